Background: an optimization exercise with open tools, aiming at a short achievable clock period and few clock cycles. Do not read the settings as production practice.
RTL that was checked went through simulation tests only; none was proved equivalent to the original.
Runs are listed by start time; runs that overlapped did not see each other's results, and the first one shown may already differ from the original design.
The series may have gaps, and a smaller design here may also do less where the tests do not look.
Only the layout flow was run in runs 2, 4, 5 and 7; the RTL was not checked for function there.
The clock port is modelled as an ideal driver; clocking choices that lean on that would not hold on a real chip.
No activity file was given, so power comes from the tool's default toggle rates.

### design/flow/design.v
`timescale 1ns/1ps
module mips(input         clk, reset,
            output [31:0] pc,
            input  [31:0] instr,
            output        memwrite,
            output [31:0] memaddr,
            output [31:0] memwritedata,
            input  [31:0] memreaddata);
  wire shift16, zeroext;
  wire [31:0] instrD;
  wire [31:0] pcplusF, pcplusD, pcplusE, pcbranch;
  wire [31:0] rd0, rd1, rd0D, rd1D, rd0E, rd1E;
  wire [31:0] immD, immE;
  wire regwriteD, regwriteE, regwriteM, regwriteW;
  wire memtoregD, memtoregE, memtoregM, memtoregW;
  wire branch, branchD, branchE;
  wire bneD, bneE;
  wire memwriteD, memwriteE, memwriteM;
  wire [31:0] regdataW;
  wire [3:0] aluopD, aluopE;
  wire [1:0] regdstD, regdstE;
  wire jump, jumpR;
  wire [31:0] aluoutE, aluoutM, aluoutW;
  wire [31:0] writedataE, writedataM;
  wire [31:0] bmuxo, jmuxo;
  wire [31:0] pcS;
  wire [4:0] writeregE, writeregM, writeregW;
  wire [1:0] alusrcAD, alusrcBD, alusrcAE, alusrcBE;
  wire [4:0] rsD, rsE, rtE, rdE;
  wire forwardAD, forwardBD;
  wire [1:0] forwardAE, forwardBE;
  wire [31:0] readdataM, readdataW;
  wire flushE, flushD, stallD, stallF;
  assign rsD = (alusrcAD != 2'b00) ? 5'b0 : instrD[25:21];
  forward_unit fu(.rsD(rsD), .rtD(instrD[20:16]), .rsE(rsE), .rtE(rtE),
                  .writeregM(writeregM), .regwriteM(regwriteM),
                  .writeregW(writeregW), .regwriteW(regwriteW),
                  .forwardAD(forwardAD), .forwardAE(forwardAE),
                  .forwardBD(forwardBD), .forwardBE(forwardBE));
  hazard_unit hu(.rsD(instrD[25:21]), .rtD(instrD[20:16]), .rtE(rtE),
                 .memtoregE(memtoregE), .branch(branch),
                 .jump(jump), .jumpR(jumpR),
                 .regwriteE(regwriteE), .writeregE(writeregE),
                 .regwriteM(regwriteM), .writeregM(writeregM),
                 .stallF(stallF), .stallD(stallD), .flushD(flushD), .flushE(flushE));
  mux2 #(32) Jmux(
    .d0       (pcplusF),
    .d1       ({pcplusD[31:28], instrD[25:0], 2'b00}),
    .s        (jump),
    .y        (jmuxo));
  mux2 #(32) JRmux(
    .d0       (jmuxo),
    .d1       (rd0D),
    .s        (jumpR),
    .y        (bmuxo));
  mux2 #(32) Bmux(
    .d0       (bmuxo),
    .d1       (pcbranch),
    .s        (branch),
    .y        (pcS));
  start_fetch sf(.clk(clk),
                 .reset(reset), .stallF(stallF),
                 .pcS(pcS), .pcF(pc));
  adder pcplus(.a (pc), .b (32'b100), .y (pcplusF));
  fetch_decode fd(.clk(clk), .reset(reset),
                  .stallD  (stallD),
                  .flushD  (flushD),
                  .instrF  (instr),
                  .instrD  (instrD),
                  .pcF     (pcplusF),
                  .pcD     (pcplusD));
  controller c(.op         (instrD[31:26]),
               .funct      (instrD[5:0]),
               .jump       (jump),
               .jumpR      (jumpR),
               .shift16    (shift16),
               .zeroext    (zeroext),
               .regwrite   (regwriteD),
               .memtoreg   (memtoregD),
               .memwrite   (memwriteD),
               .branch     (branchD),
               .bne        (bneD),
               .alucontrol (aluopD),
               .alusrcB    (alusrcBD),
               .alusrcA    (alusrcAD),
               .regdst     (regdstD));
  regfile rf(
    .clk     (clk),
    .we      (regwriteW),
    .ra1     (instrD[25:21]),
    .ra2     (instrD[20:16]),
    .wa      (writeregW),
    .wd      (regdataW),
    .rd1     (rd0),
    .rd2     (rd1));
  wire [31:0] tmp_immD, ext_immD;
  sign_ext signext(
    .a       (instrD[15:0]),
    .y       (tmp_immD));
  mux2 #(32) immzsel(
    .d0      (tmp_immD),
    .d1      ({16'b0, instrD[15:0]}),
    .s       (zeroext),
    .y       (ext_immD));
  mux2 #(32) immdsel(
    .d0      (ext_immD),
    .d1      ({instrD[15:0], 16'b0}),
    .s       (shift16),
    .y       (immD));
  wire [31:0] rdtmp;
  mux4 #(32) rdsrc(
    .d0       (rd0),
    .d1       (32'b0),
    .d2       (32'b0),
    .d3       (32'b0),
    .s        (alusrcAD),
    .y        (rdtmp));
  mux2 #(32) rdsrc0(
    .d0       (rdtmp),
    .d1       (regdataW),
    .s        (forwardAD),
    .y        (rd0D));
  mux2 #(32) rdsrc1(
    .d0       (rd1),
    .d1       (regdataW),
    .s        (forwardBD),
    .y        (rd1D));
  decode_execute de(.clk(clk), .flushE(flushE),
                    .reset(reset),
                    .pcD(pcplusD), .pcE(pcplusE),
                    .immD(immD), .immE(immE),
                    .rsD(rsD), .rsE(rsE),
                    .rtD(instrD[20:16]), .rtE(rtE),
                    .rdD(instrD[15:11]), .rdE(rdE),
                    .rd0D(rd0D), .rd0E(rd0E),
                    .rd1D(rd1D), .rd1E(rd1E),
                    .regwriteD(regwriteD), .regwriteE(regwriteE),
                    .memtoregD(memtoregD), .memtoregE(memtoregE),
                    .memwriteD(memwriteD), .memwriteE(memwriteE),
                    .branchD(branchD), .branchE(branchE),
                    .aluopD(aluopD), .aluopE(aluopE),
                    .alusrcBD(alusrcBD), .alusrcBE(alusrcBE),
                    .regdstD(regdstD), .regdstE(regdstE),
                    .bneD(bneD), .bneE(bneE));
  wire [31:0] srca, srcb;
  mux3 #(32) rd0e(
    .d0   (rd0E),
    .d1   (regdataW),
    .d2   (aluoutM),
    .s    (forwardAE),
    .y    (srca));
  mux3 #(32) rd1e(
    .d0   (rd1E),
    .d1   (regdataW),
    .d2   (aluoutM),
    .s    (forwardBE),
    .y    (writedataE));
  mux3 #(32) rd1ee(
    .d0   (writedataE),
    .d1   (immE),
    .d2   (pcplusE),
    .s    (alusrcBE),
    .y    (srcb));
  alu alu(
    .a       (srca),
    .b       (srcb),
    .alucont (aluopE),
    .result  (aluoutE));
  assign branch = branchE & (bneE ? (aluoutE != 32'b0) : (aluoutE == 32'b0));
  mux4 #(5) wreg(
    .d0   (rtE),
    .d1   (rdE),
    .d2   (5'b11111),
    .d3   (5'b0),
    .s    (regdstE),
    .y    (writeregE));
  adder pcadd(.a (pcplusE), .b ({immE[29:0], 2'b00}), .y (pcbranch));
  execute_memory em(.clk(clk),
                    .reset(reset),
                    .writeregE(writeregE), .writeregM(writeregM),
                    .writedataE(writedataE), .writedataM(writedataM),
                    .aluoutE(aluoutE), .aluoutM(aluoutM),
                    .memwriteE(memwriteE), .memwriteM(memwriteM),
                    .memtoregE(memtoregE), .memtoregM(memtoregM),
                    .regwriteE(regwriteE), .regwriteM(regwriteM));
  assign memwrite = memwriteM;
  assign memaddr = aluoutM;
  assign memwritedata = writedataM;
  assign readdataM = memreaddata;
  memory_wb mw(.clk(clk),
               .reset(reset),
               .regwriteM(regwriteM), .regwriteW(regwriteW),
               .memtoregM(memtoregM), .memtoregW(memtoregW),
               .readdataM(readdataM), .readdataW(readdataW),
               .aluoutM(aluoutM), .aluoutW(aluoutW),
               .writeregM(writeregM), .writeregW(writeregW));
  mux2 #(32) lastmux(
    .d0  (aluoutW),
    .d1  (readdataW),
    .s   (memtoregW),
    .y   (regdataW));
endmodule
module controller(input  [5:0] op, funct,
                  output [3:0] alucontrol,
                  output [1:0] regdst,
                  output [1:0] alusrcA, alusrcB,
                  output       jump, jumpR, regwrite, memtoreg, memwrite,
                  output       branch, bne, shift16, zeroext);
  wire [2:0] aluop;
  maindec md(
    .op       (op),
    .memtoreg (memtoreg),
    .memwrite (memwrite),
    .branch   (branch),
    .bne      (bne),
    .alusrcA  (alusrcA),
    .alusrc   (alusrcB),
    .regdst   (regdst),
    .regwrite (regwrite),
    .jump     (jump),
    .aluop    (aluop),
    .shift16  (shift16),
    .zeroext  (zeroext));
  aludec ad(
    .funct      (funct),
    .aluop      (aluop),
    .jumpR      (jumpR),
    .alucontrol (alucontrol));
endmodule
module maindec(input  [5:0] op,
               output       memtoreg, memwrite,
               output       branch, bne,
               output [1:0] alusrcA,
               output [1:0] alusrc,
               output [1:0] regdst,
               output       regwrite, jump, shift16, zeroext,
               output [2:0] aluop);
  reg [16:0] controls;
  assign {shift16, zeroext, regwrite, regdst, alusrcA, alusrc, branch, bne,
          memwrite, memtoreg, jump, aluop} = controls;
  always @(*)
    case(op)
      6'b000000: controls = 17'b00101000000000100;  
      6'b100011: controls = 17'b00100000100010000;  
      6'b101011: controls = 17'b00000000100100000;  
      6'b000100: controls = 17'b00000000010000001;  
      6'b000101: controls = 17'b00000000011000001;  
      6'b001000,
      6'b001001: controls = 17'b00100000100000000;  
      6'b001010: controls = 17'b00100000100000011;  
      6'b001011: controls = 17'b00100000100000101;  
      6'b001101: controls = 17'b01100000100000010;  
      6'b001111: controls = 17'b10100000100000000;  
      6'b000010: controls = 17'b00000000000001000;  
      6'b000011: controls = 17'b00110011000001000;  
      default:   controls = 17'b00000000000000000;  
    endcase
endmodule
module aludec(input      [5:0] funct,
              input      [2:0] aluop,
              output     jumpR,
              output     [3:0] alucontrol);
  reg [4:0] controls;
  assign {jumpR, alucontrol} = controls;
  always @(*)
    case(aluop)
      3'b000: controls = 5'b00010;   
      3'b001: controls = 5'b00110;   
      3'b010: controls = 5'b00001;   
      3'b011: controls = 5'b01111;   
      3'b101: controls = 5'b00111;   
      3'b100: case(funct)            
          6'b100000,
          6'b100001: controls = 5'b00010;  
          6'b100010,
          6'b100011: controls = 5'b00110;  
          6'b100100: controls = 5'b00000;  
          6'b100101: controls = 5'b00001;  
          6'b001000: controls = 5'b10000;  
          6'b101010: controls = 5'b01111;  
          6'b101011: controls = 5'b00111;  
          default:   controls = 5'b00000;  
        endcase
      default: controls = 5'b00000;
    endcase
endmodule
`timescale 1ns/1ps
module forward_unit (input [4:0] rsD, rtD, rsE, rtE,
                     input regwriteM, regwriteW,
                     input [4:0] writeregM, writeregW,
                     output forwardAD,
                     output forwardBD,
                     output [1:0] forwardAE,
                     output [1:0] forwardBE);
  wire hitM = regwriteM && (writeregM != 5'b0);
  wire hitW = regwriteW && (writeregW != 5'b0);
  assign forwardAE = (hitM && rsE == writeregM) ? 2'b10 :
                     (hitW && rsE == writeregW) ? 2'b01 : 2'b00;
  assign forwardBE = (hitM && rtE == writeregM) ? 2'b10 :
                     (hitW && rtE == writeregW) ? 2'b01 : 2'b00;
  assign forwardAD = hitW && (rsD == writeregW);
  assign forwardBD = hitW && (rtD == writeregW);
endmodule
module hazard_unit (input [4:0] rsD, rtD, rtE,
                    input memtoregE, branch, jump, jumpR,
                    input regwriteE, regwriteM,
                    input [4:0] writeregE, writeregM,
                    output stallF, stallD, flushD, flushE);
  wire lwstall = memtoregE && ((rtE == rsD) || (rtE == rtD));
  wire jrstall = jumpR && ((regwriteE && writeregE != 5'b0 && writeregE == rsD) ||
                           (regwriteM && writeregM != 5'b0 && writeregM == rsD));
  wire stall = (lwstall || jrstall) && !branch;
  assign stallF = stall;
  assign stallD = stall;
  assign flushE = stall || branch;
  assign flushD = branch || ((jump || jumpR) && !stall);
endmodule
module start_fetch(input clk,
                   input reset, stallF,
                   input [31:0] pcS,
                   output reg [31:0] pcF);
  always @(posedge clk)
  begin
    if(reset) pcF <= 32'b0;
    else if (stallF) pcF <= pcF;
    else pcF <= pcS;
  end
endmodule
module fetch_decode(input clk,
                    input reset,
                    input stallD, flushD,
                    input [31:0] pcF,
                    input [31:0] instrF,
                    output reg [31:0] pcD,
                    output reg [31:0] instrD);
  always @(posedge clk)
  begin
    if (reset || flushD) begin
      instrD <= 32'b0;
      pcD <= 32'b0;
    end
    else if (stallD) begin
      instrD <= instrD;
      pcD <= pcD;
    end
    else begin
      instrD <= instrF;
      pcD <= pcF;
    end
  end
endmodule
module decode_execute(input clk,
                      input reset, flushE,
                      input [31:0] pcD, output reg [31:0] pcE,
                      input [31:0] immD, output reg [31:0] immE,
                      input [4:0] rsD, output reg [4:0] rsE,
                      input [4:0] rtD, output reg [4:0] rtE,
                      input [4:0] rdD, output reg [4:0] rdE,
                      input [31:0] rd0D, output reg [31:0] rd0E,
                      input [31:0] rd1D, output reg [31:0] rd1E,
                      input regwriteD, output reg regwriteE,
                      input memtoregD, output reg memtoregE,
                      input memwriteD, output reg memwriteE,
                      input branchD, output reg branchE,
                      input [3:0] aluopD, output reg [3:0] aluopE,
                      input [1:0] alusrcBD, output reg [1:0] alusrcBE,
                      input [1:0] regdstD, output reg [1:0] regdstE,
                      input bneD, output reg bneE);
  always @(posedge clk)
  begin
    if (reset || flushE) begin
      pcE <= 32'b0;
      immE <= 32'b0;
      rsE <= 5'b0;
      rtE <= 5'b0;
      rdE <= 5'b0;
      rd0E <= 32'b0;
      rd1E <= 32'b0;
      regwriteE <= 1'b0;
      memtoregE <= 1'b0;
      memwriteE <= 1'b0;
      branchE <= 1'b0;
      aluopE <= 4'b0;
      alusrcBE <= 2'b0;
      regdstE <= 2'b0;
      bneE <= 1'b0;
    end
    else begin
      pcE <= pcD;
      immE <= immD;
      rsE <= rsD;
      rtE <= rtD;
      rdE <= rdD;
      rd0E <= rd0D;
      rd1E <= rd1D;
      regwriteE <= regwriteD;
      memtoregE <= memtoregD;
      memwriteE <= memwriteD;
      branchE <= branchD;
      aluopE <= aluopD;
      alusrcBE <= alusrcBD;
      regdstE <= regdstD;
      bneE <= bneD;
    end
  end
endmodule
module execute_memory(input clk,
                      input reset,
                      input [4:0] writeregE, output reg [4:0] writeregM,
                      input [31:0] writedataE, output reg [31:0] writedataM,
                      input [31:0] aluoutE, output reg [31:0] aluoutM,
                      input memwriteE, output reg memwriteM,
                      input memtoregE, output reg memtoregM,
                      input regwriteE, output reg regwriteM);
  always @(posedge clk)
  begin
    if (reset) begin
      writeregM <= 5'b0;
      writedataM <= 32'b0;
      aluoutM <= 32'b0;
      memwriteM <= 1'b0;
      memtoregM <= 1'b0;
      regwriteM <= 1'b0;
    end
    else begin
      writeregM <= writeregE;
      writedataM <= writedataE;
      aluoutM <= aluoutE;
      memwriteM <= memwriteE;
      memtoregM <= memtoregE;
      regwriteM <= regwriteE;
    end
  end
endmodule
module memory_wb(input clk,
                 input reset,
                 input regwriteM, output reg regwriteW,
                 input memtoregM, output reg memtoregW,
                 input [31:0] readdataM, output reg [31:0] readdataW,
                 input [31:0] aluoutM, output reg [31:0] aluoutW,
                 input [4:0] writeregM, output reg [4:0] writeregW);
  always @(posedge clk)
  begin
    if (reset) begin
      regwriteW <= 1'b0;
      memtoregW <= 1'b0;
      readdataW <= 32'b0;
      aluoutW <= 32'b0;
      writeregW <= 5'b0;
    end
    else begin
      regwriteW <= regwriteM;
      memtoregW <= memtoregM;
      readdataW <= readdataM;
      aluoutW <= aluoutM;
      writeregW <= writeregM;
    end
  end
endmodule
module regfile(input         clk,
               input         we,
               input  [4:0]  ra1, ra2, wa,
               input  [31:0] wd,
               output [31:0] rd1, rd2);
  reg [31:0] rf[31:0];
  always @(posedge clk)
    if (we) rf[wa] <= wd;
  assign rd1 = (ra1 != 0) ? rf[ra1] : 0;
  assign rd2 = (ra2 != 0) ? rf[ra2] : 0;
endmodule
module alu(input [31:0] a, b,
           input [3:0] alucont,
           output reg [31:0] result);
  wire [31:0] b2;
  wire sltu, slt;
  wire [32:0] sum;
  assign b2 = alucont[2] ? ~b : b;
  assign sum[32:0] = a + b2 + alucont[2];
  assign sltu = ~sum[32];
  assign slt = (a[31] != b[31]) ? a[31] : sum[31];
  always@(*)
    case(alucont[1:0])
      2'b00: result = a & b;
      2'b01: result = a | b;
      2'b10: result = sum[31:0];
      2'b11: result = {31'b0, alucont[3] ? slt : sltu};
    endcase
endmodule
module adder(input [31:0] a, b,
             output [31:0] y);
  assign y = a + b;
endmodule
module sign_ext(input [15:0] a,
                output [31:0] y);
  assign y = {{16{a[15]}}, a[15:0]};
endmodule
module mux2 #(parameter WIDTH = 8)
             (input  [WIDTH-1:0] d0, d1,
              input              s,
              output [WIDTH-1:0] y);
  assign y = s ? d1 : d0;
endmodule
module mux3 #(parameter WIDTH = 8)
              (input [WIDTH-1:0] d0, d1, d2,
               input [1:0] s,
               output reg [WIDTH-1:0] y);
  always @(*)
    case (s)
      2'b00: y = d0;
      2'b01: y = d1;
      default: y = d2;
    endcase
endmodule
module mux4 #(parameter WIDTH = 8)
              (input [WIDTH-1:0] d0, d1, d2, d3,
               input [1:0] s,
               output reg [WIDTH-1:0] y);
  always @(*)
    case (s)
      2'b00: y = d0;
      2'b01: y = d1;
      2'b10: y = d2;
      2'b11: y = d3;
    endcase
endmodule
### design/flow/run.sh
#!/bin/bash
# synth_recipe.tcl (not shown) runs the flow's synth.tcl, then flattens the netlist and writes it again
# the make line also repeats each setting of config.mk as NAME=value (left out here)
make -C /OpenROAD-flow-scripts/flow DESIGN_CONFIG=/design/flow/config.mk WORK_HOME=/design/flow/orfs CLKGATE_MAP_FILE= SYNTH_SCRIPT=/design/flow/synth_recipe.tcl finish
### design/flow/config.mk
export PLATFORM = sky130hd
export DESIGN_NAME = mips
export DESIGN_NICKNAME = mips
export VERILOG_FILES = /design/flow/design.v
export SDC_FILE = /design/flow/constraint.sdc
export NUM_CORES = 4
export LEC_CHECK = 0
export CAP_MARGIN = 20
export CORE_MARGIN = 2
export CORE_UTILIZATION = 40
export SLEW_MARGIN = 20
### design/flow/constraint.sdc
create_clock -name core_clock -period 7.5 [get_ports {clk}]
set_input_delay 1.5000 -clock core_clock [delete_from_list [all_inputs] [get_ports {clk}]]
set_output_delay 1.5000 -clock core_clock [all_outputs]
set_load 0.01 [all_outputs]
==> impl_metrics.csv, run 1 <==
group,metric,value,unit
floorplanning,fp.dieH,418,um
critical_path,end_kind,"register",
floorplanning,fp-row-count,151,
cells_and_area,fill_cells,14600,
placed_design,io_buffers,162,
sta,max_freq,139,MHz
global_route,antenna_found_initial,8,
pwr,ir_drop,0.177,mV
clock_network,cts_buffer_depth,3,
pwr,p_clk_frac,0.401,
pwr,power.total,18.9,mW
sta,worst_pin_slew,1.08,ns
global_route,grt.overflow.total,0,
critical_path,cp_common_cell,"buf_4",
critical_path,cp-start-kind,"register",
global_route,grt_pass1_vias,44600,
pwr,swShare,0.259,
global_route,grt_start_max_net_pins,110,
pwr,power.net_switching,4.91,mW
placed_design,placedCellCount,7069,
critical_path,endpoint,"c.md.controls[14]",
pwr,p_leak,27.0,nW
pwr,intPower,14.0,mW
sta,period_minus_slack,7.19,ns
yosys,synthArstFlopShare,0,
critical_path,worstPathArrival,7.92,ns
floorplanning,dieArea,0.175,mm^2
route,ant_nets,0,
outcome,outcome,"timing/DRC/antenna clean",
cells_and_area,fin_cells,7361,
yosys,ys_ff_latch,1442,
clock_network,numCtsBuffers,153,
placed_design,place.gp.congestion,0.975,
sta,drv_slew,0,
clock_network,htreeDepth,4,
pwr,p_per_area,236,mW/mm^2
clock_network,insertion_delay,0.83,ns
pwr,p_seq_frac,0.468,
route,drc,0,
route,vias,45400,
flow_run,cap_violations,0,
critical_path,crit_fanout,16,
cells_and_area,synthToLayoutAreaGrowth,17.0,%
route,routedWlPerCell,31.9,um
floorplanning,die_x,418,um
sta,min_period_over_period,0.959,
critical_path,required,8.23,ns
yosys,synth.area.top_cells,"edfxtp_1 45%, mux4_2 21%, dfxtp_1 12%",
yosys,synth_cells,4665,
yosys,synth.distinct_cells,97,
min_path,hold_path.class,"reg -> reg",
clock_network,cts_tree,"built",
yosys,syn_area_per_cell,14.7,um^2
sta,report.final.hold_viol_count,0,
yosys,synth_top_area_cell,"edfxtp_1",
yosys,synth.top_cell.area_share,0.448,
global_route,grt_pass1_wl,332,mm
sta,maxSlewHeadroom,0.274,
route,viasPerCell,6.17,
critical_path,ff2ff_path_depth,31,
sta,rsz0062_at_grt,"no",
cells_and_area,layout-drive-gt1-share,0.267,
critical_path,crit_path_max_incr_delay,0.58,ns
yosys,synth-seq-area-share,0.571,
sta,fin_skew,0.0351,ns
critical_path,cpMaxStageDelayCell,"or4_4",
placed_design,hpwlAfterDp,150,mm
clock_network,clk_pin_slew,0.06,ns
sta,finalSetupViolCount,0,
yosys,syn-num-nets,4800,
floorplanning,core,0.170,mm^2
yosys,synth_edf_count,1024,
yosys,yosysWarnings,12,
clock_network,ctsHoldBuffers,0,
global_route,grt_use_total,0.267,
critical_path,r2r_end,"c.md.controls[14]",
floorplanning,start_util,0.404,
clock_network,clock_sinks,1442,
critical_path,crit_start,"mw.writeregW[2]",
route,initialDrtViolationCount,5710,
route,dr.pass1.iters,6,
critical_path,r2r_start,"mw.writeregW[2]",
route,drt-total-wl,235,mm
critical_path,reg2reg_slack,0.31,ns
critical_path,critPathKind,"reg -> reg",
pwr,combPwrFrac,0.131,
yosys,synth_area,0.0686,mm^2
cells_and_area,layout.nets,5149,
yosys,ys.flop_type,"edfxtp_1",
clock_network,cts_root_buffer,"clkbuf_16",
floorplanning,io_pins,163,
logic make-up (layout without fill, tap and decap cells):
| group | Yosys count | in the layout | share of synthesized area |
|---|---|---|---|
| AO/OA/AOI/OAI | 681 | 681 | 0.0651 |
| XOR/XNOR | 138 | 138 | 0.0176 |
| adder cells (fa/ha/maj) | 89 | 89 | 0.0158 |
| buffers and inverters | 477 | 950 | 0.0271 |
| flip-flops | 1442 | 1442 | 0.571 |
| multiplexers | 803 | 803 | 0.234 |
| other | 0 | 5 | 0 |
| AND/OR/NAND/NOR | 1035 | 1035 | 0.0694 |
registers in the layout, indices dropped and copies added (netlist names), 2 cells and up, named ones only:
name,cells
em.writedataM,32
fd.pcD,32
de.rdE,5
mw.readdataW,32
fd.instrD,32
de.aluopE,4
rf.rf,1024
mw.writeregW,5
c.md.controls,14
em.writeregM,5
mw.aluoutW,32
sf.pcF,32
de.immE,32
de.rtE,5
de.rsE,5
de.pcE,32
de.alusrcBE,2
de.rd1E,32
de.rd0E,32
em.aluoutM,32
cell usage in the layout (no fill, tap or decap), types with 21 or more instances in the layout:
master and instances:
a211oi_1 51, a21o_1 24, a21oi_1 195, and2_1 43, buf_4 343, clkbuf_1 34, clkbuf_16 157, clkdlybuf4s50_1 161
clkinv_1 23, clkinv_2 25, dfxtp_1 403, edfxtp_1 1024, ha_1 65, inv_1 141, mux2_2 22, mux2i_1 141
mux4_2 640, nand2_1 200, nand3_1 66, nand4_1 24, nor2_1 417, nor2_4 36, nor2b_1 76, nor3_1 60
o211ai_1 21, o21ai_0 141, o22a_1 62, xnor2_1 72, xor2_1 64
how the worst min path moves through the flow:
stage	from	end	slack [ns]	depth (start not counted)
3_3_place_gp	c.md.controls[7]	de.branchE	0.41	2
2_1_floorplan	c.md.controls[8]	de.alusrcBE[0]	0.39	2
6_report	c.md.controls[7]	de.branchE	0.41	2
3_5_place_dp	c.md.controls[4]	de.memtoregE	0.40	2
5_1_grt	c.md.controls[6]	de.bneE	0.43	2
4_1_cts	c.md.controls[7]	de.branchE	0.42	2
layout make-up:
class / instances / area (um^2) / area share
Timing Repair Buffer: 526 / 4590 / 0.0573
Multi-Input combinational cell: 2746 / 28100 / 0.350
Clock inverter: 79 / 856 / 0.0107
Antenna cell: 5 / 12.5 / 0.000156
Clock buffer: 200 / 4170 / 0.0520
Inverter: 145 / 544 / 0.00679
Sequential cell: 1442 / 39200 / 0.488
Tap cell: 2218 / 2780 / 0.0346
cell usage after synthesis (9+ instances only):
library cell  instances
o21ai_1               9
inv_1               142
xnor2_1              74
nor3b_1               9
buf_1                81
o21a_1               18
nor4_1               11
maj3_1               18
dfxtp_1             418
mux4_2              640
o31a_1                9
a22oi_1              11
or3_1                16
nand3_1              69
o22a_1               62
nor2b_1              76
o31ai_1              17
nor2_1              455
and3_1               21
ha_1                 67
clkbuf_1            221
a21oi_1             199
nand4_1              24
xor2_1               64
nand2b_1             11
mux2i_1             141
a21o_1               24
and2_1               43
a31oi_1              17
o21ai_0             149
buf_2                23
a211oi_1             53
mux2_2               22
nand2_1             201
edfxtp_1           1024
o211ai_1             21
nor3_1               63
critical path, delay by kind of cell (launching register included):
family	cells	cell delay, ns
adders and majority gates	2	0.55
buffers and inverters	6	1.04
muxes	1	0.14
DFF	1	0.31
AOI/OAI and AO/OA	9	2.01
and+or+nand+nor	13	3.01
what timing repair did:
action,CTS,global route
endpoints found under the setup margin,13,73
resized for setup,5,44
pin swaps,2,12
buffers inserted,1,7
routing by layer:
metal	GRT usage	vias to the layer above	share of wire
met3	0.0534	499	0.090
met4	0.119	8	0.050
li1	-	19000	-
met1	0.359	23600	0.39
met5	0	-	0.00025
met2	0.421	2293	0.46
through the flow:
step | utilization | hold slack (ns) | area (um^2) | worst slack, ns | TNS (ns)
global placement | 0.441 | 0.407 | 74900 | -0.255 | -1.05
global route | 0.472 | 0.429 | 80200 | 0.0121 | 0
detailed placement | 0.441 | 0.404 | 74900 | -0.202 | -0.771
finish | 0.472 | 0.412 | 80200 | 0.306 | 0
floorplan | - | 0.394 | 68600 | 0.101 | 0
CTS | 0.471 | 0.416 | 79900 | 0.00392 | 0
power by group through the flow:
stage | clock network [mW] | logic, mW | registers, mW
floorplan | 0 | 1.45 | 8.92
global placement | 0 | 2.42 | 9.03
detailed placement | 0 | 2.41 | 9.03
CTS | 7.69 | 2.43 | 8.86
global route | 8.01 | 2.62 | 8.87
finish | 7.59 | 2.48 | 8.87
Testbench counts, summed over its fixed seeds: cycles 22,749.
==> run 2, diff against run 1 <==
==> design/flow/design.v (replaced) <==
`timescale 1ns/1ps
module mips(input         clk, reset,
            output [31:0] pc,
            input  [31:0] instr,
            output        memwrite,
            output [31:0] memaddr,
            output [31:0] memwritedata,
            input  [31:0] memreaddata);
  reg  [31:0] pcF;
  reg  [31:0] rasF;        
  reg  [31:0] rasC;        
  reg  [31:0] instrD;
  reg  [31:0] pc4D;        
  reg  [31:0] btgtD;       
  reg  [31:0] rasD;        
  reg         predTD;      
  reg  [31:0] aE, bE, wdE;
  reg  [31:0] altE;        
  reg         fwdAE, fwdBE, fwdWE;
  reg         subE;
  reg  [3:0]  selE;        
  reg         sltsE;       
  reg         brE, bneE, predTE, jrE, jalE;
  reg         regwriteE, memtoregE, memwriteE;
  reg  [4:0]  wrE;
  reg  [31:0] aluoutM, wdM;
  reg         regwriteM, memtoregM, memwriteM;
  reg  [4:0]  wrM;
  reg  [31:0] resW;
  reg         regwriteW;
  reg  [4:0]  wrW;
  wire        redirect;    
  wire [31:0] redirpc;
  wire        stall;       
  assign pc = pcF;
  wire [5:0] opF = instr[31:26];
  wire isJF   = (opF == 6'b000010);
  wire isJALF = (opF == 6'b000011);
  wire isBEQF = (opF == 6'b000100);
  wire isBNEF = (opF == 6'b000101);
  wire isJRF  = (opF == 6'b000000) && (instr[5:0] == 6'b001000);
  wire rseqF  = (instr[25:21] == instr[20:16]);
  wire predTF = (isBEQF & rseqF) | (isBNEF & ~rseqF);
  wire [29:0] pcinc;
  pfx_add #(30) incf(.a(pcF[31:2]), .b(30'b0), .cin(1'b1), .s(pcinc), .cout());
  wire [31:0] pc4F = {pcinc, pcF[1:0]};
  wire [15:0] blo;
  wire        bc;
  pfx_add #(16) badd(.a(pcF[17:2]), .b(instr[15:0]), .cin(1'b1), .s(blo), .cout(bc));
  wire [13:0] bhi0 = pcF[31:18];
  wire [13:0] bhip, bhim;
  pfx_add #(14) hip(.a(bhi0), .b(14'b0), .cin(1'b1), .s(bhip), .cout());
  pfx_add #(14) him(.a(bhi0), .b(14'h3fff), .cin(1'b0), .s(bhim), .cout());
  wire [13:0] bhi = instr[15] ? (bc ? bhi0 : bhim) : (bc ? bhip : bhi0);
  wire [31:0] btgtF = {bhi, blo, pcF[1:0]};
  wire [31:0] jtgtF = {pc4F[31:28], instr[25:0], 2'b00};
  wire [31:0] npcF = (isJF | isJALF) ? jtgtF :
                     predTF          ? btgtF :
                     isJRF           ? rasF  : pc4F;
  always @(posedge clk) begin
    if (reset)         pcF <= 32'b0;
    else if (redirect) pcF <= redirpc;
    else if (!stall)   pcF <= npcF;
  end
  always @(posedge clk) begin
    if (reset) begin
      rasF <= 32'b0;
      rasC <= 32'b0;
    end else begin
      if (redirect)    rasF <= rasC;
      else if (isJALF) rasF <= pc4F;
      if (jalE)        rasC <= bE;
    end
  end
  always @(posedge clk) begin
    if (reset || redirect) begin
      instrD <= 32'b0;
      predTD <= 1'b0;
    end else if (!stall) begin
      instrD <= instr;
      predTD <= predTF;
    end
    if (!stall) begin
      pc4D  <= pc4F;
      btgtD <= btgtF;
      rasD  <= rasF;
    end
  end
  wire [5:0]  op = instrD[31:26];
  wire [5:0]  fn = instrD[5:0];
  wire [4:0]  rs = instrD[25:21];
  wire [4:0]  rt = instrD[20:16];
  wire [4:0]  rd = instrD[15:11];
  wire [15:0] imm = instrD[15:0];
  wire isR    = (op == 6'b000000);
  wire rAdd   = isR & ((fn == 6'b100000) | (fn == 6'b100001));
  wire rSub   = isR & ((fn == 6'b100010) | (fn == 6'b100011));
  wire rAnd   = isR & (fn == 6'b100100);
  wire rOr    = isR & (fn == 6'b100101);
  wire rSlt   = isR & (fn == 6'b101010);
  wire rSltu  = isR & (fn == 6'b101011);
  wire isJR   = isR & (fn == 6'b001000);
  wire rAlu   = rAdd | rSub | rAnd | rOr | rSlt | rSltu;
  wire isAddi = (op == 6'b001000) | (op == 6'b001001);
  wire isSlti = (op == 6'b001010);
  wire isSltiu= (op == 6'b001011);
  wire isOri  = (op == 6'b001101);
  wire isLui  = (op == 6'b001111);
  wire isLw   = (op == 6'b100011);
  wire isSw   = (op == 6'b101011);
  wire isBeq  = (op == 6'b000100);
  wire isBne  = (op == 6'b000101);
  wire isJal  = (op == 6'b000011);
  wire isBr   = isBeq | isBne;
  wire iAlu   = isAddi | isSlti | isSltiu | isOri | isLui | isLw;
  wire [4:0] wrD = rAlu ? rd : isJal ? 5'd31 : rt;
  wire regwriteD = (rAlu | iAlu | isJal) & (wrD != 5'b0);
  wire usesA  = rAlu | isAddi | isSlti | isSltiu | isOri | isLw | isSw | isBr | isJR;
  wire usesBr = rAlu | isBr;           
  wire usesRt = usesBr | isSw;
  wire [31:0] rf1, rf2;
  regfile rf(.clk(clk), .we(regwriteW), .ra1(rs), .ra2(rt), .wa(wrW),
             .wd(resW), .rd1(rf1), .rd2(rf2));
  wire [31:0] resM = memtoregM ? memreaddata : aluoutM;
  wire fMs = regwriteM && (wrM == rs);
  wire fWs = regwriteW && (wrW == rs);
  wire fMt = regwriteM && (wrM == rt);
  wire fWt = regwriteW && (wrW == rt);
  wire [31:0] rsv = fMs ? resM : fWs ? resW : rf1;
  wire [31:0] rtv = fMt ? resM : fWt ? resW : rf2;
  wire fEs = regwriteE && (wrE == rs);
  wire fEt = regwriteE && (wrE == rt);
  assign stall = memtoregE && ((usesA && fEs) || (usesRt && fEt));
  wire [31:0] sextD = {{16{imm[15]}}, imm};
  wire [31:0] aD = (isLui | isJal) ? 32'b0 : rsv;
  wire [31:0] bD = usesBr ? rtv :
                   isJR   ? rasD :
                   isLui  ? {imm, 16'b0} :
                   isJal  ? pc4D :
                   isOri  ? {16'b0, imm} : sextD;
  wire subD  = rSub | rSlt | rSltu | isSlti | isSltiu;
  wire sltD  = rSlt | rSltu | isSlti | isSltiu;
  wire [3:0] selD = {sltD, rOr | isOri, rAnd, ~(sltD | rOr | isOri | rAnd)};
  always @(posedge clk) begin
    if (reset || redirect || stall) begin
      regwriteE <= 1'b0;
      memtoregE <= 1'b0;
      memwriteE <= 1'b0;
      brE       <= 1'b0;
      jrE       <= 1'b0;
      jalE      <= 1'b0;
    end else begin
      regwriteE <= regwriteD;
      memtoregE <= isLw;
      memwriteE <= isSw;
      brE       <= isBr;
      jrE       <= isJR;
      jalE      <= isJal;
    end
    aE     <= aD;
    bE     <= bD;
    wdE    <= rtv;
    altE   <= predTD ? pc4D : btgtD;
    fwdAE  <= usesA & fEs;
    fwdBE  <= usesBr & fEt;
    fwdWE  <= isSw & fEt;
    subE   <= subD;
    selE   <= selD;
    sltsE  <= rSlt | isSlti;
    bneE   <= isBne;
    predTE <= predTD;
    wrE    <= wrD;
  end
  wire [31:0] srca = fwdAE ? aluoutM : aE;
  wire [31:0] srcb = fwdBE ? aluoutM : bE;
  wire [31:0] wdX  = fwdWE ? aluoutM : wdE;
  wire [31:0] sum;
  wire        cout;
  pfx_add #(32) alu(.a(srca), .b(srcb ^ {32{subE}}), .cin(subE), .s(sum), .cout(cout));
  wire lt = sltsE ? ((srca[31] ^ srcb[31]) ? srca[31] : sum[31]) : ~cout;
  wire [31:0] aluoutE = ({32{selE[0]}} & sum) |
                        ({32{selE[1]}} & (srca & srcb)) |
                        ({32{selE[2]}} & (srca | srcb)) |
                        {31'b0, selE[3] & lt};
  wire eq = (srca == srcb);
  wire takenE = bneE ? ~eq : eq;
  assign redirect = (brE & (takenE ^ predTE)) | (jrE & ~eq);
  assign redirpc  = jrE ? srca : altE;
  always @(posedge clk) begin
    if (reset) begin
      regwriteM <= 1'b0;
      memtoregM <= 1'b0;
      memwriteM <= 1'b0;
    end else begin
      regwriteM <= regwriteE;
      memtoregM <= memtoregE;
      memwriteM <= memwriteE;
    end
    aluoutM <= aluoutE;
    wdM     <= wdX;
    wrM     <= wrE;
  end
  assign memwrite     = memwriteM;
  assign memaddr      = aluoutM;
  assign memwritedata = wdM;
  always @(posedge clk) begin
    if (reset) regwriteW <= 1'b0;
    else       regwriteW <= regwriteM;
    resW <= resM;
    wrW  <= wrM;
  end
endmodule
`timescale 1ns/1ps
module pfx_add #(parameter W = 32)
                (input  [W-1:0] a, b,
                 input          cin,
                 output [W-1:0] s,
                 output         cout);
  localparam L = $clog2(W);
  wire [W-1:0] p0 = a ^ b;
  wire [W-1:0] g0 = a & b;
  wire [W-1:0] gl [0:L];
  wire [W-1:0] pl [0:L];
  assign gl[0] = {g0[W-1:1], g0[0] | (p0[0] & cin)};
  assign pl[0] = p0;
  genvar k, i;
  generate
    for (k = 0; k < L; k = k + 1) begin : lvl
      for (i = 0; i < W; i = i + 1) begin : bitk
        if (i >= (1 << k)) begin : comb
          assign gl[k+1][i] = gl[k][i] | (pl[k][i] & gl[k][i - (1 << k)]);
          assign pl[k+1][i] = pl[k][i] & pl[k][i - (1 << k)];
        end else begin : pass
          assign gl[k+1][i] = gl[k][i];
          assign pl[k+1][i] = pl[k][i];
        end
      end
    end
  endgenerate
  wire [W:0] c = {gl[L], cin};
  assign s = p0 ^ c[W-1:0];
  assign cout = c[W];
endmodule
module regfile(input         clk,
               input         we,
               input  [4:0]  ra1, ra2, wa,
               input  [31:0] wd,
               output [31:0] rd1, rd2);
  reg [31:0] rf[31:0];
  always @(posedge clk)
    if (we) rf[wa] <= wd;
  assign rd1 = (ra1 != 0) ? rf[ra1] : 32'b0;
  assign rd2 = (ra2 != 0) ? rf[ra2] : 32'b0;
endmodule
--- a/design/flow/config.mk
+++ b/design/flow/config.mk
@@ -5,7 +5,9 @@
 export SDC_FILE = /design/flow/constraint.sdc
 export NUM_CORES = 4
 export LEC_CHECK = 0
+export ABC_CLOCK_PERIOD_IN_PS = 3000
 export CAP_MARGIN = 20
 export CORE_MARGIN = 2
 export CORE_UTILIZATION = 40
+export SETUP_SLACK_MARGIN = 4.5
 export SLEW_MARGIN = 20
==> run 2 against run 1 <==
Compared with the run above: still clean; combinational power up 47%; design area grew 12%; synthesized cell count down 2.5%; utilization up 3.8 points; sequential cell count up 75; final cell count rose by 1.9%; critical path type is now in -> reg; largest cell class unchanged.
==> impl_metrics.csv, run 2 <==
group,metric,value,unit
outcome,outcome,"timing/DRC/antenna clean",
floorplanning,fp.dieH,426,um
route,drt-total-wl,249,mm
route,viasPerCell,6.29,
yosys,synthArstFlopShare,0,
global_route,gr-usage-met1,0.360,
floorplanning,fp-row-count,154,
global_route,grt_start_max_net_pins,84,
clock_network,ctsHoldBuffers,0,
cells_and_area,final_common_cell,"edfxtp_1",
yosys,yosysWarnings,6,
min_path,holdPathStages,0,
global_route,gr-usage-met3,0.0483,
pwr,ir_drop,0.180,mV
critical_path,cp_cell_sequence,"buf_12 > inv_12 > ha_4 > inv_2 > fa_2 > a21o_1 > a21oi_2 > o21ai_2 > a31o_2 > a22oi_2 > buf_6 > mux2_4 > xor2_2 > a221oi_2 > a211oi_2 > o21a_1",
critical_path,crit_fanout,2,
clock_network,numCtsBuffers,162,
placed_design,place.gp.congestion,0.901,
placed_design,io_buffers,162,
sta,report.final.hold_viol_count,0,
critical_path,crit_path_max_incr_delay,0.33,ns
critical_path,r2r_end,"aluoutM[0]",
min_path,hold_end,"wrW[0]",
floorplanning,start_util,0.404,
critical_path,r2r_start,"fwdBE",
yosys,synthTopCellsByCount,"1,118 x edfxtp_1, 640 x mux4_2, 399 x dfxtp_1, 268 x nor2_1, 223 x nand2_1",
yosys,synth_edf_count,1118,
global_route,antenna_found_initial,4,
critical_path,critPathKind,"in -> reg",
pwr,p_leak,30.2,nW
yosys,syn-num-nets,4730,
critical_path,end_kind,"register",
yosys,synth.most_common_cell,"edfxtp_1",
yosys,ys.flop_type,"edfxtp_1",
cells_and_area,largest_reg_flops,1024,
clock_network,clk_pin_slew,0.06,ns
critical_path,required,8.21,ns
route,ant_nets,0,
pwr,power.total,22.7,mW
route,vias,47200,
critical_path,worstPathArrival,4.35,ns
global_route,grt_use_total,0.267,
yosys,synth_cells,4548,
sta,worst_pin_slew,1.13,ns
floorplanning,dieArea,0.182,mm^2
sta,finalSetupViolCount,0,
placed_design,hpwlAfterDp,137,mm
route,routedWlPerCell,33.2,um
flow_run,cap_violations,0,
yosys,synth.distinct_cells,73,
min_path,hp-start,"wrM[0]",
cells_and_area,layout.nets,5211,
global_route,grt.overflow.total,0,
cells_and_area,fill_cells,14200,
pwr,p_per_area,252,mW/mm^2
yosys,ys_ff_latch,1517,
cells_and_area,layout-drive-gt1-share,0.413,
sta,tns,0,ns
clock_network,cts_root_buffer,"clkbuf_16",
floorplanning,io_pins,163,
sta,maxSlewHeadroom,0.242,
cells_and_area,regMostFlops,"rf.rf",
cells_and_area,final_cell_mix,"1,118 x edfxtp_1, 640 x mux4_2, 291 x dfxtp_1, 261 x buf_4, 225 x nor2_1",
global_route,grt_pass1_vias,46400,
sta,max_freq,275,MHz
global_route,grt.busiest_layer,"met2",
clock_network,clock_sinks,1517,
yosys,synth.top_cell.area_share,0.471,
cells_and_area,multi_input_area,0.0317,mm^2
critical_path,cpMaxStageDelayCell,"fa_2",
floorplanning,core,0.177,mm^2
critical_path,reg2reg_slack,3.90,ns
clock_network,cts_buffer_depth,3,
yosys,synth_area,0.0713,mm^2
cells_and_area,seqCellArea,0.0419,mm^2
route,initialDrtViolationCount,6234,
yosys,synth-seq-area-share,0.583,
yosys,syn_area_per_cell,15.7,um^2
yosys,synth_top_area_cell,"edfxtp_1",
clock_network,htreeDepth,4,
route,drc,0,
clock_network,cts_tree,"built",
global_route,met2_usage,0.417,
critical_path,ff2ff_path_depth,14,
sta,drv_slew,0,
critical_path,cp-start-kind,"input pin",
sta,period_minus_slack,3.64,ns
clock_network,insertion_delay,0.82,ns
sta,rsz0062_at_grt,"yes",
route,dr.pass1.iters,6,
cells_and_area,synthToLayoutAreaGrowth,26.4,%
sta,fin_skew,0.0377,ns
global_route,grt_pass1_wl,345,mm
sta,min_period_over_period,0.485,
min_path,hold_path.class,"reg -> reg",
yosys,synth.area.top_cells,"edfxtp_1 47%, mux4_2 20%, dfxtp_1 11%",
floorplanning,die_x,426,um
-- run 2: stage by stage --
stage	utilization	hold slack, ns	setup slack [ns]	instance area [um^2]	cells
after floorplan	-	0.373	3.45	72000	4548
after global placement	0.430	0.353	1.99	76000	6806
after detailed placement	0.430	0.369	1.96	76000	6806
after CTS	0.493	0.388	3.96	87100	7396
after global routing	0.510	0.397	3.80	90100	7501
final	0.510	0.399	3.86	90100	7503
-- run 2: logic make-up after synthesis --
family          synth area share
mux                        0.243
compound gates            0.0624
simple gates              0.0450
fa+ha+maj                 0.0206
flops                      0.583
xor+xnor                  0.0182
buf+inv                   0.0281
-- run 2: worst max-delay path, delay by kind of cell --
kind                       cells  cell delay, ns
buffers and inverters          4            0.34
muxes                          1            0.31
AOI/OAI and AO/OA              8            1.59
adders and majority gates      2            0.45
xor gates and xnor gates       1            0.16
-- run 2: how the worst max path moves through the flow --
| stage | startpoint | to | cells after the start |
|---|---|---|---|
| floorplan | instr[0] | pcF[21] | 14 |
| global placement | instr[0] | pcF[21] | 16 |
| detailed placement | instr[0] | pcF[21] | 16 |
| CTS | instr[0] | pcF[21] | 16 |
| global route | fwdBE | aluoutM[27] | 17 |
| finish | instr[0] | pcF[21] | 16 |
-- run 2: layout make-up --
cell class                 instances  area share
tap                             2340      0.0325
clock inverter                    81     0.00855
multi-input combinational       2557       0.352
sequential                      1517       0.465
inverter                         137     0.00599
timing repair buffer             654      0.0877
antenna                            2   0.0000555
clock buffer                     215      0.0486
-- run 2: what timing repair did --
action                     4_1_cts  5_1_grt
gates cloned                    49       16
setup buffers                  245       89
pin swaps                      118      116
resized for setup              860      351
setup endpoints to repair      668      360
-- run 2: report_power, final --
part / total (mW) / switching (mW) / internal, mW
Clock: 7.95 / 3.45 / 4.50
Combinational: 3.65 / 2.00 / 1.65
Sequential: 11.1 / 0.983 / 10.2
-- run 2: per-layer routing --
layer | share of wire | vias to the layer above | routed length, um
met2 | 0.46 | 2793 | 115000
li1 | - | 19200 | -
met4 | 0.057 | 4 | 14200
met3 | 0.094 | 580 | 23400
met1 | 0.38 | 24600 | 95600
met5 | 0.00011 | - | 27
==> run 3, diff against run 2 <==
--- a/design/flow/design.v
+++ b/design/flow/design.v
@@ -42,15 +42,15 @@
   wire rseqF  = (instr[25:21] == instr[20:16]);
   wire predTF = (isBEQF & rseqF) | (isBNEF & ~rseqF);
   wire [29:0] pcinc;
-  pfx_add #(30) incf(.a(pcF[31:2]), .b(30'b0), .cin(1'b1), .s(pcinc), .cout());
+  pfx_add #(30, 5) incf(.a(pcF[31:2]), .b(30'b0), .cin(1'b1), .s(pcinc), .cout());
   wire [31:0] pc4F = {pcinc, pcF[1:0]};
   wire [15:0] blo;
   wire        bc;
-  pfx_add #(16) badd(.a(pcF[17:2]), .b(instr[15:0]), .cin(1'b1), .s(blo), .cout(bc));
+  pfx_add #(16, 4) badd(.a(pcF[17:2]), .b(instr[15:0]), .cin(1'b1), .s(blo), .cout(bc));
   wire [13:0] bhi0 = pcF[31:18];
   wire [13:0] bhip, bhim;
-  pfx_add #(14) hip(.a(bhi0), .b(14'b0), .cin(1'b1), .s(bhip), .cout());
-  pfx_add #(14) him(.a(bhi0), .b(14'h3fff), .cin(1'b0), .s(bhim), .cout());
+  pfx_add #(14, 4) hip(.a(bhi0), .b(14'b0), .cin(1'b1), .s(bhip), .cout());
+  pfx_add #(14, 4) him(.a(bhi0), .b(14'h3fff), .cin(1'b0), .s(bhim), .cout());
   wire [13:0] bhi = instr[15] ? (bc ? bhi0 : bhim) : (bc ? bhip : bhi0);
   wire [31:0] btgtF = {bhi, blo, pcF[1:0]};
   wire [31:0] jtgtF = {pc4F[31:28], instr[25:0], 2'b00};
@@ -176,7 +176,7 @@
   wire [31:0] wdX  = fwdWE ? aluoutM : wdE;
   wire [31:0] sum;
   wire        cout;
-  pfx_add #(32) alu(.a(srca), .b(srcb ^ {32{subE}}), .cin(subE), .s(sum), .cout(cout));
+  pfx_add #(32, 5) alu(.a(srca), .b(srcb ^ {32{subE}}), .cin(subE), .s(sum), .cout(cout));
   wire lt = sltsE ? ((srca[31] ^ srcb[31]) ? srca[31] : sum[31]) : ~cout;
   wire [31:0] aluoutE = ({32{selE[0]}} & sum) |
                         ({32{selE[1]}} & (srca & srcb)) |
@@ -211,12 +211,11 @@
   end
 endmodule
 `timescale 1ns/1ps
-module pfx_add #(parameter W = 32)
+module pfx_add #(parameter W = 32, parameter L = 5)    
                 (input  [W-1:0] a, b,
                  input          cin,
                  output [W-1:0] s,
                  output         cout);
-  localparam L = $clog2(W);
   wire [W-1:0] p0 = a ^ b;
   wire [W-1:0] g0 = a & b;
   wire [W-1:0] gl [0:L];
==> run 3 against run 2 <==
Compared with the run above: non-clock buffer count did not move; clock skew did not move; sequential share of layout area did not move; via count did not move; hold slack did not move; combinational power barely moved; synthesized cell count did not move; largest cell class unchanged; critical endpoint unchanged; design area did not move; count of clock-buffer cells in the layout did not move; maximum frequency did not move; highest routed layer unchanged; sequential cell count did not move; utilization did not move.
==> impl_metrics.csv, run 3 <==
group,metric,value,unit
cells_and_area,fin_util,0.510,
clock_network,clock_sinks,1517,
global_route,grt.overflow.total,0,
placed_design,hpwlAfterDp,137,mm
sta,fin_skew,0.0377,ns
sta,timing.hold.ws,0.399,ns
cells_and_area,fill_cells,14200,
cells_and_area,synthToLayoutAreaGrowth,26.4,%
sta,period_minus_slack,3.64,ns
route,ant_nets,0,
outcome,outcome,"timing/DRC/antenna clean",
global_route,antenna_found_initial,4,
sta,tns,0,ns
clock_network,cts_root_buffer,"clkbuf_16",
sta,maxSlewHeadroom,0.242,
route,viasPerCell,6.29,
clock_network,insertion_delay,0.82,ns
pwr,ir_drop,0.180,mV
critical_path,crit_path_max_incr_delay,0.33,ns
global_route,grt_pass1_vias,46400,
yosys,synth_edf_count,1118,
critical_path,critPathKind,"in -> reg",
critical_path,end_kind,"register",
yosys,synth_cells,4548,
cells_and_area,final_common_cell,"edfxtp_1",
route,routedWlPerCell,33.2,um
route,drt-total-wl,249,mm
critical_path,cp_cell_sequence,"buf_12 > inv_12 > ha_4 > inv_2 > fa_2 > a21o_1 > a21oi_2 > o21ai_2 > a31o_2 > a22oi_2 > buf_6 > mux2_4 > xor2_2 > a221oi_2 > a211oi_2 > o21a_1",
sta,rsz0062_at_grt,"yes",
yosys,ys_ff_latch,1517,
pwr,p_leak,30.2,nW
route,initialDrtViolationCount,6234,
critical_path,crit_fanout,2,
yosys,syn-num-nets,4730,
global_route,grt_pass1_wl,345,mm
sta,report.final.hold_viol_count,0,
clock_network,ctsHoldBuffers,0,
yosys,synth.top_cell.area_share,0.471,
yosys,ys.flop_type,"edfxtp_1",
sta,max_freq,275,MHz
sta,finalSetupViolCount,0,
placed_design,place.gp.congestion,0.901,
cells_and_area,layout-drive-gt1-share,0.413,
yosys,synth.distinct_cells,73,
flow_run,cap_violations,0,
yosys,synthArstFlopShare,0,
floorplanning,dieArea,0.182,mm^2
global_route,grt_start_max_net_pins,84,
cells_and_area,final_area,0.0901,mm^2
cells_and_area,regMostFlops,"rf.rf",
route,dr.pass1.iters,6,
placed_design,io_buffers,162,
cells_and_area,fin_cells,7503,
min_path,hold_path.class,"reg -> reg",
placed_design,place_ws,1.96,ns
floorplanning,fp.dieH,426,um
critical_path,worstPathArrival,4.35,ns
clock_network,numCtsBuffers,162,
sta,fin_ws,3.86,ns
yosys,synth_top_area_cell,"edfxtp_1",
cells_and_area,final_cell_mix,"1,118 x edfxtp_1, 640 x mux4_2, 291 x dfxtp_1, 261 x buf_4, 225 x nor2_1",
yosys,synth_area,0.0713,mm^2
floorplanning,core,0.177,mm^2
sta,min_period_over_period,0.485,
floorplanning,fp-row-count,154,
pwr,p_per_area,252,mW/mm^2
sta,drv_slew,0,
cells_and_area,largest_reg_flops,1024,
placed_design,place_area,0.0760,mm^2
clock_network,cts_buffer_depth,3,
yosys,synth.most_common_cell,"edfxtp_1",
critical_path,cpMaxStageDelayCell,"fa_2",
clock_network,cts_tree,"built",
yosys,syn_area_per_cell,15.7,um^2
yosys,synthTopCellsByCount,"1,118 x edfxtp_1, 640 x mux4_2, 399 x dfxtp_1, 268 x nor2_1, 223 x nand2_1",
global_route,grt_use_total,0.267,
route,drc,0,
yosys,yosysWarnings,6,
yosys,synth-seq-area-share,0.583,
critical_path,required,8.21,ns
placed_design,placedCellCount,6806,
route,vias,47200,
sta,worst_pin_slew,1.13,ns
floorplanning,io_pins,163,
yosys,synth.area.top_cells,"edfxtp_1 47%, mux4_2 20%, dfxtp_1 11%",
critical_path,cp-start-kind,"input pin",
cells_and_area,layout.nets,5211,
floorplanning,start_util,0.404,
clock_network,htreeDepth,4,
clock_network,clk_pin_slew,0.06,ns
pwr,power.total,22.7,mW
floorplanning,die_x,426,um
-- run 3: report_power, final --
part / switching [mW] / internal (mW)
sequential: 0.983 / 10.2
clock: 3.45 / 4.50
combinational: 2.00 / 1.65
total: 6.44 / 16.3
-- run 3: cell type report --
cell class / count / area [um^2] / share of cell area
Sequential cell: 1517 / 41900 / 0.465
Multi-Input combinational cell: 2557 / 31700 / 0.352
Timing Repair Buffer: 654 / 7900 / 0.0877
Clock buffer: 215 / 4380 / 0.0486
Tap cell: 2340 / 2930 / 0.0325
Clock inverter: 81 / 771 / 0.00855
Inverter: 137 / 539 / 0.00599
Antenna cell: 2 / 5.00 / 0.0000555
-- run 3: critical path, delay by kind of cell --
kind            cells  cell delay, ns
buf+inv             4            0.34
mux                 1            0.31
xor+xnor            1            0.16
compound gates      8            1.59
fa+ha+maj           2            0.45
-- run 3: logic make-up (layout without fill, tap and decap cells) --
group	after synthesis	count (layout)	synth area share
muxes	918	920	0.243
adders and majority gates	116	116	0.0206
and+or+nand+nor	720	721	0.0450
AOI/OAI and AO/OA	652	652	0.0624
buffers and inverters	477	1087	0.0281
DFF	1517	1517	0.583
other	0	2	0
xor gates and xnor gates	148	148	0.0182
-- run 3: final timing paths --
kind / slack, ns / end / from / depth (start not counted)
setup reg to reg: 3.90 / aluoutM[0] / fwdBE / 14
setup / recovery: 3.86 / pcF[21] / instr[0] / 16
hold / removal: 0.40 / wrW[0] / wrM[0] / 0
hold reg to reg: 0.40 / wrW[0] / wrM[0] / 0
-- run 3: per-layer routing --
layer | track usage | vias to the layer above | part of all wire
met1 | 0.360 | 24600 | 0.38
met4 | 0.133 | 4 | 0.057
li1 | - | 19200 | -
met2 | 0.417 | 2793 | 0.46
met5 | 0 | - | 0.00011
met3 | 0.0483 | 580 | 0.094
-- run 3: repair_timing --
item | 4_1_cts | 5_1_grt
endpoints found under the setup margin | 668 | 360
pin swaps | 118 | 116
resized for setup | 860 | 351
buffers inserted | 245 | 89
gates cloned | 49 | 16
Testbench counts for the RTL of run 3, summed over its fixed seeds: cycles 19,042.
==> run 4, diff against run 3 <==
--- a/design/flow/design.v
+++ b/design/flow/design.v
@@ -16,7 +16,6 @@
   reg         predTD;      
   reg  [31:0] aE, bE, wdE;
   reg  [31:0] altE;        
-  reg         fwdAE, fwdBE, fwdWE;
   reg         subE;
   reg  [3:0]  selE;        
   reg         sltsE;       
@@ -29,6 +28,7 @@
   reg  [31:0] resW;
   reg         regwriteW;
   reg  [4:0]  wrW;
+  wire [31:0] aluoutE;
   wire        redirect;    
   wire [31:0] redirpc;
   wire        stall;       
@@ -44,23 +44,30 @@
   wire [29:0] pcinc;
   pfx_add #(30, 5) incf(.a(pcF[31:2]), .b(30'b0), .cin(1'b1), .s(pcinc), .cout());
   wire [31:0] pc4F = {pcinc, pcF[1:0]};
+  wire        cinc = &pcF[17:2];
   wire [15:0] blo;
   wire        bc;
-  pfx_add #(16, 4) badd(.a(pcF[17:2]), .b(instr[15:0]), .cin(1'b1), .s(blo), .cout(bc));
-  wire [13:0] bhi0 = pcF[31:18];
-  wire [13:0] bhip, bhim;
-  pfx_add #(14, 4) hip(.a(bhi0), .b(14'b0), .cin(1'b1), .s(bhip), .cout());
-  pfx_add #(14, 4) him(.a(bhi0), .b(14'h3fff), .cin(1'b0), .s(bhim), .cout());
-  wire [13:0] bhi = instr[15] ? (bc ? bhi0 : bhim) : (bc ? bhip : bhi0);
+  pfx_add #(16, 4) badd(.a(pc4F[17:2]), .b(instr[15:0]), .cin(1'b0), .s(blo), .cout(bc));
+  wire [13:0] h0 = pcF[31:18];
+  wire [13:0] hp1, hp2, hm1;
+  pfx_add #(14, 4) ah1(.a(h0), .b(14'd1),    .cin(1'b0), .s(hp1), .cout());
+  pfx_add #(14, 4) ah2(.a(h0), .b(14'd2),    .cin(1'b0), .s(hp2), .cout());
+  pfx_add #(14, 4) ahm(.a(h0), .b(14'h3fff), .cin(1'b0), .s(hm1), .cout());
+  wire [13:0] hA  = cinc ? hp1 : h0;     
+  wire [13:0] hAp = cinc ? hp2 : hp1;    
+  wire [13:0] hAm = cinc ? h0  : hm1;    
+  wire [13:0] bhi = (bc & ~instr[15]) ? hAp :
+                    (~bc & instr[15]) ? hAm : hA;
   wire [31:0] btgtF = {bhi, blo, pcF[1:0]};
   wire [31:0] jtgtF = {pc4F[31:28], instr[25:0], 2'b00};
   wire [31:0] npcF = (isJF | isJALF) ? jtgtF :
-                     predTF          ? btgtF :
                      isJRF           ? rasF  : pc4F;
   always @(posedge clk) begin
     if (reset)         pcF <= 32'b0;
     else if (redirect) pcF <= redirpc;
-    else if (!stall)   pcF <= npcF;
+    else if (stall)    pcF <= pcF;
+    else if (predTF)   pcF <= btgtF;
+    else               pcF <= npcF;
   end
   always @(posedge clk) begin
     if (reset) begin
@@ -157,13 +164,10 @@
       jrE       <= isJR;
       jalE      <= isJal;
     end
-    aE     <= aD;
-    bE     <= bD;
-    wdE    <= rtv;
+    aE     <= (usesA & fEs)  ? aluoutE : aD;
+    bE     <= (usesBr & fEt) ? aluoutE : bD;
+    wdE    <= (isSw & fEt)   ? aluoutE : rtv;
     altE   <= predTD ? pc4D : btgtD;
-    fwdAE  <= usesA & fEs;
-    fwdBE  <= usesBr & fEt;
-    fwdWE  <= isSw & fEt;
     subE   <= subD;
     selE   <= selD;
     sltsE  <= rSlt | isSlti;
@@ -171,14 +175,13 @@
     predTE <= predTD;
     wrE    <= wrD;
   end
-  wire [31:0] srca = fwdAE ? aluoutM : aE;
-  wire [31:0] srcb = fwdBE ? aluoutM : bE;
-  wire [31:0] wdX  = fwdWE ? aluoutM : wdE;
+  wire [31:0] srca = aE;
+  wire [31:0] srcb = bE;
   wire [31:0] sum;
   wire        cout;
   pfx_add #(32, 5) alu(.a(srca), .b(srcb ^ {32{subE}}), .cin(subE), .s(sum), .cout(cout));
   wire lt = sltsE ? ((srca[31] ^ srcb[31]) ? srca[31] : sum[31]) : ~cout;
-  wire [31:0] aluoutE = ({32{selE[0]}} & sum) |
+  assign aluoutE = ({32{selE[0]}} & sum) |
                         ({32{selE[1]}} & (srca & srcb)) |
                         ({32{selE[2]}} & (srca | srcb)) |
                         {31'b0, selE[3] & lt};
@@ -197,7 +200,7 @@
       memwriteM <= memwriteE;
     end
     aluoutM <= aluoutE;
-    wdM     <= wdX;
+    wdM     <= wdE;
     wrM     <= wrE;
   end
   assign memwrite     = memwriteM;
==> run 4 against run 3 <==
Compared with the run above: setup slack worse by 0.014 ns; clock power increased by 2.8%; final cell count grew 2.8%; sequential power hardly changed; largest cell class unchanged; combinational power fell by 1%; hold slack worse by 0.072 ns; count of clock-buffer cells in the layout fell by 19; critical path type unchanged.
==> impl_metrics.csv, run 4 <==
group,metric,value,unit
outcome,outcome,"timing/DRC/antenna clean",
sta,max_freq,274,MHz
critical_path,worstPathArrival,4.31,ns
placed_design,io_buffers,162,
clock_network,cts_tree,"built",
route,routedWlPerCell,33.0,um
yosys,syn-num-nets,4990,
sta,tns,0,ns
yosys,synthArstFlopShare,0,
pwr,p_leak,30.1,nW
floorplanning,start_util,0.403,
sta,fin_skew,0.0322,ns
cells_and_area,layout.nets,5406,
route,vias,49400,
critical_path,ff2ff_path_depth,17,
clock_network,cts_buffer_depth,3,
critical_path,required,8.16,ns
yosys,yosysWarnings,6,
critical_path,critPathKind,"in -> reg",
yosys,synth.top_cell.area_share,0.465,
clock_network,ctsHoldBuffers,0,
placed_design,place.gp.congestion,1.00,
flow_run,cap_violations,0,
floorplanning,fp.dieH,429,um
yosys,synthTopCellsByCount,"1,118 x edfxtp_1, 636 x mux4_2, 396 x dfxtp_1, 293 x nor2_1, 253 x nand2_1",
sta,min_period_over_period,0.487,
clock_network,htreeDepth,4,
yosys,synth_area,0.0722,mm^2
sta,rsz0062_at_grt,"yes",
sta,finalSetupViolCount,0,
yosys,synth-seq-area-share,0.575,
placed_design,place_ws,2.39,ns
cells_and_area,final_cell_mix,"1,118 x edfxtp_1, 636 x mux4_2, 277 x buf_4, 241 x dfxtp_1, 239 x nor2_1",
route,viasPerCell,6.40,
route,initialDrtViolationCount,6527,
floorplanning,dieArea,0.184,mm^2
yosys,synth.area.top_cells,"edfxtp_1 46%, mux4_2 20%, dfxtp_1 11%",
route,ant_nets,0,
critical_path,endpoint,"pcF[19]",
yosys,synth_cells,4805,
cells_and_area,synthToLayoutAreaGrowth,24.3,%
yosys,synth_top_area_cell,"edfxtp_1",
pwr,p_per_area,255,mW/mm^2
route,dr.pass1.iters,6,
critical_path,cp-start-kind,"input pin",
yosys,syn_area_per_cell,15.0,um^2
route,drc,0,
global_route,antenna_found_initial,5,
global_route,grt_pass1_vias,48100,
yosys,synth.most_common_cell,"edfxtp_1",
global_route,grt_start_max_net_pins,76,
cells_and_area,fill_cells,14600,
cells_and_area,final_area,0.0898,mm^2
sta,drv_slew,0,
clock_network,insertion_delay,0.83,ns
sta,report.final.hold_viol_count,0,
placed_design,hpwlAfterDp,149,mm
yosys,synth_edf_count,1118,
min_path,hold_path.class,"reg -> reg",
global_route,grt.overflow.total,0,
floorplanning,io_pins,163,
sta,worst_pin_slew,1.26,ns
floorplanning,core,0.179,mm^2
floorplanning,die_x,429,um
global_route,grt_pass1_wl,357,mm
critical_path,crit_fanout,7,
critical_path,end_kind,"register",
cells_and_area,final_common_cell,"edfxtp_1",
yosys,ys_ff_latch,1514,
yosys,synth.distinct_cells,97,
placed_design,place_area,0.0769,mm^2
floorplanning,fp-row-count,155,
cells_and_area,regMostFlops,"rf.rf",
clock_network,cts_root_buffer,"clkbuf_16",
critical_path,reg2reg_slack,3.86,ns
sta,period_minus_slack,3.65,ns
sta,maxSlewHeadroom,0.161,
sta,fin_ws,3.85,ns
cells_and_area,largest_reg_flops,1024,
clock_network,numCtsBuffers,162,
route,drt-total-wl,254,mm
clock_network,clk_pin_slew,0.06,ns
critical_path,crit_start,"instr[13]",
critical_path,r2r_start,"pcF[2]",
cells_and_area,layout-drive-gt1-share,0.393,
clock_network,clock_sinks,1514,
yosys,ys.flop_type,"edfxtp_1",
pwr,ir_drop,0.241,mV
critical_path,r2r_end,"pcF[27]",
global_route,grt_use_total,0.269,
## run 4: cell count changes after synthesis, moves of 18 or more
cell      delta
a211oi_1    -35
a21oi_1     +25
a221oi_1    +23
a221oi_2    -26
a22oi_1     +18
clkbuf_1    +29
mux2_2      -27
mux2i_1     -35
nand2_1     +30
nor2_1      +25
o21ai_0     +24
o21ai_1     +57
xnor2_1     -45
xor2_1      +28
## run 4: area by class of cell
cell class                 count  area [um^2]  share of cell area
sequential                  1514        41900               0.466
multi-input combinational   2790        32200               0.358
timing repair buffer         603         6790              0.0756
clock buffer                 196         4320              0.0481
tap                         2355         2950              0.0328
clock inverter               103         1070              0.0120
inverter                     150          586             0.00652
antenna                        5         12.5            0.000139
## run 4: repair_timing
action / 4_1_cts / 5_1_grt
endpoints found under the setup margin: 603 / 285
endpoints found under the hold margin: 0 / 0
pin swaps: 149 / 119
resized for setup: 882 / 306
gates cloned: 31 / 8
buffers inserted: 210 / 89
## run 4: metrics by stage
step	hold WS [ns]	util	power, mW	std cells
2_1_floorplan	0.310	-	12.4	4805
3_3_place_gp	0.315	0.429	13.9	7072
3_5_place_dp	0.314	0.429	14.0	7074
4_1_cts	0.329	0.489	22.6	7614
5_1_grt	0.337	0.502	23.5	7712
6_report	0.327	0.502	22.9	7716
## run 4: layer usage
layer  global-route usage  wire (um)
met1                0.362      98100
met2                0.425     119000
met3               0.0496      23700
met4                0.125      13900
met5                    0         22
## run 4: logic make-up (layout without fill, tap and decap cells)
| group | Yosys count | count (layout) | share of synthesized area |
|---|---|---|---|
| flip-flops | 1514 | 1514 | 0.575 |
| AND/OR/NAND/NOR | 863 | 866 | 0.0555 |
| multiplexers | 854 | 855 | 0.230 |
| AO/OA/AOI/OAI | 818 | 818 | 0.0749 |
| buffers and inverters | 505 | 1052 | 0.0282 |
| XOR/XNOR | 131 | 131 | 0.0159 |
| adder cells (fa/ha/maj) | 120 | 120 | 0.0210 |
| other | 0 | 5 | 0 |
## run 4: where the power goes
group	internal, mW	total [mW]	switching, mW
Clock	4.66	8.17	3.51
Sequential	10.1	11.1	0.980
Combinational	1.60	3.61	2.01
Total	16.4	22.9	6.51
## run 4: worst min-delay path by stage
stage	from	to	slack (ns)	cells past startpoint
5_1_grt	wdE[27]	wdM[27]	0.34	0
4_1_cts	wdE[10]	wdM[10]	0.33	0
6_report	wdE[10]	wdM[10]	0.33	0
3_5_place_dp	wdE[24]	wdM[24]	0.31	0
2_1_floorplan	wdE[0]	wdM[0]	0.31	0
3_3_place_gp	wdE[7]	wdM[7]	0.31	0
## run 4: worst max-delay path, stage by stage
cell	delay (ns)
clkdlybuf4s50_1	0.58
ha_2	0.37
a211oi_2	0.29
nor2_2	0.09
a2111o_2	0.58
nand2_4	0.15
buf_4	0.12
a21oi_2	0.04
a41oi_1	0.25
and4b_1	0.27
o22ai_2	0.07
==> run 5, diff against run 4 <==
--- a/design/flow/design.v
+++ b/design/flow/design.v
@@ -14,7 +14,7 @@
   reg  [31:0] btgtD;       
   reg  [31:0] rasD;        
   reg         predTD;      
-  reg  [31:0] aE, bE, wdE;
+  reg  [31:0] aE, bE, wdE;    
   reg  [31:0] altE;        
   reg         subE;
   reg  [3:0]  selE;        
@@ -44,20 +44,15 @@
   wire [29:0] pcinc;
   pfx_add #(30, 5) incf(.a(pcF[31:2]), .b(30'b0), .cin(1'b1), .s(pcinc), .cout());
   wire [31:0] pc4F = {pcinc, pcF[1:0]};
-  wire        cinc = &pcF[17:2];
   wire [15:0] blo;
   wire        bc;
-  pfx_add #(16, 4) badd(.a(pc4F[17:2]), .b(instr[15:0]), .cin(1'b0), .s(blo), .cout(bc));
+  pfx_add #(16, 4) badd(.a(pcF[17:2]), .b(instr[15:0]), .cin(1'b1), .s(blo), .cout(bc));
   wire [13:0] h0 = pcF[31:18];
-  wire [13:0] hp1, hp2, hm1;
-  pfx_add #(14, 4) ah1(.a(h0), .b(14'd1),    .cin(1'b0), .s(hp1), .cout());
-  pfx_add #(14, 4) ah2(.a(h0), .b(14'd2),    .cin(1'b0), .s(hp2), .cout());
+  wire [13:0] hp1, hm1;
+  pfx_add #(14, 4) ahp(.a(h0), .b(14'd1),    .cin(1'b0), .s(hp1), .cout());
   pfx_add #(14, 4) ahm(.a(h0), .b(14'h3fff), .cin(1'b0), .s(hm1), .cout());
-  wire [13:0] hA  = cinc ? hp1 : h0;     
-  wire [13:0] hAp = cinc ? hp2 : hp1;    
-  wire [13:0] hAm = cinc ? h0  : hm1;    
-  wire [13:0] bhi = (bc & ~instr[15]) ? hAp :
-                    (~bc & instr[15]) ? hAm : hA;
+  wire [13:0] bhi = (bc & ~instr[15]) ? hp1 :
+                    (~bc & instr[15]) ? hm1 : h0;
   wire [31:0] btgtF = {bhi, blo, pcF[1:0]};
   wire [31:0] jtgtF = {pc4F[31:28], instr[25:0], 2'b00};
   wire [31:0] npcF = (isJF | isJALF) ? jtgtF :
@@ -165,7 +160,7 @@
       jalE      <= isJal;
     end
     aE     <= (usesA & fEs)  ? aluoutE : aD;
-    bE     <= (usesBr & fEt) ? aluoutE : bD;
+    bE     <= (usesBr & fEt) ? (aluoutE ^ {32{subD}}) : (bD ^ {32{subD}});
     wdE    <= (isSw & fEt)   ? aluoutE : rtv;
     altE   <= predTD ? pc4D : btgtD;
     subE   <= subD;
@@ -176,11 +171,11 @@
     wrE    <= wrD;
   end
   wire [31:0] srca = aE;
-  wire [31:0] srcb = bE;
+  wire [31:0] srcb = bE;       
   wire [31:0] sum;
   wire        cout;
-  pfx_add #(32, 5) alu(.a(srca), .b(srcb ^ {32{subE}}), .cin(subE), .s(sum), .cout(cout));
-  wire lt = sltsE ? ((srca[31] ^ srcb[31]) ? srca[31] : sum[31]) : ~cout;
+  pfx_add #(32, 5) alu(.a(srca), .b(srcb), .cin(subE), .s(sum), .cout(cout));
+  wire lt = sltsE ? ((srca[31] ^ ~srcb[31]) ? srca[31] : sum[31]) : ~cout;
   assign aluoutE = ({32{selE[0]}} & sum) |
                         ({32{selE[1]}} & (srca & srcb)) |
                         ({32{selE[2]}} & (srca | srcb)) |
==> design/flow/flow/run.sh (new file) <==
#!/bin/bash
# Layout flow: the standard ORFS flow (standard.sh), run unchanged for
# synthesis, then from floorplan on with two changes:
#  - the port buffers are plain sky130_fd_sc_hd__buf_4 cells (buffer_ports
#    otherwise picks a clkdlybuf4s50 delay cell, about 0.5 ns slow), and
#  - the delay cells are added to the don't-use list, so timing repair does
#    not size buffers into them.
# Each step's full output goes to a log file of its own here.
set -euo pipefail

# the platform's own don't-use list
PLAT_CFG="$FLOW_HOME/platforms/$FLOW_PLATFORM/config.mk"
DU=$(awk '/^export DONT_USE_CELLS \+= *\\/{on=1; next} on{ line=$0; cont=sub(/\\[ \t]*$/, "", line); printf "%s ", line; if (!cont) on=0 }' "$PLAT_CFG" | xargs)
DLY="sky130_fd_sc_hd__clkdlybuf4s15_1 sky130_fd_sc_hd__clkdlybuf4s15_2 sky130_fd_sc_hd__clkdlybuf4s18_1 sky130_fd_sc_hd__clkdlybuf4s18_2 sky130_fd_sc_hd__clkdlybuf4s25_1 sky130_fd_sc_hd__clkdlybuf4s25_2 sky130_fd_sc_hd__clkdlybuf4s50_1 sky130_fd_sc_hd__clkdlybuf4s50_2 sky130_fd_sc_hd__dlygate4sd1_1 sky130_fd_sc_hd__dlygate4sd2_1 sky130_fd_sc_hd__dlygate4sd3_1 sky130_fd_sc_hd__dlymetal6s2s_1 sky130_fd_sc_hd__dlymetal6s4s_1 sky130_fd_sc_hd__dlymetal6s6s_1"
echo "platform don't-use: $DU" > flow_dont_use.log
echo "added: $DLY" >> flow_dont_use.log

# synthesis exactly as the standard flow makes it
bash standard.sh synth > flow_synth.log 2>&1

# the rest of the layout
bash standard.sh "DONT_USE_CELLS=$DU $DLY" \
  "BUFFER_PORTS_ARGS=-buffer_cell sky130_fd_sc_hd__buf_4" finish > flow_layout.log 2>&1
==> design/flow/standard.sh (new file) <==
#!/bin/bash
# synth_recipe.tcl (not shown) runs the flow's synth.tcl, then flattens the netlist and writes it again
# the make line also repeats each setting of config.mk as NAME=value (left out here)
make -C /OpenROAD-flow-scripts/flow DESIGN_CONFIG=/design/flow/config.mk WORK_HOME=/design/flow/orfs CLKGATE_MAP_FILE= SYNTH_SCRIPT=/design/flow/synth_recipe.tcl "${@:-finish}"
removed: design/flow/run.sh
==> run 5 against run 4 <==
Compared with the run above: maximum frequency shrank 5.1%; power is 1.3% higher; still clean; sequential cell count unchanged; register-to-register slack got worse by 0.20 ns; final cell count is 0.47% higher; via count grew 0.61%; clock power rose by 0.9%.
==> impl_metrics.csv, run 5 <==
group,metric,value,unit
route,drc,0,
placed_design,io_buffers,162,
global_route,antenna_found_initial,11,
critical_path,cp-start-kind,"register",
floorplanning,fp.dieH,426,um
yosys,synth.most_common_cell,"edfxtp_1",
cells_and_area,layout.nets,5429,
critical_path,crit_start,"bE[0]",
route,initialDrtViolationCount,7068,
critical_path,required,8.19,ns
clock_network,numCtsBuffers,160,
sta,rsz0062_at_grt,"yes",
yosys,yosysWarnings,6,
cells_and_area,final_common_cell,"edfxtp_1",
yosys,ys_ff_latch,1514,
floorplanning,core,0.176,mm^2
critical_path,critPathKind,"reg -> reg",
yosys,synth.distinct_cells,88,
pwr,p_per_area,263,mW/mm^2
route,routedWlPerCell,34.1,um
yosys,synthTopCellsByCount,"1,118 x edfxtp_1, 637 x mux4_2, 396 x dfxtp_1, 386 x nor2_1, 244 x a21oi_1",
sta,maxSlewHeadroom,0.230,
route,drt-total-wl,264,mm
floorplanning,start_util,0.404,
placed_design,place.gp.congestion,0.966,
yosys,synth_edf_count,1118,
global_route,grt_start_max_net_pins,78,
yosys,synth_top_area_cell,"edfxtp_1",
route,vias,49700,
sta,fin_ws,3.66,ns
global_route,grt.overflow.total,0,
sta,min_period_over_period,0.513,
pwr,p_leak,29.7,nW
yosys,syn-num-nets,4880,
floorplanning,die_x,426,um
sta,max_freq,260,MHz
floorplanning,fp-row-count,154,
global_route,grt_use_total,0.281,
sta,tns,0,ns
floorplanning,io_pins,163,
yosys,ys.flop_type,"edfxtp_1",
critical_path,worstPathArrival,4.54,ns
yosys,synth.area.top_cells,"edfxtp_1 47%, mux4_2 20%, dfxtp_1 11%",
min_path,hold_path.class,"reg -> reg",
cells_and_area,synthToLayoutAreaGrowth,23.7,%
sta,period_minus_slack,3.84,ns
cells_and_area,regMostFlops,"rf.rf",
clock_network,clk_pin_slew,0.06,ns
global_route,grt_pass1_wl,360,mm
sta,drv_slew,0,
clock_network,clock_sinks,1514,
clock_network,insertion_delay,0.84,ns
global_route,grt_pass1_vias,47400,
critical_path,end_kind,"register",
placed_design,hpwlAfterDp,153,mm
outcome,outcome,"timing/DRC/antenna clean",
yosys,syn_area_per_cell,15.1,um^2
sta,fin_skew,0.0493,ns
critical_path,crit_fanout,2,
sta,worst_pin_slew,1.15,ns
pwr,ir_drop,0.268,mV
floorplanning,dieArea,0.181,mm^2
clock_network,cts_buffer_depth,3,
flow_run,cap_violations,0,
clock_network,ctsHoldBuffers,0,
cells_and_area,layout-drive-gt1-share,0.392,
yosys,synth.top_cell.area_share,0.471,
yosys,synth-seq-area-share,0.583,
yosys,synthArstFlopShare,0,
route,viasPerCell,6.41,
critical_path,r2r_start,"bE[0]",
clock_network,cts_tree,"built",
clock_network,htreeDepth,4,
cells_and_area,largest_reg_flops,1024,
yosys,synth_area,0.0712,mm^2
sta,finalSetupViolCount,0,
yosys,synth_cells,4727,
placed_design,place_ws,2.79,ns
route,ant_nets,0,
cells_and_area,final_cell_mix,"1,118 x edfxtp_1, 637 x mux4_2, 334 x nor2_1, 254 x dfxtp_1, 225 x buf_4",
clock_network,cts_root_buffer,"clkbuf_16",
route,dr.pass1.iters,6,
sta,report.final.hold_viol_count,0,
min_path,hp-start,"wdE[7]",
[run 5: cell type report]
class                   instances  area [um^2]
clock inverters                92         1030
diodes                          4         10.0
repair buffers                737         6580
inverters                     144          577
flip-flops and latches       1514        41800
fillers                     14800        88400
multi-input cells            2719        30800
well taps                    2340         2930
clock buffers                 202         4420
[run 5: path summary, 6_finish.rpt]
kind | slack, ns | to | cells after the start
min | 0.33 | wdM[7] | 0
min reg2reg | 0.33 | wdM[7] | 0
max reg2reg | 3.66 | bE[31] | 15
max | 3.66 | bE[31] | 15
[run 5: stage by stage]
stage          cell area (um^2)  utilization  hold WS, ns  instances  power (mW)
4_1_cts                   85100        0.482        0.327       7537        22.7
3_5_place_dp              75300        0.427        0.312       6985        14.1
2_1_floorplan             71600            -        0.310       4727        12.5
3_3_place_gp              75300        0.426        0.311       6984        14.0
5_1_grt                   88100        0.499        0.332       7749        23.7
6_report                  88100        0.499        0.327       7752        23.2
[run 5: worst max-delay path, stage by stage (launching register included)]
cell and delay [ns]:
dfxtp_4 0.35, fa_2 0.41, a211oi_4 0.23, o21ai_2 0.09
o211ai_1 0.35, a21o_1 0.22, a21oi_2 0.09, o211a_1 0.27
o21ai_2 0.13, a21oi_2 0.07, a211oi_2 0.29, fa_2 0.50
o221ai_4 0.29, nor3_2 0.07, a211oi_2 0.24, xor2_1 0.09
[run 5: layer usage]
layer | routed length [um] | up-vias | track usage
met2 | 121000 | 3291 | 0.441
met4 | 18000 | 6 | 0.156
met3 | 28900 | 732 | 0.0608
met1 | 96300 | 25700 | 0.364
li1 | - | 19900 | -
met5 | 43 | - | 0
[run 5: report_power, final]
group	total [mW]	internal, mW	switching [mW]
clock	8.24	4.73	3.51
sequential	11.3	10.2	1.12
combinational	3.63	1.58	2.05
[run 5: timing repair]
action / CTS / global route
endpoints found under the setup margin: 889 / 327
cloned: 32 / 23
gates resized for setup: 603 / 390
setup buffers: 226 / 188
pin swaps: 104 / 130
[run 5: cell families after synthesis]
logic type,share of synthesized area
adder cells (fa/ha/maj),0.0157
buffers and inverters,0.0280
flip-flops,0.583
XOR/XNOR,0.0165
AO/OA/AOI/OAI,0.0644
multiplexers,0.235
AND/OR/NAND/NOR,0.0576
==> run 6, diff against run 5 <==
--- a/design/flow/design.v
+++ b/design/flow/design.v
@@ -14,10 +14,9 @@
   reg  [31:0] btgtD;       
   reg  [31:0] rasD;        
   reg         predTD;      
-  reg  [31:0] aE, bE, wdE;    
+  reg  [31:0] aE, bE, wdE;
   reg  [31:0] altE;        
-  reg         subE;
-  reg  [3:0]  selE;        
+  reg  [4:0]  selE;        
   reg         sltsE;       
   reg         brE, bneE, predTE, jrE, jalE;
   reg         regwriteE, memtoregE, memwriteE;
@@ -28,6 +27,7 @@
   reg  [31:0] resW;
   reg         regwriteW;
   reg  [4:0]  wrW;
+  reg  [31:1] weW;         
   wire [31:0] aluoutE;
   wire        redirect;    
   wire [31:0] redirpc;
@@ -121,7 +121,7 @@
   wire usesBr = rAlu | isBr;           
   wire usesRt = usesBr | isSw;
   wire [31:0] rf1, rf2;
-  regfile rf(.clk(clk), .we(regwriteW), .ra1(rs), .ra2(rt), .wa(wrW),
+  regfile rf(.clk(clk), .we(weW), .ra1(rs), .ra2(rt),
              .wd(resW), .rd1(rf1), .rd2(rf2));
   wire [31:0] resM = memtoregM ? memreaddata : aluoutM;
   wire fMs = regwriteM && (wrM == rs);
@@ -140,9 +140,8 @@
                    isLui  ? {imm, 16'b0} :
                    isJal  ? pc4D :
                    isOri  ? {16'b0, imm} : sextD;
-  wire subD  = rSub | rSlt | rSltu | isSlti | isSltiu;
   wire sltD  = rSlt | rSltu | isSlti | isSltiu;
-  wire [3:0] selD = {sltD, rOr | isOri, rAnd, ~(sltD | rOr | isOri | rAnd)};
+  wire [4:0] selD = {sltD, rOr | isOri, rAnd, rSub, ~(sltD | rOr | isOri | rAnd | rSub)};
   always @(posedge clk) begin
     if (reset || redirect || stall) begin
       regwriteE <= 1'b0;
@@ -160,10 +159,9 @@
       jalE      <= isJal;
     end
     aE     <= (usesA & fEs)  ? aluoutE : aD;
-    bE     <= (usesBr & fEt) ? (aluoutE ^ {32{subD}}) : (bD ^ {32{subD}});
+    bE     <= (usesBr & fEt) ? aluoutE : bD;
     wdE    <= (isSw & fEt)   ? aluoutE : rtv;
     altE   <= predTD ? pc4D : btgtD;
-    subE   <= subD;
     selE   <= selD;
     sltsE  <= rSlt | isSlti;
     bneE   <= isBne;
@@ -171,15 +169,17 @@
     wrE    <= wrD;
   end
   wire [31:0] srca = aE;
-  wire [31:0] srcb = bE;       
-  wire [31:0] sum;
-  wire        cout;
-  pfx_add #(32, 5) alu(.a(srca), .b(srcb), .cin(subE), .s(sum), .cout(cout));
-  wire lt = sltsE ? ((srca[31] ^ ~srcb[31]) ? srca[31] : sum[31]) : ~cout;
+  wire [31:0] srcb = bE;
+  wire [31:0] sum, dif;
+  wire        coutd;
+  pfx_add #(32, 5) adda(.a(srca), .b(srcb),  .cin(1'b0), .s(sum), .cout());
+  pfx_add #(32, 5) adds(.a(srca), .b(~srcb), .cin(1'b1), .s(dif), .cout(coutd));
+  wire lt = sltsE ? ((srca[31] ^ srcb[31]) ? srca[31] : dif[31]) : ~coutd;
   assign aluoutE = ({32{selE[0]}} & sum) |
-                        ({32{selE[1]}} & (srca & srcb)) |
-                        ({32{selE[2]}} & (srca | srcb)) |
-                        {31'b0, selE[3] & lt};
+                   ({32{selE[1]}} & dif) |
+                   ({32{selE[2]}} & (srca & srcb)) |
+                   ({32{selE[3]}} & (srca | srcb)) |
+                   {31'b0, selE[4] & lt};
   wire eq = (srca == srcb);
   wire takenE = bneE ? ~eq : eq;
   assign redirect = (brE & (takenE ^ predTE)) | (jrE & ~eq);
@@ -202,8 +202,13 @@
   assign memaddr      = aluoutM;
   assign memwritedata = wdM;
   always @(posedge clk) begin
-    if (reset) regwriteW <= 1'b0;
-    else       regwriteW <= regwriteM;
+    if (reset) begin
+      regwriteW <= 1'b0;
+      weW       <= 31'b0;
+    end else begin
+      regwriteW <= regwriteM;
+      weW       <= regwriteM ? (32'b1 << wrM) >> 1 : 31'b0;
+    end
     resW <= resM;
     wrW  <= wrM;
   end
@@ -239,13 +244,45 @@
   assign cout = c[W];
 endmodule
 module regfile(input         clk,
-               input         we,
-               input  [4:0]  ra1, ra2, wa,
+               input  [31:1] we,
+               input  [4:0]  ra1, ra2,
                input  [31:0] wd,
                output [31:0] rd1, rd2);
-  reg [31:0] rf[31:0];
-  always @(posedge clk)
-    if (we) rf[wa] <= wd;
-  assign rd1 = (ra1 != 0) ? rf[ra1] : 32'b0;
-  assign rd2 = (ra2 != 0) ? rf[ra2] : 32'b0;
-endmodule
+  wire [32*32-1:0] q;
+  assign q[31:0] = 32'b0;
+  genvar k;
+  generate
+    for (k = 1; k < 32; k = k + 1) begin : r
+      reg [31:0] d;
+      always @(posedge clk)
+        if (we[k]) d <= wd;
+      assign q[32*k +: 32] = d;
+    end
+  endgenerate
+  rfmux m1(.q(q), .a(ra1), .y(rd1));
+  rfmux m2(.q(q), .a(ra2), .y(rd2));
+endmodule
+module rfmux(input  [32*32-1:0] q,
+             input  [4:0]       a,
+             output [31:0]      y);
+  wire [16*32-1:0] l1;
+  wire [8*32-1:0]  l2;
+  wire [4*32-1:0]  l3;
+  wire [2*32-1:0]  l4;
+  genvar i;
+  generate
+    for (i = 0; i < 16; i = i + 1) begin : m1
+      assign l1[32*i +: 32] = a[0] ? q[64*i+32 +: 32] : q[64*i +: 32];
+    end
+    for (i = 0; i < 8; i = i + 1) begin : m2
+      assign l2[32*i +: 32] = a[1] ? l1[64*i+32 +: 32] : l1[64*i +: 32];
+    end
+    for (i = 0; i < 4; i = i + 1) begin : m3
+      assign l3[32*i +: 32] = a[2] ? l2[64*i+32 +: 32] : l2[64*i +: 32];
+    end
+    for (i = 0; i < 2; i = i + 1) begin : m4
+      assign l4[32*i +: 32] = a[3] ? l3[64*i+32 +: 32] : l3[64*i +: 32];
+    end
+  endgenerate
+  assign y = a[4] ? l4[63:32] : l4[31:0];
+endmodule
--- a/design/flow/flow/run.sh
+++ b/design/flow/flow/run.sh
@@ -1,6 +1,11 @@
 #!/bin/bash
-# Layout flow: the standard ORFS flow (standard.sh), run unchanged for
-# synthesis, then from floorplan on with two changes:
+# Layout flow: the standard ORFS flow (standard.sh) with these changes:
+#  - synthesis leaves adders to abc (ADDER_MAP_FILE empty) instead of
+#    mapping them to the library's full/half adder cells, which cut the
+#    carry paths into pieces abc times on their own, and abc maps with
+#    flow/abc.script (one choice-computing pass and a delay-oriented
+#    mapping, instead of five restructuring rounds); everything else in
+#    synthesis (and so every register) is as standard.sh makes it,
 #  - the port buffers are plain sky130_fd_sc_hd__buf_4 cells (buffer_ports
 #    otherwise picks a clkdlybuf4s50 delay cell, about 0.5 ns slow), and
 #  - the delay cells are added to the don't-use list, so timing repair does
@@ -15,8 +20,15 @@
 echo "platform don't-use: $DU" > flow_dont_use.log
 echo "added: $DLY" >> flow_dont_use.log
 
-# synthesis exactly as the standard flow makes it
-bash standard.sh synth > flow_synth.log 2>&1
+# synthesis as the standard flow makes it (synth_recipe.tcl), but with no
+# adder cells and with abc's script replaced by flow/abc.script
+ABC_SCRIPT="$PWD/flow/abc.script"
+{
+  head -n 1 synth_recipe.tcl
+  echo "proc abc {args} { set i [lsearch -exact \$args -script]; if {\$i >= 0} { lset args [expr {\$i + 1}] {$ABC_SCRIPT} }; yosys abc {*}\$args }"
+  tail -n +2 synth_recipe.tcl
+} > flow_synth.tcl
+bash standard.sh "ADDER_MAP_FILE=" "SYNTH_SCRIPT=$PWD/flow_synth.tcl" synth > flow_synth.log 2>&1
 
 # the rest of the layout
 bash standard.sh "DONT_USE_CELLS=$DU $DLY" \
==> design/flow/flow/abc.script (new file) <==
&get -n
&st
&dch
&nf
&put
buffer -c
topo
stime -c
upsize -c
dnsize -c
==> run 6 against run 5 <==
Compared with the run above: first-iteration DRC count up 8.5%; largest power group unchanged; still clean on timing, DRC and antenna; non-clock buffer count down 184; power down 0.87%; sequential share of layout area up 0.58 points; count of clock-buffer cells in the layout up 9; global-route usage up 1.1 points; clock power up 2.8%; die area about the same.
==> impl_metrics.csv, run 6 <==
group,metric,value,unit
pwr,p_clk_frac,0.369,
yosys,ys.flop_type,"edfxtp_1",
sta,period_minus_slack,3.13,ns
pwr,swShare,0.294,
yosys,synthTopCellsByCount,"1,086 x edfxtp_1, 576 x mux4_2, 417 x dfxtp_1, 386 x nand2_1, 363 x o21ai_0",
yosys,synth.area.top_cells,"edfxtp_1 46%, mux4_2 18%, dfxtp_1 12%",
floorplanning,fp-row-count,154,
cells_and_area,layout-drive-gt1-share,0.346,
placed_design,hpwlAfterDp,163,mm
yosys,synth_top_area_cell,"edfxtp_1",
pwr,p_seq_frac,0.475,
critical_path,cp_common_cell,"a21oi_1",
critical_path,cp-start-kind,"register",
clock_network,clk_pin_slew,0.07,ns
global_route,grt_use_total,0.292,
sta,maxSlewHeadroom,0.145,
min_path,hold_path.class,"reg -> reg",
sta,timing.hold.ws,0.325,ns
cells_and_area,final_cell_mix,"1,086 x edfxtp_1, 576 x mux4_2, 382 x nand2_1, 305 x o21ai_0, 273 x nor2_1",
clock_network,cts_tree,"built",
global_route,met2_usage,0.451,
sta,fin_skew,0.0669,ns
route,dr.pass1.iters,7,
yosys,ys_ff_latch,1503,
global_route,grt.busiest_layer,"met2",
floorplanning,start_util,0.403,
floorplanning,io_pins,163,
clock_network,insertion_delay,0.84,ns
pwr,ir_drop,0.170,mV
cells_and_area,final_common_cell,"edfxtp_1",
global_route,grt.overflow.total,0,
pwr,intPower,16.2,mW
route,drt-total-wl,273,mm
clock_network,numCtsBuffers,159,
cells_and_area,multi_input_area,0.0308,mm^2
sta,min_period_over_period,0.418,
route,ant_nets,0,
route,routedWlPerCell,34.9,um
clock_network,htreeDepth,4,
yosys,synth.most_common_cell,"edfxtp_1",
cells_and_area,regMostFlops,"rf.r.d",
sta,rsz0062_at_grt,"yes",
route,vias,50600,
placed_design,place.gp.congestion,0.968,
flow_run,cap_violations,0,
sta,tns,0,ns
pwr,combPwrFrac,0.156,
critical_path,end_kind,"register",
sta,drv_slew,0,
yosys,synth_area,0.0712,mm^2
floorplanning,die_x,426,um
critical_path,path_buf_inv,0,
sta,finalSetupViolCount,0,
critical_path,cpLargestDelayFamily,"compound AO/OA/AOI/OAI gates",
yosys,syn-num-nets,5113,
global_route,grt_pass1_wl,371,mm
clock_network,cts_root_buffer,"clkbuf_16",
global_route,gr-usage-met3,0.0626,
route,drc,0,
cells_and_area,layout.nets,5424,
cells_and_area,fin_cells,7837,
clock_network,cts_buffer_depth,3,
floorplanning,fp.dieH,426,um
yosys,synth.top_cell.area_share,0.458,
placed_design,placedCellCount,7251,
route,viasPerCell,6.46,
global_route,gr-usage-met1,0.388,
critical_path,required,8.24,ns
yosys,synth_edf_count,1086,
critical_path,crit_path_max_incr_delay,0.88,ns
placed_design,io_buffers,162,
critical_path,worstPathArrival,3.87,ns
floorplanning,dieArea,0.181,mm^2
critical_path,critPathKind,"reg -> reg",
critical_path,cpMaxStageDelayCell,"a211oi_1",
yosys,synth.distinct_cells,94,
cells_and_area,seqCellArea,0.0413,mm^2
global_route,antenna_found_initial,7,
sta,worst_pin_slew,1.25,ns
cells_and_area,synthToLayoutAreaGrowth,20.9,%
clock_network,clock_sinks,1503,
sta,report.final.hold_viol_count,0,
critical_path,reg2reg_slack,4.37,ns
pwr,p_leak,28.3,nW
yosys,synthArstFlopShare,0,
yosys,synth_cells,5047,
route,initialDrtViolationCount,7667,
global_route,grt_pass1_vias,48100,
critical_path,crit_fanout,16,
yosys,yosysWarnings,6,
cells_and_area,fill_cells,15100,
pwr,power.net_switching,6.74,mW
pwr,p_per_area,267,mW/mm^2
critical_path,cp_cell_sequence,"nand4_1 > or3_1 > o21ai_0 > a21oi_1 > a211oi_1 > a21oi_1 > o21a_1",
yosys,syn_area_per_cell,14.1,um^2
outcome,outcome,"timing/DRC/antenna clean",
yosys,synth-seq-area-share,0.575,
cells_and_area,largest_reg_flops,992,
sta,max_freq,319,MHz
global_route,grt_start_max_net_pins,73,
floorplanning,core,0.176,mm^2
==> run 6: cell type report <==
cell class                      count  area share
Antenna cell                        3   0.0000872
Tap cell                         2340      0.0340
Clock buffer                      211      0.0513
Clock inverter                     86      0.0141
Timing Repair Buffer              553      0.0603
Inverter                           49     0.00233
Timing Repair inverter              1    0.000102
Multi-Input combinational cell   3091       0.357
Sequential cell                  1503       0.480
==> run 6: worst paths after layout <==
kind,startpoint,end,cells after the start
worst max-delay path,instrD[28],bE[19],7
worst min-delay path,wdE[0],wdM[0],0
worst max register to register,instrD[28],bE[19],7
worst min register to register,wdE[0],wdM[0],0
==> run 6: metal layers <==
layer | share of wire | wire length, um
met2 | 0.45 | 124000
met1 | 0.38 | 103000
met4 | 0.064 | 17600
met3 | 0.11 | 29400
met5 | 0.00015 | 40
==> run 6: timing repair <==
item                       in CTS  in global routing
pin swaps                      50                 72
cloned                         33                 22
buffers inserted              131                100
hold buffers                    0                  0
setup endpoints to repair     369                248
gates resized for setup       503                277
==> run 6: power groups by stage <==
stage	Sequential (mW)	Clock, mW	Combinational [mW]
global route	11.0	8.85	3.70
detailed placement	11.0	0	2.86
floorplan	10.5	0	1.78
global placement	11.0	0	2.86
CTS	10.9	8.52	3.25
finish	10.9	8.47	3.58
==> run 6: stage by stage <==
step,setup slack (ns),power [mW],area (um^2),utilization
5_1_grt,4.37,23.5,86100,0.488
3_3_place_gp,2.62,13.9,74600,0.422
3_5_place_dp,2.47,13.9,74600,0.423
2_1_floorplan,4.20,12.3,71600,-
4_1_cts,4.39,22.6,83800,0.475
6_report,4.37,22.9,86100,0.488
==> run 6: cell families after synthesis <==
group	after synthesis	synth area share
AOI/OAI and AO/OA	973	0.0823
xor gates and xnor gates	214	0.0271
adders and majority gates	2	0.000281
buffers and inverters	461	0.0281
DFF	1503	0.575
muxes	782	0.213
and+or+nand+nor	1112	0.0741
Testbench counts for the RTL of run 6, summed over its fixed seeds: cycles 19,042.
==> run 7, diff against run 6 <==
--- a/design/flow/design.v
+++ b/design/flow/design.v
@@ -1,5 +1,7 @@
 `timescale 1ns/1ps
-module mips(input         clk, reset,
+module mips #(parameter BLO = 16,    
+              parameter BLL = 4)     
+            (input         clk, reset,
             output [31:0] pc,
             input  [31:0] instr,
             output        memwrite,
@@ -11,14 +13,16 @@
   reg  [31:0] rasC;        
   reg  [31:0] instrD;
   reg  [31:0] pc4D;        
-  reg  [31:0] btgtD;       
   reg  [31:0] rasD;        
   reg         predTD;      
+  reg         bmissD;      
+  reg  [31:0] rv1D, rv2D;  
   reg  [31:0] aE, bE, wdE;
   reg  [31:0] altE;        
   reg  [4:0]  selE;        
   reg         sltsE;       
-  reg         brE, bneE, predTE, jrE, jalE;
+  reg         jrE, jalE;
+  reg         misEqE, misNeE;   
   reg         regwriteE, memtoregE, memwriteE;
   reg  [4:0]  wrE;
   reg  [31:0] aluoutM, wdM;
@@ -32,6 +36,8 @@
   wire        redirect;    
   wire [31:0] redirpc;
   wire        stall;       
+  wire        redirectD;   
+  wire [31:0] btrueD;      
   assign pc = pcF;
   wire [5:0] opF = instr[31:26];
   wire isJF   = (opF == 6'b000010);
@@ -44,25 +50,23 @@
   wire [29:0] pcinc;
   pfx_add #(30, 5) incf(.a(pcF[31:2]), .b(30'b0), .cin(1'b1), .s(pcinc), .cout());
   wire [31:0] pc4F = {pcinc, pcF[1:0]};
-  wire [15:0] blo;
-  wire        bc;
-  pfx_add #(16, 4) badd(.a(pcF[17:2]), .b(instr[15:0]), .cin(1'b1), .s(blo), .cout(bc));
-  wire [13:0] h0 = pcF[31:18];
-  wire [13:0] hp1, hm1;
-  pfx_add #(14, 4) ahp(.a(h0), .b(14'd1),    .cin(1'b0), .s(hp1), .cout());
-  pfx_add #(14, 4) ahm(.a(h0), .b(14'h3fff), .cin(1'b0), .s(hm1), .cout());
-  wire [13:0] bhi = (bc & ~instr[15]) ? hp1 :
-                    (~bc & instr[15]) ? hm1 : h0;
-  wire [31:0] btgtF = {bhi, blo, pcF[1:0]};
+  wire [BLO-1:0] blo;
+  wire           bc;
+  pfx_add #(BLO, BLL) badd(.a(pcF[BLO+1:2]), .b(instr[BLO-1:0]), .cin(1'b1), .s(blo), .cout(bc));
+  wire [31:0] btgtF = {pcF[31:BLO+2], blo, pcF[1:0]};
+  localparam BH = (BLO > 15) ? 15 : BLO;
+  wire [15-BH:0] bimmh = instr[15:BH];
+  wire bmissF = bc ? ~&bimmh : |bimmh;
   wire [31:0] jtgtF = {pc4F[31:28], instr[25:0], 2'b00};
   wire [31:0] npcF = (isJF | isJALF) ? jtgtF :
                      isJRF           ? rasF  : pc4F;
   always @(posedge clk) begin
-    if (reset)         pcF <= 32'b0;
-    else if (redirect) pcF <= redirpc;
-    else if (stall)    pcF <= pcF;
-    else if (predTF)   pcF <= btgtF;
-    else               pcF <= npcF;
+    if (reset)          pcF <= 32'b0;
+    else if (redirect)  pcF <= redirpc;
+    else if (stall)     pcF <= pcF;
+    else if (redirectD) pcF <= btrueD;
+    else if (predTF)    pcF <= btgtF;
+    else                pcF <= npcF;
   end
   always @(posedge clk) begin
     if (reset) begin
@@ -74,98 +78,133 @@
       if (jalE)        rasC <= bE;
     end
   end
+  wire [5:0] fnF    = instr[5:0];
+  wire isRF         = (opF == 6'b000000);
+  wire rAddF        = isRF & ((fnF == 6'b100000) | (fnF == 6'b100001));
+  wire rSubF        = isRF & ((fnF == 6'b100010) | (fnF == 6'b100011));
+  wire rAndF        = isRF & (fnF == 6'b100100);
+  wire rOrF         = isRF & (fnF == 6'b100101);
+  wire rSltF        = isRF & (fnF == 6'b101010);
+  wire rSltuF       = isRF & (fnF == 6'b101011);
+  wire rAluF        = rAddF | rSubF | rAndF | rOrF | rSltF | rSltuF;
+  wire isAddiF      = (opF == 6'b001000) | (opF == 6'b001001);
+  wire isSltiF      = (opF == 6'b001010);
+  wire isSltiuF     = (opF == 6'b001011);
+  wire isOriF       = (opF == 6'b001101);
+  wire isLuiF       = (opF == 6'b001111);
+  wire isLwF        = (opF == 6'b100011);
+  wire isSwF        = (opF == 6'b101011);
+  wire isBrF        = isBEQF | isBNEF;
+  wire iAluF        = isAddiF | isSltiF | isSltiuF | isOriF | isLuiF | isLwF;
+  wire [4:0] wrF    = rAluF ? instr[15:11] : isJALF ? 5'd31 : instr[20:16];
+  wire sltF         = rSltF | rSltuF | isSltiF | isSltiuF;
+  wire [31:0] rfF1, rfF2;
+  regfile rf(.clk(clk), .we(weW), .ra1(instr[25:21]), .ra2(instr[20:16]),
+             .wd(resW), .rd1(rfF1), .rd2(rfF2));
+  wire [31:0] rvF1 = (regwriteW && (wrW == instr[25:21])) ? resW : rfF1;
+  wire [31:0] rvF2 = (regwriteW && (wrW == instr[20:16])) ? resW : rfF2;
+  reg        regwriteD, isLwD, isSwD, isBrD, isBneD, isJRD, isJalD, isLuiD;
+  reg        usesAD, usesBrD, usesRtD, immZD, sltsD;
+  reg  [4:0] wrD;
+  reg  [4:0] selD;         
   always @(posedge clk) begin
-    if (reset || redirect) begin
-      instrD <= 32'b0;
-      predTD <= 1'b0;
+    if (reset || redirect || (redirectD && !stall)) begin
+      bmissD    <= 1'b0;
+      regwriteD <= 1'b0;
+      isLwD     <= 1'b0;
+      isSwD     <= 1'b0;
+      isBrD     <= 1'b0;
+      isJRD     <= 1'b0;
+      isJalD    <= 1'b0;
+      usesAD    <= 1'b0;
+      usesBrD   <= 1'b0;
+      usesRtD   <= 1'b0;
     end else if (!stall) begin
-      instrD <= instr;
-      predTD <= predTF;
+      bmissD    <= predTF & bmissF;
+      regwriteD <= (rAluF & (instr[15:11] != 5'b0)) | (iAluF & (instr[20:16] != 5'b0)) | isJALF;
+      isLwD     <= isLwF;
+      isSwD     <= isSwF;
+      isBrD     <= isBrF;
+      isJRD     <= isJRF;
+      isJalD    <= isJALF;
+      usesAD    <= rAluF | isAddiF | isSltiF | isSltiuF | isOriF | isLwF | isSwF | isBrF | isJRF;
+      usesBrD   <= rAluF | isBrF;
+      usesRtD   <= rAluF | isBrF | isSwF;
     end
     if (!stall) begin
-      pc4D  <= pc4F;
-      btgtD <= btgtF;
-      rasD  <= rasF;
+      rv1D <= rvF1;
+      rv2D <= rvF2;
+    end else begin
+      if (regwriteW && (wrW == instrD[25:21])) rv1D <= resW;
+      if (regwriteW && (wrW == instrD[20:16])) rv2D <= resW;
+    end
+    if (!stall) begin
+      instrD <= instr;
+      predTD <= predTF;
+      pc4D   <= pc4F;
+      rasD   <= rasF;
+      wrD    <= wrF;
+      isBneD <= isBNEF;
+      isLuiD <= isLuiF;
+      immZD  <= isOriF;
+      sltsD  <= rSltF | isSltiF;
+      selD   <= {sltF, rOrF | isOriF, rAndF, rSubF, ~(sltF | rOrF | isOriF | rAndF | rSubF)};
     end
   end
-  wire [5:0]  op = instrD[31:26];
-  wire [5:0]  fn = instrD[5:0];
   wire [4:0]  rs = instrD[25:21];
   wire [4:0]  rt = instrD[20:16];
-  wire [4:0]  rd = instrD[15:11];
   wire [15:0] imm = instrD[15:0];
-  wire isR    = (op == 6'b000000);
-  wire rAdd   = isR & ((fn == 6'b100000) | (fn == 6'b100001));
-  wire rSub   = isR & ((fn == 6'b100010) | (fn == 6'b100011));
-  wire rAnd   = isR & (fn == 6'b100100);
-  wire rOr    = isR & (fn == 6'b100101);
-  wire rSlt   = isR & (fn == 6'b101010);
-  wire rSltu  = isR & (fn == 6'b101011);
-  wire isJR   = isR & (fn == 6'b001000);
-  wire rAlu   = rAdd | rSub | rAnd | rOr | rSlt | rSltu;
-  wire isAddi = (op == 6'b001000) | (op == 6'b001001);
-  wire isSlti = (op == 6'b001010);
-  wire isSltiu= (op == 6'b001011);
-  wire isOri  = (op == 6'b001101);
-  wire isLui  = (op == 6'b001111);
-  wire isLw   = (op == 6'b100011);
-  wire isSw   = (op == 6'b101011);
-  wire isBeq  = (op == 6'b000100);
-  wire isBne  = (op == 6'b000101);
-  wire isJal  = (op == 6'b000011);
-  wire isBr   = isBeq | isBne;
-  wire iAlu   = isAddi | isSlti | isSltiu | isOri | isLui | isLw;
-  wire [4:0] wrD = rAlu ? rd : isJal ? 5'd31 : rt;
-  wire regwriteD = (rAlu | iAlu | isJal) & (wrD != 5'b0);
-  wire usesA  = rAlu | isAddi | isSlti | isSltiu | isOri | isLw | isSw | isBr | isJR;
-  wire usesBr = rAlu | isBr;           
-  wire usesRt = usesBr | isSw;
-  wire [31:0] rf1, rf2;
-  regfile rf(.clk(clk), .we(weW), .ra1(rs), .ra2(rt),
-             .wd(resW), .rd1(rf1), .rd2(rf2));
+  wire [31:0] rf1 = rv1D;
+  wire [31:0] rf2 = rv2D;
   wire [31:0] resM = memtoregM ? memreaddata : aluoutM;
   wire fMs = regwriteM && (wrM == rs);
   wire fWs = regwriteW && (wrW == rs);
   wire fMt = regwriteM && (wrM == rt);
   wire fWt = regwriteW && (wrW == rt);
-  wire [31:0] rsv = fMs ? resM : fWs ? resW : rf1;
-  wire [31:0] rtv = fMt ? resM : fWt ? resW : rf2;
+  wire [31:0] fwdsv = fMs ? resM : fWs ? resW : 32'b0;
+  wire [31:0] fwdtv = fMt ? resM : fWt ? resW : 32'b0;
+  wire        rfs   = ~fMs & ~fWs;
+  wire        rft   = ~fMt & ~fWt;
   wire fEs = regwriteE && (wrE == rs);
   wire fEt = regwriteE && (wrE == rt);
-  assign stall = memtoregE && ((usesA && fEs) || (usesRt && fEt));
+  assign stall = memtoregE && ((usesAD && fEs) || (usesRtD && fEt));
   wire [31:0] sextD = {{16{imm[15]}}, imm};
-  wire [31:0] aD = (isLui | isJal) ? 32'b0 : rsv;
-  wire [31:0] bD = usesBr ? rtv :
-                   isJR   ? rasD :
-                   isLui  ? {imm, 16'b0} :
-                   isJal  ? pc4D :
-                   isOri  ? {16'b0, imm} : sextD;
-  wire sltD  = rSlt | rSltu | isSlti | isSltiu;
-  wire [4:0] selD = {sltD, rOr | isOri, rAnd, rSub, ~(sltD | rOr | isOri | rAnd | rSub)};
+  wire [29:0] btrue;
+  pfx_add #(30, 5) bdadd(.a(pc4D[31:2]), .b(sextD[29:0]), .cin(1'b0), .s(btrue), .cout());
+  assign btrueD    = {btrue, pc4D[1:0]};
+  assign redirectD = bmissD;
+  wire [31:0] bImm = isJRD  ? rasD :
+                     isLuiD ? {imm, 16'b0} :
+                     isJalD ? pc4D :
+                     immZD  ? {16'b0, imm} : sextD;
+  wire        aZero = isLuiD | isJalD;
+  wire        aRF   = ~aZero & rfs;              
+  wire        bRF   = usesBrD & rft;             
+  wire [31:0] aOth  = aZero ? 32'b0 : fwdsv;
+  wire [31:0] bOth  = usesBrD ? fwdtv : bImm;
+  wire [31:0] rtv   = rft ? rf2 : fwdtv;
   always @(posedge clk) begin
     if (reset || redirect || stall) begin
       regwriteE <= 1'b0;
       memtoregE <= 1'b0;
       memwriteE <= 1'b0;
-      brE       <= 1'b0;
       jrE       <= 1'b0;
       jalE      <= 1'b0;
     end else begin
       regwriteE <= regwriteD;
-      memtoregE <= isLw;
-      memwriteE <= isSw;
-      brE       <= isBr;
-      jrE       <= isJR;
-      jalE      <= isJal;
+      memtoregE <= isLwD;
+      memwriteE <= isSwD;
+      jrE       <= isJRD;
+      jalE      <= isJalD;
     end
-    aE     <= (usesA & fEs)  ? aluoutE : aD;
-    bE     <= (usesBr & fEt) ? aluoutE : bD;
-    wdE    <= (isSw & fEt)   ? aluoutE : rtv;
-    altE   <= predTD ? pc4D : btgtD;
+    aE     <= (usesAD & fEs)  ? aluoutE : aRF ? rf1 : aOth;
+    bE     <= (usesBrD & fEt) ? aluoutE : bRF ? rf2 : bOth;
+    wdE    <= (isSwD & fEt)   ? aluoutE : rtv;
+    altE   <= predTD ? pc4D : btrueD;
     selE   <= selD;
-    sltsE  <= rSlt | isSlti;
-    bneE   <= isBne;
-    predTE <= predTD;
+    sltsE  <= sltsD;
+    misEqE <= ~(reset | redirect | stall) & isBrD & (predTD == isBneD);
+    misNeE <= ~(reset | redirect | stall) & ((isBrD & (predTD != isBneD)) | isJRD);
     wrE    <= wrD;
   end
   wire [31:0] srca = aE;
@@ -181,8 +220,7 @@
                    ({32{selE[3]}} & (srca | srcb)) |
                    {31'b0, selE[4] & lt};
   wire eq = (srca == srcb);
-  wire takenE = bneE ? ~eq : eq;
-  assign redirect = (brE & (takenE ^ predTE)) | (jrE & ~eq);
+  assign redirect = eq ? misEqE : misNeE;
   assign redirpc  = jrE ? srca : altE;
   always @(posedge clk) begin
     if (reset) begin
--- a/design/flow/config.mk
+++ b/design/flow/config.mk
@@ -8,6 +8,6 @@
 export ABC_CLOCK_PERIOD_IN_PS = 3000
 export CAP_MARGIN = 20
 export CORE_MARGIN = 2
-export CORE_UTILIZATION = 40
+export CORE_UTILIZATION = 50
 export SETUP_SLACK_MARGIN = 4.5
 export SLEW_MARGIN = 20
==> run 7 against run 6 <==
Compared with the run above: utilization is 10 points higher; register-to-register slack better by 0.07 ns; synthesized cell count is 21% higher; combinational power is 2% lower; die area is 15% lower; clock power is 3.2% lower; maximum frequency is 2.4% higher; non-clock buffer count is 27 lower; power is 1.1% lower; via count is 15% higher; first-iteration DRC count is 6.5% higher; routed wire length is 10% higher; critical path type unchanged.
==> impl_metrics.csv, run 7 <==
group,metric,value,unit
outcome,outcome,"timing/DRC/antenna clean",
cells_and_area,layout-drive-gt1-share,0.243,
pwr,power.total,22.7,mW
yosys,syn-num-nets,6168,
clock_network,htreeDepth,4,
critical_path,cp-start-kind,"register",
min_path,hold_end,"wdM[18]",
sta,maxSlewHeadroom,0.148,
sta,rsz0062_at_grt,"yes",
yosys,synth_top_area_cell,"edfxtp_1",
route,highest_layer,"met5",
yosys,synth-seq-area-share,0.566,
min_path,hold_path.class,"reg -> reg",
floorplanning,io_pins,163,
sta,tns,0,ns
placed_design,io_buffers,162,
sta,min_period_over_period,0.408,
floorplanning,start_util,0.504,
pwr,p_per_area,256,mW/mm^2
critical_path,ff2ff_path_depth,10,
floorplanning,dieArea,0.154,mm^2
cells_and_area,seqCellArea,0.0430,mm^2
cells_and_area,multi_input_area,0.0327,mm^2
cells_and_area,layout.nets,6376,
route,viasPerCell,6.85,
cells_and_area,final_area,0.0885,mm^2
critical_path,end_kind,"register",
route,dr.pass1.iters,9,
route,wirelength_met1,107,mm
clock_network,insertion_delay,0.83,ns
sta,drv_slew,0,
pwr,ir_drop,0.192,mV
cells_and_area,regMostFlops,"rf.r.d",
cells_and_area,largest_reg_flops,992,
yosys,synth_area,0.0755,mm^2
yosys,synthArstFlopShare,0,
floorplanning,fp-row-count,142,
yosys,ys.flop_type,"edfxtp_1",
sta,fin_skew,0.0446,ns
route,vias,58000,
yosys,syn_area_per_cell,12.4,um^2
route,routedWlPerCell,35.6,um
placed_design,hpwlAfterDp,186,mm
sta,fin_ws,4.44,ns
yosys,yosysWarnings,5,
sta,finalSetupViolCount,0,
sta,worst_pin_slew,1.28,ns
min_path,hp-start,"wdE[18]",
clock_network,clk_pin_slew,0.06,ns
route,ant_nets,0,
clock_network,cts_root_buffer,"clkbuf_16",
route,route.met2.wl,134,mm
placed_design,place.gp.congestion,0.994,
clock_network,cts_tree,"built",
clock_network,numCtsBuffers,166,
min_path,holdPathStages,0,
floorplanning,die_x,393,um
global_route,grt_pass1_wl,415,mm
route,drt-total-wl,302,mm
yosys,synth.top_cell.area_share,0.462,
critical_path,crit_fanout,8,
yosys,ys_ff_latch,1554,
flow_run,cap_violations,0,
sta,period_minus_slack,3.06,ns
cells_and_area,fill_cells,12100,
global_route,grt_use_total,0.385,
yosys,synth_cells,6102,
critical_path,r2r_start,"instrD[15]",
route,met3WireLength,35.2,mm
pwr,p_leak,29.8,nW
sta,max_freq,327,MHz
placed_design,place_ws,2.09,ns
critical_path,worstPathArrival,3.73,ns
cells_and_area,synthToLayoutAreaGrowth,17.2,%
sta,report.final.hold_viol_count,0,
global_route,grt.overflow.total,0,
floorplanning,core,0.150,mm^2
yosys,synthTopCellsByCount,"1,161 x edfxtp_1, 560 x o21ai_0, 556 x nand2_1, 464 x a21oi_1, 427 x mux4_2",
critical_path,critPathKind,"reg -> reg",
global_route,grt_start_max_net_pins,93,
clock_network,cts_buffer_depth,3,
clock_network,clock_sinks,1554,
route,initialDrtViolationCount,8165,
clock_network,ctsHoldBuffers,0,
floorplanning,fp.dieH,393,um
placed_design,place_area,0.0783,mm^2
yosys,synth_edf_count,1161,
yosys,synth.most_common_cell,"edfxtp_1",
critical_path,reg2reg_slack,4.44,ns
cells_and_area,final_cell_mix,"1,161 x edfxtp_1, 549 x nand2_1, 527 x o21ai_0, 447 x a21oi_1, 427 x mux4_2",
critical_path,required,8.18,ns
cells_and_area,final_common_cell,"edfxtp_1",
global_route,grt_pass1_vias,55000,
route,drc,0,
critical_path,r2r_end,"pcF[27]",
yosys,synth.distinct_cells,99,
global_route,antenna_found_initial,16,
yosys,synth.area.top_cells,"edfxtp_1 46%, mux4_2 13%, dfxtp_1 10%",
run 7: changes by cell type after synthesis, sizes merged, moves of 57 or more:
cell    delta
a21oi    +228
o21ai    +182
nand2    +174
mux4     -149
clkbuf   +142
a221oi    +84
inv       +84
edfxtp    +75
a31oi     +57
run 7: worst max path at each step:
stage                from  endpoint  slack (ns)  cells after the start
3_5_place_dp   instrD[23]   pcF[30]        2.09                     10
2_1_floorplan   instr[16]    pcF[2]        3.99                     12
6_report       instrD[15]   pcF[27]        4.44                     10
3_3_place_gp   instrD[23]   pcF[30]        2.26                     10
4_1_cts        instrD[23]    pcF[5]        4.34                     10
5_1_grt        instrD[15]   pcF[30]        4.37                     11
run 7: logic make-up (layout without fill, tap and decap cells):
group | Yosys count | after routing | synth area share
XOR/XNOR | 256 | 256 | 0.0314
AND/OR/NAND/NOR | 1435 | 1442 | 0.0885
flip-flops | 1554 | 1554 | 0.566
AO/OA/AOI/OAI | 1695 | 1700 | 0.139
buffers and inverters | 631 | 960 | 0.0341
multiplexers | 531 | 531 | 0.142
other | 0 | 11 | 0
run 7: metal layers:
layer | GRT usage | vias up
li1 | - | 24000
met1 | 0.486 | 29000
met2 | 0.583 | 4102
met3 | 0.0960 | 982
met4 | 0.274 | 12
met5 | 0 | -
run 7: cell type report:
| cell class | count | area share |
|---|---|---|
| sequential | 1554 | 0.486 |
| clock buffer | 224 | 0.0521 |
| multi-input combinational | 3929 | 0.369 |
| inverter | 133 | 0.00577 |
| antenna | 11 | 0.000311 |
| tap | 2016 | 0.0285 |
| timing repair buffer | 526 | 0.0497 |
| clock inverter | 77 | 0.00878 |
run 7: timing repair:
action                                  CTS  global route
buffers inserted                         94           102
pin swaps                                41            40
gates resized for setup                 447           187
endpoints found under the setup margin  475           230
cloned                                   29             7
run 7: report_power, final:
part           leakage (nW)  switching, mW  internal, mW
sequential             14.1          0.823          10.1
clock                  2.62           3.55          4.64
combinational          13.0           2.27          1.25
run 7: per-stage QoR:
stage | util | hold WS, ns | instances
floorplan | - | 0.310 | 6102
global placement | 0.522 | 0.310 | 7922
detailed placement | 0.522 | 0.312 | 7925
CTS | 0.580 | 0.322 | 8349
global route | 0.590 | 0.329 | 8461
finish | 0.590 | 0.325 | 8470
run 7: critical path, stage by stage, from the launching register on:
cell and delay (ns):
edfxtp_1 0.49, buf_8 0.21, xnor2_4 0.18, or4_4 0.56, or3_4 0.37, nor3_4 0.20, o211ai_1 0.22, a21o_1 0.28
a31oi_1 0.20, a211o_1 0.14, a21oi_1 0.05
==> run 8, diff against run 7 <==
--- a/design/flow/design.v
+++ b/design/flow/design.v
@@ -1,6 +1,7 @@
 `timescale 1ns/1ps
 module mips #(parameter BLO = 16,    
-              parameter BLL = 4)     
+              parameter BLL = 4,     
+              parameter BHL = 4)     
             (input         clk, reset,
             output [31:0] pc,
             input  [31:0] instr,
@@ -16,7 +17,10 @@
   reg  [31:0] rasD;        
   reg         predTD;      
   reg         bmissD;      
+  reg  [31:0] btgtD;       
+  reg         bcD;         
   reg  [31:0] rv1D, rv2D;  
+  reg         fEsD, fEtD, fMsD, fMtD, fWsD, fWtD;
   reg  [31:0] aE, bE, wdE;
   reg  [31:0] altE;        
   reg  [4:0]  selE;        
@@ -132,6 +136,21 @@
       usesRtD   <= rAluF | isBrF | isSwF;
     end
     if (!stall) begin
+      fEsD <= regwriteD && (wrD == instr[25:21]);
+      fEtD <= regwriteD && (wrD == instr[20:16]);
+      fMsD <= regwriteE && (wrE == instr[25:21]);
+      fMtD <= regwriteE && (wrE == instr[20:16]);
+      fWsD <= regwriteM && (wrM == instr[25:21]);
+      fWtD <= regwriteM && (wrM == instr[20:16]);
+    end else begin
+      fEsD <= 1'b0;
+      fEtD <= 1'b0;
+      fMsD <= regwriteE && (wrE == instrD[25:21]);
+      fMtD <= regwriteE && (wrE == instrD[20:16]);
+      fWsD <= regwriteM && (wrM == instrD[25:21]);
+      fWtD <= regwriteM && (wrM == instrD[20:16]);
+    end
+    if (!stall) begin
       rv1D <= rvF1;
       rv2D <= rvF2;
     end else begin
@@ -144,6 +163,8 @@
       pc4D   <= pc4F;
       rasD   <= rasF;
       wrD    <= wrF;
+      btgtD  <= btgtF;
+      bcD    <= bc;
       isBneD <= isBNEF;
       isLuiD <= isLuiF;
       immZD  <= isOriF;
@@ -157,21 +178,22 @@
   wire [31:0] rf1 = rv1D;
   wire [31:0] rf2 = rv2D;
   wire [31:0] resM = memtoregM ? memreaddata : aluoutM;
-  wire fMs = regwriteM && (wrM == rs);
-  wire fWs = regwriteW && (wrW == rs);
-  wire fMt = regwriteM && (wrM == rt);
-  wire fWt = regwriteW && (wrW == rt);
+  wire fMs = fMsD;
+  wire fWs = fWsD;
+  wire fMt = fMtD;
+  wire fWt = fWtD;
   wire [31:0] fwdsv = fMs ? resM : fWs ? resW : 32'b0;
   wire [31:0] fwdtv = fMt ? resM : fWt ? resW : 32'b0;
   wire        rfs   = ~fMs & ~fWs;
   wire        rft   = ~fMt & ~fWt;
-  wire fEs = regwriteE && (wrE == rs);
-  wire fEt = regwriteE && (wrE == rt);
+  wire fEs = fEsD;
+  wire fEt = fEtD;
   assign stall = memtoregE && ((usesAD && fEs) || (usesRtD && fEt));
   wire [31:0] sextD = {{16{imm[15]}}, imm};
-  wire [29:0] btrue;
-  pfx_add #(30, 5) bdadd(.a(pc4D[31:2]), .b(sextD[29:0]), .cin(1'b0), .s(btrue), .cout());
-  assign btrueD    = {btrue, pc4D[1:0]};
+  wire [29-BLO:0] bhi;
+  pfx_add #(30 - BLO, BHL) bdadd(.a(btgtD[31:BLO+2]), .b(sextD[29:BLO]), .cin(bcD),
+                                 .s(bhi), .cout());
+  assign btrueD    = {bhi, btgtD[BLO+1:0]};
   assign redirectD = bmissD;
   wire [31:0] bImm = isJRD  ? rasD :
                      isLuiD ? {imm, 16'b0} :
==> run 8 against run 7 <==
Compared with the run above: first-iteration DRC count decreased by 5.2%; utilization shrank 0.57 points; critical endpoint is now wdE[17]; die area shrank 0.40%; setup slack gained 0.010 ns; hold slack better by 0.0022 ns; largest cell class unchanged; area after synthesis down 0.40%; non-clock buffer count down 79; still clean on timing, DRC and antenna; design area fell by 1.2%.
==> impl_metrics.csv, run 8 <==
group,metric,value,unit
outcome,outcome,"timing/DRC/antenna clean",
critical_path,end_kind,"register",
cells_and_area,layout.nets,6039,
yosys,synth.top_cell.area_share,0.476,
cells_and_area,multi_input_area,0.0311,mm^2
cells_and_area,layout-drive-gt1-share,0.249,
floorplanning,die_x,392,um
yosys,synthArstFlopShare,0,
yosys,synth.most_common_cell,"edfxtp_1",
critical_path,r2r_end,"wdE[17]",
global_route,antenna_found_initial,10,
route,viasPerCell,6.89,
critical_path,reg2reg_slack,4.45,ns
flow_run,cap_violations,0,
yosys,synth.distinct_cells,88,
cells_and_area,seqCellArea,0.0441,mm^2
sta,rsz0062_at_grt,"yes",
cells_and_area,regMostFlops,"rf.r.d",
pwr,p_per_area,262,mW/mm^2
yosys,yosysWarnings,6,
critical_path,cp-start-kind,"register",
yosys,ys_ff_latch,1591,
yosys,synth_area,0.0752,mm^2
route,ant_nets,0,
cells_and_area,largest_reg_flops,992,
global_route,grt.overflow.total,0,
placed_design,place_ws,2.67,ns
global_route,gr-usage-met3,0.0827,
critical_path,cpLargestDelayFamily,"compound AO/OA/AOI/OAI gates",
clock_network,cts_buffer_depth,3,
placed_design,place_area,0.0784,mm^2
clock_network,cts_tree,"built",
global_route,grt_pass1_wl,407,mm
clock_network,clock_sinks,1591,
sta,worst_pin_slew,1.28,ns
min_path,hold_path.class,"reg -> reg",
floorplanning,fp.dieH,392,um
yosys,syn_area_per_cell,12.9,um^2
critical_path,path_buf_inv,1,
pwr,ir_drop,0.259,mV
yosys,synth_top_area_cell,"edfxtp_1",
yosys,syn-num-nets,5892,
sta,tns,0,ns
cells_and_area,fin_cells,8132,
global_route,grt_use_total,0.381,
critical_path,ff2ff_path_depth,10,
yosys,synth_edf_count,1192,
global_route,met2_usage,0.598,
placed_design,place.gp.congestion,1.03,
clock_network,cts_root_buffer,"clkbuf_16",
floorplanning,io_pins,163,
route,vias,56100,
global_route,grt_pass1_vias,52600,
global_route,gr-usage-met1,0.476,
global_route,grt_start_max_net_pins,90,
sta,drv_slew,0,
min_path,hp-start,"wdE[4]",
clock_network,numCtsBuffers,167,
yosys,synth_cells,5826,
min_path,holdPathStages,0,
critical_path,cpMaxStageDelayCell,"dfxtp_2",
sta,fin_skew,0.0300,ns
clock_network,clk_pin_slew,0.06,ns
placed_design,io_buffers,162,
sta,min_period_over_period,0.406,
cells_and_area,final_common_cell,"edfxtp_1",
cells_and_area,fill_cells,11900,
critical_path,worstPathArrival,3.70,ns
sta,finalSetupViolCount,0,
placed_design,placedCellCount,7673,
placed_design,hpwlAfterDp,184,mm
yosys,synth-seq-area-share,0.582,
route,drc,0,
floorplanning,fp-row-count,142,
critical_path,required,8.16,ns
cells_and_area,final_area,0.0875,mm^2
pwr,p_leak,29.2,nW
sta,max_freq,328,MHz
route,drt-total-wl,298,mm
cells_and_area,final_cell_mix,"1,192 x edfxtp_1, 449 x nand2_1, 432 x mux4_2, 409 x a21oi_1, 362 x o21ai_0",
yosys,synthTopCellsByCount,"1,192 x edfxtp_1, 463 x nand2_1, 445 x a21oi_1, 432 x mux4_2, 430 x o21ai_0",
floorplanning,dieArea,0.154,mm^2
yosys,synth.area.top_cells,"edfxtp_1 48%, mux4_2 13%, dfxtp_1 11%",
sta,fin_ws,4.45,ns
clock_network,insertion_delay,0.81,ns
route,initialDrtViolationCount,7737,
critical_path,crit_path_max_incr_delay,0.47,ns
clock_network,ctsHoldBuffers,0,
global_route,grt.busiest_layer,"met2",
route,dr.pass1.iters,7,
floorplanning,core,0.150,mm^2
route,routedWlPerCell,36.6,um
critical_path,crit_fanout,7,
sta,maxSlewHeadroom,0.148,
critical_path,cp_cell_sequence,"xor2_1 > nor3_2 > o211ai_1 > buf_4 > a21o_1 > a211o_1 > and3_1 > o311ai_1 > a21oi_2 > mux2i_2",
floorplanning,start_util,0.503,
critical_path,critPathKind,"reg -> reg",
cells_and_area,synthToLayoutAreaGrowth,16.3,%
sta,period_minus_slack,3.05,ns
sta,report.final.hold_viol_count,0,
yosys,ys.flop_type,"edfxtp_1",
critical_path,r2r_start,"aE[1]",
min_path,hold_end,"wdM[4]",
clock_network,htreeDepth,4,
run 8: cells by family (layout without fill, tap and decap cells):
kind of cell / after synthesis / after routing / share of synthesized area
other: 0 / 7 / 0
XOR/XNOR: 230 / 230 / 0.0278
flip-flops: 1591 / 1591 / 0.582
AND/OR/NAND/NOR: 1286 / 1292 / 0.0801
adder cells (fa/ha/maj): 3 / 3 / 0.000399
buffers and inverters: 598 / 871 / 0.0320
AO/OA/AOI/OAI: 1568 / 1568 / 0.132
multiplexers: 550 / 554 / 0.146
run 8: worst max path at each step:
stage,cells after the start,startpoint,to
after global routing,11,aE[24],wdE[0]
after CTS,10,aE[7],wdE[0]
after global placement,9,instr[18],rv2D[2]
after floorplan,8,instr[22],rv1D[11]
after detailed placement,7,instr[16],rv2D[17]
final,10,aE[1],wdE[17]
run 8: cell type report:
class	instances	share of cell area
clock buffer	234	0.0538
antenna	7	0.000200
clock inverter	71	0.00699
tap	2016	0.0288
inverter	119	0.00534
sequential	1591	0.504
multi-input combinational	3647	0.356
timing repair buffer	447	0.0456
run 8: stage by stage:
stage	utilization	power [mW]	hold WS, ns
floorplan	-	12.8	0.310
global placement	0.523	14.3	0.310
detailed placement	0.524	14.4	0.314
CTS	0.576	22.7	0.324
global route	0.585	23.5	0.331
finish	0.585	22.9	0.327
run 8: power by group:
| group | leakage [nW] | internal (mW) | switching, mW | total, mW |
|---|---|---|---|---|
| Clock | 2.59 | 4.65 | 3.54 | 8.19 |
| Sequential | 14.5 | 10.4 | 0.825 | 11.2 |
| Combinational | 12.1 | 1.23 | 2.25 | 3.48 |
| Total | 29.2 | 16.3 | 6.62 | 22.9 |
run 8: timing repair:
item | 4_1_cts | 5_1_grt
gates resized for setup | 391 | 161
pin swaps | 37 | 37
gates cloned | 21 | 10
endpoints found under the setup margin | 403 | 204
setup buffers | 69 | 46
run 8: metal layers:
layer / routed length [um] / vias up
met5: 55 / -
met4: 23700 / 6
met3: 31200 / 876
met2: 137000 / 3727
met1: 105000 / 28500
li1: - / 23000
Testbench counts for the RTL of run 8, summed over its fixed seeds: cycles 19,042.
==> run 9, diff against run 8 <==
--- a/design/flow/design.v
+++ b/design/flow/design.v
@@ -41,6 +41,7 @@
   wire [31:0] redirpc;
   wire        stall;       
   wire        redirectD;   
+  wire [31:0] pcD_fix;     
   wire [31:0] btrueD;      
   assign pc = pcF;
   wire [5:0] opF = instr[31:26];
@@ -68,7 +69,7 @@
     if (reset)          pcF <= 32'b0;
     else if (redirect)  pcF <= redirpc;
     else if (stall)     pcF <= pcF;
-    else if (redirectD) pcF <= btrueD;
+    else if (redirectD) pcF <= pcD_fix;
     else if (predTF)    pcF <= btgtF;
     else                pcF <= npcF;
   end
@@ -194,7 +195,6 @@
   pfx_add #(30 - BLO, BHL) bdadd(.a(btgtD[31:BLO+2]), .b(sextD[29:BLO]), .cin(bcD),
                                  .s(bhi), .cout());
   assign btrueD    = {bhi, btgtD[BLO+1:0]};
-  assign redirectD = bmissD;
   wire [31:0] bImm = isJRD  ? rasD :
                      isLuiD ? {imm, 16'b0} :
                      isJalD ? pc4D :
@@ -205,6 +205,18 @@
   wire [31:0] aOth  = aZero ? 32'b0 : fwdsv;
   wire [31:0] bOth  = usesBrD ? fwdtv : bImm;
   wire [31:0] rtv   = rft ? rf2 : fwdtv;
+  wire [31:0] rsvD  = rfs ? rf1 : fwdsv;
+  wire        zsum  = ~((aE[0] ^ bE[0]) |
+                        |((aE[31:1] ^ bE[31:1]) ^ (aE[30:0] | bE[30:0])));
+  wire        addE  = regwriteE & selE[0] & ~memtoregE;
+  wire        ldM   = memtoregM & (fMs | fMt);
+  wire        fromD = ~fEs & ~fEt;
+  wire        fromE = addE & ((fEs & (rt == 5'b0)) | (fEt & (rs == 5'b0)));
+  wire        resD  = isBrD & ~stall & ~ldM & (fromD | fromE);
+  wire        eqD   = fromD ? (rsvD == rtv) : zsum;
+  wire        takD  = isBneD ? ~eqD : eqD;
+  assign redirectD = (resD & (takD != predTD)) | bmissD;
+  assign pcD_fix   = (resD & ~takD) ? pc4D : btrueD;
   always @(posedge clk) begin
     if (reset || redirect || stall) begin
       regwriteE <= 1'b0;
@@ -225,8 +237,8 @@
     altE   <= predTD ? pc4D : btrueD;
     selE   <= selD;
     sltsE  <= sltsD;
-    misEqE <= ~(reset | redirect | stall) & isBrD & (predTD == isBneD);
-    misNeE <= ~(reset | redirect | stall) & ((isBrD & (predTD != isBneD)) | isJRD);
+    misEqE <= ~(reset | redirect | stall | resD) & isBrD & (predTD == isBneD);
+    misNeE <= ~(reset | redirect | stall) & ((isBrD & ~resD & (predTD != isBneD)) | isJRD);
     wrE    <= wrD;
   end
   wire [31:0] srca = aE;
==> run 9 against run 8 <==
Compared with the run above: first-iteration DRC count grew 12%; synthesized cell count grew 3.8%; sequential cell count is the same; hold slack worse by 0.0030 ns; utilization increased by 2.7 points; sequential share of layout area decreased by 2.8 points; critical path type is now in -> reg; largest cell class unchanged; largest power group unchanged; highest routed layer unchanged.
==> impl_metrics.csv, run 9 <==
group,metric,value,unit
clock_network,cts_tree,"built",
clock_network,numCtsBuffers,168,
yosys,synth-seq-area-share,0.575,
flow_run,cap_violations,0,
route,initialDrtViolationCount,8678,
cells_and_area,final_area,0.0928,mm^2
pwr,power.total,23.8,mW
floorplanning,die_x,394,um
route,viasPerCell,6.94,
placed_design,place_ws,1.48,ns
route,dr.pass1.iters,10,
sta,tns,0,ns
clock_network,ctsHoldBuffers,0,
placed_design,place_area,0.0794,mm^2
pwr,p_per_area,256,mW/mm^2
floorplanning,io_pins,163,
route,drc,0,
route,routedWlPerCell,36.2,um
critical_path,end_kind,"register",
yosys,ys_ff_latch,1591,
floorplanning,core,0.152,mm^2
yosys,synthArstFlopShare,0,
floorplanning,dieArea,0.155,mm^2
cells_and_area,fin_cells,8653,
yosys,synthTopCellsByCount,"1,192 x edfxtp_1, 521 x nand2_1, 494 x a21oi_1, 425 x o21ai_0, 399 x dfxtp_1",
route,ant_nets,0,
critical_path,required,8.24,ns
yosys,syn_area_per_cell,12.6,um^2
cells_and_area,layout-drive-gt1-share,0.287,
floorplanning,fp.dieH,394,um
yosys,synth.distinct_cells,79,
critical_path,worstPathArrival,4.77,ns
global_route,grt_pass1_wl,428,mm
clock_network,insertion_delay,0.83,ns
cells_and_area,fill_cells,11900,
pwr,p_leak,31.4,nW
pwr,ir_drop,0.241,mV
yosys,synth_cells,6047,
sta,fin_skew,0.0548,ns
placed_design,placedCellCount,7886,
sta,maxSlewHeadroom,0.161,
route,drt-total-wl,313,mm
global_route,grt.overflow.total,0,
yosys,yosysWarnings,6,
global_route,grt_use_total,0.390,
cells_and_area,largest_reg_flops,992,
route,vias,60000,
placed_design,io_buffers,162,
critical_path,cp-start-kind,"input pin",
clock_network,clk_pin_slew,0.06,ns
critical_path,crit_fanout,8,
yosys,synth_edf_count,1192,
floorplanning,start_util,0.502,
sta,finalSetupViolCount,0,
sta,drv_slew,0,
yosys,synth.top_cell.area_share,0.470,
sta,worst_pin_slew,1.26,ns
global_route,antenna_found_initial,13,
sta,rsz0062_at_grt,"yes",
cells_and_area,final_cell_mix,"1,192 x edfxtp_1, 502 x nand2_1, 452 x a21oi_1, 398 x mux4_2, 327 x o21ai_0",
sta,report.final.hold_viol_count,0,
yosys,synth_area,0.0761,mm^2
cells_and_area,synthToLayoutAreaGrowth,21.9,%
yosys,synth_top_area_cell,"edfxtp_1",
global_route,grt_pass1_vias,56600,
yosys,synth.area.top_cells,"edfxtp_1 47%, mux4_2 12%, dfxtp_1 10%",
outcome,outcome,"timing/DRC/antenna clean",
cells_and_area,final_common_cell,"edfxtp_1",
cells_and_area,multi_input_area,0.0335,mm^2
cells_and_area,seqCellArea,0.0441,mm^2
placed_design,place.gp.congestion,0.988,
global_route,grt_start_max_net_pins,71,
clock_network,clock_sinks,1591,
sta,period_minus_slack,4.04,ns
clock_network,cts_root_buffer,"clkbuf_16",
sta,min_period_over_period,0.538,
sta,max_freq,248,MHz
placed_design,hpwlAfterDp,186,mm
yosys,syn-num-nets,6113,
sta,fin_ws,3.46,ns
cells_and_area,layout.nets,6551,
floorplanning,fp-row-count,143,
cells_and_area,regMostFlops,"rf.r.d",
yosys,ys.flop_type,"edfxtp_1",
critical_path,critPathKind,"in -> reg",
yosys,synth.most_common_cell,"edfxtp_1",
clock_network,cts_buffer_depth,3,
min_path,hold_path.class,"reg -> reg",
clock_network,htreeDepth,4,
run 9: cell count changes after synthesis, sizes merged, moves of 33 or more:
cell and change:
nand2 +56, clkbuf +69, mux4 -34, nor3b +44, a21oi +46, buf -39
a22o -33, xnor2 +53
run 9: cell type report:
class,count,share of cell area
clock inverter,79,0.00933
timing repair buffer,760,0.0709
inverter,119,0.00512
antenna,3,0.0000809
clock buffer,226,0.0501
tap,2030,0.0274
multi-input combinational,3845,0.361
sequential,1591,0.476
run 9: routing by layer:
layer,wire [um],vias up,global-route usage
met5,86,-,0
met3,34300,1182,0.0825
met4,28400,12,0.272
met1,110000,30000,0.496
met2,140000,4446,0.597
li1,-,24400,-
run 9: cells by family after synthesis:
group | synth area share
mux | 0.138
simple gates | 0.0829
compound gates | 0.136
buf+inv | 0.0324
xor+xnor | 0.0345
fa+ha+maj | 0.000395
flops | 0.575
run 9: stage by stage:
step / utilization / hold slack (ns)
2_1_floorplan: - / 0.310
3_3_place_gp: 0.523 / 0.311
5_1_grt: 0.612 / 0.327
3_5_place_dp: 0.524 / 0.312
4_1_cts: 0.594 / 0.326
6_report: 0.612 / 0.324
run 9: worst max-delay path: stages:
cell      delay [ns]
buf_4           0.11
mux2_4          0.30
a222oi_1        0.51
xnor2_1         0.18
nand4_1         0.19
nor4_4          0.32
buf_6           0.19
and3_4          0.22
or3_4           0.16
a31oi_4         0.10
buf_12          0.18
buf_12          0.14
a31oi_4         0.20
buf_6           0.17
o211ai_1        0.10
a21oi_1         0.18
run 9: where the power goes:
group	internal (mW)	switching, mW
Combinational	1.53	2.55
Clock	4.82	3.60
Sequential	10.4	0.832
run 9: what timing repair did:
item | CTS | global route
gates resized for setup | 695 | 389
pin swaps | 131 | 137
cloned | 43 | 11
endpoints found under the setup margin | 404 | 204
endpoints found under the hold margin | 0 | 0
buffers inserted | 212 | 192
run 9: worst paths after layout:
kind,startpoint,end,slack (ns),depth (start not counted)
min,wdE[21],wdM[21],0.32,0
min reg2reg,wdE[21],wdM[21],0.32,0
max,memreaddata[15],pcF[18],3.46,16
max reg2reg,memtoregM,pcF[18],3.52,16
Testbench counts for the RTL of run 9, summed over its fixed seeds: cycles 18,685.
==> run 10, diff against run 9 <==
--- a/design/flow/design.v
+++ b/design/flow/design.v
@@ -41,7 +41,6 @@
   wire [31:0] redirpc;
   wire        stall;       
   wire        redirectD;   
-  wire [31:0] pcD_fix;     
   wire [31:0] btrueD;      
   assign pc = pcF;
   wire [5:0] opF = instr[31:26];
@@ -69,7 +68,7 @@
     if (reset)          pcF <= 32'b0;
     else if (redirect)  pcF <= redirpc;
     else if (stall)     pcF <= pcF;
-    else if (redirectD) pcF <= pcD_fix;
+    else if (redirectD) pcF <= btrueD;
     else if (predTF)    pcF <= btgtF;
     else                pcF <= npcF;
   end
@@ -195,6 +194,7 @@
   pfx_add #(30 - BLO, BHL) bdadd(.a(btgtD[31:BLO+2]), .b(sextD[29:BLO]), .cin(bcD),
                                  .s(bhi), .cout());
   assign btrueD    = {bhi, btgtD[BLO+1:0]};
+  assign redirectD = bmissD;
   wire [31:0] bImm = isJRD  ? rasD :
                      isLuiD ? {imm, 16'b0} :
                      isJalD ? pc4D :
@@ -205,18 +205,6 @@
   wire [31:0] aOth  = aZero ? 32'b0 : fwdsv;
   wire [31:0] bOth  = usesBrD ? fwdtv : bImm;
   wire [31:0] rtv   = rft ? rf2 : fwdtv;
-  wire [31:0] rsvD  = rfs ? rf1 : fwdsv;
-  wire        zsum  = ~((aE[0] ^ bE[0]) |
-                        |((aE[31:1] ^ bE[31:1]) ^ (aE[30:0] | bE[30:0])));
-  wire        addE  = regwriteE & selE[0] & ~memtoregE;
-  wire        ldM   = memtoregM & (fMs | fMt);
-  wire        fromD = ~fEs & ~fEt;
-  wire        fromE = addE & ((fEs & (rt == 5'b0)) | (fEt & (rs == 5'b0)));
-  wire        resD  = isBrD & ~stall & ~ldM & (fromD | fromE);
-  wire        eqD   = fromD ? (rsvD == rtv) : zsum;
-  wire        takD  = isBneD ? ~eqD : eqD;
-  assign redirectD = (resD & (takD != predTD)) | bmissD;
-  assign pcD_fix   = (resD & ~takD) ? pc4D : btrueD;
   always @(posedge clk) begin
     if (reset || redirect || stall) begin
       regwriteE <= 1'b0;
@@ -237,8 +225,8 @@
     altE   <= predTD ? pc4D : btrueD;
     selE   <= selD;
     sltsE  <= sltsD;
-    misEqE <= ~(reset | redirect | stall | resD) & isBrD & (predTD == isBneD);
-    misNeE <= ~(reset | redirect | stall) & ((isBrD & ~resD & (predTD != isBneD)) | isJRD);
+    misEqE <= ~(reset | redirect | stall) & isBrD & (predTD == isBneD);
+    misNeE <= ~(reset | redirect | stall) & ((isBrD & (predTD != isBneD)) | isJRD);
     wrE    <= wrD;
   end
   wire [31:0] srca = aE;
--- a/design/flow/flow/run.sh
+++ b/design/flow/flow/run.sh
@@ -9,7 +9,10 @@
 #  - the port buffers are plain sky130_fd_sc_hd__buf_4 cells (buffer_ports
 #    otherwise picks a clkdlybuf4s50 delay cell, about 0.5 ns slow), and
 #  - the delay cells are added to the don't-use list, so timing repair does
-#    not size buffers into them.
+#    not size buffers into them, and
+#  - after clock tree synthesis, flow/post_cts.tcl gives the registers that
+#    drive output ports a stronger flip-flop and the port buffers a
+#    stronger buffer (ORFS's POST_CTS_TCL hook).
 # Each step's full output goes to a log file of its own here.
 set -euo pipefail
 
@@ -31,5 +34,5 @@
 bash standard.sh "ADDER_MAP_FILE=" "SYNTH_SCRIPT=$PWD/flow_synth.tcl" synth > flow_synth.log 2>&1
 
 # the rest of the layout
-bash standard.sh "DONT_USE_CELLS=$DU $DLY" \
+POST_CTS_TCL="$PWD/flow/post_cts.tcl" bash standard.sh "DONT_USE_CELLS=$DU $DLY" \
   "BUFFER_PORTS_ARGS=-buffer_cell sky130_fd_sc_hd__buf_4" finish > flow_layout.log 2>&1
==> design/flow/flow/post_cts.tcl (new file) <==
# After clock tree synthesis: give the registers that drive output ports
# the strongest flip-flop of their kind and the port buffers a stronger
# buffer, then legalize the placement again. Timing repair leaves these
# paths alone while others are worse.
set block [ord::get_db_block]
set nbuf 0
set nff 0
foreach bterm [$block getBTerms] {
  if { [$bterm getIoType] != "OUTPUT" } { continue }
  set net [$bterm getNet]
  if { $net == "NULL" } { continue }
  set buf ""
  foreach it [$net getITerms] {
    if { [$it isOutputSignal] } { set buf [$it getInst] }
  }
  if { $buf == "" } { continue }
  if { [string match "sky130_fd_sc_hd__buf_*" [[$buf getMaster] getName]] } {
    replace_cell [$buf getName] sky130_fd_sc_hd__buf_8
    incr nbuf
  }
  set in ""
  foreach it [$buf getITerms] {
    if { [$it isInputSignal] } { set in [$it getNet] }
  }
  if { $in == "" || $in == "NULL" } { continue }
  foreach it [$in getITerms] {
    if { ![$it isOutputSignal] } { continue }
    set ff [$it getInst]
    set m [[$ff getMaster] getName]
    if { [regexp {^sky130_fd_sc_hd__dfxtp_[0-9]+$} $m] } {
      replace_cell [$ff getName] sky130_fd_sc_hd__dfxtp_4
      incr nff
    }
  }
}
puts "post_cts: $nbuf port buffers, $nff flip-flops upsized"
detailed_placement
check_placement -verbose
==> run 10 against run 9 <==
Compared with the run above: sequential cell count did not move; sequential share of layout area rose by 2.6 points; register-to-register slack improved by 0.93 ns; routed wire length fell by 5.1%; maximum frequency rose by 32%; combinational power fell by 12%; critical path depth fell by 11; via count fell by 7.0%; count of clock-buffer cells in the layout rose by 8; die area fell by 1.1%.
==> impl_metrics.csv, run 10 <==
group,metric,value,unit
outcome,outcome,"timing/DRC/antenna clean",
yosys,ys_ff_latch,1591,
cells_and_area,largest_reg_flops,992,
clock_network,insertion_delay,0.81,ns
global_route,met2_usage,0.598,
floorplanning,fp.dieH,392,um
yosys,synth.top_cell.area_share,0.476,
sta,max_freq,328,MHz
sta,fin_skew,0.0344,ns
critical_path,crit_fanout,18,
yosys,synth.distinct_cells,88,
cells_and_area,layout.nets,6024,
clock_network,clock_sinks,1591,
pwr,intPower,16.4,mW
critical_path,required,8.10,ns
global_route,antenna_found_initial,14,
yosys,synth_mux_area_frac,0.146,
global_route,grt.busiest_layer,"met2",
cells_and_area,fin_cells,8116,
yosys,synth.area.top_cells,"edfxtp_1 48%, mux4_2 13%, dfxtp_1 11%",
yosys,synthArstFlopShare,0,
flow_run,cap_violations,0,
global_route,grt_pass1_vias,52800,
global_route,grt_start_max_net_pins,90,
critical_path,end_kind,"register",
pwr,p_seq_frac,0.490,
placed_design,placedCellCount,7673,
yosys,yosysWarnings,6,
critical_path,critPathKind,"reg -> reg",
floorplanning,dieArea,0.154,mm^2
sta,report.final.hold_viol_count,0,
route,viasPerCell,6.88,
yosys,synth_top_area_cell,"edfxtp_1",
yosys,syn_area_per_cell,12.9,um^2
route,vias,55800,
yosys,synth_top_family_by_area,"multiplexers",
yosys,synth-seq-area-share,0.582,
route,dr.pass1.iters,6,
critical_path,r2r_end,"aE[16]",
route,routedWlPerCell,36.6,um
sta,drv_slew,0,
critical_path,cpMaxStageDelayCell,"dfxtp_2",
pwr,p_leak,29.4,nW
route,ant_nets,0,
route,drt-total-wl,297,mm
cells_and_area,final_cell_mix,"1,192 x edfxtp_1, 452 x nand2_1, 432 x mux4_2, 412 x a21oi_1, 362 x o21ai_0",
sta,tns,0,ns
floorplanning,fp-row-count,142,
global_route,gr-usage-met1,0.475,
yosys,synth-xor-area-share,0.0278,
placed_design,place.gp.congestion,1.03,
yosys,synth_compound_area_frac,0.132,
sta,period_minus_slack,3.05,ns
cells_and_area,layout-drive-gt1-share,0.258,
global_route,grt_use_total,0.381,
critical_path,ff2ff_path_depth,5,
yosys,synth_cells,5826,
cells_and_area,synthToLayoutAreaGrowth,17.4,%
pwr,p_clk_frac,0.354,
critical_path,worstPathArrival,3.65,ns
pwr,swShare,0.287,
pwr,ir_drop,0.258,mV
route,initialDrtViolationCount,7631,
sta,min_period_over_period,0.407,
critical_path,crit_path_max_incr_delay,0.75,ns
cells_and_area,regMostFlops,"rf.r.d",
sta,rsz0062_at_grt,"yes",
yosys,yosys.area_share.simple,0.0801,
sta,maxSlewHeadroom,0.162,
global_route,gr-usage-met3,0.0824,
clock_network,clk_pin_slew,0.06,ns
min_path,hp-start,"wdE[21]",
sta,timing.hold.ws,0.324,ns
min_path,holdPathStages,0,
yosys,synth.most_common_cell,"edfxtp_1",
floorplanning,start_util,0.503,
floorplanning,die_x,392,um
pwr,power.total,23.1,mW
min_path,hold_path.class,"reg -> reg",
yosys,synth_fa_ha_area_frac,0.000399,
cells_and_area,final_common_cell,"edfxtp_1",
critical_path,cp_cell_sequence,"buf_2 > mux2_2 > a22o_1 > a221oi_1 > a21oi_2",
floorplanning,io_pins,163,
placed_design,io_buffers,162,
global_route,grt.overflow.total,0,
critical_path,r2r_start,"memtoregM",
yosys,synthTopCellsByCount,"1,192 x edfxtp_1, 463 x nand2_1, 445 x a21oi_1, 432 x mux4_2, 430 x o21ai_0",
route,drc,0,
critical_path,cp-start-kind,"register",
pwr,p_per_area,261,mW/mm^2
clock_network,cts_tree,"built",
floorplanning,core,0.150,mm^2
sta,finalSetupViolCount,0,
critical_path,reg2reg_slack,4.45,ns
pwr,combPwrFrac,0.156,
placed_design,hpwlAfterDp,184,mm
yosys,synth_edf_count,1192,
min_path,hold_end,"wdM[21]",
global_route,grt_pass1_wl,407,mm
pwr,power.net_switching,6.63,mW
yosys,syn-num-nets,5892,
yosys,synth_area,0.0752,mm^2
yosys,ys.flop_type,"edfxtp_1",
sta,worst_pin_slew,1.26,ns
-- run 10: layout make-up --
class | instances | area (um^2)
sequential | 1591 | 44400
antenna | 6 | 15.0
multi-input combinational | 3647 | 31100
timing repair buffer | 432 | 4620
clock inverter | 71 | 612
fill | 11800 | 61300
inverter | 119 | 458
clock buffer | 234 | 4700
tap | 2016 | 2520
-- run 10: worst max-delay path: cells and delay by family, from the launching register on --
kind	cells	cell delay, ns
AOI/OAI and AO/OA	3	1.12
DFF	1	0.75
muxes	1	0.49
buffers and inverters	1	0.44
-- run 10: how the worst max path moves through the flow --
stage,startpoint,endpoint,slack [ns],cells past startpoint
2_1_floorplan,instr[22],rv1D[11],4.13,8
3_3_place_gp,instr[18],rv2D[2],2.70,9
3_5_place_dp,instr[16],rv2D[17],2.67,7
5_1_grt,usesAD,pcF[6],4.41,9
6_report,memtoregM,aE[16],4.45,5
-- run 10: routing by layer --
layer / share of wire / up-vias
met4: 0.082 / 10
met1: 0.36 / 28400
li1: - / 22900
met2: 0.46 / 3615
met3: 0.10 / 881
met5: 0.00022 / -
-- run 10: cells by family (layout without fill, tap and decap cells) --
logic type | after synthesis | in the layout
AOI/OAI and AO/OA | 1568 | 1568
buffers and inverters | 598 | 856
adders and majority gates | 3 | 3
DFF | 1591 | 1591
xor gates and xnor gates | 230 | 230
other | 0 | 6
muxes | 550 | 554
and+or+nand+nor | 1286 | 1292
-- run 10: power by group through the flow --
| stage | logic [mW] | registers [mW] | clock network, mW |
|---|---|---|---|
| final | 3.59 | 11.3 | 8.17 |
| after global routing | 3.73 | 11.3 | 8.56 |
| after detailed placement | 3.01 | 11.4 | 0 |
| after global placement | 3.00 | 11.3 | 0 |
| after floorplan | 1.69 | 11.1 | 0 |
-- run 10: stage by stage --
stage | util | area (um^2) | setup WS (ns)
after global placement | 0.523 | 78300 | 2.70
after detailed placement | 0.524 | 78400 | 2.67
final | 0.591 | 88300 | 4.45
after floorplan | - | 76500 | 4.13
after global routing | 0.590 | 88300 | 4.41
Testbench counts for the RTL of run 10, summed over its fixed seeds: cycles 19,042.
==> run 11, diff against run 10 <==
--- a/design/flow/design.v
+++ b/design/flow/design.v
@@ -19,6 +19,7 @@
   reg         bmissD;      
   reg  [31:0] btgtD;       
   reg         bcD;         
+  reg         rsZD, rtZD;  
   reg  [31:0] rv1D, rv2D;  
   reg         fEsD, fEtD, fMsD, fMtD, fWsD, fWtD;
   reg  [31:0] aE, bE, wdE;
@@ -41,6 +42,7 @@
   wire [31:0] redirpc;
   wire        stall;       
   wire        redirectD;   
+  wire [31:0] pcD_fix;     
   wire [31:0] btrueD;      
   assign pc = pcF;
   wire [5:0] opF = instr[31:26];
@@ -68,7 +70,7 @@
     if (reset)          pcF <= 32'b0;
     else if (redirect)  pcF <= redirpc;
     else if (stall)     pcF <= pcF;
-    else if (redirectD) pcF <= btrueD;
+    else if (redirectD) pcF <= pcD_fix;
     else if (predTF)    pcF <= btgtF;
     else                pcF <= npcF;
   end
@@ -164,6 +166,8 @@
       rasD   <= rasF;
       wrD    <= wrF;
       btgtD  <= btgtF;
+      rsZD   <= (instr[25:21] == 5'b0);
+      rtZD   <= (instr[20:16] == 5'b0);
       bcD    <= bc;
       isBneD <= isBNEF;
       isLuiD <= isLuiF;
@@ -194,7 +198,6 @@
   pfx_add #(30 - BLO, BHL) bdadd(.a(btgtD[31:BLO+2]), .b(sextD[29:BLO]), .cin(bcD),
                                  .s(bhi), .cout());
   assign btrueD    = {bhi, btgtD[BLO+1:0]};
-  assign redirectD = bmissD;
   wire [31:0] bImm = isJRD  ? rasD :
                      isLuiD ? {imm, 16'b0} :
                      isJalD ? pc4D :
@@ -205,6 +208,17 @@
   wire [31:0] aOth  = aZero ? 32'b0 : fwdsv;
   wire [31:0] bOth  = usesBrD ? fwdtv : bImm;
   wire [31:0] rtv   = rft ? rf2 : fwdtv;
+  wire        zsum  = ~((aE[0] ^ bE[0]) |
+                        |((aE[31:1] ^ bE[31:1]) ^ (aE[30:0] | bE[30:0])));
+  wire        addE  = regwriteE & selE[0] & ~memtoregE;
+  wire        ldM   = memtoregM & (fMs | fMt);
+  wire        fromD = ~fEs & ~fEt & rfs & rft;
+  wire        fromE = addE & ((fEs & rtZD) | (fEt & rsZD));
+  wire        resD  = isBrD & ~stall & ~ldM & (fromD | fromE);
+  wire        eqD   = fromD ? (rf1 == rf2) : zsum;
+  wire        takD  = isBneD ? ~eqD : eqD;
+  assign redirectD = (resD & (takD != predTD)) | bmissD;
+  assign pcD_fix   = (resD & ~takD) ? pc4D : btrueD;
   always @(posedge clk) begin
     if (reset || redirect || stall) begin
       regwriteE <= 1'b0;
@@ -225,8 +239,8 @@
     altE   <= predTD ? pc4D : btrueD;
     selE   <= selD;
     sltsE  <= sltsD;
-    misEqE <= ~(reset | redirect | stall) & isBrD & (predTD == isBneD);
-    misNeE <= ~(reset | redirect | stall) & ((isBrD & (predTD != isBneD)) | isJRD);
+    misEqE <= ~(reset | redirect | stall | resD) & isBrD & (predTD == isBneD);
+    misNeE <= ~(reset | redirect | stall) & ((isBrD & ~resD & (predTD != isBneD)) | isJRD);
     wrE    <= wrD;
   end
   wire [31:0] srca = aE;
==> run 11 against run 10 <==
Compared with the run above: still clean on timing, DRC and antenna; count of clock-buffer cells in the layout down 12; combinational power is 9.2% higher; utilization grew 1.6 points; maximum frequency shrank 12%; sequential share of layout area decreased by 1.3 points; via count up 9.5%; critical path depth rose by 9; sequential power about the same.
==> impl_metrics.csv, run 11 <==
group,metric,value,unit
sta,report.final.hold_viol_count,0,
global_route,grt_start_max_net_pins,80,
pwr,p_leak,30.4,nW
placed_design,io_buffers,162,
floorplanning,core,0.150,mm^2
sta,max_freq,289,MHz
floorplanning,start_util,0.504,
yosys,syn_area_per_cell,11.9,um^2
critical_path,crit_fanout,5,
critical_path,crit_start,"bE[9]",
clock_network,clock_sinks,1593,
global_route,grt.overflow.total,0,
critical_path,crit_path_max_incr_delay,0.57,ns
yosys,yosysWarnings,6,
yosys,synth-seq-area-share,0.580,
yosys,ys_ff_latch,1593,
critical_path,end_kind,"register",
floorplanning,io_pins,163,
yosys,ys.flop_type,"edfxtp_1",
cells_and_area,final_common_cell,"edfxtp_1",
cells_and_area,layout-drive-gt1-share,0.248,
global_route,grt_pass1_vias,57900,
sta,tns,0,ns
floorplanning,dieArea,0.154,mm^2
min_path,hold_path.class,"reg -> reg",
critical_path,ff2ff_path_depth,14,
yosys,synthTopCellsByCount,"1,194 x edfxtp_1, 689 x a21oi_1, 560 x o21ai_0, 544 x nand2_1, 422 x clkbuf_1",
pwr,ir_drop,0.223,mV
critical_path,cp_cell_sequence,"buf_1 > nor2_1 > a22oi_2 > o211ai_1 > or4_4 > nor4_4 > buf_6 > buf_8 > nor3_4 > o31ai_4 > buf_6 > a211oi_2 > or4_1 > a21oi_1",
sta,fin_skew,0.0487,ns
critical_path,cp-start-kind,"register",
yosys,synth_edf_count,1194,
sta,timing.hold.ws,0.324,ns
cells_and_area,synthToLayoutAreaGrowth,20.3,%
yosys,synth.distinct_cells,90,
floorplanning,die_x,393,um
critical_path,cpMaxStageDelayCell,"or4_4",
route,viasPerCell,6.97,
global_route,grt_use_total,0.407,
route,drc,0,
critical_path,required,8.23,ns
yosys,synthArstFlopShare,0,
sta,finalSetupViolCount,0,
critical_path,cp_common_cell,"buf_6",
route,vias,61100,
floorplanning,fp-row-count,142,
global_route,antenna_found_initial,9,
sta,min_period_over_period,0.462,
yosys,synth_cells,6360,
sta,rsz0062_at_grt,"yes",
pwr,p_per_area,261,mW/mm^2
route,dr.pass1.iters,12,
yosys,synth_top_area_cell,"edfxtp_1",
clock_network,clk_pin_slew,0.06,ns
yosys,synth_area,0.0756,mm^2
critical_path,r2r_start,"bE[9]",
critical_path,r2r_end,"pcF[10]",
sta,worst_pin_slew,1.30,ns
route,ant_nets,0,
cells_and_area,largest_reg_flops,992,
floorplanning,fp.dieH,393,um
yosys,synth.area.top_cells,"edfxtp_1 47%, dfxtp_1 11%, mux4_2 8.0%",
critical_path,reg2reg_slack,4.04,ns
outcome,outcome,"timing/DRC/antenna clean",
flow_run,cap_violations,0,
yosys,syn-num-nets,6426,
critical_path,endpoint,"pcF[10]",
cells_and_area,regMostFlops,"rf.r.d",
sta,maxSlewHeadroom,0.130,
sta,drv_slew,0,
cells_and_area,final_cell_mix,"1,194 x edfxtp_1, 647 x a21oi_1, 530 x nand2_1, 425 x o21ai_0, 300 x nor2_1",
route,initialDrtViolationCount,9211,
placed_design,hpwlAfterDp,198,mm
critical_path,critPathKind,"reg -> reg",
clock_network,insertion_delay,0.82,ns
clock_network,cts_tree,"built",
placed_design,place.gp.congestion,1.02,
yosys,synth.most_common_cell,"edfxtp_1",
route,drt-total-wl,323,mm
global_route,grt_pass1_wl,440,mm
cells_and_area,layout.nets,6672,
route,routedWlPerCell,36.8,um
sta,period_minus_slack,3.46,ns
yosys,synth.top_cell.area_share,0.474,
critical_path,worstPathArrival,4.19,ns
## run 11: cell types whose count changed in the layout (fill, tap and decap cells not counted), sizes merged, moves of 21 or more
cell	delta
xnor2	+21
o21ai	+126
mux2	+30
a21oi	+240
nor2b	-25
mux4	-162
nand2b	-37
nand2	+80
inv	+23
a221oi	+87
a22oi	+33
buf	+147
nand3	-27
## run 11: report_power, final
part / internal (mW) / switching [mW]
clock network: 4.82 / 3.67
registers: 10.5 / 0.846
logic: 1.41 / 2.51
total: 16.7 / 7.03
## run 11: cell families after synthesis
logic type / synth area share
XOR/XNOR: 0.0306
multiplexers: 0.102
adder cells (fa/ha/maj): 0.000132
buffers and inverters: 0.0347
flip-flops: 0.580
AO/OA/AOI/OAI: 0.174
AND/OR/NAND/NOR: 0.0786
## run 11: layer usage
metal	GRT usage	wire length, um
met5	0	39
met1	0.504	112000
met4	0.300	29800
met3	0.0840	34600
met2	0.634	146000
## run 11: worst max-delay path, delay by kind of cell (launching register included)
family	cells	cell delay [ns]
DFF	1	0.36
AOI/OAI and AO/OA	5	0.85
buffers and inverters	4	0.73
and+or+nand+nor	5	1.45
## run 11: worst min-delay path by stage
stage                     cells past startpoint      end  startpoint  slack [ns]
after floorplan                               0   wdM[0]      wdE[0]        0.31
after global placement                        0  wdM[28]     wdE[28]        0.31
after detailed placement                      0  wdM[11]     wdE[11]        0.31
after global routing                          0  wdM[10]     wdE[10]        0.32
final                                         0  wdM[11]     wdE[11]        0.32
## run 11: cell type report
class / instances / area (um^2)
sequential: 1593 / 44500
inverter: 138 / 538
fill: 12100 / 59000
timing repair buffer: 598 / 5920
timing repair inverter: 1 / 7.51
multi-input combinational: 4103 / 31900
tap: 2016 / 2520
antenna: 3 / 7.51
clock buffer: 222 / 4770
clock inverter: 95 / 817
## run 11: per-stage QoR
| stage | instance area (um^2) | setup WS (ns) | total power [mW] | instances | utilization |
|---|---|---|---|---|---|
| after floorplan | 77500 | 3.97 | 12.9 | 6360 | - |
| after global placement | 79100 | 1.67 | 14.5 | 8181 | 0.527 |
| after detailed placement | 79100 | 2.51 | 14.6 | 8184 | 0.528 |
| after global routing | 90900 | 4.05 | 24.3 | 8766 | 0.607 |
| final | 91000 | 4.04 | 23.7 | 8769 | 0.607 |
Testbench counts for the RTL of run 11, summed over its fixed seeds: cycles 18,690.

## what the ideal ports hide
The results above use ideal ports. As a check the final layouts listed here were re-extracted and re-timed, cells and wires unchanged. Step 1 assumes that a clkbuf_16 drives the clock port and a buf_2 every other input. Step 2 also shifts input and output timing later by t, the mid clock arrival at the registers, as if the neighbouring blocks saw the same clock. Three values: ideal, step 1, step 2; two values: the first two.
| run | shift t [ns] | slack for setup (ns) | worst setup path at the end | clock arrival spread, ns |
|---|---|---|---|---|
| run 1 | 0.885 | 0.306 / 0.306 / 0.306 | register to register | 0.036 / 0.037 |
| run 2 | 0.892 | 3.864 / 3.899 / 3.007 | input to register | 0.038 / 0.038 |
| run 3 | 0.892 | 3.864 / 3.899 / 3.007 | input to register | 0.038 / 0.038 |
| run 4 | 0.899 | 3.851 / 3.860 / 3.001 | input to register | 0.034 / 0.033 |
| run 5 | 0.894 | 3.655 / 3.655 / 3.252 | input to register | 0.051 / 0.052 |
| run 6 | 0.889 | 4.367 / 4.367 / 3.696 | input to register | 0.071 / 0.071 |
| run 7 | 0.893 | 4.441 / 4.213 / 3.320 | input to register | 0.049 / 0.049 |
| run 8 | 0.877 | 4.451 / 4.399 / 3.522 | input to register | 0.031 / 0.031 |
| run 9 | 0.896 | 3.465 / 3.522 / 2.637 | input to register | 0.056 / 0.056 |
| run 10 | 0.874 | 4.448 / 4.348 / 3.474 | input to register | 0.034 / 0.034 |
| run 11 | 0.875 | 4.038 / 4.024 / 3.149 | input to register | 0.050 / 0.050 |
After both steps every run listed still meets setup and hold. The setup slack of run 7, which loses most, moves by -0.228 ns with the drivers and by -1.121 ns with both steps.
